This design comes from an exercise in tuning for small area on the open sky130 flow, not from production work. Only simulation tests tie the RTL to the original design; equivalence was not proved. Order is by start time. A run may have started before the one above it ended, and the first run may already hold edits. Some runs may be left out. An edit can pass the tests and still lose a function that they never use. The clock port is modelled as an ideal driver; clocking choices that lean on that would not hold on a real chip. Power is estimated from default activity; no workload was simulated.

--- flow/config.mk ---
export PLATFORM = sky130hd
export DESIGN_NAME = clock_top
export DESIGN_NICKNAME = clock_top
export VERILOG_FILES = /design/flow/design.v
export SDC_FILE = /design/flow/constraint.sdc
export NUM_CORES = 4
export LEC_CHECK = 0
export CAP_MARGIN = 20
export CORE_MARGIN = 2
export CORE_UTILIZATION = 40
export SLEW_MARGIN = 20
--- flow/constraint.sdc ---
create_clock -name core_clock -period 10.0 [get_ports {clock}]
set_input_delay 2.0000 -clock core_clock [delete_from_list [all_inputs] [get_ports {clock}]]
set_output_delay 2.0000 -clock core_clock [all_outputs]
set_load 0.01 [all_outputs]
--- flow/design.v ---
module debounce #(
	parameter [31:0] DELAY = 500000
) (
	input wire clk_i,
	input wire rstn_i,
	input wire key_i,
	output wire debkey_o
);
	parameter [2:0] state1 = 0, state2 = 1, state3 = 2, state4 = 3, state5 = 4;
	reg [2:0] state; wire [2:0] nextstate;
	reg intclock;
	reg [23:0] clockdiv;
	always @(posedge clk_i, negedge rstn_i) begin
		if (rstn_i == 1'b0) begin
			state <= state1;
		end else begin
			case(state)
			state1 : begin
				if (intclock == 1'b0) begin
					if (key_i == 1'b1) begin
						state <= state2;
					end
				end
			end
			state2 : begin
				if (intclock == 1'b1) begin
					if (key_i == 1'b1) begin
						state <= state3;
					end
					else begin
						state <= state1;
					end
				end
			end
			state3 : begin
				if (intclock == 1'b0) begin
					if (key_i == 1'b0) begin
						state <= state4;
					end
				end
			end
			state4 : begin
				if (intclock == 1'b1) begin
					if (key_i == 1'b0) begin
						state <= state5;
					end
					else begin
						state <= state3;
					end
				end
			end
			state5 : begin
				state <= state1;
			end
			endcase
		end
	end
	always @(posedge clk_i, negedge rstn_i) begin
		if (rstn_i == 1'b0) begin
			clockdiv <= {24{1'b0}};
			intclock <= 1'b0;
		end else begin
			if (clockdiv <= DELAY) begin
				clockdiv <= clockdiv + 1;
			end
			else begin
				clockdiv <= {24{1'b0}};
				intclock <= ~intclock;
			end
		end
	end
	assign debkey_o = state == state3 ? 1'b1 : 1'b0;
endmodule
module clock_divisor(
    input wire clk_100MHz_i,
    input wire reset_i,
    output reg seconds_pulse_o
);
    reg [27:0] counter; 
    always @(posedge clk_100MHz_i) begin
        if (reset_i) begin
            counter <= 0;
            seconds_pulse_o <= 0;
        end else begin
            if (counter == 32768 - 1) begin
                counter <= 0;
                seconds_pulse_o <= 1;
            end else begin
                counter <= counter + 1;
                seconds_pulse_o <= 0;
            end
        end
    end
endmodule
module counter (
    input  wire clk_100MHz_i,
    input  wire reset_i,           
    input  wire seconds_pulse_i,
    input  wire count_enable_i,          
    input  wire [5:0] load_seconds_i,  
    input  wire [5:0] load_minutes_i,
    input  wire [4:0] load_hours_i,   
    input  wire load_time_i,
    output reg [5:0] seconds_o,    
    output reg [5:0] minutes_o,    
    output reg [4:0] hours_o       
);
    always @(posedge clk_100MHz_i) begin
        if (reset_i) begin
            seconds_o <= 0;
            minutes_o <= 0;
            hours_o   <= 0;
        end else begin            
            if (load_time_i) begin
                seconds_o <= load_seconds_i;
                minutes_o <= load_minutes_i;
                hours_o   <= load_hours_i;
            end
            else if (count_enable_i && seconds_pulse_i) begin
                if (seconds_o == 59) begin
                    seconds_o <= 0;
                    if (minutes_o == 59) begin
                        minutes_o <= 0;
                        if (hours_o == 23)
                            hours_o <= 0;
                        else
                            hours_o <= hours_o + 1;
                    end else begin
                        minutes_o <= minutes_o + 1;
                    end
                end else begin
                    seconds_o <= seconds_o + 1;
                end
            end
        end
    end
endmodule
module watch (
    input  wire clk_100MHz_i,
    input  wire reset_i,
    input  wire [5:0] seconds_i,
    input  wire [5:0] minutes_i,
    input  wire [4:0] hours_i,
    input  wire btn_config_i,  
    input  wire btn_inc_i,         
    input  wire btn_dec_i,           
    output wire count_enable_o,
    output wire [5:0] load_seconds_o,
    output wire [5:0] load_minutes_o,
    output wire [4:0] load_hours_o,
    output wire load_time_o,
    output wire [5:0] d1, d2, d3, d4, d5, d6, d7, d8
);
    reg [25:0] blink_counter;
    reg blink_signal;
    always @(posedge clk_100MHz_i) begin
        if (reset_i) begin
            blink_counter <= 26'b0;
            blink_signal <= 1'b0;
        end else begin
            blink_counter <= blink_counter + 1;
            if (blink_counter == 26'd16384) begin  
                blink_counter <= 26'b0;
                blink_signal <= ~blink_signal;
            end
        end
    end
    reg btn_config_prev, btn_inc_prev, btn_dec_prev;
    wire btn_config_edge, btn_inc_edge, btn_dec_edge;
    always @(posedge clk_100MHz_i) begin
        if (reset_i) begin
            btn_config_prev <= 0;
            btn_inc_prev <= 0;
            btn_dec_prev <= 0;
        end else begin
            btn_config_prev <= btn_config_i;
            btn_inc_prev <= btn_inc_i;
            btn_dec_prev <= btn_dec_i;
        end
    end
    assign btn_config_edge = btn_config_i && !btn_config_prev;
    assign btn_inc_edge = btn_inc_i && !btn_inc_prev;
    assign btn_dec_edge = btn_dec_i && !btn_dec_prev;
    typedef enum reg [2:0] {
        RUN = 3'b000,
        EDIT_HOURS = 3'b001,
        EDIT_MIN = 3'b010,
        EDIT_SEC = 3'b011
    } state_t;
    state_t current_state, next_state;
    reg [5:0] edit_seconds;
    reg [5:0] edit_minutes;
    reg [4:0] edit_hours;
    always @(posedge clk_100MHz_i) begin
        if (reset_i) begin
            current_state <= RUN;
            edit_seconds <= 0;
            edit_minutes <= 0;
            edit_hours <= 0;
        end else begin
            current_state <= next_state;
            case (current_state)
                RUN: begin
                    edit_seconds <= seconds_i;
                    edit_minutes <= minutes_i;
                    edit_hours <= hours_i;
                end
                EDIT_HOURS: begin
                    if (btn_inc_edge) begin 
                        if (edit_hours == 23)
                            edit_hours <= 0;
                        else
                            edit_hours <= edit_hours + 1;
                    end else if (btn_dec_edge) begin
                        if (edit_hours == 0)
                            edit_hours <= 23;
                        else
                            edit_hours <= edit_hours - 1;
                    end
                end
                EDIT_MIN: begin
                    if (btn_inc_edge) begin
                        if (edit_minutes == 59)
                            edit_minutes <= 0;
                        else
                            edit_minutes <= edit_minutes + 1;
                    end else if (btn_dec_edge) begin
                        if (edit_minutes == 0)
                            edit_minutes <= 59;
                        else
                            edit_minutes <= edit_minutes - 1;
                    end
                end
                EDIT_SEC: begin
                    if (btn_inc_edge) begin
                        if (edit_seconds == 59)
                            edit_seconds <= 0;
                        else
                            edit_seconds <= edit_seconds + 1;
                    end else if (btn_dec_edge) begin
                        if (edit_seconds == 0)
                            edit_seconds <= 59;
                        else
                            edit_seconds <= edit_seconds - 1;
                    end
                end
            endcase
        end
    end
    always @(*) begin
        next_state = current_state;
        if (btn_config_edge) begin
            case (current_state)
                RUN:        next_state = EDIT_HOURS;
                EDIT_HOURS: next_state = EDIT_MIN;
                EDIT_MIN:   next_state = EDIT_SEC;
                EDIT_SEC:   next_state = RUN;
                default:    next_state = RUN;
            endcase
        end
    end
    assign count_enable_o = (current_state == RUN);
    assign load_seconds_o = edit_seconds;
    assign load_minutes_o = edit_minutes;
    assign load_hours_o = edit_hours;
    assign load_time_o = (current_state == EDIT_SEC && btn_config_edge);
    reg [5:0] display_seconds, display_minutes;
    reg [4:0] display_hours;
    always @(*) begin
        case (current_state)
            RUN: begin
                display_seconds = seconds_i;
                display_minutes = minutes_i;
                display_hours = hours_i;
            end
            default: begin
                display_seconds = edit_seconds;
                display_minutes = edit_minutes;
                display_hours = edit_hours;
            end
        endcase
    end
    wire [3:0] hours_tens, hours_units;
    wire [3:0] minutes_tens, minutes_units;
    wire [3:0] seconds_tens, seconds_units;
    assign hours_tens = display_hours / 10;
    assign hours_units = display_hours % 10;
    assign minutes_tens = display_minutes / 10;
    assign minutes_units = display_minutes % 10;
    assign seconds_tens = display_seconds / 10;
    assign seconds_units = display_seconds % 10;
    wire hours_enable, minutes_enable, seconds_enable;
    assign hours_enable = (current_state == EDIT_HOURS) ? blink_signal : 1'b1; 
    assign minutes_enable = (current_state == EDIT_MIN) ? blink_signal : 1'b1;
    assign seconds_enable = (current_state == EDIT_SEC) ? blink_signal : 1'b1;
    assign d8 = {hours_enable, hours_tens, 1'b1};       
    assign d7 = {hours_enable, hours_units, 1'b1};      
    assign d6 = {1'b0, 4'b0000, 1'b1};                  
    assign d5 = {minutes_enable, minutes_tens, 1'b1};   
    assign d4 = {minutes_enable, minutes_units, 1'b1};  
    assign d3 = {1'b0, 4'b0000, 1'b1};                  
    assign d2 = {seconds_enable, seconds_tens, 1'b1};   
    assign d1 = {seconds_enable, seconds_units, 1'b1};  
endmodule
module dspl_drv_8dig
(
	input wire clock,
	input wire reset,
	input wire [5:0] d8,
	input wire [5:0] d7,
	input wire [5:0] d6,
	input wire [5:0] d5,
	input wire [5:0] d4,
	input wire [5:0] d3,
	input wire [5:0] d2,
	input wire [5:0] d1,
	output reg [7:0] an,
	output reg [7:0] dec_ddp
);
	parameter [31:0] HALF_MS_COUNT=16;
	reg ck_1KHz;
	reg [2:0] dig_selection;
	reg [4:0] selected_dig;
	reg [31:0] count_50K;
	wire [31:0] count_next;
	wire ck_toggle;
	wire ck_rise;
	assign count_next = count_50K + 1;
	assign ck_toggle = (count_next == (HALF_MS_COUNT - 1));
	assign ck_rise = ck_toggle & ~ck_1KHz;
	always @(posedge clock, posedge reset) begin : P1
		if (reset == 1'b1) begin
			count_50K <= 0;
			ck_1KHz <= 1'b0;
		end else begin
			if (ck_toggle) begin
				count_50K <= 0;
				ck_1KHz <=  ~ck_1KHz;
			end else begin
				count_50K <= count_next;
			end
		end
	end
	always @(posedge clock, posedge reset) begin
		if (reset == 1'b1) begin
			dig_selection <= {3{1'b0}};
			selected_dig <= {5{1'b0}};
			an <= {8{1'b1}};
		end else if (ck_rise) begin
			if (dig_selection == 3'b111) begin
				dig_selection <= {3{1'b0}};
			end
			else begin
				dig_selection <= dig_selection + 1;
			end
			if (dig_selection == 3'b000) begin
				selected_dig <= d1[4:0];
				an <= {7'b1111111, ~d1[5]};
			end
			else if (dig_selection == 3'b001) begin
				selected_dig <= d2[4:0];
				an <= {6'b111111, ~d2[5],1'b1};
			end
			else if (dig_selection == 3'b010) begin
				selected_dig <= d3[4:0];
				an <= {5'b11111, ~d3[5],2'b11};
			end
			else if (dig_selection == 3'b011) begin
				selected_dig <= d4[4:0];
				an <= {4'b1111, ~d4[5],3'b111};
			end
			else if (dig_selection == 3'b100) begin
				selected_dig <= d5[4:0];
				an <= {3'b111, ~d5[5],4'b1111};
			end
			else if (dig_selection == 3'b101) begin
				selected_dig <= d6[4:0];
				an <= {2'b11, ~d6[5],5'b11111};
			end
			else if (dig_selection == 3'b110) begin
				selected_dig <= d7[4:0];
				an <= {1'b1, ~d7[5],6'b111111};
			end
			else begin
				selected_dig <= d8[4:0];
				an <= { ~d8[5],7'b1111111};
			end
		end
	end
	always @(*) begin
		case (selected_dig[4:1])
		4'b0000 : dec_ddp[7:1] <= 7'b0000001;  
		4'b0001 : dec_ddp[7:1] <= 7'b1001111;  
		4'b0010 : dec_ddp[7:1] <= 7'b0010010;  
		4'b0011 : dec_ddp[7:1] <= 7'b0000110;  
		4'b0100 : dec_ddp[7:1] <= 7'b1001100;  
		4'b0101 : dec_ddp[7:1] <= 7'b0100100;  
		4'b0110 : dec_ddp[7:1] <= 7'b0100000;  
		4'b0111 : dec_ddp[7:1] <= 7'b0001111;  
		4'b1000 : dec_ddp[7:1] <= 7'b0000000;  
		4'b1001 : dec_ddp[7:1] <= 7'b0000100;  
		4'b1010 : dec_ddp[7:1] <= 7'b0001000;  
		4'b1011 : dec_ddp[7:1] <= 7'b1100000;  
		4'b1100 : dec_ddp[7:1] <= 7'b0110001;  
		4'b1101 : dec_ddp[7:1] <= 7'b1000010;  
		4'b1110 : dec_ddp[7:1] <= 7'b0110000;  
		default : dec_ddp[7:1] <= 7'b0111000;  
		endcase
		dec_ddp[0] <= selected_dig[0];
	end
endmodule
module clock_top(
    input wire clock,
    input wire reset_i,        
    input wire config_i,       
    input wire increment_i,    
    input wire decrement_i,    
    output wire [15:0] LED,    
    output wire [7:0] an,      
    output wire [7:0] dec_ddp  
);
    wire reset;           
    wire reset_n;         
    wire display_reset;   
    wire seconds_pulse;
    wire count_enable;
    wire [5:0] seconds, load_seconds;
    wire [5:0] minutes, load_minutes;
    wire [4:0] hours, load_hours;
    wire load_time;       
    wire [5:0] d1, d2, d3, d4, d5, d6, d7, d8;
    wire btn_config_db, btn_inc_db, btn_dec_db;
    reg [2:0] reset_sync;
    always @(posedge clock or negedge reset_i) begin
        if (!reset_i) begin
            reset_sync <= 3'b000;
        end else begin
            reset_sync <= {reset_sync[1:0], 1'b1};
        end
    end
    assign reset = ~reset_sync[2];   
    assign reset_n = reset_sync[2];  
    reg [3:0] display_reset_counter;
    always @(posedge clock or negedge reset_i) begin
        if (!reset_i) begin
            display_reset_counter <= 4'h0;
        end else if (display_reset_counter < 4'hF) begin
            display_reset_counter <= display_reset_counter + 1;
        end
    end
    assign display_reset = (display_reset_counter < 4'h4);   
    assign LED = {10'b0, seconds};
    debounce #(.DELAY(163)) deb_config (
        .clk_i(clock),
        .rstn_i(reset_n),
        .key_i(config_i),
        .debkey_o(btn_config_db)
    );
    debounce #(.DELAY(163)) deb_inc (
        .clk_i(clock),
        .rstn_i(reset_n),
        .key_i(increment_i),
        .debkey_o(btn_inc_db)
    );
    debounce #(.DELAY(163)) deb_dec (
        .clk_i(clock),
        .rstn_i(reset_n),
        .key_i(decrement_i),
        .debkey_o(btn_dec_db)
    );
    clock_divisor clk_div (
        .clk_100MHz_i(clock),
        .reset_i(reset),
        .seconds_pulse_o(seconds_pulse)
    );
    counter time_counter (
        .clk_100MHz_i(clock),
        .reset_i(reset),
        .seconds_pulse_i(seconds_pulse),
        .count_enable_i(count_enable),
        .load_seconds_i(load_seconds),
        .load_minutes_i(load_minutes),
        .load_hours_i(load_hours),
        .load_time_i(load_time),
        .seconds_o(seconds),
        .minutes_o(minutes),
        .hours_o(hours)
    );
    watch main_watch (
        .clk_100MHz_i(clock),
        .reset_i(reset),
        .seconds_i(seconds),
        .minutes_i(minutes),
        .hours_i(hours),
        .btn_config_i(btn_config_db),    
        .btn_inc_i(btn_inc_db),          
        .btn_dec_i(btn_dec_db),  
        .count_enable_o(count_enable),
        .load_seconds_o(load_seconds),
        .load_minutes_o(load_minutes),
        .load_hours_o(load_hours),
        .load_time_o(load_time),
        .d1(d1), .d2(d2), .d3(d3), .d4(d4),
        .d5(d5), .d6(d6), .d7(d7), .d8(d8)
    );
    dspl_drv_8dig display_driver (
        .clock(clock),
        .reset(display_reset),
        .d1(d1), .d2(d2), .d3(d3), .d4(d4),
        .d5(d5), .d6(d6), .d7(d7), .d8(d8),
        .an(an),
        .dec_ddp(dec_ddp)
    );
endmodule
--- flow/run.sh ---
#!/bin/bash
# synth_recipe.tcl (not shown) runs the flow's synth.tcl, then flattens the netlist and writes it again
# the make line also repeats each setting of config.mk as NAME=value (left out here)
make -C /OpenROAD-flow-scripts/flow DESIGN_CONFIG=/design/flow/config.mk WORK_HOME=/design/flow/orfs CLKGATE_MAP_FILE= SYNTH_SCRIPT=/design/flow/synth_recipe.tcl finish
==> results.yml, run 1 <==
sta:
  clock_skew_ps: 42.1
  max-slew-margin-rel_pct: 40.1
  finalHoldViolCount: 0
  period_share_pct: 44.8
  setup_viol: 0
  finalCriticalPeriod_ps: 4480
  setup_tns_ps: 0
  whs_ps: 347
  slew_violations: 0
  rsz0062_at_grt: "false"
  worst_slew_pin_slew_ps: 891
  fmax_mhz: 223
cts:
  clk_latency_ps: 570
  post_cts_resized: 0
  cts_root_buf: "clkbuf_16"
  postCtsHoldBufs: 0
  cts_setup_buffers: 0
  cts_max_path_buffers: 3
  tritoncts.num_buffers: 28
  clkSinkCount: 233
  cts_tree: "done"
  clk_pin_slew_ps: 60
  h-tree-depth: 1
global_routing:
  grt_antenna_before_repair: 0
  grt_max_degree: 78
  grt_use_total_pct: 16.8
  gr-total-overflow: 0
  grt_pass1_vias: 9751
  grt_pass1_wl_um: 47900
critical_path:
  path_cells: "inv_1, ha_1, buf_4, mux2_2, inv_1, ha_1, nand2b_1, ha_1, and3b_1, a221oi_2, a211oi_1, a221oi_1, ha_1, nand2_1, o32ai_1, a2111oi_0, a21o_1"
  end_kind: "flip-flop"
  crit_type: "flip-flop to flip-flop"
  crit_end: "display_driver.selected_dig[3]$_DFFE_PN0P_"
  worstPathArrival_ps: 4950
  rrSetupSlack_ps: 5520
  cp-startpoint: "main_watch.current_state[0]$_SDFFE_PN0P_"
  slowest_stage: "a221oi_2"
  cp-start-kind: "flip-flop"
  cp_max_fo: 43
  cpMostUsedCell: "ha_1"
  crit_required_ps: 10470
  reg2reg_depth: 17
  max_stage_delay_ps: 440
  r2r_start: "main_watch.current_state[0]$_SDFFE_PN0P_"
  regToRegEndpoint: "display_driver.selected_dig[3]$_DFFE_PN0P_"
pwr:
  ir_worst_vdd_v: 0.000152
  switchingPower_uw: 837
  total_power_uw: 2720
  p_seq_share_pct: 39.8
  combinationalPowerShare_pct: 21.1
  power.internal_uw: 1890
  clkPwrFrac_pct: 39.1
  switching_share_pct: 30.7
  power_density_mw_per_mm2: 186
  leakage_uw: 0.00605
routing:
  wl_um: 27800
  first_iter_violations: 767
  drcViolationCount: 0
  wl_per_cell_um: 14.4
  firstDrtPassIters: 5
  postRouteAntennaNets: 0
  via_per_inst: 5.42
  via_count: 10400
synth:
  yosysSeqAreaShare_pct: 41.3
  synth-edff-count: 0
  netlist_area_mm2: 0.0130
  yosysWarnings: 6
  ys_seq_elements: 233
  synthCells: 1448
  ys.flop_type: "dfrtp_1"
  synth_cell_types: 86
  syn_area_per_cell_um2: 8.96
  async_reset_ff_share_pct: 59.2
floorplan:
  fp.dieH_um: 184
  io_pins: 37
  start_util_pct: 40.9
  fp-row-count: 65
  die-area_mm2: 0.0339
  die_x_um: 184
  coreArea_mm2: 0.0317
placed_design:
  dpl.hpwl_um: 19300
  port_buffers: 24
  place_congestion: 0.913
status:
  status: "no timing/DRC/antenna violations"
finish:
  multiInputGateArea_mm2: 0.00725
  seq_area_mm2: 0.00537
  fillerInstances: 3052
  syn_to_final_growth_pct: 13.0
  fin_nets: 1551
  drive_gt1_share_pct: 7.44
  diodes: 0
job:
  cap_violations: 0
worst_hold_path:
  hold_class: "flip-flop to flip-flop"
  holdPathStages: 0
-- registers in the layout, summed over array words and instances (netlist names), 6 cells and up --
name / count
main_watch.blink_counter: 26
display_driver.an: 6
time_counter.seconds_o: 6
deb_inc.clockdiv: 24
deb_config.clockdiv: 24
deb_dec.clockdiv: 24
main_watch.edit_minutes: 6
display_driver.count_50K: 32
main_watch.edit_seconds: 6
time_counter.minutes_o: 6
clk_div.counter: 28
-- cell usage in the layout, fill, tap and decap left out, types with 15 or more instances in the layout --
cell             count
dfxtp_1             95
o211a_1             15
clkdlybuf4s50_1     24
a31oi_1             15
mux2i_1             19
and3_1              23
mux2_2              17
clkbuf_16           28
xor2_1              61
inv_1               62
a21oi_1             70
nand3_1             70
nor4_1              25
nor3_1              33
ha_1                49
nand4_1             34
nor2b_1             25
dfrtp_1            131
o21ai_0             61
xnor2_1             48
nor2_1             151
nand2_1            108
a211oi_1            16
conb_1              61
-- cells by family (layout without fill, tap and decap cells) --
| group | after synthesis | after routing | synth area share [%] |
|---|---|---|---|
| simple gates | 586 | 586 | 23.6 |
| other cells | 2 | 61 | 0.0579 |
| buf+inv | 138 | 150 | 4.57 |
| xor+xnor | 109 | 109 | 7.36 |
| compound gates | 293 | 293 | 15.2 |
| fa+ha+maj | 49 | 49 | 4.72 |
| mux | 38 | 38 | 3.22 |
| flops | 233 | 233 | 41.3 |
-- through the flow --
stage	setup WS (ps)	util [%]	instance area [µm²]	std cells
floorplan	6110	-	13200	1507
global placement	5730	43.1	13700	1869
detailed placement	5610	43.1	13700	1869
CTS	5540	46.2	14700	1921
global route	5200	46.2	14700	1921
finish	5520	46.2	14700	1921
-- cells in the mapped netlist, types with 19 or more instances --
cell type / instances / area share, %
xor2_1: 61 / 4.1
nand2_1: 108 / 3.1
and3_1: 23 / 1.1
nor3_1: 33 / 1.3
nand3_1: 70 / 2.7
mux2i_1: 19 / 1.5
nor2_1: 151 / 4.4
ha_1: 49 / 4.7
nor2b_1: 25 / 1.2
dfrtp_1: 132 / 25
nor4_1: 25 / 1.2
o21ai_0: 61 / 2.4
xnor2_1: 48 / 3.2
clkbuf_1: 43 / 1.2
dfxtp_1: 95 / 15
nand4_1: 34 / 1.6
inv_1: 62 / 1.8
a21oi_1: 70 / 2.7
-- how the worst min path moves through the flow --
stage                              end                     from  slack [ps]
2_1_floorplan  reset_sync[1]$_DFF_PN0_  reset_sync[0]$_DFF_PN0_         330
3_3_place_gp   reset_sync[1]$_DFF_PN0_  reset_sync[0]$_DFF_PN0_         330
3_5_place_dp   reset_sync[1]$_DFF_PN0_  reset_sync[0]$_DFF_PN0_         330
4_1_cts        reset_sync[1]$_DFF_PN0_  reset_sync[0]$_DFF_PN0_         350
5_1_grt        reset_sync[1]$_DFF_PN0_  reset_sync[0]$_DFF_PN0_         370
6_report       reset_sync[1]$_DFF_PN0_  reset_sync[0]$_DFF_PN0_         350
-- area by class of cell --
cell class / count / area share, %
inverters: 66 / 1.69
multi-input cells: 1136 / 49.4
clock inverters: 17 / 1.52
repair buffers: 32 / 2.05
well taps: 402 / 3.43
flip-flops and latches: 233 / 36.6
clock buffers: 35 / 5.30
-- layer usage --
metal	wire, µm	vias to the layer above	global-route usage [%]
met3	1260	46	2.55
met1	13300	4934	23.3
met5	0	-	0
li1	-	5225	-
met4	593	0	4.74
met2	12600	198	27.0
-- power groups by stage --
stage,Sequential (µW),Combinational (µW),Clock [µW]
final,1080,576,1070
after global routing,1100,653,1140
after floorplan,1060,471,0
after detailed placement,1100,570,0
after global placement,1100,562,0
after CTS,1080,573,1100
-- critical path: cells and delay by family (launching register included) --
kind,cells,cell delay [ps]
buffers and inverters,3,640
adder cells (fa/ha/maj),4,1090
AO/OA/AOI/OAI,6,1590
AND/OR/NAND/NOR,3,420
flip-flops,1,340
multiplexers,1,320
==> run 2, diff against run 1 <==
==> flow/design.v (replaced) <==
module clock_top(
    input wire clock,
    input wire reset_i,
    input wire config_i,
    input wire increment_i,
    input wire decrement_i,
    output wire [15:0] LED,
    output wire [7:0] an,
    output wire [7:0] dec_ddp
);
    reg [2:0] rs;
    always @(posedge clock or negedge reset_i) begin
        if (!reset_i) rs <= 3'b000;
        else          rs <= {rs[1], rs[1] | rs[0], ~rs[2]};
    end
    wire rst_n     = rs[2];
    wire rst       = ~rs[2];
    wire disp_rst  = ~rs[2] | rs[0];
    reg [14:0] sd;
    wire sd_low0 = ~|sd[13:0];
    always @(posedge clock or negedge rst_n) begin
        if (!rst_n) sd <= 15'd0;
        else        sd <= {sd[13:0], sd[14] ^ sd[13] ^ sd_low0};
    end
    wire pulse = sd_low0 & ~sd[14] & ~rs[0];
    localparam [14:0] BL_J = 15'd8486;
    localparam [14:0] BL_T = 15'd4251;
    reg [14:0] bl;
    reg blink;
    wire bl_hit = (bl[0] == BL_T[0]) & (bl[1] == BL_T[1]) & (bl[2] == BL_T[2]) &
                  (bl[3] == BL_T[3]) & (bl[5] == BL_T[5]) & (bl[6] == BL_T[6]) &
                  (bl[7] == BL_T[7]) & (bl[8] == BL_T[8]) & (bl[10] == BL_T[10]) &
                  (bl[12] == BL_T[12]) & (bl[14] == BL_T[14]);
    wire [14:0] bl_next = {bl[13:0], ~(bl[14] ^ bl[3])} ^ {10'd0, bl_hit, 4'd0};
    always @(posedge clock or negedge rst_n) begin
        if (!rst_n) bl <= BL_J;
        else        bl <= bl_next;
    end
    always @(posedge clock) begin
        if (rst)         blink <= 1'b0;
        else if (bl_hit) blink <= ~blink;
    end
    reg [3:0] c15;
    reg [3:0] kc;
    reg [3:0] c11;
    wire z = ~|c15;
    always @(posedge clock or negedge rst_n) begin
        if (!rst_n) c15 <= 4'd0;
        else        c15 <= {c15[2:0], ~(c15[3] ^ c15[2])};
    end
    always @(posedge clock) begin
        if (rst) begin
            kc  <= 4'd0;
            c11 <= 4'd0;
        end else if (z) begin
            kc  <= kc + 4'd1;
            c11 <= (c11 == 4'd10) ? 4'd0 : c11 + 4'd1;
        end
    end
    wire intclock = kc[0] ^ c11[0] ^ ((c11 == 4'd0) & ~z);
    wire dstep = z & kc[0];
    wire [2:0] q = kc[3:1];
    wire cfg_e, inc_e, dec_e;
    deb_fsm u_dc (.clock(clock), .rst(rst), .ic(intclock), .key(config_i),    .edge_o(cfg_e));
    deb_fsm u_di (.clock(clock), .rst(rst), .ic(intclock), .key(increment_i), .edge_o(inc_e));
    deb_fsm u_dd (.clock(clock), .rst(rst), .ic(intclock), .key(decrement_i), .edge_o(dec_e));
    reg [1:0] md;    
    reg [5:0] s_cnt, s_ed, mi;
    reg [4:0] hr;
    wire m_run = (md == 2'd0);
    wire m_eh  = (md == 2'd1);
    wire m_em  = (md == 2'd2);
    wire m_es  = (md == 2'd3);
    always @(posedge clock) begin
        if (rst)        md <= 2'd0;
        else if (cfg_e) md <= md + 2'd1;
    end
    wire [5:0] s_cnt_inc = (s_cnt == 6'd59) ? 6'd0 : s_cnt + 6'd1;
    wire [5:0] s_ed_inc  = (s_ed == 6'd59) ? 6'd0 : s_ed + 6'd1;
    wire [5:0] s_ed_dec  = (s_ed == 6'd0) ? 6'd59 : s_ed - 6'd1;
    wire [5:0] mi_inc    = (mi == 6'd59) ? 6'd0 : mi + 6'd1;
    wire [5:0] mi_dec    = (mi == 6'd0) ? 6'd59 : mi - 6'd1;
    wire [4:0] hr_inc    = (hr == 5'd23) ? 5'd0 : hr + 5'd1;
    wire [4:0] hr_dec    = (hr == 5'd0) ? 5'd23 : hr - 5'd1;
    wire tick   = m_run & pulse;
    wire c_min  = tick & ~cfg_e & (s_cnt == 6'd59);
    wire c_hr   = c_min & (mi == 6'd59);
    always @(posedge clock) begin
        if (rst)                s_cnt <= 6'd0;
        else if (m_es & cfg_e)  s_cnt <= s_ed;
        else if (tick)          s_cnt <= s_cnt_inc;
    end
    always @(posedge clock) begin
        if (m_run)              s_ed <= s_cnt;
        else if (m_es & inc_e)  s_ed <= s_ed_inc;
        else if (m_es & dec_e)  s_ed <= s_ed_dec;
    end
    always @(posedge clock) begin
        if (rst)                       mi <= 6'd0;
        else if (c_min | (m_em & inc_e)) mi <= mi_inc;
        else if (m_em & dec_e)         mi <= mi_dec;
    end
    always @(posedge clock) begin
        if (rst)                       hr <= 5'd0;
        else if (c_hr | (m_eh & inc_e)) hr <= hr_inc;
        else if (m_eh & dec_e)         hr <= hr_dec;
    end
    assign LED = {10'b0, s_cnt};
    wire [5:0] s_disp = m_run ? s_cnt : s_ed;
    reg  [5:0] fv;
    reg        fen;
    always @(*) begin
        case (q[2:1])
            2'd0:    begin fv = s_disp;       fen = ~m_es | blink; end
            2'd1:    begin fv = (q[0]) ? mi : s_disp; fen = q[0] ? (~m_em | blink) : 1'b0; end
            2'd2:    begin fv = mi;           fen = ~m_em | blink; end
            default: begin fv = {1'b0, hr};   fen = ~m_eh | blink; end
        endcase
    end
    wire tens  = (q == 3'd1) | (q == 3'd4) | (q == 3'd7);
    wire blank = (q == 3'd2) | (q == 3'd5);
    wire [3:0] fv_t = (fv >= 6'd50) ? 4'd5 : (fv >= 6'd40) ? 4'd4 : (fv >= 6'd30) ? 4'd3 :
                      (fv >= 6'd20) ? 4'd2 : (fv >= 6'd10) ? 4'd1 : 4'd0;
    wire [5:0] fv_u6 = fv - {fv_t, 3'b0} - {1'b0, fv_t, 1'b0};
    wire [3:0] dig = blank ? 4'd0 : tens ? fv_t : fv_u6[3:0];
    reg [3:0] sel;
    reg       sel0;
    reg       en;
    always @(posedge clock or posedge disp_rst) begin
        if (disp_rst) begin
            sel  <= 4'd0;
            sel0 <= 1'b0;
            en   <= 1'b0;
        end else if (dstep) begin
            sel  <= dig;
            sel0 <= 1'b1;
            en   <= fen;
        end
    end
    assign an[0] = ~(en & (q == 3'd1));
    assign an[1] = ~(en & (q == 3'd2));
    assign an[2] = 1'b1;   
    assign an[3] = ~(en & (q == 3'd4));
    assign an[4] = ~(en & (q == 3'd5));
    assign an[5] = 1'b1;   
    assign an[6] = ~(en & (q == 3'd7));
    assign an[7] = ~(en & (q == 3'd0));
    reg [6:0] seg;
    always @(*) begin
        case (sel)
            4'd0: seg = 7'b0000001;
            4'd1: seg = 7'b1001111;
            4'd2: seg = 7'b0010010;
            4'd3: seg = 7'b0000110;
            4'd4: seg = 7'b1001100;
            4'd5: seg = 7'b0100100;
            4'd6: seg = 7'b0100000;
            4'd7: seg = 7'b0001111;
            4'd8: seg = 7'b0000000;
            4'd9: seg = 7'b0000100;
            default: seg = 7'b0000100;
        endcase
    end
    assign dec_ddp = {seg, sel0};
endmodule
module deb_fsm (
    input wire clock,
    input wire rst,
    input wire ic,
    input wire key,
    output wire edge_o
);
    localparam [2:0] S1 = 3'd0, S2 = 3'd1, S3A = 3'd2, S3B = 3'd3, S4 = 3'd4, S5 = 3'd5;
    reg [2:0] st;
    always @(posedge clock) begin
        if (rst) st <= S1;
        else case (st)
            S1:  if (!ic && key) st <= S2;
            S2:  if (ic) st <= key ? S3A : S1;
            S3A, S3B: st <= (!ic && !key) ? S4 : S3B;
            S4:  if (ic) st <= key ? S3A : S5;
            default: st <= S1;
        endcase
    end
    assign edge_o = (st == S3A);
endmodule
==> results.yml, run 2 <==
floorplan:
  io_pins: 37
  start_util_pct: 41.3
  die-area_mm2: 0.0141
  coreArea_mm2: 0.0127
  fp-row-count: 41
  fp.dieH_um: 119
  die_x_um: 119
critical_path:
  r2r_start: "kc[2]$_SDFFE_PN0N_"
  cp-start-kind: "flip-flop"
  path_cells: "inv_1, ha_1, nand2b_1, a21oi_1, clkdlybuf4s50_1"
  reg2reg_depth: 13
  crit_required_ps: 8000
  end_kind: "output port"
  rrSetupSlack_ps: 6210
  max_stage_delay_ps: 550
  crit_family: "buffers and inverters"
  worstPathArrival_ps: 2000
  path_buf_inv: 2
  cp_max_fo: 4
  slowest_stage: "clkdlybuf4s50_1"
  crit_type: "flip-flop to output port"
  regToRegEndpoint: "sel[3]$_DFFE_PP0P_"
sta:
  finalHoldViolCount: 0
  timing.final.ws_setup_ps: 6000
  slew_violations: 0
  setup_tns_ps: 0
  period_share_pct: 40.0
  finalCriticalPeriod_ps: 4000
  fmax_mhz: 250
  rsz0062_at_grt: "false"
  worst_slew_pin_slew_ps: 882
  clock_skew_ps: 5.23
  max-slew-margin-rel_pct: 41.2
  setup_viol: 0
synth:
  yosysMostFrequentCell: "nor2_1"
  synthTopCellsByArea: "dfrtp_1, dfxtp_1, ha_1"
  async_reset_ff_share_pct: 50.0
  synth_cell_types: 83
  netlist_area_mm2: 0.00525
  yosysTopAreaCellShare_pct: 18.1
  synth-edff-count: 6
  ys.flop_type: "dfrtp_1"
  synthCells: 606
  syn_area_per_cell_um2: 8.67
  yosys.area.top_type: "dfrtp_1"
  ys_seq_elements: 86
  yosys-top-cells-count: "nor2_1, nand2_1, o21ai_0"
  yosysSeqAreaShare_pct: 38.1
  yosysWarnings: 2
finish:
  final_cell_mix: "nor2_1, nand2_1, o21ai_0, a21oi_1, dfrtp_1"
  diodes: 0
  top_regs: "bl x15, sd x15"
  drive_gt1_share_pct: 10.3
  final_cell_count_no_fill: 792
  seq_area_mm2: 0.00200
  syn_to_final_growth_pct: 11.3
  final_common_cell: "nor2_1"
  fillerInstances: 1280
  fin_nets: 648
  multiInputGateArea_mm2: 0.00293
cts:
  cts_root_buf: "clkbuf_16"
  tritoncts.num_buffers: 9
  cts_setup_buffers: 0
  postCtsHoldBufs: 0
  cts_tree: "done"
  clk_latency_ps: 350
  clk_pin_slew_ps: 60
  clkSinkCount: 86
  cts_max_path_buffers: 2
  h-tree-depth: 3
  post_cts_resized: 0
routing:
  postRouteAntennaNets: 0
  wl_um: 10800
  first_iter_violations: 256
  via_per_inst: 5.36
  firstDrtPassIters: 5
  via_count: 4248
  wl_per_cell_um: 13.6
  drcViolationCount: 0
global_routing:
  grt_antenna_before_repair: 0
  grt_pass1_wl_um: 18600
  grt_use_total_pct: 16.2
  grt_max_degree: 38
  grt_pass1_vias: 3838
  gr-total-overflow: 0
placed_design:
  port_buffers: 24
  dpl.hpwl_um: 7740
  place_ws_ps: 6270
  dpl.cell_count: 775
  place_congestion: 0.869
job:
  cap_violations: 0
worst_hold_path:
  hold_class: "flip-flop to asynchronous set/reset pin"
status:
  status: "no timing/DRC/antenna violations"
run 2: area by class of cell:
class / instances / area share, %
Tap cell: 172 / 3.68
Inverter: 32 / 2.05
Timing Repair Buffer: 29 / 4.71
Sequential cell: 86 / 34.3
Clock inverter: 3 / 0.428
Clock buffer: 13 / 4.81
Multi-Input combinational cell: 457 / 50.1
run 2: routing by layer:
| layer | track usage (%) | share of wire [%] |
|---|---|---|
| met1 | 21.9 | 48 |
| met2 | 25.0 | 46 |
| met5 | 0 | 0 |
| met3 | 2.70 | 3.7 |
| met4 | 8.11 | 2.1 |
run 2: metrics by stage:
step / utilization [%] / area [µm²] / hold WS, ps
final: 46.0 / 5850 / 277
after global routing: 46.0 / 5850 / 351
after CTS: 45.9 / 5840 / 305
after detailed placement: 43.5 / 5540 / 305
after global placement: 43.5 / 5540 / 285
after floorplan: - / 5290 / 283
run 2: kinds of logic (layout without fill, tap and decap cells):
kind of cell               Yosys count  count (layout)  synth area share [%]
AOI/OAI and AO/OA                  145             145                  18.3
xor gates and xnor gates            23              23                  3.83
adders and majority gates           29              29                  6.88
buffers and inverters               73              77                  6.86
DFF                                 86              86                  38.1
muxes                               18              18                  3.62
other                                2              12                 0.143
and+or+nand+nor                    230             230                  22.3
run 2: worst max path at each step:
stage | startpoint | to | slack (ps) | depth (start not counted)
global route | sel[0]$_DFFE_PP0P_ | dec_ddp[4] | 5840 | 5
CTS | sel[0]$_DFFE_PP0P_ | dec_ddp[4] | 5980 | 5
floorplan | kc[2]$_SDFFE_PN0N_ | sel[3]$_DFFE_PP0P_ | 6750 | 17
global placement | kc[2]$_SDFFE_PN0N_ | sel[3]$_DFFE_PP0P_ | 6400 | 13
detailed placement | kc[2]$_SDFFE_PN0N_ | sel[3]$_DFFE_PP0P_ | 6270 | 13
finish | sel[0]$_DFFE_PP0P_ | dec_ddp[4] | 6000 | 5
run 2: worst register-to-register path: stages, from the launching register on:
cell	delay, ps
dfxtp_1	490
ha_1	650
nor2b_1	150
a22oi_2	170
o31a_1	480
nand2_1	130
o21ai_0	280
ha_1	300
inv_1	110
nor4_1	270
o21ai_0	130
a211oi_2	280
xor2_1	160
o21ai_1	70
Power of run 2 is not shown: the default activity estimate is doubtful for this run.
==> run 3, diff against run 2 <==
==> flow/design.v (replaced) <==
module debounce (
    input wire clock,
    input wire rst,
    input wire ic,
    input wire key,
    output wire edge_o
);
    reg p, w, x;
    wire kk = key ^ p;
    always @(posedge clock) begin
        if (rst) begin
            p <= 1'b0; w <= 1'b0; x <= 1'b0;
        end else begin
            p <= p ^ (w & ic & kk);
            w <= ~ic & (w | kk) & ~(x & ~p);
            x <= w & ic & (kk | p);
        end
    end
    assign edge_o = p & x;
endmodule
module timebase (
    input  wire clock,
    input  wire rst,       
    input  wire rst_n,     
    input  wire first,     
    output wire pulse,     
    output reg  blink,     
    output wire intclock,  
    output wire dstep,     
    output wire [2:0] q    
);
    reg [14:0] sd;
    wire sd_low0 = ~|sd[13:0];
    always @(posedge clock or negedge rst_n) begin
        if (!rst_n) sd <= 15'd0;
        else        sd <= {sd[13:0], sd[14] ^ sd[13] ^ sd_low0};
    end
    assign pulse = sd_low0 & ~sd[14] & ~first;
    localparam [14:0] BL_J = 15'd8486;
    localparam [14:0] BL_T = 15'd4251;
    reg [14:0] bl;
    wire bl_hit = (bl[0] == BL_T[0]) & (bl[1] == BL_T[1]) & (bl[2] == BL_T[2]) &
                  (bl[3] == BL_T[3]) & (bl[5] == BL_T[5]) & (bl[6] == BL_T[6]) &
                  (bl[7] == BL_T[7]) & (bl[8] == BL_T[8]) & (bl[10] == BL_T[10]) &
                  (bl[12] == BL_T[12]) & (bl[14] == BL_T[14]);
    always @(posedge clock or negedge rst_n) begin
        if (!rst_n) bl <= BL_J;
        else        bl <= {bl[13:0], ~(bl[14] ^ bl[3])} ^ {10'd0, bl_hit, 4'd0};
    end
    always @(posedge clock) begin
        if (rst)         blink <= 1'b0;
        else if (bl_hit) blink <= ~blink;
    end
    reg [3:0] c15;
    reg       h;
    reg [2:0] dq;
    reg [3:0] c11;
    wire z = ~|c15;
    always @(posedge clock or negedge rst_n) begin
        if (!rst_n) c15 <= 4'd0;
        else        c15 <= {c15[2:0], ~(c15[3] ^ c15[2])};
    end
    reg [2:0] dq_next;
    always @(*) begin
        case (dq)
            3'b000:  dq_next = 3'b001;
            3'b001:  dq_next = 3'b110;
            3'b110:  dq_next = 3'b010;
            3'b010:  dq_next = 3'b011;
            3'b011:  dq_next = 3'b111;
            3'b111:  dq_next = 3'b100;
            3'b100:  dq_next = 3'b101;
            default: dq_next = 3'b000;
        endcase
    end
    always @(posedge clock) begin
        if (rst) begin
            h   <= 1'b0;
            dq  <= 3'b000;
            c11 <= 4'd0;
        end else if (z) begin
            h   <= ~h;
            if (h) dq <= dq_next;
            c11 <= (c11[3] & c11[1]) ? 4'd0 : c11 + 4'd1;
        end
    end
    assign intclock = h ^ c11[0] ^ ((c11 == 4'd0) & ~z);
    assign dstep = z & h;
    assign q = dq;
endmodule
module watch (
    input  wire clock,
    input  wire rst,
    input  wire pulse,
    input  wire cfg_e,
    input  wire inc_e,
    input  wire dec_e,
    output reg  [1:0] md,    
    output reg  [3:0] su, eu, mu, hu,
    output reg  [2:0] st, et, mt,
    output reg  [1:0] ht
);
    always @(posedge clock) begin
        if (rst)        md <= 2'd3;
        else if (cfg_e) md <= md - 2'd1;
    end
    wire m_run = (md == 2'd3);
    wire m_eh  = (md == 2'd2);
    wire m_em  = (md == 2'd1);
    wire m_es  = (md == 2'd0);
    wire tick  = m_run & pulse;
    wire dn    = dec_e & ~inc_e;
    wire eu9 = eu[3] & eu[0];
    wire eu0 = ~|eu;
    wire et5 = et[2] & et[0];
    wire et0 = ~|et;
    wire [3:0] eu_inc = eu9 ? 4'd0 : eu + 4'd1;
    wire [2:0] et_inc = eu9 ? (et5 ? 3'd0 : et + 3'd1) : et;
    wire e_up = (tick | (m_es & inc_e)) & ~cfg_e;
    wire e_dn = m_es & dn & ~cfg_e;
    always @(posedge clock) begin
        if (rst) begin
            eu <= 4'd0; et <= 3'd0;
        end else if (e_up) begin
            eu <= eu_inc; et <= et_inc;
        end else if (e_dn) begin
            eu <= eu0 ? 4'd9 : eu - 4'd1;
            if (eu0) et <= et0 ? 3'd5 : et - 3'd1;
        end
    end
    always @(posedge clock) begin
        if (rst) begin
            su <= 4'd0; st <= 3'd0;
        end else if (tick) begin
            su <= eu_inc; st <= et_inc;
        end else if (m_es & cfg_e) begin
            su <= eu; st <= et;
        end
    end
    wire c_min = tick & ~cfg_e & eu9 & et5;
    wire mu9 = mu[3] & mu[0];
    wire mu0 = ~|mu;
    wire mt5 = mt[2] & mt[0];
    wire mt0 = ~|mt;
    wire m_up = c_min | (m_em & inc_e);
    wire m_dn = m_em & dn;
    always @(posedge clock) begin
        if (rst) begin
            mu <= 4'd0; mt <= 3'd0;
        end else if (m_up) begin
            mu <= mu9 ? 4'd0 : mu + 4'd1;
            if (mu9) mt <= mt5 ? 3'd0 : mt + 3'd1;
        end else if (m_dn) begin
            mu <= mu0 ? 4'd9 : mu - 4'd1;
            if (mu0) mt <= mt0 ? 3'd5 : mt - 3'd1;
        end
    end
    wire c_hr = c_min & mu9 & mt5;
    wire h23 = ht[1] & hu[1] & hu[0];
    wire hu9 = hu[3] & hu[0];
    wire hu0 = ~|hu;
    wire ht0 = ~|ht;
    wire h_up = c_hr | (m_eh & inc_e);
    wire h_dn = m_eh & dn;
    always @(posedge clock) begin
        if (rst) begin
            hu <= 4'd0; ht <= 2'd0;
        end else if (h_up) begin
            if (h23) begin
                hu <= 4'd0; ht <= 2'd0;
            end else if (hu9) begin
                hu <= 4'd0; ht <= ht + 2'd1;
            end else
                hu <= hu + 4'd1;
        end else if (h_dn) begin
            if (ht0 & hu0) begin
                hu <= 4'd3; ht <= 2'd2;
            end else if (hu0) begin
                hu <= 4'd9; ht <= ht - 2'd1;
            end else
                hu <= hu - 4'd1;
        end
    end
endmodule
module dspl_drv (
    input  wire clock,
    input  wire disp_rst,
    input  wire dstep,
    input  wire [2:0] q,
    input  wire blink,
    input  wire [1:0] md,    
    input  wire [3:0] eu, mu, hu,
    input  wire [2:0] et, mt,
    input  wire [1:0] ht,
    output wire [7:0] an,
    output wire [7:0] dec_ddp
);
    wire [1:0] f = q[2:1];
    wire       t = q[0];
    reg  [3:0] dig;
    always @(*) begin
        case (q)
            3'b000:  dig = eu;
            3'b001:  dig = {1'b0, et};
            3'b010:  dig = mu;
            3'b011:  dig = {1'b0, mt};
            3'b100:  dig = hu;
            3'b101:  dig = {2'b00, ht};
            default: dig = 4'd0;
        endcase
    end
    wire fen = blink | (md != f);
    reg [3:0] sel;
    reg       sel0;
    reg       en;
    always @(posedge clock or posedge disp_rst) begin
        if (disp_rst) begin
            sel  <= 4'd0;
            sel0 <= 1'b0;
            en   <= 1'b0;
        end else if (dstep) begin
            sel  <= dig;
            sel0 <= 1'b1;
            en   <= fen;
        end
    end
    assign an[0] = ~(en & (q == 3'b001));
    assign an[1] = ~(en & (q == 3'b110));
    assign an[2] = 1'b1;
    assign an[3] = ~(en & (q == 3'b011));
    assign an[4] = ~(en & (q == 3'b111));
    assign an[5] = 1'b1;
    assign an[6] = ~(en & (q == 3'b101));
    assign an[7] = ~(en & (q == 3'b000));
    reg [6:0] seg;
    always @(*) begin
        case (sel)
            4'd0: seg = 7'b0000001;
            4'd1: seg = 7'b1001111;
            4'd2: seg = 7'b0010010;
            4'd3: seg = 7'b0000110;
            4'd4: seg = 7'b1001100;
            4'd5: seg = 7'b0100100;
            4'd6: seg = 7'b0100000;
            4'd7: seg = 7'b0001111;
            4'd8: seg = 7'b0000000;
            default: seg = 7'b0000100;
        endcase
    end
    assign dec_ddp = {seg, sel0};
endmodule
module clock_top(
    input wire clock,
    input wire reset_i,
    input wire config_i,
    input wire increment_i,
    input wire decrement_i,
    output wire [15:0] LED,
    output wire [7:0] an,
    output wire [7:0] dec_ddp
);
    reg [2:0] rs;
    always @(posedge clock or negedge reset_i) begin
        if (!reset_i) rs <= 3'b000;
        else          rs <= {rs[1], rs[1] | rs[0], ~rs[2]};
    end
    wire rst_n    = rs[2];
    wire rst      = ~rs[2];
    wire disp_rst = ~rs[2] | rs[0];
    wire pulse, blink, intclock, dstep;
    wire [2:0] q;
    timebase u_tb (
        .clock(clock), .rst(rst), .rst_n(rst_n), .first(rs[0]),
        .pulse(pulse), .blink(blink), .intclock(intclock), .dstep(dstep), .q(q)
    );
    wire cfg_e, inc_e, dec_e;
    debounce u_dc (.clock(clock), .rst(rst), .ic(intclock), .key(config_i),    .edge_o(cfg_e));
    debounce u_di (.clock(clock), .rst(rst), .ic(intclock), .key(increment_i), .edge_o(inc_e));
    debounce u_dd (.clock(clock), .rst(rst), .ic(intclock), .key(decrement_i), .edge_o(dec_e));
    wire [1:0] md;
    wire [3:0] su, eu, mu, hu;
    wire [2:0] st, et, mt;
    wire [1:0] ht;
    watch u_w (
        .clock(clock), .rst(rst), .pulse(pulse),
        .cfg_e(cfg_e), .inc_e(inc_e), .dec_e(dec_e),
        .md(md), .su(su), .st(st), .eu(eu), .et(et), .mu(mu), .mt(mt), .hu(hu), .ht(ht)
    );
    assign LED = {10'b0, {st, 3'b000} + {1'b0, st, 1'b0} + {2'b00, su}};
    dspl_drv u_d (
        .clock(clock), .disp_rst(disp_rst), .dstep(dstep), .q(q), .blink(blink),
        .md(md), .eu(eu), .et(et), .mu(mu), .mt(mt), .hu(hu), .ht(ht),
        .an(an), .dec_ddp(dec_ddp)
    );
endmodule
--- a/flow/config.mk
+++ b/flow/config.mk
@@ -5,7 +5,9 @@
 export SDC_FILE = /design/flow/constraint.sdc
 export NUM_CORES = 4
 export LEC_CHECK = 0
+export ABC_AREA = 1
 export CAP_MARGIN = 20
 export CORE_MARGIN = 2
 export CORE_UTILIZATION = 40
+export CTS_BUF_LIST = sky130_fd_sc_hd__clkbuf_8
 export SLEW_MARGIN = 20
==> results.yml, run 3 <==
synth:
  yosys.area.top_type: "dfrtp_1"
  synthCells: 590
  synth-edff-count: 0
  synth_cell_types: 47
  synthTopCellsByArea: "dfrtp_1, dfxtp_1, nand2_1"
  yosysTopAreaCellShare_pct: 20.2
  yosysMostFrequentCell: "nand2_1"
  netlist_area_mm2: 0.00470
  ys_seq_elements: 90
  syn_area_per_cell_um2: 7.97
  async_reset_ff_share_pct: 47.8
  yosysWarnings: 5
  yosys-top-cells-count: "nand2_1, inv_1, nor2_1"
  yosysSeqAreaShare_pct: 43.0
  ys.flop_type: "dfxtp_1"
critical_path:
  cp-start-kind: "flip-flop"
  crit_type: "flip-flop to output port"
  crit_required_ps: 8000
  cp_max_fo: 2
  end_kind: "output port"
  path_cells: "fa_1, fa_1, xor2_1, clkdlybuf4s50_1"
  slowest_stage: "clkdlybuf4s50_1"
  cpMostUsedCell: "fa_1"
  worstPathArrival_ps: 2390
  cp-startpoint: "u_w.su[3]$_SDFFE_PN0P_"
  max_stage_delay_ps: 550
  r2r_start: "u_tb.sd[13]$_DFF_PN0_"
sta:
  period_share_pct: 43.9
  max-slew-margin-rel_pct: 53.4
  finalHoldViolCount: 0
  clock_skew_ps: 8.57
  slew_violations: 0
  rsz0062_at_grt: "false"
  setup_tns_ps: 0
  setup_viol: 0
  finalCriticalPeriod_ps: 4390
  timing.final.ws_setup_ps: 5610
  worst_slew_pin_slew_ps: 698
  fmax_mhz: 228
cts:
  cts_root_buf: "clkbuf_8"
  clk_pin_slew_ps: 100
  post_cts_resized: 0
  postCtsHoldBufs: 0
  cts_max_path_buffers: 2
  cts_tree: "done"
  tritoncts.num_buffers: 9
  clkSinkCount: 90
  h-tree-depth: 3
  clk_latency_ps: 380
  cts_setup_buffers: 0
routing:
  wl_um: 9530
  firstDrtPassIters: 7
  drcViolationCount: 0
  first_iter_violations: 264
  postRouteAntennaNets: 0
  via_per_inst: 5.02
  wl_per_cell_um: 12.5
  via_count: 3826
finish:
  drive_gt1_share_pct: 6.95
  final_cell_area_mm2: 0.00523
  fin_nets: 654
  diodes: 0
  syn_to_final_growth_pct: 11.3
  utilization_pct: 45.6
  final_common_cell: "nand2_1"
  final_cell_mix: "nand2_1, inv_1, nor2_1, o21ai_0, dfxtp_1"
  top_regs: "u_tb.bl x15, u_tb.sd x15"
floorplan:
  coreArea_mm2: 0.0115
  fp.dieH_um: 112
  io_pins: 37
  die_x_um: 112
  start_util_pct: 41.0
  fp-row-count: 39
  die-area_mm2: 0.0126
placed_design:
  dpl.hpwl_um: 6960
  place_congestion: 0.883
  place_ws_ps: 6000
  placed_cell_area_mm2: 0.00502
  port_buffers: 24
job:
  cap_violations: 0
global_routing:
  grt_antenna_before_repair: 0
  grt_use_total_pct: 16.0
  grt_pass1_wl_um: 16400
  grt_max_degree: 65
  gr-total-overflow: 0
  grt_pass1_vias: 3545
status:
  status: "no timing/DRC/antenna violations"
worst_hold_path:
  hp-start: "u_tb.bl[11]$_DFF_PN0_"
  hold_class: "flip-flop to flip-flop"
[run 3: final cells by class]
| class | count | area, µm² |
|---|---|---|
| multi-input combinational | 410 | 2280 |
| fill | 1107 | 6230 |
| timing repair buffer | 25 | 248 |
| clock inverter | 7 | 87.6 |
| clock buffer | 9 | 124 |
| inverter | 78 | 294 |
| tap | 143 | 179 |
| sequential | 90 | 2020 |
[run 3: critical path: cells and delay by family, from the launching register on]
kind       cells  cell delay (ps)
fa+ha+maj      2              980
buf+inv        1              550
flops          1              340
xor+xnor       1              150
[run 3: through the flow]
step	std cells	hold WS (ps)
after CTS	762	370
after floorplan	600	283
after global placement	746	334
after detailed placement	746	337
after global routing	762	382
final	762	367
[run 3: worst paths after layout]
check                                          to  slack, ps  cells after the start
min in group asynchronous   u_tb.sd[13]$_DFF_PN0_        400                      1
setup reg to reg           u_w.et[1]$_SDFFE_PN0P_       7850                     12
setup / recovery                           LED[4]       5610                      4
hold reg to reg             u_tb.bl[12]$_DFF_PN0_        370                      0
hold / removal              u_tb.bl[12]$_DFF_PN0_        370                      0
max in group asynchronous         rs[2]$_DFF_PN0_       8060                      1
[run 3: layer usage]
metal,wire (µm),track usage [%],vias to the layer above
met4,148,4.72,0
met5,0,0,-
met2,4450,26.0,92
li1,-,-,1946
met1,4480,20.6,1778
met3,459,5.18,10
[run 3: kinds of logic (layout without fill, tap and decap cells)]
kind of cell	after synthesis	in the layout	share of synthesized area, %
DFF	90	90	43.0
buffers and inverters	100	119	9.34
xor gates and xnor gates	12	12	2.24
other	2	12	0.160
and+or+nand+nor	245	245	22.6
AOI/OAI and AO/OA	105	105	12.8
adders and majority gates	35	35	9.64
muxes	1	1	0.213
Power of run 3 is not shown: the default activity estimate is doubtful for this run.
==> run 4, diff against run 3 <==
==> flow/flow/run.sh (new file) <==
#!/bin/bash
# Own layout flow:
#  1. the standard synthesis (standard.sh synth), unchanged;
#  2. the combinational logic between the registers is mapped again with a
#     stronger, area-oriented ABC script; every register instance (name and
#     cell) is kept, and Yosys proves the new netlist equivalent to the
#     standard one (if it cannot, the standard netlist is used);
#  3. the standard layout (standard.sh finish) on that netlist, with the
#     port buffers made of buf_1 cells.
# Each tool writes its full output to a log file of its own here.
set -uo pipefail
W=$(pwd)
F=$W/flow
R=$W/orfs/results/$FLOW_PLATFORM/clock_top/base
LIB=$FLOW_HOME/platforms/$FLOW_PLATFORM/lib/sky130_fd_sc_hd__tt_025C_1v80.lib

bash standard.sh synth > $W/log_1_synth.log 2>&1 || exit 1
cp $R/1_2_yosys.v $W/std_netlist.v

python3 $F/gen_cells.py $LIB $W/cells_comb.v $W/cells_seq.v > $W/log_2_cells.log 2>&1

DU="-dont_use sky130_fd_sc_hd__probe_p_8 -dont_use sky130_fd_sc_hd__probec_p_8 -dont_use sky130_fd_sc_hd__lpflow_*"
cat > $W/reopt.ys <<EOF
read_liberty -lib $LIB
read_verilog $W/std_netlist.v
hierarchy -top $FLOW_TOP
techmap -map $W/cells_comb.v
opt_clean
techmap
opt -purge
abc -liberty $LIB $DU -script $F/reopt.abc
opt_clean -purge
hilomap -singleton -hicell sky130_fd_sc_hd__conb_1 HI -locell sky130_fd_sc_hd__conb_1 LO
splitnets
opt_clean -purge
stat -liberty $LIB
write_verilog -noattr -nohex -nodec $W/reopt_netlist.v
EOF
yosys -s $W/reopt.ys > $W/log_3_reopt.log 2>&1

cat > $W/equiv.ys <<EOF
read_verilog $W/cells_comb.v
read_verilog $W/cells_seq.v
read_verilog $W/std_netlist.v
rename $FLOW_TOP gold
read_verilog $W/reopt_netlist.v
rename $FLOW_TOP gate
proc
flatten gold gate
opt_clean
async2sync
equiv_make gold gate eq
equiv_simple -seq 2 eq
equiv_induct eq
equiv_status -assert eq
EOF
if [[ -s $W/reopt_netlist.v ]] && yosys -s $W/equiv.ys > $W/log_4_equiv.log 2>&1; then
  echo "re-mapped netlist proved equivalent; using it" > $W/log_4_choice.log
  cp $W/reopt_netlist.v $R/1_2_yosys.v
  rm -f $R/1_synth.odb $R/1_synth.sdc
else
  echo "re-mapped netlist not proved equivalent; using the standard one" > $W/log_4_choice.log
fi

bash standard.sh "BUFFER_PORTS_ARGS=-buffer_cell sky130_fd_sc_hd__buf_1" finish > $W/log_5_layout.log 2>&1
==> flow/flow/gen_cells.py (new file) <==
#!/usr/bin/env python3
"""Write Verilog models of a Liberty file's cells.
usage: gen_cells.py LIB OUT_COMB [OUT_SEQ]
OUT_COMB: combinational cells (for techmap: their logic as assigns).
OUT_SEQ:  flip-flop models (for simulation only)."""
import re, sys

def blocks(text, start=0):
    """Yield (head, body) for each top-level 'name (args) { ... }' group in text."""
    i = start
    n = len(text)
    while i < n:
        m = re.compile(r'(\w+)\s*\(([^)]*)\)\s*\{').search(text, i)
        if not m:
            return
        depth = 1
        j = m.end()
        while depth and j < n:
            c = text[j]
            if c == '{':
                depth += 1
            elif c == '}':
                depth -= 1
            j += 1
        yield m.group(1), m.group(2).strip().strip('"'), text[m.end():j - 1]
        i = j

def attr(body, name):
    m = re.search(r'\b' + name + r'\s*:\s*"?([^";]*)"?\s*;', body)
    return m.group(1).strip() if m else None

def vexpr(f):
    f = f.replace('!', '~').replace('*', '&').replace('+', '|')
    # implicit AND written as a space between operands
    f = re.sub(r'([\w)])\s+(?=[~\w(])', r'\1 & ', f)
    return f

lib = open(sys.argv[1]).read()
libbody = next(blocks(lib))[2]
comb, seq = [], []
for kind, name, body in blocks(libbody):
    if kind != 'cell':
        continue
    if attr(body, 'dont_use') == 'true':
        pass
    inner = list(blocks(body))
    kinds = {k for k, _, _ in inner}
    pins = []
    for k, pname, pbody in inner:
        if k == 'pin':
            pins.append((pname, attr(pbody, 'direction'), attr(pbody, 'function'),
                         attr(pbody, 'three_state')))
    if not pins:
        continue
    ins = [p for p, d, _, _ in pins if d == 'input']
    outs = [(p, f) for p, d, f, t in pins if d == 'output']
    if any(t for _, _, _, t in pins):
        continue
    if kinds & {'ff', 'latch', 'statetable'}:
        ffb = [b for k, _, b in inner if k == 'ff']
        if not ffb or 'clkgate' in name or 'sdf' in name or 'dfbb' in name:
            continue
        b = ffb[0]
        nxt = vexpr(attr(b, 'next_state'))
        clk = attr(b, 'clocked_on')
        clr = attr(b, 'clear')
        pre = attr(b, 'preset')
        ev = ['posedge ' + clk] if not clk.startswith('!') else ['negedge ' + clk[1:]]
        body_v = []
        cond = []
        if clr:
            c = clr.strip()
            if c.startswith('!'):
                ev.append('negedge ' + c[1:]); body_v.append(f'if (!{c[1:]}) IQ <= 1\'b0;')
            else:
                ev.append('posedge ' + c); body_v.append(f'if ({c}) IQ <= 1\'b0;')
        if pre:
            c = pre.strip()
            kw = 'else if' if body_v else 'if'
            if c.startswith('!'):
                ev.append('negedge ' + c[1:]); body_v.append(f'{kw} (!{c[1:]}) IQ <= 1\'b1;')
            else:
                ev.append('posedge ' + c); body_v.append(f'{kw} ({c}) IQ <= 1\'b1;')
        body_v.append(('else ' if body_v else '') + f'IQ <= {nxt};')
        s = f'module {name} ({", ".join(ins + [o for o, _ in outs])});\n'
        s += ''.join(f'  input {p};\n' for p in ins)
        s += ''.join(f'  output {o};\n' for o, _ in outs)
        s += '  reg IQ;\n'
        s += f'  always @({" or ".join(ev)}) begin\n    ' + '\n    '.join(body_v) + '\n  end\n'
        for o, f in outs:
            s += f'  assign {o} = {vexpr(f).replace("IQ_N", "~IQ")};\n'
        s += 'endmodule\n'
        seq.append(s)
        continue
    if not outs or any(f is None for _, f in outs):
        continue
    s = f'module {name} ({", ".join(ins + [o for o, _ in outs])});\n'
    s += ''.join(f'  input {p};\n' for p in ins)
    s += ''.join(f'  output {o};\n' for o, _ in outs)
    for o, f in outs:
        s += f'  assign {o} = {vexpr(f)};\n'
    s += 'endmodule\n'
    comb.append(s)
open(sys.argv[2], 'w').write('\n'.join(comb))
if len(sys.argv) > 3:
    open(sys.argv[3], 'w').write('\n'.join(seq))
print(len(comb), 'combinational,', len(seq), 'sequential models')
==> flow/flow/reopt.abc (new file) <==
&get -n
&st
&deepsyn -T 20
&nf -a
&put
==> flow/standard.sh (new file) <==
#!/bin/bash
# synth_recipe.tcl (not shown) runs the flow's synth.tcl, then flattens the netlist and writes it again
# the make line also repeats each setting of config.mk as NAME=value (left out here)
make -C /OpenROAD-flow-scripts/flow DESIGN_CONFIG=/design/flow/config.mk WORK_HOME=/design/flow/orfs CLKGATE_MAP_FILE= SYNTH_SCRIPT=/design/flow/synth_recipe.tcl "${@:-finish}"
removed: flow/run.sh
==> results.yml, run 4 <==
floorplan:
  io_pins: 37
  die-area_mm2: 0.0105
  fp-row-count: 35
  start_util_pct: 41.5
  coreArea_mm2: 0.00933
  fp.dieH_um: 102
  die_x_um: 102
critical_path:
  cp_max_fo: 8
  max_stage_delay_ps: 460
  end_kind: "output port"
  worstPathArrival_ps: 2130
  crit_type: "flip-flop to output port"
  crit_required_ps: 8000
  r2r_start: "u_tb.sd[10]$_DFF_PN0_"
  slowest_stage: "dfxtp_1"
  path_cells: "nand2b_1, and2_0, o21ai_0, clkinv_1, a21oi_1, o211ai_1, nand2_1, buf_1"
  cp-start-kind: "flip-flop"
  cp-startpoint: "u_w.st[1]$_SDFFE_PN0P_"
job:
  cap_violations: 0
routing:
  via_count: 3130
  via_per_inst: 5.31
  postRouteAntennaNets: 0
  drcViolationCount: 0
  wl_per_cell_um: 13.9
  firstDrtPassIters: 4
  first_iter_violations: 127
  wl_um: 8210
cts:
  clkSinkCount: 90
  post_cts_resized: 0
  cts_max_path_buffers: 2
  postCtsHoldBufs: 0
  clk_latency_ps: 360
  clk_pin_slew_ps: 90
  cts_tree: "done"
  cts_setup_buffers: 0
  cts_root_buf: "clkbuf_8"
  h-tree-depth: 3
  tritoncts.num_buffers: 9
finish:
  drive_gt1_share_pct: 4.99
  top_regs: "u_tb.bl x15, u_tb.sd x15"
  diodes: 0
  final_common_cell: "dfxtp_1"
  syn_to_final_growth_pct: 12.9
  fin_nets: 461
  seq_area_mm2: 0.00202
  fillerInstances: 896
  final_cell_mix: "dfxtp_1, nor2_1, dfrtp_1, nand2_1, o21ai_0"
  multiInputGateArea_mm2: 0.00184
synth:
  synthCells: 409
  syn_area_per_cell_um2: 9.47
  yosysWarnings: 5
  netlist_area_mm2: 0.00387
sta:
  clock_skew_ps: 7.70
  finalCriticalPeriod_ps: 4130
  fmax_mhz: 242
  max-slew-margin-rel_pct: 48.2
  worst_slew_pin_slew_ps: 770
  period_share_pct: 41.3
  timing.final.ws_setup_ps: 5870
  rsz0062_at_grt: "false"
  setup_tns_ps: 0
  setup_viol: 0
  finalHoldViolCount: 0
  slew_violations: 0
worst_hold_path:
  hp-start: "u_tb.bl[4]$_DFF_PN0_"
  hold_class: "flip-flop to flip-flop"
global_routing:
  grt_use_total_pct: 17.1
  grt_pass1_wl_um: 14000
  grt_antenna_before_repair: 0
  grt_max_degree: 61
  gr-total-overflow: 0
  grt_pass1_vias: 2864
placed_design:
  place_congestion: 0.779
  place_ws_ps: 6270
  dpl.hpwl_um: 5740
  port_buffers: 24
status:
  status: "no timing/DRC/antenna violations"
[run 4: final cells by class]
cell class                      instances  area share [%]
Sequential cell                        90            46.3
Multi-Input combinational cell        317            42.1
Tap cell                              129            3.69
Clock buffer                            9            2.83
Timing Repair Buffer                   26            2.40
Clock inverter                          7            1.63
Inverter                               12            1.03
[run 4: per-layer routing]
metal | track usage (%) | wire (µm) | vias up
met1 | 23.1 | 4000 | 1480
li1 | - | - | 1583
met2 | 27.0 | 3800 | 56
met5 | 0 | 0 | -
met4 | 5.85 | 116 | 0
met3 | 3.97 | 298 | 11
[run 4: metrics by stage]
step / hold WS (ps) / utilization, % / cells / cell area (µm²)
after floorplan: 268 / - / 419 / 3910
after global placement: 335 / 44.8 / 574 / 4180
after detailed placement: 340 / 44.8 / 574 / 4180
after CTS: 362 / 46.9 / 590 / 4370
after global routing: 364 / 46.9 / 590 / 4370
final: 355 / 46.9 / 590 / 4370
[run 4: worst max-delay path, delay by kind of cell, from the launching register on]
| family | cells | cell delay, ps |
|---|---|---|
| AO/OA/AOI/OAI | 3 | 670 |
| flip-flops | 1 | 460 |
| AND/OR/NAND/NOR | 3 | 390 |
| buffers and inverters | 2 | 260 |
[run 4: worst paths after layout]
| kind | slack (ps) | cells past startpoint | end |
|---|---|---|---|
| min in group asynchronous | 410 | 1 | u_tb.bl[6]$_DFF_PN0_ |
| setup reg to reg | 7150 | 7 | u_w.mt[2]$_SDFFE_PN0P_ |
| max in group asynchronous | 8390 | 1 | rs[2]$_DFF_PN0_ |
| hold / removal | 360 | 0 | u_tb.bl[5]$_DFF_PN1_ |
| hold reg to reg | 360 | 0 | u_tb.bl[5]$_DFF_PN1_ |
| setup / recovery | 5870 | 8 | LED[5] |
Power of run 4 is not shown: the default activity estimate is doubtful for this run.
==> run 5, diff against run 4 <==
--- a/flow/design.v
+++ b/flow/design.v
@@ -96,9 +96,10 @@
     input  wire inc_e,
     input  wire dec_e,
     output reg  [1:0] md,    
-    output reg  [3:0] su, eu, mu, hu,
-    output reg  [2:0] st, et, mt,
-    output reg  [1:0] ht
+    output reg  [5:0] sb,
+    output reg  [5:0] es,
+    output reg  [5:0] mi,
+    output reg  [4:0] hr
 );
     always @(posedge clock) begin
         if (rst)        md <= 2'd3;
@@ -109,77 +110,45 @@
     wire m_em  = (md == 2'd1);
     wire m_es  = (md == 2'd0);
     wire tick  = m_run & pulse;
-    wire dn    = dec_e & ~inc_e;
-    wire eu9 = eu[3] & eu[0];
-    wire eu0 = ~|eu;
-    wire et5 = et[2] & et[0];
-    wire et0 = ~|et;
-    wire [3:0] eu_inc = eu9 ? 4'd0 : eu + 4'd1;
-    wire [2:0] et_inc = eu9 ? (et5 ? 3'd0 : et + 3'd1) : et;
-    wire e_up = (tick | (m_es & inc_e)) & ~cfg_e;
-    wire e_dn = m_es & dn & ~cfg_e;
-    always @(posedge clock) begin
-        if (rst) begin
-            eu <= 4'd0; et <= 3'd0;
-        end else if (e_up) begin
-            eu <= eu_inc; et <= et_inc;
-        end else if (e_dn) begin
-            eu <= eu0 ? 4'd9 : eu - 4'd1;
-            if (eu0) et <= et0 ? 3'd5 : et - 3'd1;
-        end
-    end
-    always @(posedge clock) begin
-        if (rst) begin
-            su <= 4'd0; st <= 3'd0;
-        end else if (tick) begin
-            su <= eu_inc; st <= et_inc;
-        end else if (m_es & cfg_e) begin
-            su <= eu; st <= et;
-        end
-    end
-    wire c_min = tick & ~cfg_e & eu9 & et5;
-    wire mu9 = mu[3] & mu[0];
-    wire mu0 = ~|mu;
-    wire mt5 = mt[2] & mt[0];
-    wire mt0 = ~|mt;
-    wire m_up = c_min | (m_em & inc_e);
-    wire m_dn = m_em & dn;
-    always @(posedge clock) begin
-        if (rst) begin
-            mu <= 4'd0; mt <= 3'd0;
-        end else if (m_up) begin
-            mu <= mu9 ? 4'd0 : mu + 4'd1;
-            if (mu9) mt <= mt5 ? 3'd0 : mt + 3'd1;
-        end else if (m_dn) begin
-            mu <= mu0 ? 4'd9 : mu - 4'd1;
-            if (mu0) mt <= mt0 ? 3'd5 : mt - 3'd1;
-        end
-    end
-    wire c_hr = c_min & mu9 & mt5;
-    wire h23 = ht[1] & hu[1] & hu[0];
-    wire hu9 = hu[3] & hu[0];
-    wire hu0 = ~|hu;
-    wire ht0 = ~|ht;
-    wire h_up = c_hr | (m_eh & inc_e);
-    wire h_dn = m_eh & dn;
-    always @(posedge clock) begin
-        if (rst) begin
-            hu <= 4'd0; ht <= 2'd0;
-        end else if (h_up) begin
-            if (h23) begin
-                hu <= 4'd0; ht <= 2'd0;
-            end else if (hu9) begin
-                hu <= 4'd0; ht <= ht + 2'd1;
-            end else
-                hu <= hu + 4'd1;
-        end else if (h_dn) begin
-            if (ht0 & hu0) begin
-                hu <= 4'd3; ht <= 2'd2;
-            end else if (hu0) begin
-                hu <= 4'd9; ht <= ht - 2'd1;
-            end else
-                hu <= hu - 4'd1;
-        end
+    wire es59  = (es == 6'd59);
+    wire mi59  = (mi == 6'd59);
+    wire carry = tick & ~cfg_e & es59;
+    reg  [1:0] fs;       
+    always @(*) begin
+        if (m_run) fs = carry ? (mi59 ? 2'd2 : 2'd1) : 2'd0;
+        else       fs = md;
+    end
+    reg  [5:0] x;
+    always @(*) begin
+        case (fs)
+            2'd0:    x = es;
+            2'd1:    x = mi;
+            default: x = {1'b0, hr};
+        endcase
+    end
+    wire [5:0] lim = fs[1] ? 6'd23 : 6'd59;
+    wire up = m_run | inc_e;
+    wire [5:0] y = up ? ((x == lim) ? 6'd0 : x + 6'd1)
+                      : ((x == 6'd0) ? lim : x - 6'd1);
+    wire ed = (inc_e | dec_e);
+    always @(posedge clock) begin
+        if (rst)                         es <= 6'd0;
+        else if (tick & ~cfg_e)          es <= es59 ? 6'd0 : y;
+        else if (m_es & ed & ~cfg_e)     es <= y;
+    end
+    always @(posedge clock) begin
+        if (rst)                 sb <= 6'd0;
+        else if (tick)           sb <= es59 ? 6'd0 : y;
+        else if (m_es & cfg_e)   sb <= es;
+    end
+    always @(posedge clock) begin
+        if (rst)                 mi <= 6'd0;
+        else if (carry)          mi <= mi59 ? 6'd0 : y;
+        else if (m_em & ed)      mi <= y;
+    end
+    always @(posedge clock) begin
+        if (rst)                      hr <= 5'd0;
+        else if ((carry & mi59) | (m_eh & ed)) hr <= y[4:0];
     end
 endmodule
 module dspl_drv (
@@ -189,38 +158,35 @@
     input  wire [2:0] q,
     input  wire blink,
     input  wire [1:0] md,    
-    input  wire [3:0] eu, mu, hu,
-    input  wire [2:0] et, mt,
-    input  wire [1:0] ht,
+    input  wire [5:0] es, mi,
+    input  wire [4:0] hr,
     output wire [7:0] an,
     output wire [7:0] dec_ddp
 );
     wire [1:0] f = q[2:1];
     wire       t = q[0];
-    reg  [3:0] dig;
-    always @(*) begin
-        case (q)
-            3'b000:  dig = eu;
-            3'b001:  dig = {1'b0, et};
-            3'b010:  dig = mu;
-            3'b011:  dig = {1'b0, mt};
-            3'b100:  dig = hu;
-            3'b101:  dig = {2'b00, ht};
-            default: dig = 4'd0;
-        endcase
-    end
+    reg  [5:0] fv;
+    always @(*) begin
+        case (f)
+            2'b00:   fv = es;
+            2'b01:   fv = mi;
+            2'b10:   fv = {1'b0, hr};
+            default: fv = 6'd0;
+        endcase
+    end
+    wire [2:0] fv_t = (fv >= 6'd50) ? 3'd5 : (fv >= 6'd40) ? 3'd4 : (fv >= 6'd30) ? 3'd3 :
+                      (fv >= 6'd20) ? 3'd2 : (fv >= 6'd10) ? 3'd1 : 3'd0;
+    wire [5:0] fv_u = fv - {fv_t, 3'b000} - {1'b0, fv_t, 1'b0};
+    wire [3:0] dig = t ? {1'b0, fv_t} : fv_u[3:0];
     wire fen = blink | (md != f);
     reg [3:0] sel;
-    reg       sel0;
     reg       en;
     always @(posedge clock or posedge disp_rst) begin
         if (disp_rst) begin
-            sel  <= 4'd0;
-            sel0 <= 1'b0;
+            sel  <= 4'd15;
             en   <= 1'b0;
         end else if (dstep) begin
             sel  <= dig;
-            sel0 <= 1'b1;
             en   <= fen;
         end
     end
@@ -235,7 +201,6 @@
     reg [6:0] seg;
     always @(*) begin
         case (sel)
-            4'd0: seg = 7'b0000001;
             4'd1: seg = 7'b1001111;
             4'd2: seg = 7'b0010010;
             4'd3: seg = 7'b0000110;
@@ -244,10 +209,11 @@
             4'd6: seg = 7'b0100000;
             4'd7: seg = 7'b0001111;
             4'd8: seg = 7'b0000000;
-            default: seg = 7'b0000100;
-        endcase
-    end
-    assign dec_ddp = {seg, sel0};
+            4'd9: seg = 7'b0000100;
+            default: seg = 7'b0000001;
+        endcase
+    end
+    assign dec_ddp = {seg, ~(sel[3] & sel[2])};
 endmodule
 module clock_top(
     input wire clock,
@@ -278,18 +244,17 @@
     debounce u_di (.clock(clock), .rst(rst), .ic(intclock), .key(increment_i), .edge_o(inc_e));
     debounce u_dd (.clock(clock), .rst(rst), .ic(intclock), .key(decrement_i), .edge_o(dec_e));
     wire [1:0] md;
-    wire [3:0] su, eu, mu, hu;
-    wire [2:0] st, et, mt;
-    wire [1:0] ht;
+    wire [5:0] sb, es, mi;
+    wire [4:0] hr;
     watch u_w (
         .clock(clock), .rst(rst), .pulse(pulse),
         .cfg_e(cfg_e), .inc_e(inc_e), .dec_e(dec_e),
-        .md(md), .su(su), .st(st), .eu(eu), .et(et), .mu(mu), .mt(mt), .hu(hu), .ht(ht)
+        .md(md), .sb(sb), .es(es), .mi(mi), .hr(hr)
     );
-    assign LED = {10'b0, {st, 3'b000} + {1'b0, st, 1'b0} + {2'b00, su}};
+    assign LED = {10'b0, sb};
     dspl_drv u_d (
         .clock(clock), .disp_rst(disp_rst), .dstep(dstep), .q(q), .blink(blink),
-        .md(md), .eu(eu), .et(et), .mu(mu), .mt(mt), .hu(hu), .ht(ht),
+        .md(md), .es(es), .mi(mi), .hr(hr),
         .an(an), .dec_ddp(dec_ddp)
     );
 endmodule
==> flow/flow/run.sh (replaced) <==
#!/bin/bash
# Own layout flow:
#  1. the standard synthesis (standard.sh synth), unchanged;
#  2. the combinational logic between the registers is mapped again with
#     several area-oriented ABC scripts (abc_scripts.txt, one per line); every
#     register instance (name and cell) is kept. The smallest result that
#     Yosys proves equivalent to the standard netlist is used (if none is
#     proved, the standard netlist is used);
#  3. the standard layout (standard.sh finish) on that netlist, with the
#     port buffers made of buf_1 cells.
# Each tool writes its full output to a log file of its own here.
set -uo pipefail
W=$(pwd)
F=$W/flow
R=$W/orfs/results/$FLOW_PLATFORM/clock_top/base
LIB=$FLOW_HOME/platforms/$FLOW_PLATFORM/lib/sky130_fd_sc_hd__tt_025C_1v80.lib

bash standard.sh synth > $W/log_1_synth.log 2>&1 || exit 1
cp $R/1_2_yosys.v $W/std_netlist.v

python3 $F/gen_cells.py $LIB $W/cells_comb.v $W/cells_seq.v > $W/log_2_cells.log 2>&1

DU="-dont_use sky130_fd_sc_hd__probe_p_8 -dont_use sky130_fd_sc_hd__probec_p_8 -dont_use sky130_fd_sc_hd__lpflow_*"
i=0
while IFS= read -r line; do
  [[ -z "$line" ]] && continue
  i=$((i+1))
  echo "$line" | tr ';' '\n' > $W/reopt_$i.abc
  cat > $W/reopt_$i.ys <<EOF
read_liberty -lib $LIB
read_verilog $W/std_netlist.v
hierarchy -top $FLOW_TOP
techmap -map $W/cells_comb.v
opt_clean
techmap
opt -purge
abc -liberty $LIB $DU -script $W/reopt_$i.abc
opt_clean -purge
hilomap -singleton -hicell sky130_fd_sc_hd__conb_1 HI -locell sky130_fd_sc_hd__conb_1 LO
splitnets
opt_clean -purge
tee -o $W/reopt_$i.stat stat -liberty $LIB
write_verilog -noattr -nohex -nodec $W/reopt_$i.v
EOF
  timeout 300 yosys -s $W/reopt_$i.ys > $W/log_3_reopt_$i.log 2>&1 &
done < $F/abc_scripts.txt
wait

# candidates, smallest first
for f in $W/reopt_*.stat; do
  a=$(awk '/Chip area/ {print $NF}' $f)
  [[ -n "$a" ]] && echo "$a ${f%.stat}.v"
done | sort -g > $W/log_4_candidates.log

choice=""
while read -r a v; do
  [[ -s $v ]] || continue
  cat > $W/equiv.ys <<EOF
read_verilog $W/cells_comb.v
read_verilog $W/cells_seq.v
read_verilog $W/std_netlist.v
rename $FLOW_TOP gold
read_verilog $v
rename $FLOW_TOP gate
proc
flatten gold gate
opt_clean
async2sync
equiv_make gold gate eq
equiv_simple -seq 2 eq
equiv_induct eq
equiv_status -assert eq
EOF
  if timeout 600 yosys -s $W/equiv.ys > $W/log_5_equiv_$(basename $v .v).log 2>&1; then
    choice=$v
    break
  fi
done < $W/log_4_candidates.log

if [[ -n "$choice" ]]; then
  echo "using $choice (proved equivalent)" > $W/log_5_choice.log
  cp $choice $R/1_2_yosys.v
  rm -f $R/1_synth.odb $R/1_synth.sdc
else
  echo "no re-mapped netlist proved equivalent; using the standard one" > $W/log_5_choice.log
fi

bash standard.sh "BUFFER_PORTS_ARGS=-buffer_cell sky130_fd_sc_hd__buf_1" finish > $W/log_6_layout.log 2>&1
==> flow/flow/abc_scripts.txt (new file) <==
&get -n; &st; &deepsyn -T 20; &nf -a; &put
&get -n; &st; &deepsyn -T 20; &put; dch -f; amap
&get -n; &st; &deepsyn -T 20; &nf -a -R 1000; &put
&get -n; &st; &deepsyn -T 20; &put; dch -f; map -a; amap
&get -n; &st; &deepsyn -T 20 -S 1; &nf -a; &put
&get -n; &st; &deepsyn -T 20 -S 2; &put; dch -f; amap
&get -n; &st; &deepsyn -T 20 -S 3; &nf -a; &put
&get -n; &st; &deepsyn -T 20 -S 4; &put; dch -f; amap
removed: flow/flow/reopt.abc
==> results.yml, run 5 <==
finish:
  fillerInstances: 848
  diodes: 0
  final_cell_mix: "clkinv_1, nor2_1, dfxtp_1, dfrtp_1, nand2_1"
  top_regs: "u_tb.bl x15, u_tb.sd x15"
  final_common_cell: "clkinv_1"
  fin_nets: 444
  syn_to_final_growth_pct: 13.6
  drive_gt1_share_pct: 6.08
cts:
  tritoncts.num_buffers: 9
  postCtsHoldBufs: 0
  clkSinkCount: 85
  cts_tree: "done"
  h-tree-depth: 3
  clk_latency_ps: 360
  cts_setup_buffers: 0
  cts_max_path_buffers: 2
  cts_root_buf: "clkbuf_8"
  post_cts_resized: 0
  clk_pin_slew_ps: 100
synth:
  syn_area_per_cell_um2: 8.93
  synthCells: 392
  yosysWarnings: 5
  netlist_area_mm2: 0.00350
global_routing:
  grt_pass1_wl_um: 13300
  gr-total-overflow: 0
  grt_use_total_pct: 17.1
  grt_max_degree: 45
  grt_antenna_before_repair: 0
  grt_pass1_vias: 2766
routing:
  via_count: 2941
  via_per_inst: 5.33
  wl_per_cell_um: 14.0
  postRouteAntennaNets: 0
  firstDrtPassIters: 5
  wl_um: 7740
  drcViolationCount: 0
  first_iter_violations: 167
floorplan:
  io_pins: 37
  fp.dieH_um: 97.5
  coreArea_mm2: 0.00859
  die-area_mm2: 0.00951
  start_util_pct: 40.7
  fp-row-count: 34
  die_x_um: 97.5
sta:
  slew_violations: 0
  finalHoldViolCount: 0
  rsz0062_at_grt: "false"
  setup_viol: 0
  setup_tns_ps: 0
  period_share_pct: 49.5
  clock_skew_ps: 9.57
  max-slew-margin-rel_pct: 47.0
  fmax_mhz: 202
  worst_slew_pin_slew_ps: 793
  finalCriticalPeriod_ps: 4950
critical_path:
  worstPathArrival_ps: 5210
  slowest_stage: "o32ai_1"
  crit_family: "simple AND/OR/NAND/NOR gates"
  max_stage_delay_ps: 720
  cp_max_fo: 8
  path_cells: "nor4_1, nand2_1, nor4b_1, nand4_1, clkinv_1, nand2_1, o32ai_1, nor2_1, a222oi_1, nand2_1, nor2_1, clkinv_1, nor2_1, clkinv_1, nor2_1, clkinv_1, nor2_1, nand2_1, o21a_1, o22a_1, o32ai_1"
  cp-start-kind: "flip-flop"
  cpMostUsedCell: "nor2_1"
  end_kind: "flip-flop"
  crit_required_ps: 10260
  crit_type: "flip-flop to flip-flop"
  path_buf_inv: 4
placed_design:
  place_congestion: 0.891
  port_buffers: 24
  dpl.hpwl_um: 5900
worst_hold_path:
  hold_class: "flip-flop to asynchronous set/reset pin"
job:
  cap_violations: 0
status:
  status: "no timing/DRC/antenna violations"
run 5: cell types whose count changed in the layout (fill, tap and decap cells not counted), moves of 10 or more:
| cell | delta |
|---|---|
| clkinv_1 | +51 |
| nor2_1 | +15 |
| nor3_1 | -12 |
| o21ai_0 | -11 |
| o22ai_1 | +14 |
| xnor2_1 | -10 |
| xor2_1 | -10 |
run 5: final timing paths:
check,startpoint,end,slack (ps),cells past startpoint
worst max-delay path,u_tb.sd[3]$_DFF_PN0_,u_w.es[2]$_SDFFE_PN0P_,5050,21
worst min-delay path,rs[2]$_DFF_PN0_,u_tb.c15[2]$_DFF_PN0_,320,1
worst max register to register,u_tb.sd[3]$_DFF_PN0_,u_w.es[2]$_SDFFE_PN0P_,5050,21
worst min register to register,rs[2]$_DFF_PN0_,u_tb.c15[2]$_DFF_PN0_,320,1
max in group asynchronous,reset_i,rs[2]$_DFF_PN0_,8400,1
min in group core_clock,u_tb.bl[11]$_DFF_PN0_,u_tb.bl[12]$_DFF_PN0_,360,0
run 5: per-stage QoR:
step	utilization (%)	hold WS, ps	instance area, µm²	cells	setup slack [ps]
final	46.3	316	3980	552	5050
after global routing	46.3	375	3980	552	4150
after CTS	46.3	347	3980	552	5110
after detailed placement	44.0	333	3780	536	5150
after global placement	44.0	333	3780	536	5380
after floorplan	-	233	3540	402	5790
run 5: layout make-up:
type / count / area [µm²] / share of cell area [%]
inverter: 63 / 236 / 5.95
sequential: 85 / 1920 / 48.4
clock inverter: 7 / 73.8 / 1.86
multi-input combinational: 254 / 1380 / 34.7
clock buffer: 9 / 124 / 3.12
tap: 108 / 135 / 3.40
timing repair buffer: 26 / 105 / 2.64
run 5: routing by layer:
layer / GRT usage [%] / vias to the layer above / wire length (µm)
met5: 0 / - / 0
met4: 5.88 / 0 / 78
met3: 3.45 / 9 / 351
met2: 26.8 / 81 / 3540
met1: 23.8 / 1356 / 3770
li1: - / 1495 / -
Power of run 5 is not shown: the default activity estimate is doubtful for this run.
==> run 6, diff against run 5 <==
--- a/flow/flow/run.sh
+++ b/flow/flow/run.sh
@@ -85,4 +85,4 @@
   echo "no re-mapped netlist proved equivalent; using the standard one" > $W/log_5_choice.log
 fi
 
-bash standard.sh "BUFFER_PORTS_ARGS=-buffer_cell sky130_fd_sc_hd__buf_1" finish > $W/log_6_layout.log 2>&1
+bash standard.sh "BUFFER_PORTS_ARGS=-buffer_cell sky130_fd_sc_hd__buf_1" SKIP_REPAIR_TIE_FANOUT=1 finish > $W/log_6_layout.log 2>&1
--- a/flow/config.mk
+++ b/flow/config.mk
@@ -10,4 +10,6 @@
 export CORE_MARGIN = 2
 export CORE_UTILIZATION = 40
 export CTS_BUF_LIST = sky130_fd_sc_hd__clkbuf_8
+export CTS_CLUSTER_DIAMETER = 100
+export CTS_CLUSTER_SIZE = 20
 export SLEW_MARGIN = 20
==> results.yml, run 6 <==
status:
  status: "no timing/DRC/antenna violations"
routing:
  wl_per_cell_um: 14.8
  via_per_inst: 5.44
  wl_um: 8040
  firstDrtPassIters: 5
  via_count: 2948
  first_iter_violations: 188
  drcViolationCount: 0
  postRouteAntennaNets: 0
cts:
  cts_setup_buffers: 0
  tritoncts.num_buffers: 9
  clk_pin_slew_ps: 90
  cts_max_path_buffers: 2
  post_cts_resized: 0
  h-tree-depth: 3
  cts_tree: "done"
  cts_root_buf: "clkbuf_8"
  postCtsHoldBufs: 0
  clkSinkCount: 85
  clk_latency_ps: 370
sta:
  setup_tns_ps: 0
  max-slew-margin-rel_pct: 46.6
  rsz0062_at_grt: "false"
  worst_slew_pin_slew_ps: 798
  clock_skew_ps: 6.78
  finalCriticalPeriod_ps: 5090
  fmax_mhz: 197
  slew_violations: 0
  setup_viol: 0
  period_share_pct: 50.9
  finalHoldViolCount: 0
placed_design:
  place_congestion: 0.918
  port_buffers: 24
  dpl.hpwl_um: 5960
finish:
  top_regs: "u_tb.bl x15, u_tb.sd x15"
  fin_nets: 434
  diodes: 0
  drive_gt1_share_pct: 6.22
  syn_to_final_growth_pct: 13.4
  final_cell_mix: "clkinv_1, nor2_1, dfxtp_1, dfrtp_1, nand2_1"
  final_common_cell: "clkinv_1"
global_routing:
  grt_pass1_wl_um: 13800
  grt_use_total_pct: 18.0
  grt_antenna_before_repair: 0
  grt_pass1_vias: 2798
  grt_max_degree: 45
  gr-total-overflow: 0
critical_path:
  rrSetupSlack_ps: 4910
  crit_required_ps: 10240
  cp-start-kind: "flip-flop"
  crit_type: "flip-flop to flip-flop"
  cp_max_fo: 8
  end_kind: "flip-flop"
  worstPathArrival_ps: 5330
floorplan:
  start_util_pct: 40.7
  die-area_mm2: 0.00951
  io_pins: 37
  fp.dieH_um: 97.5
  die_x_um: 97.5
  coreArea_mm2: 0.00859
  fp-row-count: 34
synth:
  synthCells: 392
  syn_area_per_cell_um2: 8.93
  yosysWarnings: 5
  netlist_area_mm2: 0.00350
worst_hold_path:
  hold_class: "flip-flop to asynchronous set/reset pin"
job:
  cap_violations: 0
## run 6: cell types whose count changed in the layout (fill, tap and decap cells not counted), sizes merged
cell and change:
clkinv -1, clkinvlp +1, conb -10, inv -2, bufinv +2
## run 6: metrics by stage
stage | utilization, % | area, µm² | setup slack, ps | hold slack, ps | cells
6_report | 46.2 | 3970 | 4910 | 337 | 542
2_1_floorplan | - | 3500 | 5790 | 233 | 392
3_3_place_gp | 43.5 | 3740 | 5320 | 328 | 526
5_1_grt | 46.2 | 3970 | 4340 | 369 | 542
4_1_cts | 46.2 | 3970 | 4970 | 344 | 542
3_5_place_dp | 43.5 | 3740 | 5150 | 336 | 526
## run 6: critical path, cell delays in order, from the launching register on
cell and delay [ps]:
dfrtp_1 390, nor4_1 400, nand2_1 100, nor4b_1 360
nand4_1 370, clkinv_1 150, nand2_1 100, o32ai_1 720
nor2_1 200, a222oi_1 460, nand2_1 130, nor2_1 180
clkinv_1 110, nor2_1 160, clkinv_1 100, nor2_1 150
clkinv_1 100, nor2_1 180, nand2_1 90, nand2_1 90
o32a_1 280, o221ai_1 150
## run 6: metal layers
layer	up-vias	part of all wire, %	global-route usage (%)
li1	1482	-	-
met1	1385	49	25.2
met2	70	45	27.1
met3	11	4.4	4.24
met4	0	1.6	6.84
met5	-	0	0
## run 6: layout make-up
| cell class | instances | area [µm²] |
|---|---|---|
| fill | 848 | 4620 |
| tap | 108 | 135 |
| sequential | 85 | 1920 |
| clock inverter | 7 | 105 |
| timing repair buffer | 26 | 105 |
| clock buffer | 9 | 124 |
| inverter | 63 | 236 |
| multi-input combinational | 244 | 1340 |
## run 6: worst paths after layout
check	start	end	cells past startpoint
setup / recovery	u_tb.sd[4]$_DFF_PN0_	u_w.sb[3]$_SDFFE_PN0P_	21
hold / removal	rs[0]$_DFF_PN0_	u_d.en$_DFFE_PP0P_	1
setup reg to reg	u_tb.sd[4]$_DFF_PN0_	u_w.sb[3]$_SDFFE_PN0P_	21
hold reg to reg	rs[0]$_DFF_PN0_	u_d.en$_DFFE_PP0P_	1
max in group asynchronous	reset_i	rs[2]$_DFF_PN0_	1
min in group core_clock	u_tb.bl[9]$_DFF_PN0_	u_tb.bl[10]$_DFF_PN0_	0
Power of run 6 is not shown: the default activity estimate is doubtful for this run.
==> run 7, diff against run 6 <==
--- a/flow/flow/run.sh
+++ b/flow/flow/run.sh
@@ -85,4 +85,4 @@
   echo "no re-mapped netlist proved equivalent; using the standard one" > $W/log_5_choice.log
 fi
 
-bash standard.sh "BUFFER_PORTS_ARGS=-buffer_cell sky130_fd_sc_hd__buf_1" SKIP_REPAIR_TIE_FANOUT=1 finish > $W/log_6_layout.log 2>&1
+bash standard.sh "BUFFER_PORTS_ARGS=-buffer_cell sky130_fd_sc_hd__buf_1" finish > $W/log_6_layout.log 2>&1
--- a/flow/config.mk
+++ b/flow/config.mk
@@ -9,7 +9,7 @@
 export CAP_MARGIN = 20
 export CORE_MARGIN = 2
 export CORE_UTILIZATION = 40
-export CTS_BUF_LIST = sky130_fd_sc_hd__clkbuf_8
-export CTS_CLUSTER_DIAMETER = 100
-export CTS_CLUSTER_SIZE = 20
+export CTS_BUF_LIST = sky130_fd_sc_hd__clkbuf_16
+export CTS_CLUSTER_DIAMETER = 200
+export CTS_CLUSTER_SIZE = 40
 export SLEW_MARGIN = 20
==> results.yml, run 7 <==
status:
  status: "no timing/DRC/antenna violations"
cts:
  clk_pin_slew_ps: 70
  h-tree-depth: 3
  clk_latency_ps: 330
  tritoncts.num_buffers: 9
  postCtsHoldBufs: 0
  cts_max_path_buffers: 2
  clkSinkCount: 85
  cts_tree: "done"
  cts_setup_buffers: 0
  post_cts_resized: 0
  cts_root_buf: "clkbuf_16"
global_routing:
  grt_max_degree: 45
  grt_use_total_pct: 17.2
  grt_pass1_vias: 2778
  grt_antenna_before_repair: 0
  grt_pass1_wl_um: 13300
  gr-total-overflow: 0
finish:
  syn_to_final_growth_pct: 16.5
  drive_gt1_share_pct: 6.08
  final_cell_area_mm2: 0.00408
  diodes: 0
  top_regs: "u_tb.bl x15, u_tb.sd x15"
  fin_nets: 444
  final_common_cell: "clkinv_1"
  fillerInstances: 828
  final_cell_mix: "clkinv_1, nor2_1, dfxtp_1, dfrtp_1, nand2_1"
routing:
  via_per_inst: 5.40
  wl_um: 7740
  via_count: 2979
  firstDrtPassIters: 5
  drcViolationCount: 0
  first_iter_violations: 175
  postRouteAntennaNets: 0
  wl_per_cell_um: 14.0
critical_path:
  worstPathArrival_ps: 5160
  crit_type: "flip-flop to flip-flop"
  max_stage_delay_ps: 700
  path_cells: "nor4_1, nand2_1, nor4b_1, nand4_1, clkinv_1, nand2_1, o32ai_1, nor2_1, a222oi_1, nand2_1, nor2_1, clkinv_1, nor2_1, clkinv_1, nor2_1, clkinv_1, nor2_1, nand2_1, o21a_1, o22a_1, o32ai_1"
  cp-start-kind: "flip-flop"
  cp_max_fo: 8
  slowest_stage: "o32ai_1"
  end_kind: "flip-flop"
  crit_required_ps: 10250
  cpMostUsedCell: "nor2_1"
sta:
  max-slew-margin-rel_pct: 48.8
  setup_tns_ps: 0
  slew_violations: 0
  rsz0062_at_grt: "false"
  fmax_mhz: 204
  clock_skew_ps: 4.46
  period_share_pct: 49.1
  finalCriticalPeriod_ps: 4910
  finalHoldViolCount: 0
  setup_viol: 0
  worst_slew_pin_slew_ps: 766
placed_design:
  place_congestion: 0.891
  dpl.hpwl_um: 5900
  port_buffers: 24
  placed_cell_area_mm2: 0.00378
floorplan:
  fp-row-count: 34
  coreArea_mm2: 0.00859
  fp.dieH_um: 97.5
  io_pins: 37
  die_x_um: 97.5
  start_util_pct: 40.7
  die-area_mm2: 0.00951
worst_hold_path:
  hold_class: "flip-flop to asynchronous set/reset pin"
synth:
  synthCells: 392
  yosysWarnings: 5
  netlist_area_mm2: 0.00350
  syn_area_per_cell_um2: 8.93
job:
  cap_violations: 0
run 7: area by class of cell:
type                            instances  area (µm²)  share of cell area, %
Clock buffer                            9         225                   5.52
Inverter                               63         236                   5.80
Clock inverter                          7        73.8                   1.81
Sequential cell                        85        1920                   47.2
Tap cell                              108         135                   3.31
Multi-Input combinational cell        254        1380                   33.8
Timing Repair Buffer                   26         105                   2.58
run 7: worst paths after layout:
check	start	slack, ps	endpoint	cells after the start
setup / recovery	u_tb.sd[3]$_DFF_PN0_	5090	u_w.es[2]$_SDFFE_PN0P_	21
hold / removal	rs[2]$_DFF_PN0_	320	u_tb.bl[9]$_DFF_PN0_	1
min in group core_clock	u_tb.bl[11]$_DFF_PN0_	360	u_tb.bl[12]$_DFF_PN0_	0
hold reg to reg	rs[2]$_DFF_PN0_	320	u_tb.bl[9]$_DFF_PN0_	1
setup reg to reg	u_tb.sd[3]$_DFF_PN0_	5090	u_w.es[2]$_SDFFE_PN0P_	21
max in group asynchronous	reset_i	8380	rs[2]$_DFF_PN0_	1
run 7: critical path, delay by kind of cell, from the launching register on:
family	cells	cell delay, ps
flip-flops	1	380
buffers and inverters	4	460
AO/OA/AOI/OAI	5	1730
AND/OR/NAND/NOR	12	2240
run 7: metal layers:
metal / up-vias / part of all wire [%] / track usage, %
met2: 96 / 45 / 26.7
met5: - / 0 / 0
met3: 15 / 5.5 / 3.24
li1: 1489 / - / -
met1: 1379 / 48 / 24.0
met4: 0 / 1.8 / 6.52
run 7: metrics by stage:
stage	cells	setup WS, ps	util (%)	hold WS (ps)
after floorplan	402	5790	-	233
after global placement	536	5380	44.0	333
after detailed placement	536	5150	44.0	333
after CTS	552	5110	47.4	345
after global routing	552	4150	47.4	369
final	552	5090	47.4	325
Power of run 7 is not shown: the default activity estimate is doubtful for this run.
==> run 8, diff against run 7 <==
--- a/flow/flow/run.sh
+++ b/flow/flow/run.sh
@@ -85,4 +85,4 @@
   echo "no re-mapped netlist proved equivalent; using the standard one" > $W/log_5_choice.log
 fi
 
-bash standard.sh "BUFFER_PORTS_ARGS=-buffer_cell sky130_fd_sc_hd__buf_1" finish > $W/log_6_layout.log 2>&1
+bash standard.sh "BUFFER_PORTS_ARGS=-buffer_cell sky130_fd_sc_hd__buf_1" "CTS_ARGS=-sink_clustering_enable -repair_clock_nets -buf_list sky130_fd_sc_hd__clkbuf_16 -sink_clustering_size 30 -sink_clustering_max_diameter 100 -dont_use_dummy_load" finish > $W/log_6_layout.log 2>&1
--- a/flow/config.mk
+++ b/flow/config.mk
@@ -9,7 +9,5 @@
 export CAP_MARGIN = 20
 export CORE_MARGIN = 2
 export CORE_UTILIZATION = 40
-export CTS_BUF_LIST = sky130_fd_sc_hd__clkbuf_16
-export CTS_CLUSTER_DIAMETER = 200
-export CTS_CLUSTER_SIZE = 40
+export CTS_BUF_LIST = sky130_fd_sc_hd__clkbuf_8
 export SLEW_MARGIN = 20
==> results.yml, run 8 <==
critical_path:
  max_stage_delay_ps: 700
  cp_max_fo: 8
  rrSetupSlack_ps: 5090
  crit_type: "flip-flop to flip-flop"
  worstPathArrival_ps: 5140
  end_kind: "flip-flop"
  reg2reg_depth: 21
  path_cells: "nor4_1, nand2_1, nor4b_1, nand4_1, clkinv_1, nand2_1, o32ai_1, nor2_1, a222oi_1, nand2_1, nor2_1, clkinv_1, nor2_1, clkinv_1, nor2_1, clkinv_1, nor2_1, nand2_1, o21a_1, o22a_1, o32ai_1"
  slowest_stage: "o32ai_1"
  path_depth: 21
  crit_required_ps: 10240
  cp-start-kind: "flip-flop"
  r2r_start: "u_tb.sd[3]$_DFF_PN0_"
  crit_family: "simple AND/OR/NAND/NOR gates"
  regToRegEndpoint: "u_w.es[2]$_SDFFE_PN0P_"
  cpMostUsedCell: "nor2_1"
  path_buf_inv: 4
global_routing:
  grt_pass1_vias: 2755
  grt_antenna_before_repair: 0
  gr-total-overflow: 0
  grt_pass1_wl_um: 13200
  grt_max_degree: 45
  grt_use_total_pct: 17.0
job:
  cap_violations: 0
sta:
  worst_slew_pin_slew_ps: 762
  clock_skew_ps: 23.9
  fmax_mhz: 204
  slew_violations: 0
  setup_tns_ps: 0
  rsz0062_at_grt: "false"
  max-slew-margin-rel_pct: 49.1
  finalHoldViolCount: 0
  setup_viol: 0
  period_share_pct: 49.1
  finalCriticalPeriod_ps: 4910
  timing.final.ws_setup_ps: 5090
routing:
  first_iter_violations: 197
  wl_per_cell_um: 14.2
  wl_um: 7750
  drcViolationCount: 0
  postRouteAntennaNets: 0
  via_count: 2985
  firstDrtPassIters: 5
  via_per_inst: 5.48
cts:
  clk_latency_ps: 340
  cts_max_path_buffers: 2
  cts_root_buf: "clkbuf_16"
  clkSinkCount: 85
  tritoncts.num_buffers: 9
  cts_tree: "done"
  clk_pin_slew_ps: 70
  postCtsHoldBufs: 0
  h-tree-depth: 3
  post_cts_resized: 0
  cts_setup_buffers: 0
floorplan:
  die-area_mm2: 0.00951
  fp.dieH_um: 97.5
  start_util_pct: 40.7
  coreArea_mm2: 0.00859
  die_x_um: 97.5
  fp-row-count: 34
  io_pins: 37
finish:
  top_regs: "u_tb.bl x15, u_tb.sd x15"
  final_common_cell: "clkinv_1"
  drive_gt1_share_pct: 4.58
  diodes: 0
  syn_to_final_growth_pct: 14.4
  final_cell_mix: "clkinv_1, nor2_1, dfxtp_1, dfrtp_1, nand2_1"
  fin_nets: 444
  fillerInstances: 842
synth:
  syn_area_per_cell_um2: 8.93
  synthCells: 392
  yosysWarnings: 5
  netlist_area_mm2: 0.00350
placed_design:
  place_ws_ps: 5150
  place_congestion: 0.891
  dpl.hpwl_um: 5900
  port_buffers: 24
status:
  status: "no timing/DRC/antenna violations"
worst_hold_path:
  hold_class: "flip-flop to asynchronous set/reset pin"
[run 8: worst max path at each step]
stage	endpoint	from	slack, ps
floorplan	u_w.es[2]$_SDFFE_PN0P_	u_tb.sd[4]$_DFF_PN0_	5790
global route	u_w.es[2]$_SDFFE_PN0P_	u_tb.sd[3]$_DFF_PN0_	4150
CTS	u_w.es[2]$_SDFFE_PN0P_	u_tb.sd[3]$_DFF_PN0_	5110
global placement	u_w.es[2]$_SDFFE_PN0P_	u_tb.sd[4]$_DFF_PN0_	5380
detailed placement	u_w.es[2]$_SDFFE_PN0P_	u_tb.sd[4]$_DFF_PN0_	5150
finish	u_w.es[2]$_SDFFE_PN0P_	u_tb.sd[3]$_DFF_PN0_	5090
[run 8: layer usage]
layer | GRT usage [%] | part of all wire [%] | wire, µm
met5 | 0 | 0 | 0
met4 | 6.52 | 1.7 | 132
met3 | 2.81 | 5.6 | 437
met2 | 26.8 | 45 | 3500
met1 | 23.6 | 47 | 3680
[run 8: stage by stage]
stage               util (%)  cell area, µm²  hold WS, ps  std cells
finish                  46.6            4000          313        545
global route            46.6            4000          360        545
CTS                     46.6            4000          329        545
detailed placement      44.0            3780          333        536
global placement        44.0            3780          333        536
floorplan                  -            3540          233        402
[run 8: layout make-up]
type                       instances  area, µm²  share of cell area (%)
timing repair buffer              26        105                    2.63
clock buffer                       9        225                    5.63
sequential                        85       1920                    48.0
tap                              108        135                    3.38
multi-input combinational        254       1380                    34.4
inverter                          63        236                    5.91
Power of run 8 is not shown: the default activity estimate is doubtful for this run.
==> run 9, diff against run 8 <==
--- a/flow/flow/run.sh
+++ b/flow/flow/run.sh
@@ -85,4 +85,4 @@
   echo "no re-mapped netlist proved equivalent; using the standard one" > $W/log_5_choice.log
 fi
 
-bash standard.sh "BUFFER_PORTS_ARGS=-buffer_cell sky130_fd_sc_hd__buf_1" "CTS_ARGS=-sink_clustering_enable -repair_clock_nets -buf_list sky130_fd_sc_hd__clkbuf_16 -sink_clustering_size 30 -sink_clustering_max_diameter 100 -dont_use_dummy_load" finish > $W/log_6_layout.log 2>&1
+bash standard.sh "BUFFER_PORTS_ARGS=-buffer_cell sky130_fd_sc_hd__buf_1" "CTS_ARGS=-repair_clock_nets -buf_list sky130_fd_sc_hd__clkbuf_8 -dont_use_dummy_load" finish > $W/log_6_layout.log 2>&1
==> results.yml, run 9 <==
placed_design:
  dpl.hpwl_um: 5900
  place_congestion: 0.891
  port_buffers: 24
finish:
  fin_nets: 444
  drive_gt1_share_pct: 4.58
  final_cell_mix: "clkinv_1, nor2_1, dfxtp_1, dfrtp_1, nand2_1"
  diodes: 0
  final_common_cell: "clkinv_1"
  syn_to_final_growth_pct: 11.5
  fillerInstances: 856
  top_regs: "u_tb.bl x15, u_tb.sd x15"
worst_hold_path:
  hold_class: "flip-flop to asynchronous set/reset pin"
global_routing:
  gr-total-overflow: 0
  grt_antenna_before_repair: 0
  grt_pass1_wl_um: 13200
  grt_max_degree: 45
  grt_pass1_vias: 2742
  grt_use_total_pct: 17.0
synth:
  syn_area_per_cell_um2: 8.93
  synthCells: 392
  netlist_area_mm2: 0.00350
  yosysWarnings: 5
cts:
  cts_setup_buffers: 0
  clk_pin_slew_ps: 100
  h-tree-depth: 3
  clkSinkCount: 85
  cts_max_path_buffers: 2
  postCtsHoldBufs: 0
  clk_latency_ps: 360
  cts_tree: "done"
  cts_root_buf: "clkbuf_8"
  post_cts_resized: 0
  tritoncts.num_buffers: 9
routing:
  drcViolationCount: 0
  first_iter_violations: 180
  wl_um: 7690
  via_count: 2937
  firstDrtPassIters: 4
  via_per_inst: 5.39
  postRouteAntennaNets: 0
  wl_per_cell_um: 14.1
sta:
  slew_violations: 0
  fmax_mhz: 204
  rsz0062_at_grt: "false"
  setup_tns_ps: 0
  finalHoldViolCount: 0
  period_share_pct: 49.0
  finalCriticalPeriod_ps: 4900
  whs_ps: 296
  worst_slew_pin_slew_ps: 755
  max-slew-margin-rel_pct: 49.5
  clock_skew_ps: 36.4
  setup_viol: 0
critical_path:
  r2r_start: "u_tb.sd[3]$_DFF_PN0_"
  cp-start-kind: "flip-flop"
  rrSetupSlack_ps: 5100
  reg2reg_depth: 21
  cp-startpoint: "u_tb.sd[3]$_DFF_PN0_"
  worstPathArrival_ps: 5150
  end_kind: "flip-flop"
  crit_end: "u_w.es[2]$_SDFFE_PN0P_"
  regToRegEndpoint: "u_w.es[2]$_SDFFE_PN0P_"
  cp_max_fo: 8
  crit_type: "flip-flop to flip-flop"
  crit_required_ps: 10250
floorplan:
  io_pins: 37
  die-area_mm2: 0.00951
  fp.dieH_um: 97.5
  die_x_um: 97.5
  start_util_pct: 40.7
  coreArea_mm2: 0.00859
  fp-row-count: 34
status:
  status: "no timing/DRC/antenna violations"
job:
  cap_violations: 0
run 9: metal layers:
metal / part of all wire (%) / routed length, µm / GRT usage, %
met1: 48 / 3700 / 23.7
met2: 45 / 3440 / 26.7
met3: 5.9 / 457 / 3.67
met4: 1.2 / 89 / 5.24
met5: 0 / 0 / 0
run 9: critical path, stage by stage, from the launching register on:
cell,delay [ps]
dfrtp_1,380
nor4_1,280
nand2_1,80
nor4b_1,340
nand4_1,360
clkinv_1,160
nand2_1,100
o32ai_1,690
nor2_1,200
a222oi_1,480
nand2_1,140
nor2_1,170
clkinv_1,100
nor2_1,150
clkinv_1,100
nor2_1,150
clkinv_1,100
nor2_1,180
nand2_1,90
o21a_1,100
o22a_1,240
o32ai_1,220
run 9: worst min path at each step:
stage | from | end | slack, ps | cells after the start
finish | rs[2]$_DFF_PN0_ | u_tb.bl[9]$_DFF_PN0_ | 300 | 1
CTS | rs[2]$_DFF_PN0_ | u_tb.c15[2]$_DFF_PN0_ | 320 | 1
detailed placement | rs[0]$_DFF_PN0_ | u_d.en$_DFFE_PP0P_ | 330 | 1
global placement | rs[0]$_DFF_PN0_ | u_d.en$_DFFE_PP0P_ | 330 | 1
floorplan | rs[0]$_DFF_PN0_ | u_d.en$_DFFE_PP0P_ | 230 | 1
global route | rs[2]$_DFF_PN0_ | u_tb.c15[2]$_DFF_PN0_ | 350 | 1
run 9: per-stage QoR:
stage	utilization [%]	area [µm²]	setup WS, ps	std cells
after CTS	45.4	3900	5110	545
after floorplan	-	3540	5790	402
after global routing	45.4	3900	4150	545
after global placement	44.0	3780	5380	536
final	45.4	3900	5100	545
after detailed placement	44.0	3780	5150	536
run 9: area by class of cell:
cell class	instances	area, µm²	share of cell area (%)
clock buffer	9	124	3.18
inverter	63	236	6.06
multi-input combinational	254	1380	35.3
sequential	85	1920	49.3
tap	108	135	3.46
timing repair buffer	26	105	2.69
Power of run 9 is not shown: the default activity estimate is doubtful for this run.
==> run 10, diff against run 9 <==
--- a/flow/flow/run.sh
+++ b/flow/flow/run.sh
@@ -85,4 +85,4 @@
   echo "no re-mapped netlist proved equivalent; using the standard one" > $W/log_5_choice.log
 fi
 
-bash standard.sh "BUFFER_PORTS_ARGS=-buffer_cell sky130_fd_sc_hd__buf_1" "CTS_ARGS=-repair_clock_nets -buf_list sky130_fd_sc_hd__clkbuf_8 -dont_use_dummy_load" finish > $W/log_6_layout.log 2>&1
+bash standard.sh "BUFFER_PORTS_ARGS=-buffer_cell sky130_fd_sc_hd__buf_1" "CTS_ARGS=-sink_clustering_enable -repair_clock_nets -buf_list sky130_fd_sc_hd__clkbuf_8 -dont_use_dummy_load" finish > $W/log_6_layout.log 2>&1
==> results.yml, run 10 <==
floorplan:
  start_util_pct: 40.7
  fp.dieH_um: 97.5
  die_x_um: 97.5
  fp-row-count: 34
  coreArea_mm2: 0.00859
  die-area_mm2: 0.00951
  io_pins: 37
synth:
  synthCells: 392
  yosysWarnings: 5
  netlist_area_mm2: 0.00350
  syn_area_per_cell_um2: 8.93
worst_hold_path:
  hold_class: "flip-flop to asynchronous set/reset pin"
finish:
  final_cell_mix: "clkinv_1, nor2_1, dfxtp_1, dfrtp_1, nand2_1"
  drive_gt1_share_pct: 4.58
  fin_nets: 444
  final_common_cell: "clkinv_1"
  diodes: 0
  top_regs: "u_tb.bl x15, u_tb.sd x15"
  fillerInstances: 856
  syn_to_final_growth_pct: 11.5
placed_design:
  dpl.hpwl_um: 5900
  place_congestion: 0.891
  port_buffers: 24
cts:
  cts_max_path_buffers: 2
  h-tree-depth: 3
  clk_latency_ps: 360
  postCtsHoldBufs: 0
  cts_root_buf: "clkbuf_8"
  cts_tree: "done"
  post_cts_resized: 0
  tritoncts.num_buffers: 9
  cts_setup_buffers: 0
  clk_pin_slew_ps: 100
  clkSinkCount: 85
critical_path:
  crit_required_ps: 10250
  worstPathArrival_ps: 5150
  crit_type: "flip-flop to flip-flop"
  cp_max_fo: 8
  cp-start-kind: "flip-flop"
  end_kind: "flip-flop"
sta:
  slew_violations: 0
  setup_tns_ps: 0
  rsz0062_at_grt: "false"
  max-slew-margin-rel_pct: 49.5
  fmax_mhz: 204
  worst_slew_pin_slew_ps: 755
  clock_skew_ps: 36.4
  finalHoldViolCount: 0
  setup_viol: 0
  finalCriticalPeriod_ps: 4900
  period_share_pct: 49.0
global_routing:
  grt_max_degree: 45
  grt_pass1_wl_um: 13200
  grt_pass1_vias: 2742
  gr-total-overflow: 0
  grt_antenna_before_repair: 0
  grt_use_total_pct: 17.0
routing:
  via_count: 2937
  postRouteAntennaNets: 0
  via_per_inst: 5.39
  first_iter_violations: 180
  wl_per_cell_um: 14.1
  drcViolationCount: 0
  firstDrtPassIters: 4
  wl_um: 7690
status:
  status: "no timing/DRC/antenna violations"
job:
  cap_violations: 0
## run 10: cell counts in the layout (fill, tap and decap cells not counted)
Identical to the previous run, type by type.
## run 10: critical path: stages, from the launching register on
cell	delay (ps)
dfrtp_1	380
nor4_1	280
nand2_1	80
nor4b_1	340
nand4_1	360
clkinv_1	160
nand2_1	100
o32ai_1	690
nor2_1	200
a222oi_1	480
nand2_1	140
nor2_1	170
clkinv_1	100
nor2_1	150
clkinv_1	100
nor2_1	150
clkinv_1	100
nor2_1	180
nand2_1	90
o21a_1	100
o22a_1	240
o32ai_1	220
## run 10: area by class of cell
type,instances,area (µm²),share of cell area (%)
multi-input cells,254,1380,35.3
repair buffers,26,105,2.69
inverters,63,236,6.06
clock buffers,9,124,3.18
flip-flops and latches,85,1920,49.3
well taps,108,135,3.46
## run 10: routing by layer
| metal | global-route usage, % | share of wire, % |
|---|---|---|
| met5 | 0 | 0 |
| met4 | 5.24 | 1.2 |
| met1 | 23.7 | 48 |
| met2 | 26.7 | 45 |
| met3 | 3.67 | 5.9 |
## run 10: path summary, 6_finish.rpt
path,startpoint,depth (start not counted),to,slack (ps)
max reg2reg,u_tb.sd[3]$_DFF_PN0_,21,u_w.es[2]$_SDFFE_PN0P_,5100
max in group asynchronous,reset_i,1,rs[2]$_DFF_PN0_,8380
min reg2reg,rs[2]$_DFF_PN0_,1,u_tb.bl[9]$_DFF_PN0_,300
min in group core_clock,u_tb.c15[1]$_DFF_PN0_,0,u_tb.c15[2]$_DFF_PN0_,350
max,u_tb.sd[3]$_DFF_PN0_,21,u_w.es[2]$_SDFFE_PN0P_,5100
min,rs[2]$_DFF_PN0_,1,u_tb.bl[9]$_DFF_PN0_,300
## run 10: metrics by stage
step	cell area (µm²)	hold WS, ps	setup slack, ps	instances	util [%]
floorplan	3540	233	5790	402	-
finish	3900	296	5100	545	45.4
global placement	3780	333	5380	536	44.0
CTS	3900	319	5110	545	45.4
global route	3900	346	4150	545	45.4
detailed placement	3780	333	5150	536	44.0
Power of run 10 is not shown: the default activity estimate is doubtful for this run.
==> run 11, diff against run 10 <==
--- a/flow/design.v
+++ b/flow/design.v
@@ -110,8 +110,8 @@
     wire m_em  = (md == 2'd1);
     wire m_es  = (md == 2'd0);
     wire tick  = m_run & pulse;
-    wire es59  = (es == 6'd59);
-    wire mi59  = (mi == 6'd59);
+    wire es59  = es[5] & es[4] & es[3] & es[1] & es[0];    
+    wire mi59  = mi[5] & mi[4] & mi[3] & mi[1] & mi[0];    
     wire carry = tick & ~cfg_e & es59;
     reg  [1:0] fs;       
     always @(*) begin
@@ -128,8 +128,10 @@
     end
     wire [5:0] lim = fs[1] ? 6'd23 : 6'd59;
     wire up = m_run | inc_e;
-    wire [5:0] y = up ? ((x == lim) ? 6'd0 : x + 6'd1)
-                      : ((x == 6'd0) ? lim : x - 6'd1);
+    wire xlim = fs[1] ? (x[4] & x[2] & x[1] & x[0]) : (x[5] & x[4] & x[3] & x[1] & x[0]);
+    wire [5:0] xs = x + {{5{~up}}, 1'b1};
+    wire [5:0] y = up ? (xlim ? 6'd0 : xs)
+                      : ((x == 6'd0) ? lim : xs);
     wire ed = (inc_e | dec_e);
     always @(posedge clock) begin
         if (rst)                         es <= 6'd0;
==> flow/flow/abc_scripts.txt (replaced) <==
&get -n; &st; &deepsyn -T 20; &put; dch -f; amap
&get -n; &st; &deepsyn -T 20; &nf -a -R 1000; &put
&get -n; &st; &deepsyn -T 20; &put; dch -f; map -a; amap
&get -n; &st; &deepsyn -T 20; &put; dch -f; amap; &get -n; &st; &deepsyn -T 20; &put; dch -f; amap
&get -n; &st; &deepsyn -T 20 -S 11; &put; dch -f; amap
&get -n; &st; &deepsyn -T 20 -S 12; &put; dch -f; amap
&get -n; &st; &deepsyn -T 20 -S 13; &put; dch -f; amap
&get -n; &st; &deepsyn -T 20; &nf -a; &put
==> results.yml, run 11 <==
critical_path:
  slowest_stage: "a222oi_1"
  regToRegEndpoint: "u_w.sb[2]$_SDFFE_PN0P_"
  end_kind: "flip-flop"
  r2r_start: "u_tb.sd[9]$_DFF_PN0_"
  cp-start-kind: "flip-flop"
  rrSetupSlack_ps: 4930
  cp_max_fo: 9
  crit_required_ps: 10180
  max_stage_delay_ps: 710
  worstPathArrival_ps: 5250
  path_cells: "nor4_1, nand2_1, nor4b_1, nand4_1, clkinv_1, nand4_1, nor3_1, clkinv_1, o21ai_0, nor2_1, a222oi_1, nand2_1, or3_1, or3_1, a31oi_1, o221ai_1"
  reg2reg_depth: 16
  crit_type: "flip-flop to flip-flop"
global_routing:
  met2_usage_pct: 23.3
  grt_pass1_wl_um: 12700
  met1_usage_pct: 25.1
  grt_pass1_vias: 2585
  gr-total-overflow: 0
  use_met3_pct: 4.05
  busiest_layer: "met1"
  grt_use_total_pct: 16.5
  grt_antenna_before_repair: 0
  grt_max_degree: 49
finish:
  diodes: 0
  syn_to_final_growth_pct: 11.3
  top_regs: "u_tb.bl x15, u_tb.sd x15"
  fillerInstances: 847
  final_cell_mix: "clkinv_1, nor2_1, dfxtp_1, nand2_1, dfrtp_1"
  final_common_cell: "clkinv_1"
  fin_nets: 436
  seq_area_mm2: 0.00192
  drive_gt1_share_pct: 4.43
  multiInputGateArea_mm2: 0.00136
floorplan:
  start_util_pct: 41.7
  fp.dieH_um: 97.0
  die-area_mm2: 0.00940
  die_x_um: 97.0
  io_pins: 37
  fp-row-count: 33
  coreArea_mm2: 0.00830
cts:
  h-tree-depth: 3
  post_cts_resized: 0
  tritoncts.num_buffers: 9
  clkSinkCount: 85
  clk_pin_slew_ps: 100
  cts_root_buf: "clkbuf_8"
  cts_setup_buffers: 0
  postCtsHoldBufs: 0
  clk_latency_ps: 350
  cts_max_path_buffers: 2
  cts_tree: "done"
status:
  status: "no timing/DRC/antenna violations"
placed_design:
  port_buffers: 24
  place_congestion: 0.882
  dpl.hpwl_um: 5570
routing:
  wl_um: 7600
  postRouteAntennaNets: 0
  via_count: 2912
  drcViolationCount: 0
  wl_per_cell_um: 14.2
  via_per_inst: 5.45
  first_iter_violations: 195
  firstDrtPassIters: 5
sta:
  setup_tns_ps: 0
  setup_viol: 0
  worst_slew_pin_slew_ps: 961
  slew_violations: 0
  finalHoldViolCount: 0
  max-slew-margin-rel_pct: 35.3
  finalCriticalPeriod_ps: 5070
  clock_skew_ps: 37.3
  period_share_pct: 50.7
  rsz0062_at_grt: "false"
  fmax_mhz: 197
job:
  cap_violations: 0
synth:
  synthCells: 385
  yosysWarnings: 5
  netlist_area_mm2: 0.00346
  syn_area_per_cell_um2: 8.98
worst_hold_path:
  hold_class: "flip-flop to asynchronous set/reset pin"
[run 11: final cells by class]
| type | count | share of cell area, % |
|---|---|---|
| Multi-Input combinational cell | 253 | 35.3 |
| Tap cell | 105 | 3.41 |
| Inverter | 57 | 5.56 |
| Timing Repair Buffer | 25 | 2.54 |
| Sequential cell | 85 | 50.0 |
| Clock buffer | 9 | 3.22 |
[run 11: critical path, delay by kind of cell, from the launching register on]
family                 cells  cell delay (ps)
and+or+nand+nor           10             2640
AOI/OAI and AO/OA          4             1640
DFF                        1              390
buffers and inverters      2              240
[run 11: stage by stage]
step	std cells	area [µm²]	worst slack (ps)	hold slack [ps]	util (%)
after detailed placement	525	3720	5020	329	44.9
after floorplan	395	3490	5750	233	-
after global routing	534	3850	4360	364	46.4
after CTS	534	3850	5010	305	46.4
after global placement	525	3720	5310	324	44.9
final	534	3850	4930	286	46.4
[run 11: how the worst max path moves through the flow]
| stage | from | to | cells past startpoint |
|---|---|---|---|
| after floorplan | u_tb.sd[4]$_DFF_PN0_ | u_w.sb[2]$_SDFFE_PN0P_ | 16 |
| after global placement | u_tb.sd[3]$_DFF_PN0_ | u_w.sb[2]$_SDFFE_PN0P_ | 16 |
| after detailed placement | u_tb.sd[9]$_DFF_PN0_ | u_w.sb[2]$_SDFFE_PN0P_ | 16 |
| after CTS | u_tb.sd[9]$_DFF_PN0_ | u_w.sb[2]$_SDFFE_PN0P_ | 16 |
| after global routing | u_tb.sd[9]$_DFF_PN0_ | u_w.sb[2]$_SDFFE_PN0P_ | 16 |
| final | u_tb.sd[9]$_DFF_PN0_ | u_w.sb[2]$_SDFFE_PN0P_ | 16 |
[run 11: per-layer routing]
| metal | vias to the layer above | part of all wire, % | wire, µm |
|---|---|---|---|
| met1 | 1375 | 51 | 3890 |
| met4 | 0 | 0.66 | 50 |
| li1 | 1458 | - | - |
| met2 | 75 | 43 | 3250 |
| met5 | - | 0 | 0 |
| met3 | 4 | 5.4 | 410 |
Power of run 11 is not shown: the default activity estimate is doubtful for this run.
==> run 12, diff against run 11 <==
--- a/flow/design.v
+++ b/flow/design.v
@@ -29,23 +29,25 @@
     output wire dstep,     
     output wire [2:0] q    
 );
+    localparam [14:0] P15 = 15'b010101010101010;
     reg [14:0] sd;
-    wire sd_low0 = ~|sd[13:0];
-    always @(posedge clock or negedge rst_n) begin
-        if (!rst_n) sd <= 15'd0;
-        else        sd <= {sd[13:0], sd[14] ^ sd[13] ^ sd_low0};
+    wire sd_low0 = (sd[13:0] == P15[13:0]);            
+    always @(posedge clock) begin
+        if (rst) sd <= P15;                             
+        else     sd <= {~sd[13:0], ~(sd[14] ^ sd[13]) ^ sd_low0};
     end
     assign pulse = sd_low0 & ~sd[14] & ~first;
     localparam [14:0] BL_J = 15'd8486;
     localparam [14:0] BL_T = 15'd4251;
+    localparam [14:0] BL_R = BL_T ^ P15;
     reg [14:0] bl;
-    wire bl_hit = (bl[0] == BL_T[0]) & (bl[1] == BL_T[1]) & (bl[2] == BL_T[2]) &
-                  (bl[3] == BL_T[3]) & (bl[5] == BL_T[5]) & (bl[6] == BL_T[6]) &
-                  (bl[7] == BL_T[7]) & (bl[8] == BL_T[8]) & (bl[10] == BL_T[10]) &
-                  (bl[12] == BL_T[12]) & (bl[14] == BL_T[14]);
-    always @(posedge clock or negedge rst_n) begin
-        if (!rst_n) bl <= BL_J;
-        else        bl <= {bl[13:0], ~(bl[14] ^ bl[3])} ^ {10'd0, bl_hit, 4'd0};
+    wire bl_hit = (bl[0] == BL_R[0]) & (bl[1] == BL_R[1]) & (bl[2] == BL_R[2]) &
+                  (bl[3] == BL_R[3]) & (bl[5] == BL_R[5]) & (bl[6] == BL_R[6]) &
+                  (bl[7] == BL_R[7]) & (bl[8] == BL_R[8]) & (bl[10] == BL_R[10]) &
+                  (bl[12] == BL_R[12]) & (bl[14] == BL_R[14]);
+    always @(posedge clock) begin
+        if (rst) bl <= BL_J ^ P15;
+        else     bl <= {~bl[13:0], bl[14] ^ bl[3]} ^ {10'd0, bl_hit, 4'd0};
     end
     always @(posedge clock) begin
         if (rst)         blink <= 1'b0;
@@ -55,10 +57,10 @@
     reg       h;
     reg [2:0] dq;
     reg [3:0] c11;
-    wire z = ~|c15;
-    always @(posedge clock or negedge rst_n) begin
-        if (!rst_n) c15 <= 4'd0;
-        else        c15 <= {c15[2:0], ~(c15[3] ^ c15[2])};
+    wire z = (c15 == 4'b1010);                          
+    always @(posedge clock) begin
+        if (rst) c15 <= 4'b1010;
+        else     c15 <= {~c15[2:0], c15[3] ^ c15[2]};
     end
     reg [2:0] dq_next;
     always @(*) begin
@@ -185,7 +187,7 @@
     reg       en;
     always @(posedge clock or posedge disp_rst) begin
         if (disp_rst) begin
-            sel  <= 4'd15;
+            sel  <= 4'd12;
             en   <= 1'b0;
         end else if (dstep) begin
             sel  <= dig;
@@ -212,7 +214,7 @@
             4'd7: seg = 7'b0001111;
             4'd8: seg = 7'b0000000;
             4'd9: seg = 7'b0000100;
-            default: seg = 7'b0000001;
+            default: seg = 7'b0000001;    
         endcase
     end
     assign dec_ddp = {seg, ~(sel[3] & sel[2])};
==> results.yml, run 12 <==
synth:
  netlist_area_mm2: 0.00344
  yosysWarnings: 5
  syn_area_per_cell_um2: 8.18
  synthCells: 420
finish:
  fin_nets: 472
  syn_to_final_growth_pct: 11.6
  top_regs: "u_tb.bl x15, u_tb.sd x15"
  drive_gt1_share_pct: 2.80
  final_common_cell: "dfxtp_1"
  final_cell_mix: "dfxtp_1, nor2_1, clkinv_1, nand2_1, o21ai_0"
  diodes: 0
  final_cell_area_mm2: 0.00383
  fillerInstances: 841
sta:
  worst_slew_pin_slew_ps: 875
  whs_ps: 333
  period_share_pct: 45.5
  rsz0062_at_grt: "false"
  setup_tns_ps: 0
  setup_viol: 0
  max-slew-margin-rel_pct: 41.7
  finalCriticalPeriod_ps: 4550
  fmax_mhz: 220
  slew_violations: 0
  finalHoldViolCount: 0
  clock_skew_ps: 30.9
routing:
  via_count: 3124
  firstDrtPassIters: 4
  via_per_inst: 5.48
  first_iter_violations: 152
  drcViolationCount: 0
  wl_per_cell_um: 13.9
  postRouteAntennaNets: 0
  wl_um: 7900
cts:
  cts_root_buf: "clkbuf_8"
  clkSinkCount: 85
  postCtsHoldBufs: 0
  post_cts_resized: 0
  cts_max_path_buffers: 2
  tritoncts.num_buffers: 9
  cts_setup_buffers: 0
  clk_pin_slew_ps: 80
  clk_latency_ps: 360
  h-tree-depth: 3
  cts_tree: "done"
job:
  cap_violations: 0
global_routing:
  grt_pass1_vias: 2799
  grt_use_total_pct: 17.5
  gr-total-overflow: 0
  grt_max_degree: 29
  grt_pass1_wl_um: 13500
  grt_antenna_before_repair: 0
placed_design:
  placed_cell_area_mm2: 0.00371
  place_congestion: 0.883
  dpl.hpwl_um: 5950
  port_buffers: 24
floorplan:
  die_x_um: 96.7
  start_util_pct: 41.6
  fp-row-count: 33
  fp.dieH_um: 96.7
  die-area_mm2: 0.00935
  coreArea_mm2: 0.00826
  io_pins: 37
status:
  status: "no timing/DRC/antenna violations"
critical_path:
  reg2reg_depth: 20
  regToRegEndpoint: "u_w.sb[4]$_SDFFE_PN0P_"
  cp_max_fo: 9
  rrSetupSlack_ps: 5450
  end_kind: "flip-flop"
  crit_required_ps: 10230
  cp-start-kind: "flip-flop"
  r2r_start: "u_tb.sd[13]$_SDFF_PN1_"
  crit_type: "flip-flop to flip-flop"
  worstPathArrival_ps: 4780
worst_hold_path:
  hold_class: "flip-flop to asynchronous set/reset pin"
run 12: how the worst max path moves through the flow:
stage	startpoint	endpoint	slack, ps	cells after the start
floorplan	u_tb.sd[13]$_SDFF_PN1_	u_w.sb[4]$_SDFFE_PN0P_	6250	20
global placement	u_tb.sd[13]$_SDFF_PN1_	u_w.sb[4]$_SDFFE_PN0P_	5820	20
finish	u_tb.sd[13]$_SDFF_PN1_	u_w.sb[4]$_SDFFE_PN0P_	5450	20
CTS	u_tb.sd[13]$_SDFF_PN1_	u_w.sb[4]$_SDFFE_PN0P_	5560	20
detailed placement	u_tb.sd[13]$_SDFF_PN1_	u_w.sb[4]$_SDFFE_PN0P_	5590	20
global route	u_tb.sd[13]$_SDFF_PN1_	u_w.sb[4]$_SDFFE_PN0P_	4920	20
run 12: layout make-up:
| cell class | count | area, µm² | share of cell area [%] |
|---|---|---|---|
| sequential | 85 | 1740 | 45.5 |
| tap | 105 | 131 | 3.43 |
| inverter | 57 | 214 | 5.58 |
| multi-input combinational | 288 | 1520 | 39.5 |
| clock buffer | 9 | 124 | 3.23 |
| timing repair buffer | 26 | 105 | 2.74 |
run 12: through the flow:
stage / setup slack [ps] / util (%) / std cells
2_1_floorplan: 6250 / - / 430
3_3_place_gp: 5820 / 44.9 / 561
3_5_place_dp: 5590 / 44.9 / 561
4_1_cts: 5560 / 46.4 / 570
5_1_grt: 4920 / 46.4 / 570
6_report: 5450 / 46.4 / 570
run 12: routing by layer:
metal  vias up  wire, µm  track usage [%]
li1       1573         -                -
met1      1455      3920             24.4
met2        86      3470             26.9
met3        10       377             2.82
met4         0       136             7.48
met5         -         0                0
run 12: worst max-delay path, cell delays in order (launching register included):
cell and delay, ps:
dfxtp_1 340, nor4bb_1 330, nand4_1 120, or4_1 440
nor2_1 290, clkinv_1 130, nor2_1 130, nand2_1 80
nor2_1 150, a21oi_1 100, clkinv_1 170, nor2_1 130
nand2_1 80, o221ai_1 240, or2_0 360, or3_1 360
nor2_1 180, nor2_1 80, o21ai_0 410, o21ai_0 180
o21a_1 120
Power of run 12 is not shown: the default activity estimate is doubtful for this run.
==> run 13, diff against run 12 <==
--- a/flow/flow/run.sh
+++ b/flow/flow/run.sh
@@ -7,7 +7,8 @@
 #     Yosys proves equivalent to the standard netlist is used (if none is
 #     proved, the standard netlist is used);
 #  3. the standard layout (standard.sh finish) on that netlist, with the
-#     port buffers made of buf_1 cells.
+#     port buffers made of buf_1 cells and the clock tree made by
+#     manual_cts.tcl (4 clkbuf_8 leaf buffers driven by the clock port).
 # Each tool writes its full output to a log file of its own here.
 set -uo pipefail
 W=$(pwd)
@@ -85,4 +86,7 @@
   echo "no re-mapped netlist proved equivalent; using the standard one" > $W/log_5_choice.log
 fi
 
-bash standard.sh "BUFFER_PORTS_ARGS=-buffer_cell sky130_fd_sc_hd__buf_1" "CTS_ARGS=-sink_clustering_enable -repair_clock_nets -buf_list sky130_fd_sc_hd__clkbuf_8 -dont_use_dummy_load" finish > $W/log_6_layout.log 2>&1
+bash standard.sh "BUFFER_PORTS_ARGS=-buffer_cell sky130_fd_sc_hd__buf_1" \
+  "PRE_CTS_TCL=$F/manual_cts.tcl" CTS_LEAVES=4 CTS_LEAF_BUF=sky130_fd_sc_hd__clkbuf_8 CTS_BIG_BUF=sky130_fd_sc_hd__clkbuf_16 CTS_BIG_AT=0 \
+  "CTS_ARGS=-sink_clustering_enable -repair_clock_nets -buf_list sky130_fd_sc_hd__clkbuf_8 -dont_use_dummy_load" \
+  finish > $W/log_6_layout.log 2>&1
==> flow/flow/manual_cts.tcl (new file) <==
# Clock tree made by hand, run before ORFS's clock_tree_synthesis (PRE_CTS_TCL):
# the registers are split into CTS_LEAVES groups by position (k-means), each
# group is driven by one buffer placed at its centre (CTS_BIG_BUF for a group
# of more than CTS_BIG_AT registers, else CTS_LEAF_BUF), and the
# clock port drives those buffers. The clock nets are then left out of
# clock_tree_synthesis, so it adds nothing; the rest of the CTS step
# (legalisation, timing repair) runs as usual.
set K $::env(CTS_LEAVES)
set BUF $::env(CTS_LEAF_BUF)
set block [ord::get_db_block]
set db [ord::get_db]
set clk [$block findNet clock]
set sinks {}
foreach it [$clk getITerms] {
  set inst [$it getInst]
  set bb [$inst getBBox]
  lappend sinks [list $it [expr {([$bb xMin] + [$bb xMax]) / 2}] [expr {([$bb yMin] + [$bb yMax]) / 2}]]
}
set n [llength $sinks]
puts "manual CTS: $n clock sinks, $K leaf buffers $BUF"
# k-means on the sink positions, seeded by sinks spread through the list
set sorted [lsort -real -index 1 $sinks]
set cent {}
for {set k 0} {$k < $K} {incr k} {
  set s [lindex $sorted [expr {(2 * $k + 1) * $n / (2 * $K)}]]
  lappend cent [list [lindex $s 1] [lindex $s 2]]
}
for {set iter 0} {$iter < 50} {incr iter} {
  set asg {}
  foreach s $sinks {
    set best 0
    set bd 1e18
    for {set k 0} {$k < $K} {incr k} {
      set c [lindex $cent $k]
      set d [expr {abs([lindex $s 1] - [lindex $c 0]) + abs([lindex $s 2] - [lindex $c 1])}]
      if {$d < $bd} { set bd $d; set best $k }
    }
    lappend asg $best
  }
  set newc {}
  for {set k 0} {$k < $K} {incr k} {
    set sx 0.0; set sy 0.0; set c 0
    foreach s $sinks a $asg {
      if {$a == $k} { set sx [expr {$sx + [lindex $s 1]}]; set sy [expr {$sy + [lindex $s 2]}]; incr c }
    }
    if {$c > 0} { lappend newc [list [expr {$sx / $c}] [expr {$sy / $c}]] } else { lappend newc [lindex $cent $k] }
  }
  set cent $newc
}
set BIG_BUF $::env(CTS_BIG_BUF)
set BIG_AT $::env(CTS_BIG_AT)
set skip [list clock]
for {set k 0} {$k < $K} {incr k} {
  set cnt 0
  foreach a $asg { if {$a == $k} { incr cnt } }
  # a larger buffer for a larger group
  set master [$db findMaster [expr {$cnt > $BIG_AT ? $BIG_BUF : $BUF}]]
  set inst [odb::dbInst_create $block $master "clkleaf_$k"]
  set net [odb::dbNet_create $block "clknet_leaf_$k"]
  $net setSigType CLOCK
  [$inst findITerm A] connect $clk
  [$inst findITerm X] connect $net
  set c [lindex $cent $k]
  $inst setLocation [expr {int([lindex $c 0])}] [expr {int([lindex $c 1])}]
  $inst setPlacementStatus PLACED
  set cnt 0
  foreach s $sinks a $asg {
    if {$a == $k} { set it [lindex $s 0]; $it disconnect; $it connect $net; incr cnt }
  }
  puts "manual CTS: clkleaf_$k ([$master getName]) drives $cnt sinks"
  lappend skip "clknet_leaf_$k"
}
set_cts_config -skip_nets $skip
==> results.yml, run 13 <==
critical_path:
  r2r_start: "u_tb.sd[13]$_SDFF_PN1_"
  slowest_stage: "or4_1"
  rrSetupSlack_ps: 5430
  regToRegEndpoint: "u_w.sb[4]$_SDFFE_PN0P_"
  cp-start-kind: "flip-flop"
  reg2reg_depth: 20
  crit_required_ps: 10030
  cp_max_fo: 9
  max_stage_delay_ps: 440
  end_kind: "flip-flop"
  worstPathArrival_ps: 4600
  crit_type: "flip-flop to flip-flop"
  path_cells: "nor4bb_1, nand4_1, or4_1, nor2_1, clkinv_1, nor2_1, nand2_1, nor2_1, a21oi_1, clkinv_1, nor2_1, nand2_1, o221ai_1, or2_0, or3_1, nor2_1, nor2_1, o21ai_0, o21ai_0, o21a_1"
  cpMostUsedCell: "nor2_1"
routing:
  firstDrtPassIters: 5
  via_count: 3096
  wl_um: 7790
  postRouteAntennaNets: 0
  via_per_inst: 5.48
  wl_per_cell_um: 13.8
  drcViolationCount: 0
  first_iter_violations: 170
worst_hold_path:
  hold_class: "flip-flop to asynchronous set/reset pin"
global_routing:
  busiest_layer: "met2"
  gr-total-overflow: 0
  grt_use_total_pct: 16.1
  met2_usage_pct: 26.4
  grt_max_degree: 29
  grt_antenna_before_repair: 0
  grt_pass1_wl_um: 13300
  use_met3_pct: 1.23
  grt_pass1_vias: 2773
  met1_usage_pct: 24.2
finish:
  top_regs: "u_tb.bl x15, u_tb.sd x15"
  final_cell_mix: "dfxtp_1, nor2_1, clkinv_1, nand2_1, o21ai_0"
  final_common_cell: "dfxtp_1"
  syn_to_final_growth_pct: 10.9
  drive_gt1_share_pct: 1.74
  diodes: 0
  fin_nets: 467
sta:
  fmax_mhz: 219
  finalHoldViolCount: 0
  rsz0062_at_grt: "false"
  finalCriticalPeriod_ps: 4570
  max-slew-margin-rel_pct: 41.3
  setup_tns_ps: 0
  clock_skew_ps: 30.0
  worst_slew_pin_slew_ps: 880
  setup_viol: 0
  slew_violations: 0
  whs_ps: 341
  period_share_pct: 45.7
placed_design:
  place_congestion: 0.883
  dpl.hpwl_um: 5950
  port_buffers: 24
synth:
  netlist_area_mm2: 0.00344
  syn_area_per_cell_um2: 8.18
  synthCells: 420
  yosysWarnings: 5
cts:
  post_cts_resized: 0
  clk_latency_ps: 160
  clk_pin_slew_ps: 100
  postCtsHoldBufs: 0
  cts_setup_buffers: 0
floorplan:
  coreArea_mm2: 0.00826
  fp-row-count: 33
  start_util_pct: 41.6
  die-area_mm2: 0.00935
  die_x_um: 96.7
  io_pins: 37
  fp.dieH_um: 96.7
job:
  cap_violations: 0
status:
  status: "no timing/DRC/antenna violations"
## run 13: worst max-delay path by stage
stage	end	cells past startpoint	start
after floorplan	u_w.sb[4]$_SDFFE_PN0P_	20	u_tb.sd[13]$_SDFF_PN1_
after global placement	u_w.sb[4]$_SDFFE_PN0P_	20	u_tb.sd[13]$_SDFF_PN1_
after detailed placement	u_w.sb[4]$_SDFFE_PN0P_	20	u_tb.sd[13]$_SDFF_PN1_
after CTS	u_w.sb[4]$_SDFFE_PN0P_	20	u_tb.sd[13]$_SDFF_PN1_
after global routing	u_w.sb[4]$_SDFFE_PN0P_	20	u_tb.sd[13]$_SDFF_PN1_
final	u_w.sb[4]$_SDFFE_PN0P_	20	u_tb.sd[13]$_SDFF_PN1_
## run 13: stage by stage
step                      cells  instance area, µm²  setup slack [ps]  utilization (%)
final                       565                3810              5430             46.1
after global routing        565                3810              4880             46.1
after CTS                   565                3810              5570             46.1
after detailed placement    561                3710              5590             44.9
after global placement      561                3710              5820             44.9
after floorplan             430                3470              6250                -
## run 13: per-layer routing
metal | vias to the layer above | wire, µm
met1 | 1445 | 3880
met5 | - | 0
met3 | 9 | 373
li1 | 1559 | -
met4 | 0 | 106
met2 | 83 | 3430
## run 13: final cells by class
type,count,area [µm²]
Sequential cell,85,1740
Timing Repair Buffer,26,105
Inverter,57,214
Multi-Input combinational cell,288,1520
Tap cell,105,131
Fill cell,836,4450
Buffer,4,100
## run 13: worst max-delay path, delay by kind of cell, from the launching register on
kind	cells	cell delay (ps)
simple gates	13	2710
buf+inv	2	300
compound gates	5	1060
flops	1	350
Power of run 13 is not shown: the default activity estimate is doubtful for this run.
==> run 14, diff against run 13 <==
--- a/flow/flow/run.sh
+++ b/flow/flow/run.sh
@@ -87,6 +87,6 @@
 fi
 
 bash standard.sh "BUFFER_PORTS_ARGS=-buffer_cell sky130_fd_sc_hd__buf_1" \
-  "PRE_CTS_TCL=$F/manual_cts.tcl" CTS_LEAVES=4 CTS_LEAF_BUF=sky130_fd_sc_hd__clkbuf_8 CTS_BIG_BUF=sky130_fd_sc_hd__clkbuf_16 CTS_BIG_AT=0 \
+  "PRE_CTS_TCL=$F/manual_cts.tcl" CTS_LEAVES=4 CTS_LEAF_BUF=sky130_fd_sc_hd__clkbuf_8 CTS_BIG_BUF=sky130_fd_sc_hd__clkbuf_16 CTS_BIG_AT=18 \
   "CTS_ARGS=-sink_clustering_enable -repair_clock_nets -buf_list sky130_fd_sc_hd__clkbuf_8 -dont_use_dummy_load" \
   finish > $W/log_6_layout.log 2>&1
==> results.yml, run 14 <==
global_routing:
  grt_antenna_before_repair: 0
  grt_max_degree: 29
  grt_pass1_wl_um: 13300
  grt_pass1_vias: 2765
  grt_use_total_pct: 16.2
  gr-total-overflow: 0
placed_design:
  place_ws_ps: 5590
  place_congestion: 0.883
  dpl.hpwl_um: 5950
  port_buffers: 24
critical_path:
  cp-start-kind: "flip-flop"
  crit_type: "flip-flop to flip-flop"
  path_cells: "nor4bb_1, nand4_1, or4_1, nor2_1, clkinv_1, nor2_1, nand2_1, nor2_1, a21oi_1, clkinv_1, nor2_1, nand2_1, o221ai_1, or2_0, or3_1, nor2_1, nor2_1, o21ai_0, o21ai_0, o21a_1"
  crit_family: "simple AND/OR/NAND/NOR gates"
  cpMostUsedCell: "nor2_1"
  slowest_stage: "or4_1"
  path_buf_inv: 2
  crit_required_ps: 10050
  max_stage_delay_ps: 440
  worstPathArrival_ps: 4570
  end_kind: "flip-flop"
  cp_max_fo: 9
floorplan:
  fp-row-count: 33
  die_x_um: 96.7
  start_util_pct: 41.6
  coreArea_mm2: 0.00826
  io_pins: 37
  die-area_mm2: 0.00935
  fp.dieH_um: 96.7
routing:
  firstDrtPassIters: 4
  postRouteAntennaNets: 0
  drcViolationCount: 0
  via_per_inst: 5.43
  first_iter_violations: 153
  wl_um: 7780
  via_count: 3068
  wl_per_cell_um: 13.8
sta:
  timing.final.ws_setup_ps: 5480
  setup_viol: 0
  clock_skew_ps: 14.5
  setup_tns_ps: 0
  finalCriticalPeriod_ps: 4520
  fmax_mhz: 221
  period_share_pct: 45.2
  max-slew-margin-rel_pct: 41.8
  finalHoldViolCount: 0
  slew_violations: 0
  worst_slew_pin_slew_ps: 873
  rsz0062_at_grt: "false"
cts:
  clk_pin_slew_ps: 100
  cts_setup_buffers: 0
  postCtsHoldBufs: 0
  post_cts_resized: 0
  clk_latency_ps: 160
finish:
  diodes: 0
  final_common_cell: "dfxtp_1"
  top_regs: "u_tb.bl x15, u_tb.sd x15"
  fin_nets: 467
  syn_to_final_growth_pct: 10.2
  final_cell_mix: "dfxtp_1, nor2_1, clkinv_1, nand2_1, o21ai_0"
  drive_gt1_share_pct: 1.74
synth:
  netlist_area_mm2: 0.00344
  synthCells: 420
  yosysWarnings: 5
  syn_area_per_cell_um2: 8.18
status:
  status: "no timing/DRC/antenna violations"
job:
  cap_violations: 0
worst_hold_path:
  hold_class: "flip-flop to asynchronous set/reset pin"
## run 14: per-stage QoR
stage                     cell area (µm²)  std cells  hold slack (ps)  util, %
after global routing                 3790        565              390     45.9
after global placement               3710        561              324     44.9
final                                3790        565              343     45.9
after detailed placement             3710        561              340     44.9
after CTS                            3790        565              342     45.9
after floorplan                      3470        430              230        -
## run 14: per-layer routing
layer | GRT usage, % | wire [µm] | up-vias
li1 | - | - | 1562
met1 | 24.1 | 3940 | 1433
met2 | 26.5 | 3410 | 65
met3 | 0.939 | 311 | 8
met4 | 2.38 | 125 | 0
met5 | 0 | 0 | -
## run 14: path summary, 6_finish.rpt
| kind | startpoint | endpoint | slack (ps) | cells past startpoint |
|---|---|---|---|---|
| worst max-delay path | u_tb.sd[13]$_SDFF_PN1_ | u_w.sb[4]$_SDFFE_PN0P_ | 5480 | 20 |
| worst min-delay path | rs[0]$_DFF_PN0_ | u_d.en$_DFFE_PP0P_ | 340 | 1 |
| worst max register to register | u_tb.sd[13]$_SDFF_PN1_ | u_w.sb[4]$_SDFFE_PN0P_ | 5480 | 20 |
| worst min register to register | rs[0]$_DFF_PN0_ | u_d.en$_DFFE_PP0P_ | 340 | 1 |
| max in group asynchronous | reset_i | rs[1]$_DFF_PN0_ | 8240 | 1 |
| min in group core_clock | u_tb.bl[11]$_SDFF_PN1_ | u_tb.bl[12]$_SDFF_PN0_ | 370 | 1 |
## run 14: area by class of cell
class | instances | area (µm²)
Buffer | 4 | 77.6
Fill cell | 838 | 4470
Inverter | 57 | 214
Multi-Input combinational cell | 288 | 1520
Sequential cell | 85 | 1740
Tap cell | 105 | 131
Timing Repair Buffer | 26 | 105
Power of run 14 is not shown: the default activity estimate is doubtful for this run.
==> run 15, diff against run 14 <==
--- a/flow/flow/run.sh
+++ b/flow/flow/run.sh
@@ -44,6 +44,8 @@
 write_verilog -noattr -nohex -nodec $W/reopt_$i.v
 EOF
   timeout 300 yosys -s $W/reopt_$i.ys > $W/log_3_reopt_$i.log 2>&1 &
+  # at most NUM_CORES at a time (ABC's time limits are wall-clock)
+  while (( $(jobs -rp | wc -l) >= ${NUM_CORES:-4} )); do sleep 1; done
 done < $F/abc_scripts.txt
 wait
 
--- a/flow/flow/abc_scripts.txt
+++ b/flow/flow/abc_scripts.txt
@@ -6,3 +6,11 @@
 &get -n; &st; &deepsyn -T 20 -S 12; &put; dch -f; amap
 &get -n; &st; &deepsyn -T 20 -S 13; &put; dch -f; amap
 &get -n; &st; &deepsyn -T 20; &nf -a; &put
+&get -n; &st; &deepsyn -T 20 -S 14; &put; dch -f; amap
+&get -n; &st; &deepsyn -T 20 -S 15; &put; dch -f; amap
+&get -n; &st; &deepsyn -T 20 -S 16; &put; dch -f; amap
+&get -n; &st; &deepsyn -T 20 -S 17; &put; dch -f; amap
+&get -n; &st; &deepsyn -T 20 -S 18; &nf -a -R 1000; &put
+&get -n; &st; &deepsyn -T 20 -S 19; &nf -a -R 1000; &put
+&get -n; &st; &deepsyn -T 20 -S 20; &put; dch -f; map -a; amap
+&get -n; &st; &deepsyn -T 20 -S 21; &put; dch -f; map -a; amap
==> results.yml, run 15 <==
status:
  status: "no timing/DRC/antenna violations"
floorplan:
  die_x_um: 96.4
  fp.dieH_um: 96.4
  fp-row-count: 33
  die-area_mm2: 0.00930
  io_pins: 37
  coreArea_mm2: 0.00826
  start_util_pct: 41.4
critical_path:
  slowest_stage: "or4_1"
  worstPathArrival_ps: 4410
  max_stage_delay_ps: 600
  crit_required_ps: 10040
  end_kind: "flip-flop"
  crit_type: "flip-flop to flip-flop"
  path_cells: "nor4b_1, nand4b_1, or4_1, nor3_1, nand3_1, o21a_1, and3_1, a221oi_1, nand2_1, o21ai_0, o21a_1, o21ai_0, o21ai_0, a21oi_1, a32o_1"
  crit_family: "simple AND/OR/NAND/NOR gates"
  cp_max_fo: 11
  cp-start-kind: "flip-flop"
  path_buf_inv: 0
  cpMostUsedCell: "o21ai_0"
sta:
  period_share_pct: 43.7
  slew_violations: 0
  clock_skew_ps: 21.7
  max-slew-margin-rel_pct: 37.6
  finalCriticalPeriod_ps: 4370
  rsz0062_at_grt: "false"
  fmax_mhz: 229
  setup_tns_ps: 0
  setup_viol: 0
  finalHoldViolCount: 0
  worst_slew_pin_slew_ps: 927
routing:
  wl_per_cell_um: 13.6
  wl_um: 7420
  firstDrtPassIters: 5
  drcViolationCount: 0
  postRouteAntennaNets: 0
  first_iter_violations: 185
  via_per_inst: 5.46
  via_count: 2975
placed_design:
  dpl.cell_count: 541
  port_buffers: 24
  dpl.hpwl_um: 5490
  place_congestion: 0.907
cts:
  cts_setup_buffers: 0
  clk_pin_slew_ps: 100
  post_cts_resized: 0
  postCtsHoldBufs: 0
  clk_latency_ps: 160
synth:
  syn_area_per_cell_um2: 8.54
  netlist_area_mm2: 0.00342
  synthCells: 400
  yosysWarnings: 5
finish:
  final_cell_count_no_fill: 545
  diodes: 0
  final_common_cell: "dfxtp_1"
  fin_nets: 447
  drive_gt1_share_pct: 1.82
  final_cell_mix: "dfxtp_1, nand2_1, nor2_1, o21ai_0, a21oi_1"
  syn_to_final_growth_pct: 10.3
  top_regs: "u_tb.bl x15, u_tb.sd x15"
global_routing:
  grt_use_total_pct: 16.1
  grt_pass1_wl_um: 12500
  gr-total-overflow: 0
  grt_pass1_vias: 2594
  grt_max_degree: 31
  grt_antenna_before_repair: 0
worst_hold_path:
  hold_class: "flip-flop to flip-flop"
job:
  cap_violations: 0
run 15: path summary, 6_finish.rpt:
| path | slack, ps | depth (start not counted) | end | from |
|---|---|---|---|---|
| worst min-delay path | 380 | 1 | u_tb.bl[12]$_SDFF_PN0_ | u_tb.bl[11]$_SDFF_PN1_ |
| max in group asynchronous | 8050 | 3 | u_d.en$_DFFE_PP0P_ | rs[2]$_DFF_PN0_ |
| worst max register to register | 5630 | 15 | u_w.es[5]$_SDFFE_PN0P_ | u_tb.sd[8]$_SDFF_PN0_ |
| min in group asynchronous | 420 | 1 | u_d.sel[0]$_DFFE_PP0P_ | rs[0]$_DFF_PN0_ |
| worst max-delay path | 5630 | 15 | u_w.es[5]$_SDFFE_PN0P_ | u_tb.sd[8]$_SDFF_PN0_ |
| worst min register to register | 380 | 1 | u_tb.bl[12]$_SDFF_PN0_ | u_tb.bl[11]$_SDFF_PN1_ |
run 15: layer usage:
metal / track usage (%) / part of all wire (%) / vias up
met4: 1.88 / 1.1 / 0
met5: 0 / 0 / -
met1: 23.0 / 48 / 1368
li1: - / - / 1503
met2: 26.9 / 45 / 97
met3: 1.86 / 6.1 / 7
run 15: final cells by class:
type	instances	area, µm²
Buffer	4	77.6
Inverter	14	52.6
Sequential cell	85	1740
Multi-Input combinational cell	311	1660
Tap cell	105	131
Timing Repair Buffer	26	105
Fill cell	847	4490
run 15: metrics by stage:
stage | hold slack [ps] | util [%] | worst slack [ps] | area [µm²]
after CTS | 362 | 45.6 | 5740 | 3770
after global placement | 360 | 44.7 | 5970 | 3690
after floorplan | 248 | - | 6310 | 3450
after global routing | 397 | 45.6 | 5250 | 3770
after detailed placement | 360 | 44.7 | 5740 | 3690
final | 381 | 45.6 | 5630 | 3770
Power of run 15 is not shown: the default activity estimate is doubtful for this run.
==> run 16, diff against run 15 <==
==> flow/run.sh (new file) <==
#!/bin/bash
# synth_recipe.tcl (not shown) runs the flow's synth.tcl, then flattens the netlist and writes it again
# the make line also repeats each setting of config.mk as NAME=value (left out here)
make -C /OpenROAD-flow-scripts/flow DESIGN_CONFIG=/design/flow/config.mk WORK_HOME=/design/flow/orfs CLKGATE_MAP_FILE= SYNTH_SCRIPT=/design/flow/synth_recipe.tcl finish
removed: flow/flow/run.sh
removed: flow/flow/abc_scripts.txt
removed: flow/flow/gen_cells.py
removed: flow/flow/manual_cts.tcl
removed: flow/standard.sh
==> results.yml, run 16 <==
critical_path:
  r2r_start: "u_w.md[0]$_SDFFE_PN1P_"
  crit_required_ps: 8000
  cp-startpoint: "u_d.sel[0]$_DFFE_PP0P_"
  worstPathArrival_ps: 1980
  crit_type: "flip-flop to output port"
  end_kind: "output port"
  cp_max_fo: 4
  cp-start-kind: "flip-flop"
sta:
  setup_tns_ps: 0
  period_share_pct: 39.8
  clock_skew_ps: 13.6
  max-slew-margin-rel_pct: 59.3
  finalHoldViolCount: 0
  fmax_mhz: 251
  finalCriticalPeriod_ps: 3980
  setup_viol: 0
  rsz0062_at_grt: "false"
  slew_violations: 0
  worst_slew_pin_slew_ps: 610
placed_design:
  place_congestion: 0.838
  dpl.hpwl_um: 7330
  port_buffers: 24
cts:
  cts_setup_buffers: 0
  cts_max_path_buffers: 2
  clk_latency_ps: 360
  post_cts_resized: 0
  cts_root_buf: "clkbuf_8"
  tritoncts.num_buffers: 9
  clk_pin_slew_ps: 90
  clkSinkCount: 85
  postCtsHoldBufs: 0
  cts_tree: "done"
  h-tree-depth: 3
synth:
  synth_cell_types: 47
  yosys.area.top_type: "dfxtp_1"
  netlist_area_mm2: 0.00447
  async_reset_ff_share_pct: 9.41
  yosysWarnings: 5
  yosysTopAreaCellShare_pct: 34.5
  yosysSeqAreaShare_pct: 39.0
  syn_area_per_cell_um2: 7.49
  synthCells: 597
  synthTopCellsByArea: "dfxtp_1, nand2_1, inv_1"
  yosys-top-cells-count: "nand2_1, dfxtp_1, inv_1"
  yosysMostFrequentCell: "nand2_1"
  synth-edff-count: 0
  ys_seq_elements: 85
  ys.flop_type: "dfxtp_1"
finish:
  final_common_cell: "nand2_1"
  drive_gt1_share_pct: 9.44
  top_regs: "u_tb.bl x15, u_tb.sd x15"
  diodes: 0
  final_cell_mix: "nand2_1, dfxtp_1, inv_1, nor2_1, a21oi_1"
  multiInputGateArea_mm2: 0.00230
  fillerInstances: 1133
  syn_to_final_growth_pct: 11.7
  seq_area_mm2: 0.00174
  fin_nets: 647
floorplan:
  io_pins: 37
  coreArea_mm2: 0.0109
  start_util_pct: 41.0
  die_x_um: 110
  die-area_mm2: 0.0120
  fp-row-count: 38
  fp.dieH_um: 110
worst_hold_path:
  hp-start: "u_tb.bl[10]$_SDFF_PN0_"
  hold_class: "flip-flop to flip-flop"
routing:
  via_count: 3862
  wl_um: 9760
  drcViolationCount: 0
  first_iter_violations: 234
  firstDrtPassIters: 5
  wl_per_cell_um: 12.8
  via_per_inst: 5.05
  postRouteAntennaNets: 0
global_routing:
  grt_use_total_pct: 17.6
  gr-total-overflow: 0
  grt_max_degree: 37
  grt_pass1_wl_um: 16800
  grt_pass1_vias: 3664
  grt_antenna_before_repair: 0
status:
  status: "no timing/DRC/antenna violations"
job:
  cap_violations: 0
-- run 16: worst paths after layout --
kind                                          endpoint  slack, ps  cells past startpoint
worst max-delay path                        dec_ddp[3]       6020                      6
worst min-delay path            u_tb.bl[11]$_SDFF_PN1_        390                      1
worst max register to register  u_w.es[5]$_SDFFE_PN0P_       6560                     21
worst min register to register  u_tb.bl[11]$_SDFF_PN1_        390                      1
max in group asynchronous              rs[0]$_DFF_PN0_       8030                      1
min in group asynchronous           u_d.en$_DFFE_PP0P_        400                      1
-- run 16: logic make-up after synthesis --
family / share of synthesized area, %
AO/OA/AOI/OAI: 16.1
XOR/XNOR: 1.76
adder cells (fa/ha/maj): 6.33
buffers and inverters: 10.2
flip-flops: 39.0
other: 0.168
AND/OR/NAND/NOR: 26.4
-- run 16: layout make-up --
type                       instances  area share, %
tap                              140           3.51
clock buffer                      10           2.76
multi-input combinational        420           46.2
sequential                        85           34.9
timing repair buffer              27           5.26
inverter                          77           5.79
clock inverter                     6           1.55
-- run 16: metrics by stage --
step	hold WS (ps)	instances	utilization, %	area (µm²)	setup WS, ps
after global placement	356	749	43.9	4780	6410
after CTS	384	765	45.8	4990	6020
final	386	765	45.8	4990	6020
after global routing	400	765	45.8	4990	5810
after floorplan	266	607	-	4510	6860
after detailed placement	358	749	43.9	4780	6400
-- run 16: critical path, stage by stage (launching register included) --
cell and delay, ps:
dfrtp_1 410, inv_1 100, ha_1 210, o21ai_0 130, o21ai_0 100, a31oi_1 140
clkdlybuf4s50_1 550
-- run 16: metal layers --
metal,GRT usage [%],wire length [µm],part of all wire (%),up-vias
met5,0,0,0,-
met3,2.67,386,4.0,16
li1,-,-,-,1969
met1,24.2,4910,50,1787
met2,28.1,4320,44,90
met4,5.88,142,1.5,0
Power of run 16 is not shown: the default activity estimate is doubtful for this run.
==> run 17, diff against run 16 <==
--- a/flow/design.v
+++ b/flow/design.v
@@ -21,7 +21,6 @@
 module timebase (
     input  wire clock,
     input  wire rst,       
-    input  wire rst_n,     
     input  wire first,     
     output wire pulse,     
     output reg  blink,     
@@ -234,13 +233,12 @@
         if (!reset_i) rs <= 3'b000;
         else          rs <= {rs[1], rs[1] | rs[0], ~rs[2]};
     end
-    wire rst_n    = rs[2];
     wire rst      = ~rs[2];
     wire disp_rst = ~rs[2] | rs[0];
     wire pulse, blink, intclock, dstep;
     wire [2:0] q;
     timebase u_tb (
-        .clock(clock), .rst(rst), .rst_n(rst_n), .first(rs[0]),
+        .clock(clock), .rst(rst), .first(rs[0]),
         .pulse(pulse), .blink(blink), .intclock(intclock), .dstep(dstep), .q(q)
     );
     wire cfg_e, inc_e, dec_e;
==> flow/flow/run.sh: back to that of run 15 <==
==> flow/flow/abc_scripts.txt (new file) <==
&get -n; &st; &deepsyn -T 20; &put; dch -f; amap
&get -n; &st; &deepsyn -T 20; &nf -a -R 1000; &put
&get -n; &st; &deepsyn -T 20; &put; dch -f; map -a; amap
&get -n; &st; &deepsyn -T 20; &put; dch -f; amap; &get -n; &st; &deepsyn -T 20; &put; dch -f; amap
&get -n; &st; &deepsyn -T 20 -S 11; &put; dch -f; amap
&get -n; &st; &deepsyn -T 20 -S 12; &put; dch -f; amap
&get -n; &st; &deepsyn -T 20 -S 13; &put; dch -f; amap
&get -n; &st; &deepsyn -T 20; &nf -a; &put
&get -n; &st; &deepsyn -T 20 -S 14; &put; dch -f; amap
&get -n; &st; &deepsyn -T 20 -S 15; &put; dch -f; amap
&get -n; &st; &deepsyn -T 20 -S 16; &put; dch -f; amap
&get -n; &st; &deepsyn -T 20 -S 17; &put; dch -f; amap
&get -n; &st; &deepsyn -T 20 -S 18; &nf -a -R 1000; &put
&get -n; &st; &deepsyn -T 20 -S 19; &nf -a -R 1000; &put
&get -n; &st; &deepsyn -T 20 -S 20; &put; dch -f; map -a; amap
&get -n; &st; &deepsyn -T 20 -S 21; &put; dch -f; map -a; amap
==> flow/flow/gen_cells.py: back to that of run 4 <==
==> flow/flow/manual_cts.tcl: back to that of run 13 <==
==> flow/standard.sh (new file) <==
#!/bin/bash
# synth_recipe.tcl (not shown) runs the flow's synth.tcl, then flattens the netlist and writes it again
# the make line also repeats each setting of config.mk as NAME=value (left out here)
make -C /OpenROAD-flow-scripts/flow DESIGN_CONFIG=/design/flow/config.mk WORK_HOME=/design/flow/orfs CLKGATE_MAP_FILE= SYNTH_SCRIPT=/design/flow/synth_recipe.tcl "${@:-finish}"
removed: flow/run.sh
==> results.yml, run 17 <==
status:
  status: "no timing/DRC/antenna violations"
floorplan:
  coreArea_mm2: 0.00826
  start_util_pct: 41.4
  fp-row-count: 33
  fp.dieH_um: 96.4
  die-area_mm2: 0.00930
  io_pins: 37
  die_x_um: 96.4
critical_path:
  cp-start-kind: "flip-flop"
  crit_type: "flip-flop to flip-flop"
  end_kind: "flip-flop"
  r2r_start: "u_tb.sd[8]$_SDFF_PN0_"
  crit_required_ps: 10040
  cp_max_fo: 11
  worstPathArrival_ps: 4410
  cp-startpoint: "u_tb.sd[8]$_SDFF_PN0_"
routing:
  wl_um: 7420
  via_per_inst: 5.46
  firstDrtPassIters: 5
  drcViolationCount: 0
  wl_per_cell_um: 13.6
  first_iter_violations: 185
  via_count: 2975
  postRouteAntennaNets: 0
sta:
  worst_slew_pin_slew_ps: 927
  whs_ps: 381
  setup_tns_ps: 0
  clock_skew_ps: 21.7
  finalHoldViolCount: 0
  slew_violations: 0
  max-slew-margin-rel_pct: 37.6
  rsz0062_at_grt: "false"
  setup_viol: 0
  finalCriticalPeriod_ps: 4370
  period_share_pct: 43.7
  fmax_mhz: 229
global_routing:
  grt_pass1_wl_um: 12500
  grt_max_degree: 31
  grt_pass1_vias: 2594
  grt_use_total_pct: 16.1
  gr-total-overflow: 0
  grt_antenna_before_repair: 0
placed_design:
  placed_cell_area_mm2: 0.00369
  port_buffers: 24
  dpl.hpwl_um: 5490
  place_congestion: 0.907
cts:
  clk_latency_ps: 160
  cts_setup_buffers: 0
  postCtsHoldBufs: 0
  clk_pin_slew_ps: 100
  post_cts_resized: 0
job:
  cap_violations: 0
finish:
  syn_to_final_growth_pct: 10.3
  diodes: 0
  utilization_pct: 45.6
  fin_nets: 447
  final_cell_mix: "dfxtp_1, nand2_1, nor2_1, o21ai_0, a21oi_1"
  top_regs: "u_tb.bl x15, u_tb.sd x15"
  drive_gt1_share_pct: 1.82
  final_common_cell: "dfxtp_1"
  final_cell_area_mm2: 0.00377
synth:
  syn_area_per_cell_um2: 8.54
  netlist_area_mm2: 0.00342
  yosysWarnings: 5
  synthCells: 400
worst_hold_path:
  hp-start: "u_tb.bl[11]$_SDFF_PN1_"
  hold_class: "flip-flop to flip-flop"
run 17: worst max-delay path: stages, from the launching register on:
cell,delay (ps)
dfxtp_1,330
nor4b_1,370
nand4b_1,200
or4_1,600
nor3_1,390
nand3_1,220
o21a_1,260
and3_1,210
a221oi_1,490
nand2_1,140
o21ai_0,260
o21a_1,190
o21ai_0,110
o21ai_0,150
a21oi_1,90
a32o_1,240
run 17: final timing paths:
path	end	slack, ps	cells past startpoint
max in group asynchronous	u_d.en$_DFFE_PP0P_	8050	3
min in group asynchronous	u_d.sel[0]$_DFFE_PP0P_	420	1
min	u_tb.bl[12]$_SDFF_PN0_	380	1
min reg2reg	u_tb.bl[12]$_SDFF_PN0_	380	1
max	u_w.es[5]$_SDFFE_PN0P_	5630	15
max reg2reg	u_w.es[5]$_SDFFE_PN0P_	5630	15
run 17: cell type report:
| class | count | area (µm²) |
|---|---|---|
| tap | 105 | 131 |
| sequential | 85 | 1740 |
| timing repair buffer | 26 | 105 |
| buffer | 4 | 77.6 |
| inverter | 14 | 52.6 |
| multi-input combinational | 311 | 1660 |
| fill | 847 | 4490 |
run 17: per-layer routing:
metal	part of all wire (%)	track usage, %	routed length [µm]
met5	0	0	0
met4	1.1	1.88	81
met3	6.1	1.86	449
met2	45	26.9	3340
met1	48	23.0	3550
run 17: stage by stage:
step | std cells | setup WS (ps)
floorplan | 410 | 6310
global placement | 541 | 5970
detailed placement | 541 | 5740
CTS | 545 | 5740
global route | 545 | 5250
finish | 545 | 5630
Power of run 17 is not shown: the default activity estimate is doubtful for this run.
==> run 18, diff against run 17 <==
--- a/flow/config.mk
+++ b/flow/config.mk
@@ -8,6 +8,6 @@
 export ABC_AREA = 1
 export CAP_MARGIN = 20
 export CORE_MARGIN = 2
-export CORE_UTILIZATION = 40
+export CORE_UTILIZATION = 65
 export CTS_BUF_LIST = sky130_fd_sc_hd__clkbuf_8
 export SLEW_MARGIN = 20
==> results.yml, run 18 <==
floorplan:
  die_x_um: 76.5
  fp-row-count: 26
  coreArea_mm2: 0.00507
  start_util_pct: 67.3
  io_pins: 37
  die-area_mm2: 0.00585
  fp.dieH_um: 76.5
critical_path:
  cp-start-kind: "flip-flop"
  slowest_stage: "or4_1"
  r2r_start: "u_tb.sd[0]$_SDFF_PN0_"
  cp_max_fo: 11
  rrSetupSlack_ps: 5750
  end_kind: "flip-flop"
  reg2reg_depth: 16
  worstPathArrival_ps: 4300
  crit_type: "flip-flop to flip-flop"
  max_stage_delay_ps: 610
  cpMostUsedCell: "o21ai_0"
  crit_required_ps: 10060
  regToRegEndpoint: "u_w.es[5]$_SDFFE_PN0P_"
  path_cells: "nand4b_1, nor4_1, nand4b_1, or4_1, nor3_1, nand3_1, o21a_1, and3_1, a221oi_1, nand2_1, o21ai_0, o21a_1, o21ai_0, o21ai_0, a21oi_1, a32o_1"
sta:
  finalHoldViolCount: 0
  fmax_mhz: 235
  max-slew-margin-rel_pct: 38.1
  rsz0062_at_grt: "false"
  whs_ps: 352
  clock_skew_ps: 28.2
  setup_viol: 0
  slew_violations: 0
  period_share_pct: 42.5
  finalCriticalPeriod_ps: 4250
  setup_tns_ps: 0
  worst_slew_pin_slew_ps: 921
  timing.final.ws_setup_ps: 5750
routing:
  postRouteAntennaNets: 0
  wl_um: 7570
  via_count: 3092
  via_per_inst: 6.06
  firstDrtPassIters: 6
  drcViolationCount: 0
  first_iter_violations: 381
  wl_per_cell_um: 14.8
finish:
  syn_to_final_growth_pct: 9.01
  drive_gt1_share_pct: 1.82
  top_regs: "u_tb.bl x15, u_tb.sd x15"
  final_common_cell: "dfxtp_1"
  fin_nets: 447
  diodes: 0
  final_cell_count_no_fill: 510
  final_cell_mix: "dfxtp_1, nand2_1, nor2_1, o21ai_0, a21oi_1"
placed_design:
  dpl.cell_count: 506
  port_buffers: 24
  dpl.hpwl_um: 5560
  place_ws_ps: 5840
  place_congestion: 0.948
global_routing:
  grt_use_total_pct: 25.6
  grt_pass1_wl_um: 12700
  grt_pass1_vias: 2736
  grt_antenna_before_repair: 0
  grt_max_degree: 35
  gr-total-overflow: 0
job:
  cap_violations: 0
synth:
  syn_area_per_cell_um2: 8.54
  yosysWarnings: 5
  synthCells: 400
  netlist_area_mm2: 0.00342
cts:
  postCtsHoldBufs: 0
  post_cts_resized: 0
  clk_pin_slew_ps: 110
  clk_latency_ps: 170
  cts_setup_buffers: 0
status:
  status: "no timing/DRC/antenna violations"
worst_hold_path:
  hold_class: "flip-flop to asynchronous set/reset pin"
-- run 18: worst max path at each step --
stage | depth (start not counted) | from | to
after floorplan | 16 | u_tb.sd[0]$_SDFF_PN0_ | u_w.es[5]$_SDFFE_PN0P_
after global placement | 16 | u_tb.sd[0]$_SDFF_PN0_ | u_w.es[5]$_SDFFE_PN0P_
after detailed placement | 16 | u_tb.sd[0]$_SDFF_PN0_ | u_w.es[5]$_SDFFE_PN0P_
after CTS | 16 | u_tb.sd[0]$_SDFF_PN0_ | u_w.es[5]$_SDFFE_PN0P_
after global routing | 16 | u_tb.sd[0]$_SDFF_PN0_ | u_w.es[5]$_SDFFE_PN0P_
final | 16 | u_tb.sd[0]$_SDFF_PN0_ | u_w.es[5]$_SDFFE_PN0P_
-- run 18: routing by layer --
layer	global-route usage (%)	wire length [µm]
met5	0	0
met4	4.00	79
met3	2.73	562
met2	43.0	3610
met1	36.6	3320
-- run 18: cell type report --
type	instances	area (µm²)
flip-flops and latches	85	1740
multi-input cells	311	1660
fillers	406	1350
repair buffers	26	105
well taps	70	87.6
plain buffers	4	77.6
inverters	14	52.6
-- run 18: critical path: cells and delay by family (launching register included) --
family / cells / cell delay, ps
AO/OA/AOI/OAI: 8 / 1800
flip-flops: 1 / 320
AND/OR/NAND/NOR: 8 / 2050
-- run 18: per-stage QoR --
step | utilization [%] | cell area [µm²]
2_1_floorplan | - | 3450
3_3_place_gp | 71.9 | 3650
3_5_place_dp | 71.9 | 3650
4_1_cts | 73.4 | 3720
5_1_grt | 73.4 | 3720
6_report | 73.4 | 3720
Power of run 18 is not shown: the default activity estimate is doubtful for this run.
==> run 19, diff against run 18 <==
--- a/flow/flow/run.sh
+++ b/flow/flow/run.sh
@@ -89,6 +89,6 @@
 fi
 
 bash standard.sh "BUFFER_PORTS_ARGS=-buffer_cell sky130_fd_sc_hd__buf_1" \
-  "PRE_CTS_TCL=$F/manual_cts.tcl" CTS_LEAVES=4 CTS_LEAF_BUF=sky130_fd_sc_hd__clkbuf_8 CTS_BIG_BUF=sky130_fd_sc_hd__clkbuf_16 CTS_BIG_AT=18 \
+  "PRE_CTS_TCL=$F/manual_cts.tcl" CTS_LEAVES=4 CTS_LEAF_BUF=sky130_fd_sc_hd__clkbuf_8 CTS_BIG_BUF=sky130_fd_sc_hd__clkbuf_16 CTS_BIG_AT=30 \
   "CTS_ARGS=-sink_clustering_enable -repair_clock_nets -buf_list sky130_fd_sc_hd__clkbuf_8 -dont_use_dummy_load" \
   finish > $W/log_6_layout.log 2>&1
==> results.yml, run 19 <==
sta:
  slew_violations: 0
  finalCriticalPeriod_ps: 4260
  clock_skew_ps: 28.7
  fmax_mhz: 235
  rsz0062_at_grt: "false"
  max-slew-margin-rel_pct: 36.8
  worst_slew_pin_slew_ps: 940
  period_share_pct: 42.6
  setup_viol: 0
  finalHoldViolCount: 0
  setup_tns_ps: 0
cts:
  clk_pin_slew_ps: 120
  cts_setup_buffers: 0
  post_cts_resized: 0
  postCtsHoldBufs: 0
  clk_latency_ps: 170
finish:
  top_regs: "u_tb.bl x15, u_tb.sd x15"
  fin_nets: 447
  diodes: 0
  syn_to_final_growth_pct: 8.68
  seq_area_mm2: 0.00174
  final_common_cell: "dfxtp_1"
  multiInputGateArea_mm2: 0.00166
  final_cell_mix: "dfxtp_1, nand2_1, nor2_1, o21ai_0, a21oi_1"
  drive_gt1_share_pct: 1.82
  fillerInstances: 407
  final_cell_area_mm2: 0.00371
routing:
  drcViolationCount: 0
  firstDrtPassIters: 8
  first_iter_violations: 382
  via_per_inst: 6.03
  postRouteAntennaNets: 0
  via_count: 3077
  wl_per_cell_um: 14.8
  wl_um: 7530
critical_path:
  max_stage_delay_ps: 590
  cpMostUsedCell: "o21ai_0"
  path_buf_inv: 0
  cp-start-kind: "flip-flop"
  end_kind: "flip-flop"
  crit_family: "simple AND/OR/NAND/NOR gates"
  cp-startpoint: "u_tb.sd[0]$_SDFF_PN0_"
  crit_required_ps: 10050
  r2r_start: "u_tb.sd[0]$_SDFF_PN0_"
  worstPathArrival_ps: 4310
  slowest_stage: "or4_1"
  cp_max_fo: 11
  path_cells: "nand4b_1, nor4_1, nand4b_1, or4_1, nor3_1, nand3_1, o21a_1, and3_1, a221oi_1, nand2_1, o21ai_0, o21a_1, o21ai_0, o21ai_0, a21oi_1, a32o_1"
  crit_type: "flip-flop to flip-flop"
floorplan:
  fp.dieH_um: 76.5
  coreArea_mm2: 0.00507
  die_x_um: 76.5
  start_util_pct: 67.3
  die-area_mm2: 0.00585
  fp-row-count: 26
  io_pins: 37
status:
  status: "no timing/DRC/antenna violations"
placed_design:
  dpl.hpwl_um: 5560
  placed_cell_area_mm2: 0.00365
  port_buffers: 24
  place_congestion: 0.948
synth:
  yosysWarnings: 5
  netlist_area_mm2: 0.00342
  synthCells: 400
  syn_area_per_cell_um2: 8.54
worst_hold_path:
  hold_class: "flip-flop to asynchronous set/reset pin"
global_routing:
  grt_use_total_pct: 25.5
  grt_pass1_vias: 2729
  grt_max_degree: 35
  grt_antenna_before_repair: 0
  grt_pass1_wl_um: 12700
  gr-total-overflow: 0
job:
  cap_violations: 0
-- run 19: path summary, 6_finish.rpt --
kind	end	slack (ps)	cells past startpoint
max in group asynchronous	rs[0]$_DFF_PN0_	8240	1
worst min register to register	u_d.sel[0]$_DFFE_PP0P_	360	1
worst min-delay path	u_d.sel[0]$_DFFE_PP0P_	360	1
worst max-delay path	u_w.es[5]$_SDFFE_PN0P_	5740	16
worst max register to register	u_w.es[5]$_SDFFE_PN0P_	5740	16
min in group core_clock	u_tb.bl[14]$_SDFF_PN0_	390	1
-- run 19: final cells by class --
| cell class | instances | area share (%) |
|---|---|---|
| Tap cell | 70 | 2.36 |
| Multi-Input combinational cell | 311 | 44.6 |
| Buffer | 4 | 1.79 |
| Timing Repair Buffer | 26 | 2.83 |
| Sequential cell | 85 | 47.0 |
| Inverter | 14 | 1.42 |
-- run 19: through the flow --
stage	instances	setup WS (ps)	utilization (%)	hold WS, ps
3_3_place_gp	506	6000	71.9	332
3_5_place_dp	506	5840	71.9	360
5_1_grt	510	5190	73.2	400
2_1_floorplan	410	6310	-	248
6_report	510	5740	73.2	358
4_1_cts	510	5830	73.2	360
-- run 19: per-layer routing --
layer	track usage, %	wire (µm)
met1	36.5	3310
met2	42.9	3620
met3	2.73	501
met4	4.00	95
met5	0	0
-- run 19: worst register-to-register path: stages, from the launching register on --
cell and delay (ps):
dfxtp_1 330, nand4b_1 160, nor4_1 230, nand4b_1 180
or4_1 590, nor3_1 330, nand3_1 210, o21a_1 260
and3_1 210, a221oi_1 440, nand2_1 130, o21ai_0 260
o21a_1 190, o21ai_0 110, o21ai_0 160, a21oi_1 90
a32o_1 240
Power of run 19 is not shown: the default activity estimate is doubtful for this run.
==> run 20, diff against run 19 <==
--- a/flow/design.v
+++ b/flow/design.v
@@ -201,22 +201,15 @@
     assign an[5] = 1'b1;
     assign an[6] = ~(en & (q == 3'b101));
     assign an[7] = ~(en & (q == 3'b000));
-    reg [6:0] seg;
-    always @(*) begin
-        case (sel)
-            4'd1: seg = 7'b1001111;
-            4'd2: seg = 7'b0010010;
-            4'd3: seg = 7'b0000110;
-            4'd4: seg = 7'b1001100;
-            4'd5: seg = 7'b0100100;
-            4'd6: seg = 7'b0100000;
-            4'd7: seg = 7'b0001111;
-            4'd8: seg = 7'b0000000;
-            4'd9: seg = 7'b0000100;
-            default: seg = 7'b0000001;    
-        endcase
-    end
-    assign dec_ddp = {seg, ~(sel[3] & sel[2])};
+    wire A = sel[3], B = sel[2], C = sel[1], D = sel[0];
+    wire s_a = ~A & ~C & (B ^ D);
+    wire s_b = B & (C ^ D);
+    wire s_c = ~B & C & ~D;
+    wire s_d = s_a | (B & C & D);
+    wire s_e = D | (~A & B & ~C);
+    wire s_f = (C & (~B | D)) | (~A & ~B & D);
+    wire s_g = (~A & ~B & ~C) | (B & C & D) | (A & B);
+    assign dec_ddp = {s_a, s_b, s_c, s_d, s_e, s_f, s_g, ~(A & B)};
 endmodule
 module clock_top(
     input wire clock,
--- a/flow/flow/run.sh
+++ b/flow/flow/run.sh
@@ -89,6 +89,6 @@
 fi
 
 bash standard.sh "BUFFER_PORTS_ARGS=-buffer_cell sky130_fd_sc_hd__buf_1" \
-  "PRE_CTS_TCL=$F/manual_cts.tcl" CTS_LEAVES=4 CTS_LEAF_BUF=sky130_fd_sc_hd__clkbuf_8 CTS_BIG_BUF=sky130_fd_sc_hd__clkbuf_16 CTS_BIG_AT=30 \
+  "PRE_CTS_TCL=$F/manual_cts.tcl" CTS_LEAVES=4 CTS_LEAF_BUF=sky130_fd_sc_hd__clkbuf_8 CTS_BIG_BUF=sky130_fd_sc_hd__clkbuf_16 CTS_BIG_AT=18 \
   "CTS_ARGS=-sink_clustering_enable -repair_clock_nets -buf_list sky130_fd_sc_hd__clkbuf_8 -dont_use_dummy_load" \
   finish > $W/log_6_layout.log 2>&1
--- a/flow/config.mk
+++ b/flow/config.mk
@@ -8,6 +8,6 @@
 export ABC_AREA = 1
 export CAP_MARGIN = 20
 export CORE_MARGIN = 2
-export CORE_UTILIZATION = 65
+export CORE_UTILIZATION = 40
 export CTS_BUF_LIST = sky130_fd_sc_hd__clkbuf_8
 export SLEW_MARGIN = 20
==> results.yml, run 20 <==
critical_path:
  max_stage_delay_ps: 520
  crit_type: "flip-flop to flip-flop"
  cp-start-kind: "flip-flop"
  regToRegEndpoint: "u_w.sb[3]$_SDFFE_PN0P_"
  cp_max_fo: 6
  worstPathArrival_ps: 4440
  end_kind: "flip-flop"
  r2r_start: "u_tb.sd[8]$_SDFF_PN0_"
  crit_required_ps: 10040
  rrSetupSlack_ps: 5600
  path_cells: "nor4b_1, nand4b_1, nor3_1, nand4_1, nor3_1, nand2_1, nor2_1, a21oi_1, clkinv_1, nor2_1, a222oi_1, nand3_1, nor3b_1, o22a_1, nand2_1, o2111ai_1, o21ai_0, o221a_1"
  slowest_stage: "a222oi_1"
  reg2reg_depth: 18
sta:
  finalHoldViolCount: 0
  finalCriticalPeriod_ps: 4400
  setup_viol: 0
  clock_skew_ps: 18.1
  max-slew-margin-rel_pct: 48.5
  setup_tns_ps: 0
  period_share_pct: 44.0
  fmax_mhz: 227
  slew_violations: 0
  rsz0062_at_grt: "false"
  worst_slew_pin_slew_ps: 772
worst_hold_path:
  hold_class: "flip-flop to asynchronous set/reset pin"
routing:
  wl_um: 7340
  first_iter_violations: 177
  drcViolationCount: 0
  via_count: 2985
  postRouteAntennaNets: 0
  wl_per_cell_um: 13.2
  firstDrtPassIters: 5
  via_per_inst: 5.38
global_routing:
  gr-total-overflow: 0
  grt_max_degree: 29
  grt_use_total_pct: 16.3
  grt_pass1_vias: 2754
  grt_pass1_wl_um: 12600
  grt_antenna_before_repair: 0
cts:
  cts_setup_buffers: 0
  postCtsHoldBufs: 0
  post_cts_resized: 0
  clk_latency_ps: 160
  clk_pin_slew_ps: 100
finish:
  drive_gt1_share_pct: 1.56
  diodes: 0
  final_common_cell: "dfxtp_1"
  syn_to_final_growth_pct: 10.4
  final_cell_mix: "dfxtp_1, nor2_1, clkinv_1, nand2_1, buf_1"
  fin_nets: 457
  top_regs: "u_tb.bl x15, u_tb.sd x15"
  utilization_pct: 45.6
floorplan:
  fp-row-count: 33
  start_util_pct: 41.3
  io_pins: 37
  die-area_mm2: 0.00928
  fp.dieH_um: 96.3
  coreArea_mm2: 0.00826
  die_x_um: 96.3
placed_design:
  place_congestion: 0.894
  port_buffers: 24
  dpl.hpwl_um: 5570
job:
  cap_violations: 0
synth:
  syn_area_per_cell_um2: 8.30
  yosysWarnings: 5
  netlist_area_mm2: 0.00341
  synthCells: 411
status:
  status: "no timing/DRC/antenna violations"
-- run 20: metrics by stage --
step | area, µm² | setup WS [ps] | std cells | hold slack [ps]
after floorplan | 3450 | 6360 | 421 | 237
after global placement | 3680 | 5960 | 551 | 356
after detailed placement | 3680 | 5730 | 551 | 362
after CTS | 3760 | 5710 | 555 | 363
after global routing | 3760 | 5200 | 555 | 396
final | 3760 | 5600 | 555 | 358
-- run 20: worst max-delay path by stage --
stage                           from  depth (start not counted)                     end  slack [ps]
2_1_floorplan  u_tb.sd[8]$_SDFF_PN0_                         18  u_w.sb[3]$_SDFFE_PN0P_        6360
3_3_place_gp   u_tb.sd[8]$_SDFF_PN0_                         18  u_w.sb[3]$_SDFFE_PN0P_        5960
3_5_place_dp   u_tb.sd[8]$_SDFF_PN0_                         18  u_w.sb[3]$_SDFFE_PN0P_        5730
4_1_cts        u_tb.sd[8]$_SDFF_PN0_                         18  u_w.sb[3]$_SDFFE_PN0P_        5710
5_1_grt        u_tb.sd[8]$_SDFF_PN0_                         18  u_w.sb[3]$_SDFFE_PN0P_        5200
6_report       u_tb.sd[8]$_SDFF_PN0_                         18  u_w.sb[3]$_SDFFE_PN0P_        5600
-- run 20: final cells by class --
type                            count  area, µm²
Buffer                              4       88.8
Sequential cell                    85       1740
Timing Repair Buffer               25       97.6
Fill cell                         802       4490
Inverter                           53        199
Tap cell                          105        131
Multi-Input combinational cell    283       1500
-- run 20: layer usage --
layer	routed length, µm	vias to the layer above	global-route usage [%]
met5	0	-	0
li1	-	1529	-
met2	3370	53	26.4
met3	234	13	1.33
met4	135	0	3.05
met1	3600	1390	24.0
-- run 20: critical path: cells and delay by family, from the launching register on --
family / cells / cell delay (ps)
AO/OA/AOI/OAI: 6 / 1450
buffers and inverters: 1 / 120
flip-flops: 1 / 330
AND/OR/NAND/NOR: 11 / 2360
Power of run 20 is not shown: the default activity estimate is doubtful for this run.
==> run 21, diff against run 20 <==
--- a/flow/design.v
+++ b/flow/design.v
@@ -177,10 +177,46 @@
             default: fv = 6'd0;
         endcase
     end
-    wire [2:0] fv_t = (fv >= 6'd50) ? 3'd5 : (fv >= 6'd40) ? 3'd4 : (fv >= 6'd30) ? 3'd3 :
-                      (fv >= 6'd20) ? 3'd2 : (fv >= 6'd10) ? 3'd1 : 3'd0;
-    wire [5:0] fv_u = fv - {fv_t, 3'b000} - {1'b0, fv_t, 1'b0};
-    wire [3:0] dig = t ? {1'b0, fv_t} : fv_u[3:0];
+    reg [2:0] fv_t;
+    reg [2:0] fv_r;
+    always @(*) begin
+        case (fv[5:1])
+            5'd0: begin fv_t = 3'd0; fv_r = 3'd0; end
+            5'd1: begin fv_t = 3'd0; fv_r = 3'd1; end
+            5'd2: begin fv_t = 3'd0; fv_r = 3'd2; end
+            5'd3: begin fv_t = 3'd0; fv_r = 3'd3; end
+            5'd4: begin fv_t = 3'd0; fv_r = 3'd4; end
+            5'd5: begin fv_t = 3'd1; fv_r = 3'd0; end
+            5'd6: begin fv_t = 3'd1; fv_r = 3'd1; end
+            5'd7: begin fv_t = 3'd1; fv_r = 3'd2; end
+            5'd8: begin fv_t = 3'd1; fv_r = 3'd3; end
+            5'd9: begin fv_t = 3'd1; fv_r = 3'd4; end
+            5'd10: begin fv_t = 3'd2; fv_r = 3'd0; end
+            5'd11: begin fv_t = 3'd2; fv_r = 3'd1; end
+            5'd12: begin fv_t = 3'd2; fv_r = 3'd2; end
+            5'd13: begin fv_t = 3'd2; fv_r = 3'd3; end
+            5'd14: begin fv_t = 3'd2; fv_r = 3'd4; end
+            5'd15: begin fv_t = 3'd3; fv_r = 3'd0; end
+            5'd16: begin fv_t = 3'd3; fv_r = 3'd1; end
+            5'd17: begin fv_t = 3'd3; fv_r = 3'd2; end
+            5'd18: begin fv_t = 3'd3; fv_r = 3'd3; end
+            5'd19: begin fv_t = 3'd3; fv_r = 3'd4; end
+            5'd20: begin fv_t = 3'd4; fv_r = 3'd0; end
+            5'd21: begin fv_t = 3'd4; fv_r = 3'd1; end
+            5'd22: begin fv_t = 3'd4; fv_r = 3'd2; end
+            5'd23: begin fv_t = 3'd4; fv_r = 3'd3; end
+            5'd24: begin fv_t = 3'd4; fv_r = 3'd4; end
+            5'd25: begin fv_t = 3'd5; fv_r = 3'd0; end
+            5'd26: begin fv_t = 3'd5; fv_r = 3'd1; end
+            5'd27: begin fv_t = 3'd5; fv_r = 3'd2; end
+            5'd28: begin fv_t = 3'd5; fv_r = 3'd3; end
+            5'd29: begin fv_t = 3'd5; fv_r = 3'd4; end
+            5'd30: begin fv_t = 3'd5; fv_r = 3'd0; end
+            5'd31: begin fv_t = 3'd5; fv_r = 3'd1; end
+            default: begin fv_t = 3'd0; fv_r = 3'd0; end
+        endcase
+    end
+    wire [3:0] dig = t ? {1'b0, fv_t} : {fv_r, fv[0]};
     wire fen = blink | (md != f);
     reg [3:0] sel;
     reg       en;
==> results.yml, run 21 <==
status:
  status: "no timing/DRC/antenna violations"
sta:
  slew_violations: 0
  max-slew-margin-rel_pct: 52.8
  timing.final.ws_setup_ps: 5500
  setup_tns_ps: 0
  worst_slew_pin_slew_ps: 708
  fmax_mhz: 222
  setup_viol: 0
  period_share_pct: 45.0
  finalHoldViolCount: 0
  rsz0062_at_grt: "false"
  clock_skew_ps: 14.9
  finalCriticalPeriod_ps: 4500
finish:
  fin_nets: 460
  syn_to_final_growth_pct: 10.1
  top_regs: "u_tb.bl x15, u_tb.sd x15"
  final_cell_mix: "dfxtp_1, nor2_1, clkinv_1, nand2_1, buf_1"
  diodes: 0
  utilization_pct: 45.5
  drive_gt1_share_pct: 1.55
  fillerInstances: 867
critical_path:
  end_kind: "flip-flop"
  path_buf_inv: 2
  crit_family: "simple AND/OR/NAND/NOR gates"
  crit_type: "flip-flop to flip-flop"
  crit_required_ps: 10040
  r2r_start: "u_w.md[0]$_SDFFE_PN1P_"
  slowest_stage: "or4_1"
  regToRegEndpoint: "u_w.sb[5]$_SDFFE_PN0P_"
  rrSetupSlack_ps: 5500
  cp_max_fo: 8
  cpMostUsedCell: "nor2_1"
  reg2reg_depth: 16
  path_cells: "clkinv_1, or4_1, nor2_1, nand4_1, nor3_1, o21bai_1, nor2_1, a222oi_1, nand2_1, or2_0, o21ai_0, o21ai_0, nor2_1, clkinv_1, o221ai_1, o221ai_1"
  max_stage_delay_ps: 540
  cp-start-kind: "flip-flop"
  worstPathArrival_ps: 4530
cts:
  cts_setup_buffers: 0
  postCtsHoldBufs: 0
  clk_latency_ps: 160
  post_cts_resized: 0
  clk_pin_slew_ps: 100
floorplan:
  fp-row-count: 33
  coreArea_mm2: 0.00822
  io_pins: 37
  fp.dieH_um: 96.2
  start_util_pct: 41.3
  die-area_mm2: 0.00925
  die_x_um: 96.2
synth:
  yosysWarnings: 5
  synthCells: 414
  syn_area_per_cell_um2: 8.21
  netlist_area_mm2: 0.00340
routing:
  wl_per_cell_um: 13.5
  firstDrtPassIters: 4
  postRouteAntennaNets: 0
  via_per_inst: 5.39
  first_iter_violations: 156
  via_count: 3008
  wl_um: 7540
  drcViolationCount: 0
global_routing:
  grt_antenna_before_repair: 0
  grt_pass1_vias: 2655
  gr-total-overflow: 0
  grt_max_degree: 35
  grt_use_total_pct: 16.5
  grt_pass1_wl_um: 12600
worst_hold_path:
  hold_class: "flip-flop to asynchronous set/reset pin"
placed_design:
  dpl.hpwl_um: 5720
  port_buffers: 24
  place_congestion: 0.909
  place_ws_ps: 5590
job:
  cap_violations: 0
[run 21: per-stage QoR]
step / hold slack (ps) / instance area [µm²] / std cells
finish: 357 / 3740 / 558
global route: 399 / 3740 / 558
CTS: 355 / 3740 / 558
detailed placement: 353 / 3660 / 554
global placement: 350 / 3660 / 554
floorplan: 230 / 3430 / 424
[run 21: area by class of cell]
| type | instances | area (µm²) | area share, % |
|---|---|---|---|
| flip-flops and latches | 85 | 1740 | 46.6 |
| plain buffers | 4 | 77.6 | 2.07 |
| repair buffers | 25 | 97.6 | 2.61 |
| multi-input cells | 287 | 1500 | 40.0 |
| inverters | 52 | 195 | 5.22 |
| well taps | 105 | 131 | 3.51 |
[run 21: layer usage]
layer,global-route usage (%),share of wire (%),vias to the layer above
met2,26.9,44,60
li1,-,-,1532
met4,1.55,1.1,0
met5,0,0,-
met1,24.6,51,1410
met3,1.25,3.9,6
[run 21: how the worst max path moves through the flow]
stage          depth (start not counted)                      to  slack (ps)                   start
4_1_cts                               16  u_w.sb[5]$_SDFFE_PN0P_        5590  u_w.md[0]$_SDFFE_PN1P_
2_1_floorplan                         16  u_w.sb[5]$_SDFFE_PN0P_        6140  u_w.md[0]$_SDFFE_PN1P_
3_5_place_dp                          16  u_w.sb[5]$_SDFFE_PN0P_        5590  u_w.md[0]$_SDFFE_PN1P_
5_1_grt                               16  u_w.sb[5]$_SDFFE_PN0P_        4980  u_w.md[0]$_SDFFE_PN1P_
6_report                              16  u_w.sb[5]$_SDFFE_PN0P_        5500  u_w.md[0]$_SDFFE_PN1P_
3_3_place_gp                          13  u_w.sb[2]$_SDFFE_PN0P_        5800  u_w.md[0]$_SDFFE_PN1P_
[run 21: worst reg2reg max path, cell delays in order (launching register included)]
cell      delay (ps)
dfxtp_1          460
clkinv_1         160
or4_1            550
nor2_1           200
nand4_1          180
nor3_1           280
o21bai_1         320
nor2_1           170
a222oi_1         520
nand2_1          130
or2_0            290
o21ai_0          220
o21ai_0          180
nor2_1           180
clkinv_1          80
o221ai_1         280
o221ai_1         180
Power of run 21 is not shown: the default activity estimate is doubtful for this run.

==> static timing again, ports no longer ideal <==
The results above use ideal ports. As a check the final layouts listed here were re-extracted and re-timed, cells and wires unchanged.
Step 1: set_driving_cell puts a clkbuf_16 on clock and a buf_2 on each other input, an assumption about the parent block.
Step 2 adds t to the input delays and takes it off the output delays; t is the mean of the earliest and latest rising clock arrival at the registers after step 1. Input paths then give back, and output paths get back, about the clock's delay inside the block.
a / b / c = ideal ports / drivers / drivers and shift; a / b = the first two.
run | t, ns | setup slack, ns | hold WS [ns] | worst setup path at the end | worst register clock-pin slew, ns
run 1 | 0.597 | 5.521 / 5.521 / 5.521 | 0.347 / 0.347 / 0.347 | register to register | 0.06 / 0.06
run 2 | 0.385 | 5.999 / 5.958 / 6.214 | 0.277 / 0.277 / 0.277 | register to register | 0.06 / 0.06
run 3 | 0.406 | 5.606 / 5.571 / 5.977 | 0.367 / 0.367 / 0.367 | register to output | 0.10 / 0.10
run 4 | 0.384 | 5.872 / 5.842 / 6.226 | 0.355 / 0.355 / 0.355 | register to output | 0.09 / 0.09
run 5 | 0.380 | 5.054 / 5.054 / 5.054 | 0.316 / 0.316 / 0.316 | register to register | 0.10 / 0.10
run 6 | 0.399 | 4.913 / 4.913 / 4.913 | 0.337 / 0.337 / 0.337 | register to register | 0.09 / 0.09
run 7 | 0.367 | 5.089 / 5.089 / 5.089 | 0.325 / 0.325 / 0.325 | register to register | 0.07 / 0.07
run 8 | 0.363 | 5.094 / 5.094 / 5.094 | 0.313 / 0.313 / 0.313 | register to register | 0.07 / 0.07
run 9 | 0.367 | 5.100 / 5.100 / 5.100 | 0.296 / 0.296 / 0.296 | register to register | 0.10 / 0.10
run 10 | 0.367 | 5.100 / 5.100 / 5.100 | 0.296 / 0.296 / 0.296 | register to register | 0.10 / 0.10
run 11 | 0.366 | 4.935 / 4.935 / 4.935 | 0.286 / 0.286 / 0.286 | register to register | 0.10 / 0.10
run 12 | 0.376 | 5.454 / 5.454 / 5.454 | 0.333 / 0.333 / 0.333 | register to register | 0.09 / 0.09
run 13 | 0.227 | 5.428 / 5.428 / 5.428 | 0.341 / 0.341 / 0.341 | register to register | 0.10 / 0.10
run 14 | 0.227 | 5.481 / 5.481 / 5.481 | 0.343 / 0.343 / 0.343 | register to register | 0.10 / 0.10
run 15 | 0.226 | 5.632 / 5.632 / 5.632 | 0.381 / 0.381 / 0.381 | register to register | 0.11 / 0.11
run 16 | 0.386 | 6.022 / 5.988 / 6.374 | 0.386 / 0.386 / 0.386 | register to output | 0.10 / 0.10
run 17 | 0.226 | 5.632 / 5.632 / 5.632 | 0.381 / 0.381 / 0.381 | register to register | 0.11 / 0.11
run 18 | 0.226 | 5.753 / 5.753 / 5.753 | 0.352 / 0.352 / 0.352 | register to register | 0.11 / 0.11
run 19 | 0.222 | 5.744 / 5.744 / 5.744 | 0.358 / 0.358 / 0.358 | register to register | 0.12 / 0.12
run 20 | 0.227 | 5.601 / 5.601 / 5.601 | 0.358 / 0.358 / 0.358 | register to register | 0.10 / 0.10
run 21 | 0.225 | 5.504 / 5.504 / 5.504 | 0.357 / 0.357 / 0.357 | register to register | 0.10 / 0.10
After both steps setup and hold are still met in every run listed.
